This is an optimization exercise on Yosys and OpenROAD, whose aim is small area, a short achievable clock period and few clock cycles, not a production implementation.
The RTL was checked by simulation tests, not by an equivalence proof against the original design.
The runs stand in the order in which they began. Some may have run side by side, so a run need not build on the results above it, and the first need not be the original design.
The series may have gaps, and a smaller design here may also do less where the tests do not look.
No activity file was given, so power comes from the tool's default toggle rates.

$ cat flow/constraint.sdc
create_clock -name core_clock -period 5.5 [get_ports {clk}]
set_input_delay 1.1000 -clock core_clock [delete_from_list [all_inputs] [get_ports {clk}]]
set_output_delay 1.1000 -clock core_clock [all_outputs]
set_load 0.01 [all_outputs]
$ cat flow/design.v
`timescale 1ns / 1ps
module ADD (
    input [31:0] a,
    input [31:0] b,
    output [32:0] sum
);
    assign sum = a + b;
endmodule
module SUB (
    input [31:0] a,
    input [31:0] b,
    output [32:0] diff
);
    assign diff = a - b;
endmodule
module AND (
    input [31:0] a,
    input [31:0] b,
    output [31:0] res
);
    assign res = a & b;
endmodule
module OR (
    input [31:0] a,
    input [31:0] b,
    output [31:0] res
);
    assign res = a | b;
endmodule
module XOR (
    input [31:0] a,
    input [31:0] b,
    output [31:0] res
);
    assign res = a ^ b;
endmodule
module NOT (
    input [31:0] a,
    output [31:0] res
);
    assign res = ~a;
endmodule
module SLA (
    input [31:0] a,
    input  b,
    output [31:0] res
);
    assign res = a << b;
endmodule
module SRA (
    input [31:0] a,
    input  b,
    output [31:0] res
);
    wire [31:0] y,resu;
    assign y = a;
    assign resu = y >> b;
    assign res = {a[31],resu[30:0]};
endmodule
module SRL (
    input [31:0] a,
    input  b,
    output [31:0] res
);
    assign res = a >> b;
endmodule
module ALU (
    input [31:0] a,
    input [31:0] b,
    input [3:0] opcode,
    input en,
    output reg [31:0] res
);
    wire [31:0] ano,oro,xoo,noo,slao,srao,srlo;
    wire [32:0] ado,suo;
    ADD func1(a,b,ado);
    SUB func2(a,b,suo);
    AND func3(a,b,ano);
    OR func4(a,b,oro);
    XOR func5(a,b,xoo);
    NOT func6(a,noo);
    SLA func7(a,b[0],slao);
    SRA func8(a,b[0],srao);
    SRL func9(a,b[0],srlo);
    always @(*) begin
        case(opcode)
            4'b0000: res = ado[31:0];
            4'b0001: res = suo[31:0];
            4'b0010: res = ano;
            4'b0011: res = oro;
            4'b0100: res = xoo;
            4'b0101: res = noo;
            4'b0110: res = slao;
            4'b0111: res = srao;
            4'b1000: res = srlo;
            4'b1001: res = a + 4;
            4'b1010: res = a - 4;
            4'b1011: res = a;
            default: res = 32'd0;
        endcase
    end
endmodule
module regBank (
    input clk,
    input reset,
    input [4:0] rd1,
    input [4:0] rd2,
    input [4:0] wr,
    input [31:0] data_in,
    input we,
    input re1,
    input re2,
    output [31:0] data_out1,
    output [31:0] data_out2,
    input [1:0] incdec
    );
    reg [31:0] regi [1:15];
    reg [31:0] sp;
    wire [31:0] temp = 32'd0;
    always @(posedge clk) begin
        if(we) begin
            if(wr != 5'd0 && wr < 5'd16) regi[wr] <= data_in;
        end
    end
    always @(posedge clk) begin
        if(reset) sp <= 32'd900;
        else if(incdec == 2'b01) begin
            sp <= sp + 32'd4;
        end
        else if(incdec == 2'b10) begin
            sp <= sp - 32'd4;
        end
        else if(we && wr == 5'd16) sp <= data_in;
    end
    function [31:0] rdreg(input [4:0] r);
        if(r == 5'd0 || r > 5'd16) rdreg = 32'd0;
        else if(r == 5'd16) rdreg = sp;
        else rdreg = regi[r[3:0]];
    endfunction
    assign data_out1 = re1 ? rdreg(rd1) : temp;
    assign data_out2 = re2 ? rdreg(rd2) : temp;
endmodule
module CheckReg (
    input clk,
    input re,
    input we,
    input [31:0] data_in,
    output [31:0] data_out
);
    reg [31:0] data;
    wire [31:0] temp = 32'd0;
    always @(posedge clk) begin
        if(we) data <= data_in;
    end
    assign data_out = re ? data : temp;
endmodule
module CheckRegR (
    input clk,
    input reset,
    input re,
    input we,
    input [31:0] data_in,
    output [31:0] data_out
);
    reg [31:0] data;
    wire [31:0] temp = 32'd0;
    always @(posedge clk) begin
        if(reset) data <= 32'd0;
        else if(we) data <= data_in;
    end
    assign data_out = re ? data : temp;
endmodule
module regdecoder (
    input [31:0] ir,
    output [4:0] rd1,
    output [4:0] rd2,
    output [4:0] wr
);
    assign rd1 = (ir[31:28] == 4'b0101 || ir[31:28] == 4'b0111)?5'b10000:ir[27:23];
    assign rd2 = (ir[31:28] == 4'b0110)?5'd16:(ir[31:28] == 4'b0101)?ir[27:23]:ir[22:18];
    assign wr = (ir[31:28] == 0) ? ir[17:13] : (ir[31:28] == 4'b0101)?ir[27:23]:ir[22:18];
endmodule
`timescale 1ns / 1ps
module signextend1 (
    input [13:0] imm1,
    input en,
    output [31:0] extout
);
    assign extout = imm1[13] ? {18'b111111111111111111,imm1} : {18'd0,imm1};
endmodule
module signextend2 (
    input [27:0] imm2,
    input en,
    output [31:0] extout
);
    assign extout = imm2[27] ? {{2'b11,imm2},{2'b00}} : {{2'd0,imm2},2'b00}; 
endmodule
module signextend3 (
    input [8:0] shamt,
    input en,
    output [31:0] extout
);
    assign extout = shamt[8] ? {23'b11111111111111111111111,shamt} : {23'd0,shamt};
endmodule
module signextend4 (
    input [18:0] shamt1,
    input en,
    output [31:0] extout
);
    assign extout = shamt1[18] ? {11'b11111111111,shamt1,2'd0} : {11'd0,shamt1,2'd0};
endmodule
module pcselect (
    input [31:0] lmdo,npco,
    input select,
    output [31:0] pco
);
    assign pco = (select == 1'b1) ? lmdo : npco;
endmodule
module Mux2_1 (
    input [31:0] in1,
    input [31:0] in2,
    input sel,
    output [31:0] out
);
    assign out = sel ? in2 : in1;
endmodule
module Mux4_1 (
    input [31:0] in1,
    input [31:0] in2,
    input [31:0] in3,
    input [31:0] in4,
    input [1:0] sel,
    output [31:0] out
);
    assign out = (sel == 2'b00) ? in1 : (sel == 2'b01) ? in2 : (sel == 2'b10) ? in3 : in4;
endmodule
`timescale 1ns / 1ps
module incr (
    input [31:0] in,
    output [31:0] out
);
    assign out = in + 4;
endmodule
module conditionb (
    input [31:0] val,
    input [2:0] cond,
    output flag
);
    assign flag = (cond == 3'b000) ? 1'b0 : (cond == 3'b001) ? (val[31] ) ? 1'b1 : 1'b0 : (cond == 3'b010) ? (val[31] == 0) ? 1'b1 : 1'b0 : (cond == 3'b011) ? (val == 0 ) ? 1'b1 : 1'b0 : 1'b1;
endmodule
`timescale 1ns / 1ps
module controlunit (
    input clk,
    input en,
    input reset,
    input [31:0] ir,
    output reg pcre,pcwe,npcre,npcwe,regbwe,regbre1,regbre2,sgen,alumux1sel,alumux2sel,aluoutre,aluoutwe,Are,Awe,Bre,Bwe,dmemwe,lmdre,lmdwe,reginmuxsel,irwe,
    output reg [1:0] immmuxsel,
    output reg [3:0] alusel,
    output reg [2:0] cond,
    output reg [1:0] incdec,
    output reg swap,select,
    output halted
);
    reg [3:0] mainstate;
    reg [3:0] substate;
    reg [31:0] irst;
    assign halted = (mainstate == 4'd12);
    always @(posedge clk) begin
        if(reset) begin
            mainstate <= 4'd0;
            substate <= 4'd0;
            {pcre,pcwe,npcre,npcwe,regbwe,regbre1,regbre2,sgen,alumux1sel,alumux2sel,aluoutre,aluoutwe,Are,Awe,Bre,Bwe,dmemwe,lmdre,lmdwe,reginmuxsel,irwe} <= 21'd0;
            immmuxsel <= 2'd0;
            alusel <= 4'd0;
            cond <= 3'd0;
            incdec <= 2'd0;
            swap <= 1'b0;
            select <= 1'b0;
        end
        else begin
        case (mainstate)
            4'd0: begin
                if(en) begin
                pcre <= 1;
                npcwe <= 1;
                irwe <= 1;
                mainstate <= 4'd1;
                end
            end 
            4'd1: begin
                pcre <= 1;
                npcwe <= 0;
                irwe <= 0;
                mainstate <= 4'd2;
                select <= 1'd0;
            end
            4'd2: begin
                irst <= ir;
                if(ir[31:28] == 4'b1000) mainstate <= 4'd4;
                else mainstate <= ir[31:28] + 3;
                pcre <= 0;
            end
            4'd3: begin
                case (substate)
                    4'd0: begin
                        regbwe <= 0;
                        regbre1 <= 1;
                        regbre2 <= 1;
                        substate <= 4'd1;
                        sgen <= 1'b1;
                        Awe <= 1;
                        Bwe <= 1;
                        immmuxsel <= 2'b10;
                    end 
                    4'd1: begin
                        regbre1 <= 0;
                        regbre2 <= 0;
                        substate <= 4'd2;
                        Awe <= 0;
                        Bwe <= 0;
                        Are <= 1;
                        Bre <= 1;
                        alumux1sel <= 0;
                        alumux2sel <= 0;
                        alusel <= irst[3:0];
                    end
                    4'd2: begin
                        substate <= 4'd3;
                        aluoutwe <= 1;
                    end
                    4'd3: begin
                        substate <= 4'd4;
                        aluoutwe <= 0;
                        aluoutre <= 1;
                        reginmuxsel <= 1;
                        cond <= 3'b000;
                        npcre <= 1;
                        pcwe <= 1;
                        regbwe <= 1;
                    end
                    4'd4: begin
                        substate <= 4'd0;
                        mainstate <= 4'd0;
                        aluoutre <= 0;
                        reginmuxsel <= 0;
                        cond <= 3'b000;
                        npcre <= 0;
                        pcwe <= 0;
                        regbwe <= 0;
                    end
                    default: 
                    substate <= 4'd0;
                endcase
            end
            4'd4: begin
                case (substate)
                    4'd0: begin
                        regbwe <= 0;
                        regbre1 <= 1;
                        regbre2 <= 0;
                        substate <= 4'd1;
                        sgen <= 1'b1;
                        Awe <= 1;
                        Bwe <= 0;
                        immmuxsel <= 2'b00;
                    end
                    4'd1: begin
                        regbre1 <= 0;
                        substate <= 4'd2;
                        Awe <= 0;
                        Are <= 1;
                        alumux1sel <= 0;
                        alumux2sel <= 1;
                        alusel <= irst[3:0];
                    end
                    4'd2: begin
                        substate <= 4'd3;
                        aluoutwe <= 1;
                    end
                    4'd3: begin
                        substate <= 4'd4;
                        aluoutwe <= 0;
                        aluoutre <= 1;
                        reginmuxsel <= 1;
                        cond <= 3'b000;
                        npcre <= 1;
                        pcwe <= 1;
                        regbwe <= 1;
                    end
                    4'd4: begin
                        substate <= 4'd0;
                        mainstate <= 4'd0;
                        aluoutre <= 0;
                        reginmuxsel <= 0;
                        cond <= 3'b000;
                        npcre <= 0;
                        pcwe <= 0;
                        regbwe <= 0;
                    end
                    default:
                    substate <= 4'd0;
                endcase
            end 
            4'd5 : begin
                case (substate)
                    4'd0: begin
                        regbwe <= 0;
                        regbre1 <= 1;
                        regbre2 <= 1;
                        substate <= 4'd1;
                        sgen <= 1'b1;
                        Awe <= 1;
                        Bwe <= 1;
                        immmuxsel <= 2'b00;
                    end
                    4'd1: begin
                        regbre1 <= 0;
                        regbre2 <= 0;
                        substate <= 4'd2;
                        Awe <= 0;
                        Are <= 1;
                        Bwe <= 0;
                        Bre <= 1;
                        alumux1sel <= 0;
                        alumux2sel <= 1;
                        alusel <= 4'd0;
                    end
                    4'd2: begin
                        substate <= 4'd3;
                        aluoutwe <= 1;
                    end
                    4'd3: begin
                        aluoutwe <= 0;
                        aluoutre <= 1;
                        cond <= 3'b000;
                        npcre <= 1;
                        pcwe <= 1;
                        if(irst[0]==0) begin
                            substate <= 4'd4;
                            lmdwe <= 1'b1;
                            lmdre <= 1'b1;
                            reginmuxsel <= 1'b0;
                        end
                        else begin
                            substate <= 4'd5;
                            dmemwe <= 1'b1;
                        end
                    end
                    4'd4: begin
                        lmdwe <= 1'b0;
                        regbwe <= 1'b1;
                        substate <= 4'd6;
                    end
                    4'd5: begin
                        dmemwe <= 1'b0;
                        regbwe <= 1'b0;
                        substate <= 4'd6;
                    end
                    4'd6: begin
                        substate <= 4'd0;
                        mainstate <= 4'd0;
                        aluoutre <= 0;
                        cond <= 3'b000;
                        npcre <= 0;
                        pcwe <= 0;
                        regbwe <= 0;
                    end
                    default:
                    substate <= 4'd0;
                endcase
            end
            4'd6 : begin
                case (substate)
                    4'd0: begin
                        sgen <= 1'b1;
                        regbwe <= 0;
                        immmuxsel <= 2'b01;
                        substate <= 4'd1;
                        npcre <= 1'b1;
                        alumux1sel <= 1'b1;
                        alumux2sel <= 1'b1;
                        alusel <= 4'd0;
                        aluoutwe <= 1'b1;
                    end 
                    4'd1: begin
                        substate <= 4'd2;
                        aluoutwe <= 0;
                        aluoutre <= 1'b1;
                        cond <= 3'b100;
                        pcwe <= 1'b1;
                        regbwe <= 1'b0;
                    end
                    4'd2: begin
                        substate <= 4'd0;
                        aluoutre <= 0;
                        cond <= 3'b000;
                        npcre <= 0;
                        pcwe <= 0;
                        regbwe <= 0;
                        mainstate <= 4'd0;
                    end
                    default: 
                    substate <= 4'd0;
                endcase
            end
            4'd7: begin
                case (substate)
                    4'd0: begin
                        regbwe <= 0;
                        regbre1 <= 1;
                        regbre2 <= 0;
                        substate <= 4'd1;
                        sgen <= 1'b1;
                        Awe <= 1;
                        Bwe <= 0;
                        immmuxsel <= 2'b11;
                    end
                    4'd1: begin
                        regbre1 <= 0;
                        substate <= 4'd2;
                        npcre <= 1'b1;
                        Awe <= 0;
                        Are <= 1;
                        alumux1sel <= 1;
                        alumux2sel <= 1;
                        alusel <= 4'd0;
                        aluoutwe <= 1'b1;
                        cond <= irst[2:0] + 1;
                    end
                    4'd2: begin
                        substate <= 4'd3;
                        aluoutwe <= 0;
                        aluoutre <= 1'b1;
                        pcwe <= 1'b1;
                        regbwe <= 1'b0;
                    end
                    4'd3: begin
                        substate <= 4'd0;
                        aluoutre <= 0;
                        cond <= 3'b000;
                        npcre <= 0;
                        pcwe <= 0;
                        regbwe <= 0;
                        mainstate <= 4'd0;
                    end
                    default: 
                    substate <= 4'd0;
                endcase
            end
            4'd8: begin
                case (substate)
                    4'd0: begin
                        regbwe <= 0;
                        regbre1 <= 0;
                        regbre2 <= 1;
                        Awe <= 0;
                        Bwe <= 1;
                        if(irst[0] == 1'b0) begin
                        incdec <= 2'b10;
                        substate <= 4'd1;
                        end
                        else begin
                        incdec <= 2'b01;
                        substate <= 4'd2;
                        end
                    end
                    4'd1: begin
                        regbre2 <= 0;
                        substate <= 4'd3;
                        Are <= 1;
                        aluoutwe <= 1'b0;
                        regbre1 <= 1'b1;
                        Awe <= 1'b1;
                        alumux1sel <= 1'b0;
                        alusel <= 4'b1001;
                        incdec <= 2'b00;
                        Bwe <= 1'b0;
                    end
                    4'd3: begin
                        regbre2 <= 0;
                        substate <= 4'd4;
                        Are <= 1;
                        aluoutwe <= 1'b1;
                        regbre1 <= 1'b0;
                        Awe <= 1'b0;
                    end
                    4'd4: begin
                        substate <= 4'd5;
                        aluoutre <= 1'b1;
                        Bre <= 1;
                        dmemwe <= 1'b1;
                        npcre <= 1'b1;
                        pcwe <= 1'b1;
                        cond <= 3'b000;
                    end
                    4'd5: begin
                        substate <= 4'd0;
                        mainstate <= 4'd0;
                        aluoutre <= 0;
                        dmemwe <= 1'b0;
                        npcre <= 0;
                        pcwe <= 0;
                        cond <= 3'b000;
                    end
                    4'd2: begin
                        regbre2 <= 0;
                        substate <= 4'd6;
                        Are <= 1;
                        aluoutwe <= 1'b0;
                        regbre1 <= 1'b1;
                        Awe <= 1'b1;
                        alumux1sel <= 1'b0;
                        alusel <= 4'b1011;
                        incdec <= 2'b00;
                    end
                    4'd6: begin
                        regbre2 <= 0;
                        substate <= 4'd7;
                        Are <= 1;
                        aluoutwe <= 1'b1;
                        regbre1 <= 1'b0;
                        Awe <= 1'b0;
                    end
                    4'd7: begin
                        substate <= 4'd8;
                        aluoutre <= 1'b1;
                        Bre <= 0;
                        npcre <= 1'b1;
                        pcwe <= 1'b1;
                        cond <= 3'b000;
                        lmdwe <= 1'b1;
                    end
                    4'd8: begin
                        substate <= 4'd9;
                        aluoutre <= 0;
                        npcre <= 0;
                        pcwe <= 0;
                        cond <= 3'b000;
                        lmdwe <= 1'b0;
                        lmdre <= 1'b1;
                        reginmuxsel <= 1'b0;
                        regbwe <= 1'b1;
                    end
                    4'd9: begin
                        substate <= 4'd0;
                        mainstate <= 4'd0;
                        lmdre <= 1'b0;
                        reginmuxsel <= 1'b0;
                        regbwe <= 1'b0;
                        cond <= 3'b000;
                        npcre <= 0;
                        pcwe <= 0;
                        Bwe <= 0;
                    end
                    default: 
                    substate <= 4'd0;
                endcase
            end
            4'd9: begin
                case (substate)
                    4'd0: begin
                        incdec <= 2'b00;
                        regbwe <= 0;
                        substate <= 4'd1;
                        sgen <= 1'b1;
                        npcre <= 1'b1;
                    end 
                    4'd1: begin
                        substate <= 4'd2;
                        regbre2 <= 1'b1;
                        Awe <= 1;
                        Bwe <= 1;
                        alumux1sel <= 1'b1;
                        alusel <= 4'b1011;
                        Are <= 1'b1;
                        Bre <= 1'b1;
                        incdec <= 2'b00;
                    end
                    4'd2: begin
                        substate <= 4'd3;
                        aluoutwe <= 1'b1;
                        aluoutre <= 1'b1;
                        regbre1 <= 1'b0;
                        Awe <= 1'b0;
                        Bwe <= 1'b0;
                    end
                    4'd3: begin
                        substate <= 4'd4;
                        aluoutwe <= 1'b0;
                        aluoutre <= 1'b1;
                        swap <= 1'b1;
                        dmemwe <= 1'b1;
                    end
                    4'd4: begin
                        substate <= 4'd5;
                        aluoutre <= 1;
                        dmemwe <= 1'b1;
                        swap <= 1'b1;
                        npcre <= 1'b1;
                        pcwe <= 1'b0;
                        cond <= 3'b000;
                    end
                    4'd5: begin
                        swap <= 0;
                        dmemwe <= 0;
                        substate <= 4'd6;
                        npcre <= 1'b1;
                        cond <= 3'b000;
                        sgen <= 1'b1;
                        immmuxsel <= 2'b01;
                        alumux1sel <= 1'b1;
                        alumux2sel <= 1'b1;
                        alusel <= 4'b0000;
                        aluoutwe <= 1'b1;
                        aluoutre <= 1'b1;
                        incdec <= 2'b10;
                    end
                    4'd6: begin
                        substate <= 4'd7;
                        aluoutwe <= 1'b0;
                        aluoutre <= 1'b1;
                        Awe <= 1'b0;
                        Bwe <= 1'b0;
                        cond <= 3'b100;
                        regbwe <= 1'b0;
                        pcwe <= 1'b1;
                        incdec <= 2'b00;
                    end
                    4'd7: begin
                        substate <= 4'd0;
                        aluoutre <= 0;
                        cond <= 3'b000;
                        npcre <= 0;
                        pcwe <= 0;
                        regbwe <= 0;
                        mainstate <= 4'd0;
                    end
                    default:
                    substate <= 4'd0; 
                endcase
            end
            4'd10: begin
                case (substate)
                    4'd0: begin
                        substate <= 4'd1;
                        regbre1 <= 1'b1;
                        Awe <= 1'b1;
                        Are <= 1'b1;
                        alumux1sel <= 1'b0;
                        alusel <= 4'b1001;
                        incdec <= 2'b00;
                    end
                    4'd1: begin
                        substate <= 4'd2;
                        aluoutwe <= 1'b1;
                        aluoutre <= 1'b1;
                        regbre1 <= 1'b0;
                        Awe <= 1'b0;
                        incdec <= 2'b01;
                    end
                    4'd2: begin
                        substate <= 4'd3;
                        aluoutwe <= 1'b0;
                        aluoutre <= 1'b1;
                        regbre2 <= 1'b0;
                        Bwe <= 1'b0;
                        Bre <= 1'b0;
                        incdec <= 2'b00;
                        lmdwe <= 1'b1;
                    end
                    4'd3: begin
                        substate <= 4'd4;
                        aluoutre <= 0;
                        lmdwe <= 1'b0;
                        lmdre <= 1'b1;
                        reginmuxsel <= 1'b0;
                        regbwe <= 1'b0;
                        select <= 1'b1;
                        cond <= 3'b000;
                        npcre <= 1'b1;
                        pcwe <= 1'b1;
                    end
                    4'd4: begin
                        substate <= 4'd0;
                        mainstate <= 4'd0;
                        lmdre <= 1'b0;
                        select <= 1'b0;
                        pcwe <= 0;
                    end
                    default: 
                    substate <= 4'd0;
                endcase
            end
            4'd12: begin
                mainstate <= mainstate;
            end
            4'd13: begin
                case (substate)
                    4'd0: begin
                        cond <= 3'b000;
                        npcre <= 1'b1;
                        pcwe <= 1'b1;
                        substate <= 4'd1;
                    end 
                    4'd1: begin
                        substate <= 0;
                        mainstate <= 0;
                        npcre <= 0;
                        pcwe <= 0;
                    end
                    default: 
                    substate <= 4'd0;
                endcase
            end
        endcase
    end
    end
endmodule
`timescale 1ns / 1ps
module topmodule (
    input clk,
    input en,reset,
    output [31:0] imem_addr,
    input  [31:0] imem_rdata,
    output [31:0] dmem_addr,
    output [31:0] dmem_wdata,
    output dmem_we,
    input  [31:0] dmem_rdata,
    output halted
);
    wire pcre,pcwe,npcre,npcwe,regbwe,regbre1,regbre2,sgen,alumux1sel,alumux2sel,aluoutre,aluoutwe,Are,Awe,Bre,Bwe,dmemwe,lmdre,lmdwe,reginmuxsel,irwe,swap,select;
    wire [1:0] immmuxsel,incdec;
    wire [3:0] alusel;
    wire [2:0] cond;
    wire [31:0] ir;
    controlunit cu(clk,en,reset,ir,pcre,pcwe,npcre,npcwe,regbwe,regbre1,regbre2,sgen,alumux1sel,alumux2sel,aluoutre,aluoutwe,Are,Awe,Bre,Bwe,dmemwe,lmdre,lmdwe,reginmuxsel,irwe,immmuxsel,alusel,cond,incdec,swap,select,halted);
    datapath dp(clk,reset,pcre,pcwe,npcre,npcwe,regbwe,regbre1,regbre2,sgen,alumux1sel,alumux2sel,aluoutre,aluoutwe,Are,Awe,Bre,Bwe,dmemwe,lmdre,lmdwe,reginmuxsel,irwe,immmuxsel,cond,alusel,ir,incdec,swap,select,
                imem_addr,imem_rdata,dmem_addr,dmem_wdata,dmem_we,dmem_rdata);
endmodule
`timescale 1ns / 1ps
module datapath (
    input clk,
    input reset,
    input pcre,pcwe,npcre,npcwe,regbwe,regbre1,regbre2,sgen,alumux1sel,alumux2sel,aluoutre,aluoutwe,Are,Awe,Bre,Bwe,dmemwe,lmdre,lmdwe,reginmuxsel,irwe,
    input [1:0] immmuxsel,
    input[2:0] cond,
    input [3:0] alusel,
    output [31:0] dpout,
    input [1:0] incdec,
    input swap,select,
    output [31:0] imem_addr,
    input  [31:0] imem_rdata,
    output [31:0] dmem_addr,
    output [31:0] dmem_wdata,
    output dmem_we,
    input  [31:0] dmem_rdata
);
    wire [4:0] rd1,rd2,wr;
    wire flag;
    wire [31:0] pcdatout,npcout,pcplus4,irout,inst,regbdata_out1,regbdata_out2,sg1out,sg2out,sg3out,sg4out,siexval,alumux1out,alumux2out,aluresult,aluoutout,Aout,Bout,dmemout,pcdatin,lmdout,regbdata_in,pcin;
    CheckRegR pc(clk,reset,pcre,pcwe,pcdatin,pcdatout);
    incr pcp4(pcdatout,pcplus4);
    CheckReg npc(clk,npcre,npcwe,pcplus4,npcout);
    assign imem_addr = pcdatout;
    assign inst = imem_rdata;
    assign dpout = inst;
    CheckReg ir(clk,1'b1,irwe,inst,irout);
    regdecoder rd(irout,rd1,rd2,wr);
    regBank regb(clk,reset,rd1,rd2,wr,regbdata_in,regbwe,regbre1,regbre2,regbdata_out1,regbdata_out2,incdec);
    CheckReg A(clk,Are,Awe,regbdata_out1,Aout);
    CheckReg B(clk,Bre,Bwe,regbdata_out2,Bout);
    signextend1 sg1(irout[17:4],sgen,sg1out);
    signextend2 sg2(irout[27:0],sgen,sg2out);
    signextend3 sg3(irout[12:4],sgen,sg3out);
    signextend4 sg4(irout[22:4],sgen,sg4out);
    Mux4_1 immmux(sg1out,sg2out,sg3out,sg4out,immmuxsel,siexval);
    Mux2_1 alumux1(Aout,npcout,alumux1sel,alumux1out);
    Mux2_1 alumux2(Bout,siexval,alumux2sel,alumux2out);
    ALU alu(alumux1out,alumux2out,alusel,1'b1,aluresult);
    CheckReg aluout(clk,aluoutre,aluoutwe,aluresult,aluoutout);
    assign dmem_addr = swap ? Bout : aluoutout;
    assign dmem_wdata = swap ? aluoutout : Bout;
    assign dmem_we = dmemwe;
    assign dmemout = dmem_rdata;
    CheckReg LMD(clk,lmdre,lmdwe,dmemout,lmdout);
    conditionb cdb(Aout,cond,flag);
    Mux2_1 pcmux(npcout,aluoutout,flag,pcin);
    pcselect selector(lmdout,pcin,select,pcdatin);
    Mux2_1 reginmux(lmdout,aluoutout,reginmuxsel,regbdata_in);
endmodule
$ cat flow/config.mk
export PLATFORM = sky130hd
export DESIGN_NAME = topmodule
export DESIGN_NICKNAME = topmodule
export VERILOG_FILES = /design/flow/design.v
export SDC_FILE = /design/flow/constraint.sdc
export NUM_CORES = 4
export LEC_CHECK = 0
export CAP_MARGIN = 20
export CORE_MARGIN = 2
export CORE_UTILIZATION = 40
export PLACE_DENSITY = 0.6
export SLEW_MARGIN = 20
$ cat flow/run.sh
#!/bin/bash
# synth_recipe.tcl (not shown) runs the flow's synth.tcl, then flattens the netlist and writes it again
# the make line also repeats each setting of config.mk as NAME=value (left out here)
make -C /OpenROAD-flow-scripts/flow DESIGN_CONFIG=/design/flow/config.mk WORK_HOME=/design/flow/orfs CLKGATE_MAP_FILE= SYNTH_SCRIPT=/design/flow/synth_recipe.tcl finish
==> results of run 1 <==
==> critical path, stage by stage (launching register included) <==
cell and delay (ns):
dfxtp_1 0.69, nor2b_1 0.64, a21oi_1 0.18, buf_4 0.19, ha_1 0.26, nand4_1 0.22
or2_2 0.20, o31ai_1 0.09, xnor2_1 0.20, ha_1 0.39, nand2_1 0.16, nor2_1 0.18
or4b_2 0.61, nand4_1 0.14, a21oi_1 0.10, a2111oi_0 0.44, buf_4 0.19, a221oi_1 0.06
o31ai_1 0.14
==> Yosys cell counts, types with 33 or more instances <==
library cell / number / share of area, %
a21oi_1: 342 / 3.6
o211ai_1: 144 / 2.3
mux2i_1: 296 / 6.2
nor3_1: 71 / 0.75
nor2_1: 294 / 2.3
clkbuf_1: 316 / 2.5
xor2_1: 37 / 0.68
buf_2: 50 / 0.53
ha_1: 135 / 3.5
inv_1: 128 / 1.0
o21ai_0: 461 / 4.8
o221ai_1: 240 / 4.4
buf_1: 33 / 0.26
a31oi_1: 52 / 0.68
nand2b_1: 65 / 0.85
a22oi_1: 33 / 0.52
xnor2_1: 87 / 1.6
and2_1: 61 / 0.80
o22ai_1: 45 / 0.59
dfxtp_1: 104 / 4.4
a221oi_1: 47 / 0.86
edfxtp_1: 676 / 43
nand2_1: 390 / 3.1
nand3_1: 147 / 1.5
a211oi_1: 140 / 2.2
==> final cells by class <==
class                      instances  area (um^2)  area share (%)
clock buffer                     109         2360            4.37
clock inverter                    51          557            1.03
timing repair buffer             337         3060            5.66
multi-input combinational       3499        23300            43.1
sequential                       780        22400            41.4
tap                             1536         1920            3.55
inverter                         132          497           0.918
antenna                            1         2.50         0.00462
==> logic make-up after synthesis <==
family | Yosys count
simple gates | 1225
xor+xnor | 124
buf+inv | 545
flops | 780
fa+ha+maj | 138
compound gates | 1708
mux | 304
==> flip-flops by register name (all words and copies together) (netlist names), 2 cells and up <==
name / count
dp.aluout.data: 32
cu.alusel: 4
dp.A.data: 32
cu.irst: 4
dp.LMD.data: 32
cu.incdec: 2
dp.pc.data: 32
cu.substate: 4
cu.cond: 3
dp.ir.data: 32
cu.immmuxsel: 2
dp.B.data: 32
cu.mainstate: 4
dp.regb.regi: 480
dp.npc.data: 32
dp.regb.sp: 32
==> metal layers <==
layer / vias up / share of wire, % / global-route usage, %
met5: - / 0 / 0
met4: 0 / 4.7 / 12.2
met3: 400 / 9.5 / 4.98
met2: 2287 / 46 / 47.4
met1: 20500 / 40 / 40.3
li1: 18657 / - / -
==> power by group <==
group	switching [uW]	internal, uW
Combinational	7030	3910
Sequential	942	7340
Clock	2600	3450
Total	10600	14700
==> metrics by stage <==
step / utilization (%) / worst slack, ns
after floorplan: - / 1.11
after global placement: 43.3 / 0.371
final: 45.8 / 0.238
after detailed placement: 43.3 / 0.351
after global routing: 45.8 / 0.0486
after CTS: 45.8 / 0.296
==> how the worst min path moves through the flow <==
stage / start / end / slack (ns) / depth (start not counted)
5_1_grt: cu.lmdre / cu.lmdre / 0.47 / 2
2_1_floorplan: cu.regbre2 / cu.regbre2 / 0.43 / 2
4_1_cts: cu.lmdre / cu.lmdre / 0.46 / 2
3_5_place_dp: cu.lmdre / cu.lmdre / 0.45 / 2
3_3_place_gp: cu.lmdre / cu.lmdre / 0.44 / 2
6_report: cu.lmdre / cu.lmdre / 0.45 / 2
==> what timing repair did <==
| action | 4_1_cts | 5_1_grt |
|---|---|---|
| buffers inserted | 0 | 0 |
| setup endpoints to repair | 0 | 2 |
| resized for setup | 0 | 1 |
| hold endpoints to repair | 0 | 0 |
==> results.sh, run 1 <==
export IMPL_place_hpwl_um=128000
export IMPL_leakage_uw=0.0180
export IMPL_finClkSkew_ns=0.0395
export IMPL_syn_to_final_growth_pct=13.7
export IMPL_r2r_end="dp.aluout.data[24]"
export IMPL_cp_endpoint="dp.aluout.data[24]"
export IMPL_placementRows=126
export IMPL_syn_instance_count=4824
export IMPL_wl_per_cell_um=29.0
export IMPL_total_power_uw=25300
export IMPL_cts_buffer_depth=3
export IMPL_place_gp_congestion=0.974
export IMPL_status="finished clean"
export IMPL_power_density_mw_per_mm2=467
export IMPL_routed_via_count=41844
export IMPL_synth_top_family_by_area="compound AO/OA/AOI/OAI gates"
export IMPL_yosys_warnings=5
export IMPL_synth_flop_cell="edfxtp_1"
export IMPL_route_detailed_drc=0
export IMPL_antenna_found_initial=6
export IMPL_initial_core_util_pct=40.3
export IMPL_avgSynthCellArea_um2=9.87
export IMPL_final_common_cell="edfxtp_1"
export IMPL_cts_made_buffers=89
export IMPL_postSynthNetCount=5028
export IMPL_ys_ff_latch=780
export IMPL_crit_fanout=13
export IMPL_ys_types=93
export IMPL_end_kind="flip-flop"
export IMPL_clk_root_buffer_cell="clkbuf_16"
export IMPL_final_cell_mix="edfxtp_1 (676), o21ai_0 (432), nand2_1 (390), a21oi_1 (341), mux2i_1 (295)"
export IMPL_reg2reg_slack_ns=0.24
export IMPL_cts_hold_buf=0
export IMPL_yosysSeqAreaShare_pct=47.0
export IMPL_core_mm2=0.118
export IMPL_peakVddDrop_v=0.000250
export IMPL_clk_latency_ns=0.71
export IMPL_design_area_mm2=0.0541
export IMPL_grt_util_all_layers_pct=29.8
export IMPL_synth_edf_count=676
export IMPL_clk_transition_reported_paths_ns=0.07
export IMPL_final_cell_count_no_fill=6445
export IMPL_reg2reg_depth=18
export IMPL_grt_pass1_wl_um=271000
export IMPL_dieArea_mm2=0.122
export IMPL_fin_crit_sh_pct=95.7
export IMPL_slew_violations=0
export IMPL_synth_compound_area_share_pct=23.7
export IMPL_rr_startpoint="cu.alumux2sel"
export IMPL_synth_xor_area_share_pct=2.28
export IMPL_start_kind="flip-flop"
export IMPL_period_minus_slack_ns=5.26
export IMPL_cp_arrival_ns=5.75
export IMPL_nNetsFinal=5043
export IMPL_die_x_um=349
export IMPL_cts_tree="done"
export IMPL_dp_cells=6284
export IMPL_chipHeight_um=349
export IMPL_tightest_slew_ns=1.12
export IMPL_vias_per_cell=6.49
export IMPL_synth_simple_area_share_pct=12.3
export IMPL_totalWireLength_um=187000
export IMPL_placement_io_buffers=164
export IMPL_syn_area_mm2=0.0476
export IMPL_path_class="reg -> reg"
export IMPL_crit_start="cu.alumux2sel"
export IMPL_place_area_mm2=0.0512
export IMPL_rsz0062_at_grt="no"
export IMPL_synth_async_sr_flop_share_pct=0
export IMPL_holdWs_ns=0.454
export IMPL_worstPathRequired_ns=5.99
export IMPL_grt_pass1_vias=39426
export IMPL_fmax_mhz=190
export IMPL_slew_headroom_pct=25.4
export IMPL_synthMuxAreaShare_pct=6.46
export IMPL_drive_above_1_share_pct=8.48
export IMPL_cap_violations=0
export IMPL_setup_violations=0
export IMPL_hold_violations=0
export IMPL_synth_fa_ha_area_share_pct=3.65
export IMPL_overflow=0
export IMPL_firstDrtPassIters=6
export IMPL_setup_tns_final_ns=0
export IMPL_ios=165
export IMPL_nFillCells=10983
export IMPL_numClockSinks=780
export IMPL_dr_first_iter_drc_count=5541
export IMPL_grt_max_degree=193
export IMPL_hold_class="reg -> reg"
export IMPL_ant_nets=0
export IMPL_cts_max_level=3
Testbench counts, summed over its fixed seeds: cycles 585,216.
==> run 2, diff against run 1 <==
==> flow/design.v (replaced) <==
`timescale 1ns / 1ps
module topmodule (
    input clk,
    input en,reset,
    output [31:0] imem_addr,
    input  [31:0] imem_rdata,
    output [31:0] dmem_addr,
    output [31:0] dmem_wdata,
    output dmem_we,
    input  [31:0] dmem_rdata,
    output halted
);
    reg [31:0] pc;
    reg [31:0] sp;
    reg        halt_r;
    reg [31:0] regi [1:15];
    wire [31:0] ir = imem_rdata;
    wire [3:0]  op = ir[31:28];
    wire is_alur = (op == 4'd0);
    wire is_alui = (op == 4'd1) || (op == 4'd8);
    wire is_mem  = (op == 4'd2);
    wire is_ld   = is_mem & ~ir[0];
    wire is_st   = is_mem &  ir[0];
    wire is_jmp  = (op == 4'd3);
    wire is_br   = (op == 4'd4);
    wire is_push = (op == 4'd5) & ~ir[0];
    wire is_pop  = (op == 4'd5) &  ir[0];
    wire is_call = (op == 4'd6);
    wire is_ret  = (op == 4'd7);
    wire is_halt = (op == 4'd9);
    function [31:0] rdreg(input [4:0] r);
        if (r[4]) rdreg = sp;
        else if (r[3:0] == 4'd0) rdreg = 32'd0;
        else rdreg = regi[r[3:0]];
    endfunction
    wire [31:0] a = rdreg(ir[27:23]);
    wire [31:0] b = rdreg(ir[22:18]);
    wire [31:0] imm = {{18{ir[17]}}, ir[17:4]};
    wire [31:0] bop = is_alur ? b : imm;
    wire [3:0]  f = ir[3:0];
    wire        use4 = ~is_mem & ((f == 4'd9) | (f == 4'd10));
    wire        sub  = ~is_mem & ((f == 4'd1) | (f == 4'd10));
    wire [31:0] addb = use4 ? 32'd4 : bop;
    wire [31:0] sum  = a + (addb ^ {32{sub}}) + {31'd0, sub};
    reg [31:0] res;
    always @(*) begin
        case (f)
            4'd0, 4'd1, 4'd9, 4'd10: res = sum;
            4'd2: res = a & bop;
            4'd3: res = a | bop;
            4'd4: res = a ^ bop;
            4'd5: res = ~a;
            4'd6: res = bop[0] ? {a[30:0], 1'b0} : a;
            4'd7: res = bop[0] ? {a[31], a[31:1]} : a;
            4'd8: res = bop[0] ? {1'b0, a[31:1]} : a;
            4'd11: res = a;
            default: res = 32'd0;
        endcase
    end
    wire [31:0] spp4 = {sp[31:2] + 30'd1, sp[1:0]};
    wire [31:0] spm4 = {sp[31:2] - 30'd1, sp[1:0]};
    wire [31:0] npc = {pc[31:2] + 30'd1, pc[1:0]};
    wire [29:0] off = (is_jmp | is_call) ? {{2{ir[27]}}, ir[27:0]} : {{11{ir[22]}}, ir[22:4]};
    wire [31:0] target = {npc[31:2] + off, pc[1:0]};
    reg taken;
    always @(*) begin
        case (ir[2:0])
            3'd7: taken = 1'b0;
            3'd0: taken = a[31];
            3'd1: taken = ~a[31];
            3'd2: taken = (a == 32'd0);
            default: taken = 1'b1;
        endcase
    end
    assign imem_addr  = pc;
    assign dmem_addr  = is_mem ? sum : (is_pop | is_ret) ? spp4 : sp;
    assign dmem_wdata = is_call ? npc : is_push ? a : b;
    assign dmem_we    = en & (is_st | is_push | is_call);
    assign halted     = halt_r;
    wire [4:0]  widx  = is_alur ? ir[17:13] : is_pop ? ir[27:23] : ir[22:18];
    wire        wen   = en & (is_alur | is_alui | is_ld | is_pop);
    wire [31:0] wdata = (is_ld | is_pop) ? dmem_rdata : res;
    always @(posedge clk) begin
        if (wen && widx[4] == 1'b0 && widx[3:0] != 4'd0) regi[widx[3:0]] <= wdata;
    end
    always @(posedge clk) begin
        if (reset) sp <= 32'd900;
        else if (en) begin
            if (wen && widx == 5'd16) sp <= wdata;
            else if (is_push | is_call) sp <= spm4;
            else if (is_pop | is_ret) sp <= spp4;
        end
    end
    always @(posedge clk) begin
        if (reset) pc <= 32'd0;
        else if (en && !is_halt) begin
            if (is_ret) pc <= dmem_rdata;
            else if (is_jmp | is_call | (is_br & taken)) pc <= target;
            else pc <= npc;
        end
    end
    always @(posedge clk) begin
        if (reset) halt_r <= 1'b0;
        else if (en && is_halt) halt_r <= 1'b1;
    end
endmodule
==> results.sh, run 2 <==
export IMPL_setup_ws_ns=-1.41
export IMPL_cp_arrival_ns=5.81
export IMPL_setup_tns_final_ns=-48.72
export IMPL_slew_headroom_pct=32.5
export IMPL_largest_reg_flops=480
export IMPL_place_hpwl_um=112000
export IMPL_clk_root_buffer_cell="clkbuf_16"
export IMPL_end_kind="output pin"
export IMPL_multi_input_area_mm2=0.0204
export IMPL_syn_to_final_growth_pct=34.6
export IMPL_yosysTopAreaCellShare_pct=39.8
export IMPL_n_antenna_cell=0
export IMPL_ys_ff_latch=545
export IMPL_fmax_mhz=145
export IMPL_cts_buffer_depth=3
export IMPL_ys_top_cells_by_count="edfxtp_1 (480), nor2_1 (311), mux4_2 (223), nand2_1 (209), clkbuf_1 (193)"
export IMPL_combinationalPowerShare_pct=32.1
export IMPL_start_kind="input port"
export IMPL_synth_area_top_cells="edfxtp_1 (40%), mux4_2 (14%), ha_1 (4.4%), dfxtp_1 (3.6%), mux2i_1 (3.3%)"
export IMPL_final_cell_count_no_fill=5226
export IMPL_crit_start="imem_rdata[18]"
export IMPL_status="finished with violations"
export IMPL_syn_instance_count=3215
export IMPL_slew_violations=0
export IMPL_drive_above_1_share_pct=35.3
export IMPL_grt_max_degree=57
export IMPL_yosysSeqAreaShare_pct=43.4
export IMPL_fin_crit_sh_pct=126
export IMPL_seqCellArea_mm2=0.0157
export IMPL_leakage_uw=0.0193
export IMPL_vias_per_cell=6.18
export IMPL_final_common_cell="buf_4"
export IMPL_cts_max_level=2
export IMPL_pwr_share_seq_pct=37.0
export IMPL_postSynthNetCount=3411
export IMPL_dieArea_mm2=0.0929
export IMPL_rr_startpoint="regi[12][11]"
export IMPL_reg2reg_depth=28
export IMPL_worstPathRequired_ns=4.40
export IMPL_clk_latency_ns=0.65
export IMPL_cap_violations=0
export IMPL_peakVddDrop_v=0.000228
export IMPL_ios=165
export IMPL_path_class="in -> out"
export IMPL_die_x_um=305
export IMPL_nNetsFinal=4200
export IMPL_internal_power_uw=8870
export IMPL_route_detailed_drc=0
export IMPL_syn_area_mm2=0.0362
export IMPL_totalWireLength_um=153000
export IMPL_nFillCells=7671
export IMPL_ys_types=84
export IMPL_cts_made_buffers=57
export IMPL_initial_core_util_pct=40.3
export IMPL_dp_cells=5007
export IMPL_rsz0062_at_grt="yes"
export IMPL_synth_area_leader_cell="edfxtp_1"
export IMPL_power_density_mw_per_mm2=263
export IMPL_chipHeight_um=305
export IMPL_synth_edf_count=480
export IMPL_dr_first_iter_drc_count=4286
export IMPL_numClockSinks=545
export IMPL_grt_util_all_layers_pct=32.0
export IMPL_final_cell_mix="buf_4 (713), edfxtp_1 (480), nor2_1 (274), mux4_2 (223), nand2_1 (206)"
export IMPL_clkPwrFrac_pct=30.9
export IMPL_r2r_end="regi[7][26]"
export IMPL_core_mm2=0.0899
export IMPL_synth_flop_cell="edfxtp_1"
export IMPL_place_gp_congestion=1.08
export IMPL_placement_io_buffers=164
export IMPL_yosysMostFrequentCell="edfxtp_1"
export IMPL_routed_via_count=32294
export IMPL_period_minus_slack_ns=6.91
export IMPL_wl_per_cell_um=29.3
export IMPL_ant_nets=0
export IMPL_p_switching_uw=3960
export IMPL_firstDrtPassIters=8
export IMPL_reg2reg_slack_ns=-0.15
export IMPL_so_faults="setup timing"
export IMPL_swShare_pct=30.8
export IMPL_overflow=0
export IMPL_finClkSkew_ns=0.0344
export IMPL_hold_depth=2
export IMPL_hold_violations=0
export IMPL_grt_pass1_vias=30404
export IMPL_total_power_uw=12800
export IMPL_synth_async_sr_flop_share_pct=0
export IMPL_placementRows=110
export IMPL_avgSynthCellArea_um2=11.3
export IMPL_setup_violations=178
export IMPL_crit_fanout=8
export IMPL_tightest_slew_ns=1.01
export IMPL_cts_tree="done"
export IMPL_yosys_warnings=1
export IMPL_clk_transition_reported_paths_ns=0.06
export IMPL_hold_class="reg -> reg"
export IMPL_grt_pass1_wl_um=217000
export IMPL_cp_endpoint="dmem_addr[24]"
export IMPL_fin_util_pct=54.2
export IMPL_antenna_found_initial=0
-- run 2: cell count changes after synthesis, sizes merged, moves of 123 or more --
| cell | before | now |
|---|---|---|
| o211ai | 144 | 21 |
| edfxtp | 676 | 480 |
| o221ai | 240 | 49 |
| mux2i | 297 | 119 |
| o21ai | 464 | 147 |
| clkbuf | 316 | 193 |
| nand2 | 391 | 209 |
| a21oi | 342 | 181 |
| mux4 | 1 | 223 |
-- run 2: per-layer routing --
layer  vias up  part of all wire, %  global-route usage, %
met2      1851                   44                   48.7
met4         0                  6.9                   18.8
met1     16028                   39                   43.3
li1      14061                    -                      -
met3       354                  9.3                   4.92
met5         -                    0                      0
-- run 2: cell families after synthesis --
family / after synthesis / synth area share [%]
compound gates: 830 / 15.8
xor+xnor: 156 / 3.77
fa+ha+maj: 129 / 4.50
buf+inv: 366 / 4.05
flops: 545 / 43.4
mux: 374 / 18.2
simple gates: 815 / 10.3
-- run 2: power by group through the flow --
| stage | Sequential (uW) | Combinational (uW) | Clock [uW] |
|---|---|---|---|
| 2_1_floorplan | 4830 | 1710 | 0 |
| 3_3_place_gp | 4830 | 3520 | 0 |
| 3_5_place_dp | 4830 | 3530 | 0 |
| 4_1_cts | 4740 | 3780 | 4000 |
| 5_1_grt | 4750 | 4310 | 4150 |
| 6_report | 4740 | 4120 | 3970 |
-- run 2: repair_timing --
item / in CTS / in global routing
pin swaps: 72 / 86
hold buffers: 0 / 0
gates cloned: 4 / 6
resized for setup: 239 / 135
buffers inserted: 69 / 50
setup endpoints to repair: 354 / 320
-- run 2: worst max-delay path, stage by stage --
cell     delay [ns]
buf_16         0.14
buf_6          0.12
mux4_2         0.48
mux4_2         0.49
a22oi_2        0.29
nor2_1         0.11
a21oi_2        0.13
nand2_1        0.08
xor2_1         0.16
ha_1           0.30
nor2b_4        0.14
o21ai_2        0.15
a21oi_2        0.08
o41a_1         0.38
o21ai_4        0.25
buf_6          0.15
a21oi_4        0.05
o311a_4        0.33
o41ai_4        0.29
xnor2_1        0.20
nor2_1         0.08
a21oi_2        0.12
buf_2          0.14
-- run 2: worst min path at each step --
stage	from	endpoint
2_1_floorplan	pc[0]	pc[0]
3_3_place_gp	halt_r	halt_r
6_report	halt_r	halt_r
4_1_cts	halt_r	halt_r
5_1_grt	halt_r	halt_r
3_5_place_dp	halt_r	halt_r
-- run 2: final cells by class --
cell class                      count  share of cell area (%)
Inverter                          110                   0.848
Clock inverter                     40                   0.863
Tap cell                         1176                    3.02
Sequential cell                   545                    32.3
Multi-Input combinational cell   2306                    41.9
Clock buffer                       65                    3.03
Timing Repair Buffer              984                    18.1
-- run 2: per-stage QoR --
stage          hold WS (ns)  setup WS (ns)  cell area [um^2]
2_1_floorplan         0.493          -1.26             36600
3_3_place_gp          0.452          -2.24             44700
3_5_place_dp          0.472          -2.31             44700
4_1_cts               0.485          -1.39             47800
5_1_grt               0.513          -1.55             48700
6_report              0.473          -1.41             48700
Testbench counts for the RTL of run 2, summed over its fixed seeds: cycles 71,172.
==> run 3, diff against run 2 <==
==> flow/design.v (replaced) <==
`timescale 1ns / 1ps
module topmodule (
    input clk,
    input en,reset,
    output [31:0] imem_addr,
    input  [31:0] imem_rdata,
    output [31:0] dmem_addr,
    output [31:0] dmem_wdata,
    output dmem_we,
    input  [31:0] dmem_rdata,
    output halted
);
    reg [31:0] pc;
    reg [31:0] sp;
    reg        halt_r;
    reg [31:0] regi [1:15];
    reg        v2;           
    reg [31:0] a2;           
    reg [31:0] b2;           
    reg        cin2;         
    reg [31:0] d2;           
    reg [31:0] t2;           
    reg [3:0]  f2;           
    reg [2:0]  c2;           
    reg [4:0]  w2;           
    reg        wen2;         
    reg        ld2, st2, br2, push2, pop2, call2, ret2;
    reg        pred2;        
    reg        retd2;        
    wire [32:0] sum33 = {a2, 1'b1} + {b2, cin2};
    wire [31:0] sum = sum33[32:1];
    reg [31:0] res;
    always @(*) begin
        case (f2)
            4'd0, 4'd1, 4'd9, 4'd10: res = sum;
            4'd2: res = a2 & b2;
            4'd3: res = a2 | b2;
            4'd4: res = a2 ^ b2;
            4'd5: res = ~a2;
            4'd6: res = b2[0] ? {a2[30:0], 1'b0} : a2;
            4'd7: res = b2[0] ? {a2[31], a2[31:1]} : a2;
            4'd8: res = b2[0] ? {1'b0, a2[31:1]} : a2;
            4'd11: res = a2;
            default: res = 32'd0;
        endcase
    end
    reg taken2;
    always @(*) begin
        case (c2)
            3'd7: taken2 = 1'b0;
            3'd0: taken2 = a2[31];
            3'd1: taken2 = ~a2[31];
            3'd2: taken2 = (a2 == 32'd0);
            default: taken2 = 1'b1;
        endcase
    end
    wire        spdec = push2 | call2;
    wire [31:0] spn   = {sp[31:2] + {{29{spdec}}, 1'b1}, sp[1:0]};    
    wire        ldw   = ld2 | pop2;
    wire [31:0] wd2   = ldw ? dmem_rdata : res;
    wire        wr2   = v2 & wen2;
    wire        redirect = v2 & ((br2 & (taken2 ^ pred2)) | (ret2 & ~retd2));
    reg [31:0] sp_d;
    always @(*) begin
        if (wr2 && w2 == 5'd16) sp_d = wd2;
        else if (v2 & (push2 | call2 | pop2 | ret2)) sp_d = spn;
        else sp_d = sp;
    end
    assign dmem_addr  = (ld2 | st2) ? sum : (push2 | call2) ? sp : spn;
    assign dmem_wdata = call2 ? t2 : push2 ? a2 : d2;
    assign dmem_we    = en & v2 & (st2 | push2 | call2);
    assign imem_addr  = pc;
    assign halted     = halt_r;
    wire [31:0] ir = imem_rdata;
    wire [3:0]  op = ir[31:28];
    wire is_alur = (op == 4'd0);
    wire is_alui = (op == 4'd1) || (op == 4'd8);
    wire is_mem  = (op == 4'd2);
    wire is_jmp  = (op == 4'd3);
    wire is_br   = (op == 4'd4);
    wire is_stk  = (op == 4'd5);
    wire is_call = (op == 4'd6);
    wire is_ret  = (op == 4'd7);
    wire is_halt = (op == 4'd9);
    function [31:0] rdreg(input [4:0] r);
        if (r[4]) rdreg = sp_d;
        else if (r[3:0] == 4'd0) rdreg = 32'd0;
        else if (wr2 && w2 == r) rdreg = wd2;
        else rdreg = regi[r[3:0]];
    endfunction
    wire [31:0] ra = rdreg(ir[27:23]);
    wire [31:0] rb = rdreg(ir[22:18]);
    wire [3:0]  f1    = (is_alur | is_alui) ? ir[3:0] : 4'd0;
    wire        use4  = (f1 == 4'd9) | (f1 == 4'd10);
    wire        sub1  = (f1 == 4'd1) | (f1 == 4'd10);
    wire [31:0] imm   = {{18{ir[17]}}, ir[17:4]};
    wire [31:0] bsel  = use4 ? 32'd4 : is_alur ? rb : imm;
    wire [31:0] npc    = {pc[31:2] + 30'd1, pc[1:0]};
    wire [29:0] off    = (is_jmp | is_call) ? {{2{ir[27]}}, ir[27:0]} : {{11{ir[22]}}, ir[22:4]};
    wire [30:0] tgt31  = {pc[31:2], 1'b1} + {off, 1'b1};
    wire [31:0] target = {tgt31[30:1], pc[1:0]};
    wire [4:0]  w1   = is_alur ? ir[17:13] : is_stk ? ir[27:23] : ir[22:18];
    wire        wen1 = is_alur | is_alui | (is_mem & ~ir[0]) | (is_stk & ir[0]);
    wire        stop1 = is_halt & ~redirect;
    wire        bdyn = (ir[2:0] == 3'd0) | (ir[2:0] == 3'd1) | (ir[2:0] == 3'd2);
    wire        pt1  = is_br & (bdyn ? ir[22] : (ir[2:0] != 3'd7));
    wire        rfast = is_ret & ~(ld2 | st2 | push2 | pop2 | call2 | ret2) & ~(wr2 & w2 == 5'd16);    
    always @(posedge clk) begin
        if (reset) begin
            pc <= 32'd0;
            v2 <= 1'b0;
            halt_r <= 1'b0;
        end else if (en && !halt_r) begin
            if (redirect) pc <= ret2 ? dmem_rdata : t2;
            else if (rfast) pc <= dmem_rdata;
            else if (is_jmp | is_call | pt1) pc <= target;
            else if (!is_halt) pc <= npc;
            v2 <= ~redirect & ~is_halt;
            if (stop1) halt_r <= 1'b1;
        end
    end
    always @(posedge clk) begin
        if (en) begin
            a2    <= ra;
            b2    <= sub1 ? ~bsel : bsel;
            cin2  <= sub1;
            d2    <= rb;
            t2    <= (is_call | pt1) ? npc : target;
            pred2 <= pt1;
            retd2 <= rfast;
            f2    <= f1;
            c2    <= ir[2:0];
            w2    <= w1;
            wen2  <= wen1;
            ld2   <= is_mem & ~ir[0];
            st2   <= is_mem & ir[0];
            br2   <= is_br;
            push2 <= is_stk & ~ir[0];
            pop2  <= is_stk & ir[0];
            call2 <= is_call;
            ret2  <= is_ret;
        end
    end
    always @(posedge clk) begin
        if (en && wr2 && w2[4] == 1'b0 && w2[3:0] != 4'd0) regi[w2[3:0]] <= wd2;
    end
    always @(posedge clk) begin
        if (reset) sp <= 32'd900;
        else if (en) sp <= sp_d;
    end
endmodule
==> results.sh, run 3 <==
export IMPL_setup_violations=0
export IMPL_fin_util_pct=46.9
export IMPL_yosysSeqAreaShare_pct=46.1
export IMPL_n_antenna_cell=0
export IMPL_yosysTopAreaCellShare_pct=43.1
export IMPL_chipHeight_um=335
export IMPL_placementRows=121
export IMPL_combinationalPowerShare_pct=25.9
export IMPL_overflow=0
export IMPL_synth_xor_area_share_pct=2.99
export IMPL_grt_max_degree=75
export IMPL_swShare_pct=32.1
export IMPL_clk_root_buffer_cell="clkbuf_16"
export IMPL_dr_first_iter_drc_count=5420
export IMPL_slew_violations=0
export IMPL_pwr_share_seq_pct=39.9
export IMPL_ios=165
export IMPL_syn_to_final_growth_pct=16.2
export IMPL_rr_startpoint="a2[2]"
export IMPL_yosysMostFrequentCell="edfxtp_1"
export IMPL_worst_path_most_repeated_cell="mux2i_1"
export IMPL_synth_edf_count=631
export IMPL_reg2reg_slack_ns=0.79
export IMPL_fin_crit_sh_pct=97.7
export IMPL_slew_headroom_pct=21.1
export IMPL_drive_above_1_share_pct=17.4
export IMPL_ys_types=109
export IMPL_synth_compound_area_share_pct=15.9
export IMPL_internal_power_uw=10700
export IMPL_hold_depth=0
export IMPL_reg2reg_depth=10
export IMPL_nNetsFinal=4320
export IMPL_grt_pass1_wl_um=246000
export IMPL_clkPwrFrac_pct=34.1
export IMPL_leakage_uw=0.0185
export IMPL_finClkSkew_ns=0.0561
export IMPL_place_hpwl_um=124000
export IMPL_cts_max_level=3
export IMPL_period_minus_slack_ns=5.37
export IMPL_hold_end="t2[1]"
export IMPL_yosys_warnings=1
export IMPL_numClockSinks=697
export IMPL_final_cell_count_no_fill=5606
export IMPL_hold_class="reg -> reg"
export IMPL_cap_violations=0
export IMPL_rsz0062_at_grt="yes"
export IMPL_crit_fanout=15
export IMPL_synth_top_family_by_area="multiplexers"
export IMPL_synth_simple_area_share_pct=11.1
export IMPL_placement_io_buffers=164
export IMPL_status="finished clean"
export IMPL_die_x_um=335
export IMPL_ys_ff_latch=697
export IMPL_vias_per_cell=6.47
export IMPL_ant_nets=0
export IMPL_syn_instance_count=3925
export IMPL_grt_util_all_layers_pct=30.1
export IMPL_tightest_slew_ns=1.18
export IMPL_synth_area_leader_cell="edfxtp_1"
export IMPL_cts_buffer_depth=3
export IMPL_r2r_end="pc[27]"
export IMPL_fmax_mhz=186
export IMPL_ys_top_cells_by_count="edfxtp_1 (631), nand2_1 (394), nor2_1 (325), a21oi_1 (249), o21ai_0 (230)"
export IMPL_worstPathRequired_ns=4.40
export IMPL_cp_arrival_ns=4.27
export IMPL_postSynthNetCount=4118
export IMPL_synth_area_top_cells="edfxtp_1 (43%), mux4_2 (12%), mux2i_1 (4.3%), ha_1 (3.5%), nand2_1 (3.4%)"
export IMPL_start_kind="flip-flop"
export IMPL_synthMuxAreaShare_pct=16.5
export IMPL_hold_violations=0
export IMPL_final_common_cell="edfxtp_1"
export IMPL_syn_area_mm2=0.0440
export IMPL_grt_pass1_vias=34005
export IMPL_routed_via_count=36279
export IMPL_synth_fa_ha_area_share_pct=3.64
export IMPL_nFillCells=9843
export IMPL_final_cell_mix="edfxtp_1 (631), nand2_1 (394), nor2_1 (312), a21oi_1 (238), mux4_2 (225)"
export IMPL_core_mm2=0.109
export IMPL_slowest_delay_ns=0.57
export IMPL_cts_hold_buf=0
export IMPL_totalWireLength_um=174000
export IMPL_wl_per_cell_um=31.0
export IMPL_avgSynthCellArea_um2=11.2
export IMPL_initial_core_util_pct=40.4
export IMPL_p_switching_uw=5080
export IMPL_route_detailed_drc=0
export IMPL_antenna_found_initial=4
export IMPL_crit_slowest_cell="clkdlybuf4s50_1"
export IMPL_dieArea_mm2=0.113
export IMPL_largest_reg_flops=480
export IMPL_synth_flop_cell="edfxtp_1"
export IMPL_crit_chain="or2_4 -> buf_12 -> ha_2 -> a21o_1 -> a21oi_2 -> a211oi_4 -> buf_4 -> a211o_1 -> a21oi_1 -> xnor2_2 -> mux2i_1 -> mux2i_1 -> clkdlybuf4s50_1"
export IMPL_path_class="reg -> out"
export IMPL_setup_tns_final_ns=0
export IMPL_power_density_mw_per_mm2=310
export IMPL_synth_async_sr_flop_share_pct=0
export IMPL_min_delay_start="pc[1]"
export IMPL_clk_latency_ns=0.67
export IMPL_cts_tree="done"
export IMPL_peakVddDrop_v=0.000229
export IMPL_cts_made_buffers=78
export IMPL_clk_transition_reported_paths_ns=0.06
export IMPL_place_gp_congestion=1.03
export IMPL_dp_cells=5449
export IMPL_end_kind="output pin"
export IMPL_firstDrtPassIters=6
-- run 3: changes by cell type after synthesis, moves of 33 or more --
cell	delta
nand2_1	+185
edfxtp_1	+151
a21oi_1	+69
o21ai_1	+46
buf_2	+33
o21ai_0	+86
mux2i_1	+68
-- run 3: cell type report --
type | count | area (um^2) | share of cell area (%)
Timing Repair Buffer | 390 | 3480 | 6.82
Inverter | 129 | 484 | 0.948
Tap cell | 1414 | 1770 | 3.46
Clock inverter | 52 | 564 | 1.11
Sequential cell | 697 | 20300 | 39.7
Multi-Input combinational cell | 2831 | 22400 | 43.9
Clock buffer | 93 | 2060 | 4.03
-- run 3: timing repair --
| action | in CTS | in global routing |
|---|---|---|
| pin swaps | 3 | 7 |
| buffers inserted | 4 | 6 |
| resized for setup | 11 | 49 |
| endpoints found under the setup margin | 11 | 19 |
| gates cloned | 0 | 2 |
-- run 3: per-stage QoR --
stage | worst slack (ns) | area, um^2 | power (uW) | hold WS [ns]
after floorplan | 0.0821 | 44000 | 8540 | 0.473
after global placement | -0.0275 | 48100 | 10300 | 0.475
after detailed placement | -0.0142 | 48100 | 10300 | 0.476
after CTS | -0.0918 | 50800 | 15700 | 0.490
after global routing | -0.0297 | 51100 | 16200 | 0.501
final | 0.126 | 51100 | 15800 | 0.495
-- run 3: power by group through the flow --
stage	clock [uW]	sequential, uW	combinational [uW]
5_1_grt	5630	6310	4300
3_3_place_gp	0	6410	3890
4_1_cts	5450	6300	3940
2_1_floorplan	0	6310	2230
3_5_place_dp	0	6410	3900
6_report	5400	6310	4100
-- run 3: logic make-up after synthesis --
family                     count (synthesis)
and+or+nand+nor                         1059
buffers and inverters                    397
xor gates and xnor gates                 150
DFF                                      697
muxes                                    440
AOI/OAI and AO/OA                       1056
adders and majority gates                126
-- run 3: routing by layer --
metal  up-vias  wire (um)  track usage [%]
li1      15552          -                -
met3       455      18800             5.98
met5         -         35                0
met1     18005      68000             40.8
met4         6      10200             14.4
met2      2261      76900             46.2
-- run 3: critical path, delay by kind of cell (launching register included) --
family,cells,cell delay [ns]
fa+ha+maj,1,0.31
compound gates,5,1.06
buf+inv,3,0.91
xor+xnor,1,0.19
simple gates,1,0.34
mux,2,0.42
flops,1,0.38
-- run 3: how the worst max path moves through the flow --
| stage | start | to | slack, ns | cells after the start |
|---|---|---|---|---|
| 2_1_floorplan | push2 | dmem_addr[28] | 0.08 | 17 |
| 3_3_place_gp | imem_rdata[28] | t2[29] | -0.03 | 17 |
| 3_5_place_dp | imem_rdata[28] | pc[27] | -0.01 | 17 |
| 4_1_cts | push2 | dmem_addr[31] | -0.09 | 16 |
| 5_1_grt | push2 | dmem_addr[18] | -0.03 | 15 |
| 6_report | push2 | dmem_addr[13] | 0.13 | 13 |
Testbench counts for the RTL of run 3, summed over its fixed seeds: cycles 73,723.
==> run 4, diff against run 3 <==
--- a/flow/design.v
+++ b/flow/design.v
@@ -54,19 +54,15 @@
             default: taken2 = 1'b1;
         endcase
     end
-    wire        spdec = push2 | call2;
-    wire [31:0] spn   = {sp[31:2] + {{29{spdec}}, 1'b1}, sp[1:0]};    
+    wire [31:0] spp4 = {sp[31:2] + 30'd1, sp[1:0]};
+    wire [31:0] spm4 = {sp[31:2] - 30'd1, sp[1:0]};
     wire        ldw   = ld2 | pop2;
     wire [31:0] wd2   = ldw ? dmem_rdata : res;
     wire        wr2   = v2 & wen2;
     wire        redirect = v2 & ((br2 & (taken2 ^ pred2)) | (ret2 & ~retd2));
-    reg [31:0] sp_d;
-    always @(*) begin
-        if (wr2 && w2 == 5'd16) sp_d = wd2;
-        else if (v2 & (push2 | call2 | pop2 | ret2)) sp_d = spn;
-        else sp_d = sp;
-    end
-    assign dmem_addr  = (ld2 | st2) ? sum : (push2 | call2) ? sp : spn;
+    wire [31:0] sp_s = ~v2 ? sp : (push2 | call2) ? spm4 : (pop2 | ret2) ? spp4 : sp;
+    wire [31:0] sp_d = (wr2 && w2 == 5'd16) ? wd2 : sp_s;
+    assign dmem_addr  = (ld2 | st2) ? b2 : (push2 | call2) ? sp : spp4;
     assign dmem_wdata = call2 ? t2 : push2 ? a2 : d2;
     assign dmem_we    = en & v2 & (st2 | push2 | call2);
     assign imem_addr  = pc;
@@ -90,21 +86,25 @@
     endfunction
     wire [31:0] ra = rdreg(ir[27:23]);
     wire [31:0] rb = rdreg(ir[22:18]);
+    wire [4:0]  rbase = ir[27:23];
+    wire [31:0] base  = rbase[4] ? sp_s : (rbase[3:0] == 4'd0) ? 32'd0 : regi[rbase[3:0]];
+    wire        hazard = is_mem & wr2 & (w2 == rbase);
+    wire [31:0] imm   = {{18{ir[17]}}, ir[17:4]};
+    wire [31:0] addr1 = base + imm;
     wire [3:0]  f1    = (is_alur | is_alui) ? ir[3:0] : 4'd0;
     wire        use4  = (f1 == 4'd9) | (f1 == 4'd10);
     wire        sub1  = (f1 == 4'd1) | (f1 == 4'd10);
-    wire [31:0] imm   = {{18{ir[17]}}, ir[17:4]};
     wire [31:0] bsel  = use4 ? 32'd4 : is_alur ? rb : imm;
     wire [31:0] npc    = {pc[31:2] + 30'd1, pc[1:0]};
-    wire [29:0] off    = (is_jmp | is_call) ? {{2{ir[27]}}, ir[27:0]} : {{11{ir[22]}}, ir[22:4]};
-    wire [30:0] tgt31  = {pc[31:2], 1'b1} + {off, 1'b1};
-    wire [31:0] target = {tgt31[30:1], pc[1:0]};
+    wire [30:0] tj31   = {pc[31:2], 1'b1} + {{2{ir[27]}}, ir[27:0], 1'b1};
+    wire [30:0] tb31   = {pc[31:2], 1'b1} + {{11{ir[22]}}, ir[22:4], 1'b1};
+    wire [31:0] tgt_j  = {tj31[30:1], pc[1:0]};
+    wire [31:0] tgt_b  = {tb31[30:1], pc[1:0]};
     wire [4:0]  w1   = is_alur ? ir[17:13] : is_stk ? ir[27:23] : ir[22:18];
     wire        wen1 = is_alur | is_alui | (is_mem & ~ir[0]) | (is_stk & ir[0]);
-    wire        stop1 = is_halt & ~redirect;
     wire        bdyn = (ir[2:0] == 3'd0) | (ir[2:0] == 3'd1) | (ir[2:0] == 3'd2);
     wire        pt1  = is_br & (bdyn ? ir[22] : (ir[2:0] != 3'd7));
-    wire        rfast = is_ret & ~(ld2 | st2 | push2 | pop2 | call2 | ret2) & ~(wr2 & w2 == 5'd16);    
+    wire        rfast = is_ret & ~(ld2 | st2 | push2 | pop2 | call2 | ret2) & ~(wr2 & w2 == 5'd16);
     always @(posedge clk) begin
         if (reset) begin
             pc <= 32'd0;
@@ -112,22 +112,22 @@
             halt_r <= 1'b0;
         end else if (en && !halt_r) begin
             if (redirect) pc <= ret2 ? dmem_rdata : t2;
+            else if (hazard | is_halt) pc <= pc;
             else if (rfast) pc <= dmem_rdata;
-            else if (is_jmp | is_call | pt1) pc <= target;
-            else if (!is_halt) pc <= npc;
-            v2 <= ~redirect & ~is_halt;
-            if (stop1) halt_r <= 1'b1;
+            else if (is_jmp | is_call) pc <= tgt_j;
+            else if (pt1) pc <= tgt_b;
+            else pc <= npc;
+            v2 <= ~redirect & ~is_halt & ~hazard;
+            if (is_halt & ~redirect) halt_r <= 1'b1;
         end
     end
     always @(posedge clk) begin
         if (en) begin
             a2    <= ra;
-            b2    <= sub1 ? ~bsel : bsel;
+            b2    <= is_mem ? addr1 : sub1 ? ~bsel : bsel;
             cin2  <= sub1;
             d2    <= rb;
-            t2    <= (is_call | pt1) ? npc : target;
-            pred2 <= pt1;
-            retd2 <= rfast;
+            t2    <= (is_call | pt1) ? npc : tgt_b;
             f2    <= f1;
             c2    <= ir[2:0];
             w2    <= w1;
@@ -139,6 +139,8 @@
             pop2  <= is_stk & ir[0];
             call2 <= is_call;
             ret2  <= is_ret;
+            pred2 <= pt1;
+            retd2 <= rfast;
         end
     end
     always @(posedge clk) begin
==> results.sh, run 4 <==
export IMPL_status="finished clean"
export IMPL_pwr_share_seq_pct=40.2
export IMPL_wl_met1_um=74700
export IMPL_synth_flop_cell="edfxtp_1"
export IMPL_fmax_mhz=191
export IMPL_wl_met2_um=83000
export IMPL_combinationalPowerShare_pct=23.4
export IMPL_dr_wl_met3_um=19400
export IMPL_highest_layer="met4"
export IMPL_grt_max_degree=107
export IMPL_synth_edf_count=631
export IMPL_path_class="in -> reg"
export IMPL_firstDrtPassIters=6
export IMPL_cts_tree="done"
export IMPL_place_area_mm2=0.0516
export IMPL_total_power_uw=15600
export IMPL_tightest_slew_ns=1.22
export IMPL_drive_above_1_share_pct=17.6
export IMPL_ys_ff_latch=697
export IMPL_cts_buffer_depth=3
export IMPL_dieArea_mm2=0.119
export IMPL_worstPathRequired_ns=5.92
export IMPL_end_kind="flip-flop"
export IMPL_grt_pass1_wl_um=271000
export IMPL_synth_area_top_cells="edfxtp_1 (41%), mux4_2 (12%), ha_1 (4.3%), mux2i_1 (3.6%), o21ai_0 (3.5%)"
export IMPL_cts_max_level=3
export IMPL_postSynthNetCount=4556
export IMPL_overflow=0
export IMPL_yosysTopAreaCellShare_pct=40.7
export IMPL_nFillCells=10573
export IMPL_period_minus_slack_ns=5.24
export IMPL_post_cts_resize_count=0
export IMPL_syn_to_final_growth_pct=16.9
export IMPL_vias_per_cell=6.45
export IMPL_final_common_cell="edfxtp_1"
export IMPL_crit_fanout=7
export IMPL_design_area_mm2=0.0544
export IMPL_antenna_found_initial=5
export IMPL_ios=165
export IMPL_wl_per_cell_um=30.8
export IMPL_yosys_warnings=1
export IMPL_placement_io_buffers=164
export IMPL_peakVddDrop_v=0.000218
export IMPL_p_switching_uw=4810
export IMPL_fin_crit_sh_pct=95.3
export IMPL_ys_types=100
export IMPL_yosysSeqAreaShare_pct=43.5
export IMPL_setup_violations=0
export IMPL_numClockSinks=697
export IMPL_grt_pass1_vias=37593
export IMPL_initial_core_util_pct=40.2
export IMPL_yosysMostFrequentCell="edfxtp_1"
export IMPL_cp_arrival_ns=5.67
export IMPL_internal_power_uw=10800
export IMPL_totalWireLength_um=190000
export IMPL_grt_util_all_layers_pct=31.1
export IMPL_routed_via_count=39918
export IMPL_hold_violations=0
export IMPL_power_density_mw_per_mm2=286
export IMPL_synth_async_sr_flop_share_pct=0
export IMPL_final_cell_mix="edfxtp_1 (631), nand2_1 (388), nor2_1 (357), o21ai_0 (327), buf_4 (312)"
export IMPL_setup_ws_ns=0.257
export IMPL_placementRows=125
export IMPL_route_detailed_drc=0
export IMPL_syn_area_mm2=0.0466
export IMPL_clk_transition_reported_paths_ns=0.06
export IMPL_largest_reg_flops=480
export IMPL_cts_made_buffers=78
export IMPL_chipHeight_um=345
export IMPL_rsz0062_at_grt="no"
export IMPL_ant_nets=0
export IMPL_synth_area_leader_cell="edfxtp_1"
export IMPL_place_hpwl_um=140000
export IMPL_swShare_pct=30.8
export IMPL_die_x_um=345
export IMPL_nNetsFinal=4822
export IMPL_leakage_uw=0.0200
export IMPL_ys_top_cells_by_count="edfxtp_1 (631), nand2_1 (388), nor2_1 (371), o21ai_0 (328), a21oi_1 (306)"
export IMPL_hold_class="reg -> reg"
export IMPL_holdWs_ns=0.477
export IMPL_slew_violations=0
export IMPL_core_mm2=0.116
export IMPL_avgSynthCellArea_um2=10.8
export IMPL_place_gp_congestion=1.05
export IMPL_syn_instance_count=4326
export IMPL_fin_util_pct=47.0
export IMPL_cts_setup_buffers=0
export IMPL_dr_first_iter_drc_count=5882
export IMPL_place_worst_setup_slack_ns=-0.385
export IMPL_slew_headroom_pct=19.0
export IMPL_start_kind="input port"
export IMPL_clk_root_buffer_cell="clkbuf_16"
export IMPL_clkPwrFrac_pct=36.3
export IMPL_cap_violations=0
export IMPL_cts_hold_buf=0
export IMPL_finClkSkew_ns=0.0607
export IMPL_clk_latency_ns=0.69
==> run 4: changes by cell type after synthesis, moves of 22 or more <==
cell | previous run | this run
mux4_2 | 225 | 254
o21ai_1 | 49 | 3
nor3_1 | 53 | 75
nor2_1 | 325 | 371
ha_1 | 123 | 159
a22o_1 | 14 | 47
clkbuf_1 | 165 | 210
inv_1 | 126 | 161
o21ai_0 | 230 | 328
a21oi_1 | 249 | 306
==> run 4: worst paths after layout <==
check	startpoint	slack [ns]	endpoint	cells after the start
worst max-delay path	imem_rdata[23]	0.26	b2[30]	18
worst min-delay path	pc[0]	0.48	t2[0]	0
worst max register to register	sp[2]	0.31	b2[31]	21
worst min register to register	pc[0]	0.48	t2[0]	0
==> run 4: power groups by stage <==
stage          combinational (uW)  clock, uW  sequential, uW
6_report                     3650       5660            6270
5_1_grt                      3850       5930            6270
4_1_cts                      3540       5710            6260
3_5_place_dp                 3530          0            6370
3_3_place_gp                 3510          0            6360
2_1_floorplan                2080          0            6260
==> run 4: logic make-up (layout without fill, tap and decap cells) <==
logic type,after synthesis,in the layout,synth area share (%)
muxes,432,432,16.2
adders and majority gates,163,163,4.45
AOI/OAI and AO/OA,1198,1198,16.6
DFF,697,697,43.5
other,0,4,0
xor gates and xnor gates,173,173,3.25
and+or+nand+nor,1200,1200,12.1
buffers and inverters,463,795,3.92
==> run 4: layout make-up <==
type	count	area [um^2]	share of cell area [%]
Antenna cell	4	10.0	0.0184
Clock buffer	92	2040	3.74
Clock inverter	54	714	1.31
Inverter	161	604	1.11
Multi-Input combinational cell	3166	24600	45.3
Sequential cell	697	20300	37.2
Tap cell	1524	1910	3.50
Timing Repair Buffer	488	4230	7.78
==> run 4: metrics by stage <==
step                TNS, ns  cells
floorplan           -0.0125   4326
finish                    0   6186
CTS                       0   6182
detailed placement    -2.50   6036
global placement      -2.38   6035
global route              0   6184
==> run 4: layer usage <==
| metal | GRT usage, % | up-vias |
|---|---|---|
| met1 | 41.8 | 19737 |
| met5 | 0 | - |
| met3 | 5.95 | 462 |
| met4 | 18.1 | 0 |
| met2 | 47.0 | 2506 |
| li1 | - | 17213 |
==> run 4: critical path, stage by stage <==
cell and delay, ns:
clkbuf_8 0.17, buf_4 0.19, mux4_2 0.49, mux4_2 0.53, a22o_1 0.22, ha_1 0.21
fa_1 0.42, a211o_1 0.29, a21oi_1 0.28, o31ai_1 0.13, buf_4 0.16, a221o_1 0.35
nand2_1 0.18, a211oi_2 0.13, o21ai_0 0.26, a21o_1 0.15, a21oi_1 0.05, a2111oi_1 0.34
Testbench counts for the RTL of run 4, summed over its fixed seeds: cycles 73,737.
==> run 5, diff against run 4 <==
==> flow/flow/run.sh (new file) <==
#!/bin/bash
# Standard layout (standard.sh, unchanged synthesis) with extra ORFS
# settings from flow/extra.mk appended to the config: the port buffers are
# plain buffers instead of the default delay-cell buffers.
set -euo pipefail
cat flow/extra.mk >> config.mk
bash standard.sh > standard.log 2>&1
==> flow/flow/extra.mk (new file) <==
export BUFFER_PORTS_ARGS = -buffer_cell sky130_fd_sc_hd__buf_2
==> flow/standard.sh (new file) <==
#!/bin/bash
# synth_recipe.tcl (not shown) runs the flow's synth.tcl, then flattens the netlist and writes it again
# the make line also repeats each setting of config.mk as NAME=value (left out here)
make -C /OpenROAD-flow-scripts/flow DESIGN_CONFIG=/design/flow/config.mk WORK_HOME=/design/flow/orfs CLKGATE_MAP_FILE= SYNTH_SCRIPT=/design/flow/synth_recipe.tcl "${@:-finish}"
--- a/flow/config.mk
+++ b/flow/config.mk
@@ -10,3 +10,4 @@
 export CORE_UTILIZATION = 40
 export PLACE_DENSITY = 0.6
 export SLEW_MARGIN = 20
+export BUFFER_PORTS_ARGS = -buffer_cell sky130_fd_sc_hd__buf_2
removed: flow/run.sh
==> results.sh, run 5 <==
export IMPL_tightest_slew_ns=1.28
export IMPL_crit_fanout=7
export IMPL_grt_pass1_vias=37414
export IMPL_highest_layer="met5"
export IMPL_postSynthNetCount=4556
export IMPL_cap_violations=0
export IMPL_grt_max_degree=119
export IMPL_cts_setup_buffers=0
export IMPL_slew_headroom_pct=13.7
export IMPL_path_class="in -> reg"
export IMPL_yosysTopAreaCellShare_pct=40.7
export IMPL_final_common_cell="edfxtp_1"
export IMPL_synth_async_sr_flop_share_pct=0
export IMPL_routed_via_count=39278
export IMPL_place_hpwl_um=140000
export IMPL_setup_tns_final_ns=0
export IMPL_grt_pass1_wl_um=269000
export IMPL_synth_area_top_cells="edfxtp_1 (41%), mux4_2 (12%), ha_1 (4.3%), mux2i_1 (3.6%), o21ai_0 (3.5%)"
export IMPL_crit_buf_inv=3
export IMPL_crit_chain="buf_8 -> buf_4 -> mux4_2 -> mux4_2 -> a22o_1 -> ha_1 -> fa_1 -> a211o_1 -> a21oi_1 -> o31ai_1 -> a221o_1 -> nand2_1 -> a211oi_1 -> buf_4 -> o21ai_0 -> a21o_1 -> a21oi_1 -> a2111oi_1"
export IMPL_synth_edf_count=631
export IMPL_period_minus_slack_ns=5.21
export IMPL_fin_util_pct=46.1
export IMPL_clk_root_buffer_cell="clkbuf_16"
export IMPL_cts_max_level=3
export IMPL_peakVddDrop_v=0.000206
export IMPL_vias_per_cell=6.40
export IMPL_ys_types=100
export IMPL_drive_above_1_share_pct=20.1
export IMPL_place_worst_setup_slack_ns=-0.344
export IMPL_synth_area_leader_cell="edfxtp_1"
export IMPL_worstPathRequired_ns=5.94
export IMPL_ios=165
export IMPL_leakage_uw=0.0199
export IMPL_dieArea_mm2=0.119
export IMPL_finClkSkew_ns=0.0432
export IMPL_ys_ff_latch=697
export IMPL_avgSynthCellArea_um2=10.8
export IMPL_place_gp_congestion=1.01
export IMPL_cp_top_family="compound AO/OA/AOI/OAI gates"
export IMPL_wl_per_cell_um=30.7
export IMPL_core_mm2=0.116
export IMPL_cts_tree="done"
export IMPL_cts_buffer_depth=3
export IMPL_power_density_mw_per_mm2=286
export IMPL_hold_violations=0
export IMPL_wl_met2_um=83300
export IMPL_yosys_warnings=1
export IMPL_hold_class="reg -> reg"
export IMPL_status="finished clean"
export IMPL_antenna_found_initial=4
export IMPL_grt_util_all_layers_pct=30.9
export IMPL_nNetsFinal=4781
export IMPL_start_kind="input port"
export IMPL_dr_first_iter_drc_count=5215
export IMPL_cp_arrival_ns=5.65
export IMPL_firstDrtPassIters=6
export IMPL_syn_area_mm2=0.0466
export IMPL_yosysMostFrequentCell="edfxtp_1"
export IMPL_ant_nets=0
export IMPL_chipHeight_um=345
export IMPL_setup_ws_ns=0.286
export IMPL_design_area_mm2=0.0534
export IMPL_die_x_um=345
export IMPL_ys_top_cells_by_count="edfxtp_1 (631), nand2_1 (388), nor2_1 (371), o21ai_0 (328), a21oi_1 (306)"
export IMPL_placementRows=125
export IMPL_cts_made_buffers=79
export IMPL_end_kind="flip-flop"
export IMPL_cts_hold_buf=0
export IMPL_slew_violations=0
export IMPL_initial_core_util_pct=40.2
export IMPL_setup_violations=0
export IMPL_fin_crit_sh_pct=94.8
export IMPL_syn_instance_count=4326
export IMPL_route_detailed_drc=0
export IMPL_final_cell_mix="edfxtp_1 (631), nand2_1 (388), nor2_1 (356), o21ai_0 (327), a21oi_1 (306)"
export IMPL_fmax_mhz=192
export IMPL_numClockSinks=697
export IMPL_overflow=0
export IMPL_synth_flop_cell="edfxtp_1"
export IMPL_rsz0062_at_grt="no"
export IMPL_syn_to_final_growth_pct=14.6
export IMPL_yosysSeqAreaShare_pct=43.5
export IMPL_place_area_mm2=0.0506
export IMPL_crit_slowest_cell="mux4_2"
export IMPL_clk_transition_reported_paths_ns=0.06
export IMPL_clk_latency_ns=0.68
export IMPL_totalWireLength_um=188000
export IMPL_largest_reg_flops=480
export IMPL_slowest_delay_ns=0.51
export IMPL_dr_wl_met3_um=17500
export IMPL_placement_io_buffers=164
export IMPL_wl_met1_um=75300
## run 5: cell count changes in the layout (fill, tap and decap cells not counted), moves of 3 or more
cell             delta
buf_12              +7
buf_2             +152
buf_4              -50
bufinv_16           -6
clkbuf_8            +3
clkdlybuf4s50_1   -152
clkinv_2            -4
clkinv_4            +5
clkinvlp_4          +4
diode_2             -3
## run 5: routing by layer
metal	vias up	global-route usage [%]
met4	2	17.3
met2	2234	47.0
met3	436	5.88
li1	17117	-
met1	19489	41.4
met5	-	0
## run 5: kinds of logic (layout without fill, tap and decap cells)
logic type | after synthesis | count (layout) | share of synthesized area, %
XOR/XNOR | 173 | 173 | 3.25
adder cells (fa/ha/maj) | 163 | 163 | 4.45
flip-flops | 697 | 697 | 43.5
other | 0 | 1 | 0
AND/OR/NAND/NOR | 1200 | 1200 | 12.1
AO/OA/AOI/OAI | 1198 | 1198 | 16.6
buffers and inverters | 463 | 752 | 3.92
multiplexers | 432 | 432 | 16.2
## run 5: stage by stage
stage | hold slack (ns) | std cells | total power (uW)
CTS | 0.479 | 6139 | 15200
finish | 0.479 | 6140 | 15300
global placement | 0.464 | 5994 | 9770
global route | 0.491 | 6139 | 15700
detailed placement | 0.459 | 5994 | 9770
floorplan | 0.483 | 4326 | 8340
## run 5: cell type report
type	count	area, um^2
Fill cell	10656	62400
Clock buffer	95	2110
Multi-Input combinational cell	3166	24600
Inverter	161	604
Timing Repair Buffer	446	3250
Antenna cell	1	2.50
Tap cell	1524	1910
Sequential cell	697	20300
Clock inverter	50	579
## run 5: path summary, 6_finish.rpt
kind             to           start  depth (start not counted)  slack (ns)
max          b2[30]  imem_rdata[23]                         18        0.29
min reg2reg   t2[0]           pc[0]                          0        0.48
max reg2reg  b2[29]           sp[2]                         20        0.36
min           t2[0]           pc[0]                          0        0.48
## run 5: power by group
group | total, uW | internal, uW | switching [uW] | leakage (uW)
clock | 5480 | 3150 | 2330 | 0.00129
combinational | 3510 | 1290 | 2220 | 0.0123
sequential | 6270 | 6030 | 233 | 0.00637
total | 15300 | 10500 | 4790 | 0.0199
## run 5: worst register-to-register path, cell delays in order, from the launching register on
cell,delay (ns)
dfxtp_1,0.46
ha_1,0.21
and4_1,0.30
buf_4,0.18
nand4_1,0.14
a21o_1,0.24
xnor2_2,0.19
a22o_1,0.26
ha_1,0.31
buf_4,0.15
o211ai_1,0.11
o21ai_0,0.17
a22oi_1,0.26
buf_4,0.16
o21ai_0,0.18
a221oi_1,0.42
o21ai_0,0.17
buf_4,0.17
a21oi_1,0.28
o21ai_0,0.13
a2111oi_0,0.41
## run 5: what timing repair did
| action | 4_1_cts | 5_1_grt |
|---|---|---|
| endpoints found under the hold margin | 0 | 0 |
| endpoints found under the setup margin | 0 | 4 |
| gates resized for setup | 0 | 2 |
==> run 6, diff against run 5 <==
--- a/flow/design.v
+++ b/flow/design.v
@@ -18,14 +18,10 @@
     reg [31:0] a2;           
     reg [31:0] b2;           
     reg        cin2;         
-    reg [31:0] d2;           
-    reg [31:0] t2;           
     reg [3:0]  f2;           
-    reg [2:0]  c2;           
     reg [4:0]  w2;           
     reg        wen2;         
-    reg        ld2, st2, br2, push2, pop2, call2, ret2;
-    reg        pred2;        
+    reg        ld2, st2, push2, pop2, call2, ret2;
     reg        retd2;        
     wire [32:0] sum33 = {a2, 1'b1} + {b2, cin2};
     wire [31:0] sum = sum33[32:1];
@@ -44,26 +40,16 @@
             default: res = 32'd0;
         endcase
     end
-    reg taken2;
-    always @(*) begin
-        case (c2)
-            3'd7: taken2 = 1'b0;
-            3'd0: taken2 = a2[31];
-            3'd1: taken2 = ~a2[31];
-            3'd2: taken2 = (a2 == 32'd0);
-            default: taken2 = 1'b1;
-        endcase
-    end
     wire [31:0] spp4 = {sp[31:2] + 30'd1, sp[1:0]};
     wire [31:0] spm4 = {sp[31:2] - 30'd1, sp[1:0]};
     wire        ldw   = ld2 | pop2;
     wire [31:0] wd2   = ldw ? dmem_rdata : res;
     wire        wr2   = v2 & wen2;
-    wire        redirect = v2 & ((br2 & (taken2 ^ pred2)) | (ret2 & ~retd2));
+    wire        redirect = v2 & ret2 & ~retd2;
     wire [31:0] sp_s = ~v2 ? sp : (push2 | call2) ? spm4 : (pop2 | ret2) ? spp4 : sp;
     wire [31:0] sp_d = (wr2 && w2 == 5'd16) ? wd2 : sp_s;
     assign dmem_addr  = (ld2 | st2) ? b2 : (push2 | call2) ? sp : spp4;
-    assign dmem_wdata = call2 ? t2 : push2 ? a2 : d2;
+    assign dmem_wdata = call2 ? b2 : a2;
     assign dmem_we    = en & v2 & (st2 | push2 | call2);
     assign imem_addr  = pc;
     assign halted     = halt_r;
@@ -102,8 +88,17 @@
     wire [31:0] tgt_b  = {tb31[30:1], pc[1:0]};
     wire [4:0]  w1   = is_alur ? ir[17:13] : is_stk ? ir[27:23] : ir[22:18];
     wire        wen1 = is_alur | is_alui | (is_mem & ~ir[0]) | (is_stk & ir[0]);
-    wire        bdyn = (ir[2:0] == 3'd0) | (ir[2:0] == 3'd1) | (ir[2:0] == 3'd2);
-    wire        pt1  = is_br & (bdyn ? ir[22] : (ir[2:0] != 3'd7));
+    reg taken1;
+    always @(*) begin
+        case (ir[2:0])
+            3'd7: taken1 = 1'b0;
+            3'd0: taken1 = ra[31];
+            3'd1: taken1 = ~ra[31];
+            3'd2: taken1 = (ra == 32'd0);
+            default: taken1 = 1'b1;
+        endcase
+    end
+    wire        pt1  = is_br & taken1;
     wire        rfast = is_ret & ~(ld2 | st2 | push2 | pop2 | call2 | ret2) & ~(wr2 & w2 == 5'd16);
     always @(posedge clk) begin
         if (reset) begin
@@ -111,7 +106,7 @@
             v2 <= 1'b0;
             halt_r <= 1'b0;
         end else if (en && !halt_r) begin
-            if (redirect) pc <= ret2 ? dmem_rdata : t2;
+            if (redirect) pc <= dmem_rdata;
             else if (hazard | is_halt) pc <= pc;
             else if (rfast) pc <= dmem_rdata;
             else if (is_jmp | is_call) pc <= tgt_j;
@@ -123,23 +118,18 @@
     end
     always @(posedge clk) begin
         if (en) begin
-            a2    <= ra;
-            b2    <= is_mem ? addr1 : sub1 ? ~bsel : bsel;
+            a2    <= (is_mem & ir[0]) ? rb : ra;
+            b2    <= is_mem ? addr1 : is_call ? npc : sub1 ? ~bsel : bsel;
             cin2  <= sub1;
-            d2    <= rb;
-            t2    <= (is_call | pt1) ? npc : tgt_b;
             f2    <= f1;
-            c2    <= ir[2:0];
             w2    <= w1;
             wen2  <= wen1;
             ld2   <= is_mem & ~ir[0];
             st2   <= is_mem & ir[0];
-            br2   <= is_br;
             push2 <= is_stk & ~ir[0];
             pop2  <= is_stk & ir[0];
             call2 <= is_call;
             ret2  <= is_ret;
-            pred2 <= pt1;
             retd2 <= rfast;
         end
     end
==> flow/run.sh (new file) <==
#!/bin/bash
# synth_recipe.tcl (not shown) runs the flow's synth.tcl, then flattens the netlist and writes it again
# the make line also repeats each setting of config.mk as NAME=value (left out here)
make -C /OpenROAD-flow-scripts/flow DESIGN_CONFIG=/design/flow/config.mk WORK_HOME=/design/flow/orfs CLKGATE_MAP_FILE= SYNTH_SCRIPT=/design/flow/synth_recipe.tcl finish
--- a/flow/config.mk
+++ b/flow/config.mk
@@ -10,4 +10,3 @@
 export CORE_UTILIZATION = 40
 export PLACE_DENSITY = 0.6
 export SLEW_MARGIN = 20
-export BUFFER_PORTS_ARGS = -buffer_cell sky130_fd_sc_hd__buf_2
removed: flow/flow/run.sh
removed: flow/flow/extra.mk
removed: flow/standard.sh
==> results.sh, run 6 <==
export IMPL_status="finished with violations"
export IMPL_so_faults="setup timing"
export IMPL_place_hpwl_um=152000
export IMPL_synth_async_sr_flop_share_pct=0
export IMPL_place_gp_congestion=1.07
export IMPL_fin_util_pct=49.6
export IMPL_synth_fa_ha_area_share_pct=4.57
export IMPL_routed_via_count=41250
export IMPL_initial_core_util_pct=40.3
export IMPL_ys_ff_latch=628
export IMPL_cts_buffer_depth=3
export IMPL_slew_violations=0
export IMPL_hold_depth=2
export IMPL_power_density_mw_per_mm2=261
export IMPL_reg2reg_slack_ns=-0.04
export IMPL_firstDrtPassIters=7
export IMPL_clk_root_buffer_cell="clkbuf_16"
export IMPL_syn_to_final_growth_pct=23.3
export IMPL_slew_headroom_pct=26.6
export IMPL_total_power_uw=14300
export IMPL_cp_arrival_ns=6.12
export IMPL_cts_tree="done"
export IMPL_yosysSeqAreaShare_pct=40.9
export IMPL_start_kind="flip-flop"
export IMPL_clk_latency_ns=0.67
export IMPL_cts_made_buffers=70
export IMPL_setup_ws_ns=-0.0414
export IMPL_min_delay_start="sp[3]"
export IMPL_nNetsFinal=5146
export IMPL_synth_flop_cell="edfxtp_1"
export IMPL_synth_xor_area_share_pct=3.74
export IMPL_peakVddDrop_v=0.000214
export IMPL_antenna_found_initial=4
export IMPL_final_common_cell="buf_4"
export IMPL_crit_fanout=14
export IMPL_yosysMostFrequentCell="edfxtp_1"
export IMPL_grt_pass1_wl_um=280000
export IMPL_postSynthNetCount=4553
export IMPL_holdWs_ns=0.549
export IMPL_rr_startpoint="f2[3]"
export IMPL_cts_max_level=3
export IMPL_yosysTopAreaCellShare_pct=37.9
export IMPL_end_kind="flip-flop"
export IMPL_r2r_end="pc[3]"
export IMPL_place_worst_setup_slack_ns=-0.718
export IMPL_synth_compound_area_share_pct=18.2
export IMPL_clk_transition_reported_paths_ns=0.06
export IMPL_totalWireLength_um=200000
export IMPL_p_switching_uw=4690
export IMPL_reg2reg_depth=19
export IMPL_wl_met1_um=77900
export IMPL_grt_util_all_layers_pct=34.2
export IMPL_finClkSkew_ns=0.0379
export IMPL_avgSynthCellArea_um2=10.3
export IMPL_period_minus_slack_ns=5.54
export IMPL_syn_area_mm2=0.0445
export IMPL_hold_violations=0
export IMPL_grt_max_degree=68
export IMPL_swShare_pct=32.8
export IMPL_ys_top_cells_by_count="edfxtp_1 (562), nand2_1 (390), nor2_1 (382), a21oi_1 (305), o21ai_0 (287)"
export IMPL_highest_layer="met5"
export IMPL_cap_violations=0
export IMPL_worstPathRequired_ns=6.08
export IMPL_fin_crit_sh_pct=101
export IMPL_numClockSinks=628
export IMPL_yosys_warnings=1
export IMPL_synthMuxAreaShare_pct=14.7
export IMPL_ys_types=104
export IMPL_combinationalPowerShare_pct=28.7
export IMPL_route_detailed_drc=0
export IMPL_vias_per_cell=6.38
export IMPL_setup_violations=3
export IMPL_placementRows=122
export IMPL_syn_instance_count=4326
export IMPL_dieArea_mm2=0.114
export IMPL_internal_power_uw=9630
export IMPL_core_mm2=0.111
export IMPL_leakage_uw=0.0206
export IMPL_synth_edf_count=562
export IMPL_synth_area_top_cells="edfxtp_1 (38%), mux4_2 (10%), ha_1 (4.4%), mux2i_1 (4.3%), a21oi_1 (3.4%)"
export IMPL_setup_tns_final_ns=-0.0490
export IMPL_tightest_slew_ns=1.10
export IMPL_chipHeight_um=337
export IMPL_pwr_share_seq_pct=38.8
export IMPL_die_x_um=337
export IMPL_synth_area_leader_cell="edfxtp_1"
export IMPL_final_cell_mix="buf_4 (641), edfxtp_1 (562), nand2_1 (390), nor2_1 (367), a21oi_1 (299)"
export IMPL_synth_top_family_by_area="compound AO/OA/AOI/OAI gates"
export IMPL_ios=165
export IMPL_fmax_mhz=180
export IMPL_overflow=0
export IMPL_ant_nets=0
export IMPL_clkPwrFrac_pct=32.5
export IMPL_path_class="reg -> reg"
export IMPL_n_antenna_cell=0
export IMPL_largest_reg_flops=480
export IMPL_wl_met2_um=88300
export IMPL_placement_io_buffers=164
export IMPL_dr_first_iter_drc_count=5480
export IMPL_wl_per_cell_um=31.0
export IMPL_hold_end="sp[3]"
export IMPL_hold_class="reg -> reg"
export IMPL_synth_simple_area_share_pct=13.6
export IMPL_dr_wl_met3_um=18400
export IMPL_drive_above_1_share_pct=22.9
export IMPL_grt_pass1_vias=38232
export IMPL_rsz0062_at_grt="yes"
==> run 6: worst max path at each step <==
stage,startpoint,to,slack [ns]
2_1_floorplan,imem_rdata[23],b2[31],0.007
3_3_place_gp,imem_rdata[23],pc[10],-0.58
5_1_grt,f2[3],pc[19],-0.008
4_1_cts,b2[0],pc[17],0.009
6_report,f2[3],pc[3],-0.04
3_5_place_dp,imem_rdata[23],pc[17],-0.72
==> run 6: cell families after synthesis <==
| logic type | count (synthesis) |
|---|---|
| muxes | 405 |
| xor gates and xnor gates | 190 |
| and+or+nand+nor | 1268 |
| DFF | 628 |
| AOI/OAI and AO/OA | 1227 |
| adders and majority gates | 160 |
| buffers and inverters | 448 |
==> run 6: power groups by stage <==
stage	Sequential [uW]	Combinational, uW	Clock [uW]
final	5550	4110	4650
after global routing	5550	4310	4860
after CTS	5550	3920	4690
after detailed placement	5650	3890	0
after global placement	5650	3880	0
after floorplan	5580	2060	0
==> run 6: final cells by class <==
cell class	count	area, um^2
Clock buffer	85	1870
Clock inverter	41	342
Fill cell	10248	55700
Inverter	129	484
Multi-Input combinational cell	3250	24900
Sequential cell	628	18200
Tap cell	1488	1860
Timing Repair Buffer	840	7140
==> run 6: stage by stage <==
stage               cells  cell area (um^2)
floorplan            4326             44700
finish               6461             54800
detailed placement   6301             52100
global route         6461             54800
CTS                  6428             54300
global placement     6300             52100
==> run 6: metal layers <==
layer  vias up  GRT usage (%)
li1      17838              -
met1     20306           44.8
met2      2545           53.0
met3       557           5.66
met4         4           21.5
met5         -              0
==> run 6: critical path, cell delays in order, from the launching register on <==
cell and delay (ns):
edfxtp_1 0.57, buf_4 0.31, nor2_1 0.23, a22oi_1 0.24, nor2_1 0.09, o41ai_2 0.48, buf_4 0.19, a31oi_1 0.13
a222oi_1 0.47, nand4b_1 0.34, nor4_1 0.27, buf_4 0.15, nand4b_1 0.09, or4_4 0.59, o21ai_4 0.34, clkbuf_16 0.23
buf_4 0.11, mux2i_1 0.06, a211o_1 0.31, a311oi_2 0.23
==> run 6: what timing repair did <==
action | 4_1_cts | 5_1_grt
gates resized for setup | 6 | 53
setup buffers | 1 | 30
pin swaps | 2 | 31
hold buffers | 0 | 0
gates cloned | 0 | 3
setup endpoints to repair | 29 | 29
Testbench counts for the RTL of run 6, summed over its fixed seeds: cycles 72,631.
==> run 7, diff against run 6 <==
--- a/flow/config.mk
+++ b/flow/config.mk
@@ -9,4 +9,5 @@
 export CORE_MARGIN = 2
 export CORE_UTILIZATION = 40
 export PLACE_DENSITY = 0.6
+export SETUP_SLACK_MARGIN = 0.8
 export SLEW_MARGIN = 20
==> results.sh, run 7 <==
export IMPL_synth_edf_count=562
export IMPL_hold_end="v2"
export IMPL_final_cell_mix="buf_4 (625), edfxtp_1 (562), nand2_1 (381), nor2_1 (363), a21oi_1 (274)"
export IMPL_slew_violations=0
export IMPL_peakVddDrop_v=0.000287
export IMPL_reg2reg_depth=21
export IMPL_min_delay_start="v2"
export IMPL_setup_violations=0
export IMPL_cts_made_buffers=71
export IMPL_r2r_end="pc[21]"
export IMPL_worstPathRequired_ns=6.08
export IMPL_ios=165
export IMPL_grt_use_met2_pct=53.6
export IMPL_met1_usage_pct=44.5
export IMPL_yosysTopAreaCellShare_pct=37.9
export IMPL_crit_start="b2[19]"
export IMPL_start_kind="flip-flop"
export IMPL_initial_core_util_pct=40.3
export IMPL_use_met3_pct=6.99
export IMPL_finClkSkew_ns=0.0355
export IMPL_syn_to_final_growth_pct=27.4
export IMPL_cts_buffer_depth=3
export IMPL_rr_startpoint="b2[19]"
export IMPL_die_x_um=337
export IMPL_nNetsFinal=5178
export IMPL_clk_root_buffer_cell="clkbuf_16"
export IMPL_hold_class="reg -> reg"
export IMPL_cp_arrival_ns=5.76
export IMPL_cts_tree="done"
export IMPL_ant_nets=0
export IMPL_tightest_slew_ns=1.09
export IMPL_placementRows=122
export IMPL_slew_headroom_pct=27.3
export IMPL_place_gp_congestion=1.06
export IMPL_fin_util_pct=51.3
export IMPL_design_area_mm2=0.0567
export IMPL_yosys_warnings=1
export IMPL_final_common_cell="buf_4"
export IMPL_syn_instance_count=4326
export IMPL_dr_first_iter_drc_count=5380
export IMPL_cts_hold_buf=0
export IMPL_numClockSinks=628
export IMPL_period_minus_slack_ns=5.18
export IMPL_wl_per_cell_um=31.1
export IMPL_fin_crit_sh_pct=94.1
export IMPL_antenna_found_initial=6
export IMPL_status="finished clean"
export IMPL_leakage_uw=0.0212
export IMPL_dieArea_mm2=0.114
export IMPL_synth_flop_cell="edfxtp_1"
export IMPL_overflow=0
export IMPL_crit_fanout=5
export IMPL_cts_max_level=3
export IMPL_drive_above_1_share_pct=26.7
export IMPL_grt_busiest_layer="met2"
export IMPL_route_detailed_drc=0
export IMPL_avgSynthCellArea_um2=10.3
export IMPL_largest_reg_flops=480
export IMPL_power_density_mw_per_mm2=264
export IMPL_synth_area_top_cells="edfxtp_1 (38%), mux4_2 (10%), ha_1 (4.4%), mux2i_1 (4.3%), a21oi_1 (3.4%)"
export IMPL_place_hpwl_um=150000
export IMPL_grt_max_degree=120
export IMPL_grt_pass1_vias=39104
export IMPL_yosysMostFrequentCell="edfxtp_1"
export IMPL_hold_violations=0
export IMPL_firstDrtPassIters=6
export IMPL_end_kind="flip-flop"
export IMPL_synth_async_sr_flop_share_pct=0
export IMPL_grt_pass1_wl_um=284000
export IMPL_totalWireLength_um=202000
export IMPL_chipHeight_um=337
export IMPL_path_class="reg -> reg"
export IMPL_clk_latency_ns=0.67
export IMPL_fmax_mhz=193
export IMPL_ys_types=104
export IMPL_core_mm2=0.111
export IMPL_vias_per_cell=6.35
export IMPL_placement_io_buffers=164
export IMPL_reg2reg_slack_ns=0.32
export IMPL_cap_violations=0
export IMPL_rsz0062_at_grt="yes"
export IMPL_hold_depth=2
export IMPL_synth_area_leader_cell="edfxtp_1"
export IMPL_yosysSeqAreaShare_pct=40.9
export IMPL_clk_transition_reported_paths_ns=0.06
export IMPL_ys_top_cells_by_count="edfxtp_1 (562), nand2_1 (390), nor2_1 (382), a21oi_1 (305), o21ai_0 (287)"
export IMPL_postSynthNetCount=4553
export IMPL_place_area_mm2=0.0518
export IMPL_ys_ff_latch=628
export IMPL_syn_area_mm2=0.0445
export IMPL_grt_util_all_layers_pct=34.6
export IMPL_routed_via_count=41251
-- run 7: cell families after synthesis --
group / count (synthesis) / share of synthesized area [%]
AO/OA/AOI/OAI: 1227 / 18.2
flip-flops: 628 / 40.9
AND/OR/NAND/NOR: 1268 / 13.6
adder cells (fa/ha/maj): 160 / 4.57
XOR/XNOR: 190 / 3.74
multiplexers: 405 / 14.7
buffers and inverters: 448 / 4.27
-- run 7: routing by layer --
layer / vias up / part of all wire [%]
li1: 17913 / -
met1: 20324 / 39
met2: 2451 / 45
met3: 555 / 9.6
met4: 8 / 7.2
met5: - / 0.028
-- run 7: worst max-delay path, cell delays in order, from the launching register on --
cell	delay [ns]
edfxtp_1	0.56
inv_1	0.14
ha_4	0.24
and3_1	0.18
o21a_1	0.17
a211o_1	0.38
a2111o_1	0.53
nand2_2	0.14
buf_4	0.12
o21a_1	0.11
nor3_1	0.04
o32ai_1	0.28
buf_4	0.20
o221ai_4	0.12
or4_4	0.57
buf_6	0.15
o21ai_4	0.14
buf_6	0.16
buf_12	0.14
mux2_2	0.34
o31ai_2	0.19
a31o_2	0.17
-- run 7: how the worst max path moves through the flow --
stage / to / slack, ns / cells after the start
2_1_floorplan: b2[31] / 0.05 / 24
3_3_place_gp: b2[31] / -0.26 / 22
3_5_place_dp: pc[16] / -0.34 / 17
4_1_cts: pc[21] / 0.37 / 22
5_1_grt: pc[23] / 0.26 / 21
6_report: pc[21] / 0.32 / 21
-- run 7: through the flow --
step                cells  power, uW  worst slack, ns  setup TNS, ns  hold WS [ns]
detailed placement   6260       9520           -0.339          -6.23         0.504
global placement     6260       9530           -0.261          -3.73         0.500
global route         6494      15400            0.259              0         0.554
finish               6498      14900            0.325              0         0.526
floorplan            4326       7650           0.0536              0         0.473
CTS                  6458      14700            0.366              0         0.515
-- run 7: layout make-up --
cell class              instances  area, um^2
fillers                     10053       53900
multi-input cells            3250       25900
repair buffers                871        7750
clock buffers                  81        1900
flip-flops and latches        628       18200
well taps                    1488        1860
clock inverters                47         558
inverters                     129         484
diodes                          4        10.0
-- run 7: report_power, final --
| group | internal [uW] | switching, uW |
|---|---|---|
| clock network | 2900 | 2120 |
| logic | 1800 | 2570 |
| registers | 5390 | 165 |
| total | 10100 | 4850 |
-- run 7: repair_timing --
item	CTS	global route
resized for setup	156	171
gates cloned	6	2
buffers inserted	64	34
pin swaps	71	83
endpoints found under the setup margin	49	51
==> run 8, diff against run 7 <==
--- a/flow/design.v
+++ b/flow/design.v
@@ -22,6 +22,9 @@
     reg [4:0]  w2;           
     reg        wen2;         
     reg        ld2, st2, push2, pop2, call2, ret2;
+    reg        br2;          
+    reg        pred2;        
+    reg [2:0]  c2;           
     reg        retd2;        
     wire [32:0] sum33 = {a2, 1'b1} + {b2, cin2};
     wire [31:0] sum = sum33[32:1];
@@ -45,7 +48,15 @@
     wire        ldw   = ld2 | pop2;
     wire [31:0] wd2   = ldw ? dmem_rdata : res;
     wire        wr2   = v2 & wen2;
-    wire        redirect = v2 & ret2 & ~retd2;
+    reg taken2;
+    always @(*) begin
+        case (c2)
+            3'd0: taken2 = a2[31];
+            3'd1: taken2 = ~a2[31];
+            default: taken2 = (a2 == 32'd0);
+        endcase
+    end
+    wire        redirect = v2 & ((ret2 & ~retd2) | (br2 & (taken2 ^ pred2)));
     wire [31:0] sp_s = ~v2 ? sp : (push2 | call2) ? spm4 : (pop2 | ret2) ? spp4 : sp;
     wire [31:0] sp_d = (wr2 && w2 == 5'd16) ? wd2 : sp_s;
     assign dmem_addr  = (ld2 | st2) ? b2 : (push2 | call2) ? sp : spp4;
@@ -73,8 +84,9 @@
     wire [31:0] ra = rdreg(ir[27:23]);
     wire [31:0] rb = rdreg(ir[22:18]);
     wire [4:0]  rbase = ir[27:23];
-    wire [31:0] base  = rbase[4] ? sp_s : (rbase[3:0] == 4'd0) ? 32'd0 : regi[rbase[3:0]];
-    wire        hazard = is_mem & wr2 & (w2 == rbase);
+    wire [31:0] base  = rbase[4] ? sp : (rbase[3:0] == 4'd0) ? 32'd0 : regi[rbase[3:0]];
+    wire        fwd_a = (wr2 & (w2 == rbase)) | (rbase[4] & v2 & (push2 | pop2 | call2 | ret2));
+    wire        hazard = is_mem & fwd_a;
     wire [31:0] imm   = {{18{ir[17]}}, ir[17:4]};
     wire [31:0] addr1 = base + imm;
     wire [3:0]  f1    = (is_alur | is_alui) ? ir[3:0] : 4'd0;
@@ -88,17 +100,19 @@
     wire [31:0] tgt_b  = {tb31[30:1], pc[1:0]};
     wire [4:0]  w1   = is_alur ? ir[17:13] : is_stk ? ir[27:23] : ir[22:18];
     wire        wen1 = is_alur | is_alui | (is_mem & ~ir[0]) | (is_stk & ir[0]);
+    wire        bdyn = (ir[2:0] == 3'd0) | (ir[2:0] == 3'd1) | (ir[2:0] == 3'd2);
     reg taken1;
     always @(*) begin
         case (ir[2:0])
             3'd7: taken1 = 1'b0;
-            3'd0: taken1 = ra[31];
-            3'd1: taken1 = ~ra[31];
-            3'd2: taken1 = (ra == 32'd0);
+            3'd0: taken1 = base[31];
+            3'd1: taken1 = ~base[31];
+            3'd2: taken1 = (base == 32'd0);
             default: taken1 = 1'b1;
         endcase
     end
-    wire        pt1  = is_br & taken1;
+    wire        bpred = is_br & bdyn & fwd_a;
+    wire        pt1  = is_br & (bpred ? ir[22] : taken1);
     wire        rfast = is_ret & ~(ld2 | st2 | push2 | pop2 | call2 | ret2) & ~(wr2 & w2 == 5'd16);
     always @(posedge clk) begin
         if (reset) begin
@@ -106,7 +120,7 @@
             v2 <= 1'b0;
             halt_r <= 1'b0;
         end else if (en && !halt_r) begin
-            if (redirect) pc <= dmem_rdata;
+            if (redirect) pc <= ret2 ? dmem_rdata : b2;
             else if (hazard | is_halt) pc <= pc;
             else if (rfast) pc <= dmem_rdata;
             else if (is_jmp | is_call) pc <= tgt_j;
@@ -119,7 +133,11 @@
     always @(posedge clk) begin
         if (en) begin
             a2    <= (is_mem & ir[0]) ? rb : ra;
-            b2    <= is_mem ? addr1 : is_call ? npc : sub1 ? ~bsel : bsel;
+            b2    <= is_mem ? addr1 : (is_call | (bpred & ir[22])) ? npc : bpred ? tgt_b :
+                     sub1 ? ~bsel : bsel;
+            br2   <= bpred;
+            pred2 <= ir[22];
+            c2    <= ir[2:0];
             cin2  <= sub1;
             f2    <= f1;
             w2    <= w1;
==> flow/flow/run.sh (new file) <==
#!/bin/bash
# Standard layout (standard.sh, unchanged synthesis) with extra ORFS
# settings from flow/extra.mk appended to the config: the port buffers are
# plain buffers instead of the default delay-cell buffers.
set -euo pipefail
cat flow/extra.mk >> config.mk
bash standard.sh > standard.log 2>&1
==> flow/flow/extra.mk (new file) <==
export BUFFER_PORTS_ARGS = -buffer_cell sky130_fd_sc_hd__buf_2
==> flow/standard.sh (new file) <==
#!/bin/bash
# synth_recipe.tcl (not shown) runs the flow's synth.tcl, then flattens the netlist and writes it again
# the make line also repeats each setting of config.mk as NAME=value (left out here)
make -C /OpenROAD-flow-scripts/flow DESIGN_CONFIG=/design/flow/config.mk WORK_HOME=/design/flow/orfs CLKGATE_MAP_FILE= SYNTH_SCRIPT=/design/flow/synth_recipe.tcl "${@:-finish}"
--- a/flow/config.mk
+++ b/flow/config.mk
@@ -9,5 +9,6 @@
 export CORE_MARGIN = 2
 export CORE_UTILIZATION = 40
 export PLACE_DENSITY = 0.6
-export SETUP_SLACK_MARGIN = 0.8
+export SETUP_SLACK_MARGIN = 0.3
 export SLEW_MARGIN = 20
+export BUFFER_PORTS_ARGS = -buffer_cell sky130_fd_sc_hd__buf_2
removed: flow/run.sh
==> results.sh, run 8 <==
export IMPL_grt_util_all_layers_pct=36.3
export IMPL_fin_crit_sh_pct=92.6
export IMPL_nNetsFinal=4854
export IMPL_yosys_warnings=1
export IMPL_place_gp_congestion=1.04
export IMPL_clkPwrFrac_pct=34.0
export IMPL_core_mm2=0.111
export IMPL_setup_tns_final_ns=0
export IMPL_grt_max_degree=78
export IMPL_synth_area_leader_cell="edfxtp_1"
export IMPL_cts_setup_buffers=0
export IMPL_grt_pass1_vias=39003
export IMPL_chipHeight_um=338
export IMPL_placement_io_buffers=164
export IMPL_syn_instance_count=4373
export IMPL_swShare_pct=33.5
export IMPL_route_detailed_drc=0
export IMPL_synth_async_sr_flop_share_pct=0
export IMPL_start_kind="flip-flop"
export IMPL_avgSynthCellArea_um2=10.2
export IMPL_ios=165
export IMPL_ys_types=84
export IMPL_slew_headroom_pct=21.6
export IMPL_total_power_uw=14100
export IMPL_synth_area_top_cells="edfxtp_1 (38%), mux4_2 (9.3%), mux2i_1 (5.1%), ha_1 (4.4%), o21ai_0 (3.6%)"
export IMPL_largest_reg_flops=480
export IMPL_power_density_mw_per_mm2=275
export IMPL_dr_first_iter_drc_count=6136
export IMPL_design_area_mm2=0.0514
export IMPL_setup_violations=0
export IMPL_tightest_slew_ns=1.16
export IMPL_cts_made_buffers=73
export IMPL_finClkSkew_ns=0.0291
export IMPL_overflow=0
export IMPL_clk_transition_reported_paths_ns=0.06
export IMPL_p_switching_uw=4730
export IMPL_cts_hold_buf=0
export IMPL_place_hpwl_um=162000
export IMPL_syn_to_final_growth_pct=14.9
export IMPL_postSynthNetCount=4600
export IMPL_syn_area_mm2=0.0447
export IMPL_clk_latency_ns=0.67
export IMPL_placementRows=122
export IMPL_hold_violations=0
export IMPL_grt_pass1_wl_um=300000
export IMPL_synth_edf_count=567
export IMPL_synth_flop_cell="edfxtp_1"
export IMPL_crit_fanout=5
export IMPL_yosysTopAreaCellShare_pct=38.1
export IMPL_clk_root_buffer_cell="clkbuf_16"
export IMPL_ys_ff_latch=633
export IMPL_combinationalPowerShare_pct=26.1
export IMPL_dieArea_mm2=0.115
export IMPL_numClockSinks=633
export IMPL_drive_above_1_share_pct=18.6
export IMPL_period_minus_slack_ns=5.09
export IMPL_pwr_share_seq_pct=39.9
export IMPL_firstDrtPassIters=8
export IMPL_cp_arrival_ns=5.46
export IMPL_path_class="reg -> reg"
export IMPL_post_cts_resize_count=0
export IMPL_initial_core_util_pct=40.4
export IMPL_antenna_found_initial=12
export IMPL_worstPathRequired_ns=5.87
export IMPL_wl_per_cell_um=34.7
export IMPL_totalWireLength_um=214000
export IMPL_yosysSeqAreaShare_pct=41.0
export IMPL_final_cell_mix="edfxtp_1 (567), nand2_1 (412), nor2_1 (335), o21ai_0 (314), a21oi_1 (294)"
export IMPL_peakVddDrop_v=0.000224
export IMPL_rsz0062_at_grt="no"
export IMPL_vias_per_cell=6.68
export IMPL_cts_tree="done"
export IMPL_cts_max_level=3
export IMPL_slew_violations=0
export IMPL_ys_top_cells_by_count="edfxtp_1 (567), nand2_1 (412), nor2_1 (348), o21ai_0 (323), a21oi_1 (294)"
export IMPL_final_common_cell="edfxtp_1"
export IMPL_hold_class="reg -> reg"
export IMPL_cap_violations=0
export IMPL_yosysMostFrequentCell="edfxtp_1"
export IMPL_routed_via_count=41221
export IMPL_status="finished clean"
export IMPL_cts_buffer_depth=3
export IMPL_leakage_uw=0.0191
export IMPL_die_x_um=338
export IMPL_ant_nets=0
export IMPL_internal_power_uw=9390
export IMPL_fmax_mhz=196
export IMPL_place_area_mm2=0.0491
export IMPL_end_kind="flip-flop"
==> run 8: worst max-delay path: stages (launching register included) <==
cell and delay [ns]:
edfxtp_1 0.48, inv_1 0.18, fa_1 0.51, nand2b_1 0.21
a21oi_1 0.51, o21ai_0 0.29, o21ai_1 0.39, xor2_1 0.18
a21oi_1 0.15, o21ai_1 0.78, mux2_2 0.35, a22oi_1 0.09
buf_4 0.19, mux2i_1 0.33, o21ai_0 0.17
==> run 8: per-layer routing <==
layer / up-vias / part of all wire (%) / track usage [%]
met5: - / 0.045 / 0
met4: 16 / 7.2 / 21.9
met3: 596 / 9.9 / 6.32
met2: 2711 / 44 / 56.1
met1: 20440 / 39 / 47.5
li1: 17458 / - / -
==> run 8: path summary, 6_finish.rpt <==
path / startpoint / end / slack [ns] / depth (start not counted)
setup / recovery: a2[0] / b2[9] / 0.41 / 14
hold / removal: halt_r / halt_r / 0.60 / 2
setup reg to reg: a2[0] / b2[9] / 0.41 / 14
hold reg to reg: halt_r / halt_r / 0.60 / 2
==> run 8: final cells by class <==
class / count / area (um^2)
antenna: 1 / 2.50
fill: 10357 / 59400
clock inverter: 35 / 322
sequential: 633 / 18300
timing repair buffer: 481 / 3570
tap: 1488 / 1860
multi-input combinational: 3313 / 24900
inverter: 125 / 469
clock buffer: 96 / 1950
==> run 8: power groups by stage <==
stage / logic, uW / registers, uW / clock network (uW)
3_3_place_gp: 3550 / 5720 / 0
6_report: 3690 / 5640 / 4790
2_1_floorplan: 2010 / 5620 / 0
4_1_cts: 3570 / 5620 / 4820
5_1_grt: 3850 / 5630 / 5000
3_5_place_dp: 3550 / 5720 / 0
==> run 8: per-stage QoR <==
step / util [%] / instances / hold WS (ns) / setup slack [ns]
after floorplan: - / 4373 / 0.498 / 0.308
after global placement: 44.3 / 6039 / 0.561 / 0.111
after detailed placement: 44.3 / 6039 / 0.565 / 0.0901
after CTS: 46.4 / 6170 / 0.578 / 0.479
after global routing: 46.4 / 6171 / 0.619 / 0.305
final: 46.4 / 6172 / 0.597 / 0.406
==> run 8: cells by family (layout without fill, tap and decap cells) <==
family                     count (synthesis)  after routing  synth area share [%]
AOI/OAI and AO/OA                       1301           1301                  19.0
xor gates and xnor gates                 192            192                  3.76
adders and majority gates                160            160                  4.54
buffers and inverters                    427            737                  3.80
DFF                                      633            633                  41.0
muxes                                    461            461                  15.6
other                                      0              1                     0
and+or+nand+nor                         1199           1199                  12.3
Testbench counts for the RTL of run 8, summed over its fixed seeds: cycles 73,073.
==> run 9, diff against run 8 <==
--- a/flow/design.v
+++ b/flow/design.v
@@ -17,6 +17,7 @@
     reg        v2;           
     reg [31:0] a2;           
     reg [31:0] b2;           
+    reg        ac2, as2;     
     reg        cin2;         
     reg [3:0]  f2;           
     reg [4:0]  w2;           
@@ -43,8 +44,18 @@
             default: res = 32'd0;
         endcase
     end
-    wire [31:0] spp4 = {sp[31:2] + 30'd1, sp[1:0]};
-    wire [31:0] spm4 = {sp[31:2] - 30'd1, sp[1:0]};
+    function [29:0] inc30(input [29:0] x);
+        integer i;
+        for (i = 0; i < 30; i = i + 1)
+            inc30[i] = x[i] ^ (&(x | ~({30{1'b1}} >> (30 - i))));
+    endfunction
+    function [29:0] dec30(input [29:0] x);
+        integer i;
+        for (i = 0; i < 30; i = i + 1)
+            dec30[i] = x[i] ^ ~(|(x & ({30{1'b1}} >> (30 - i))));
+    endfunction
+    wire [31:0] spp4 = {inc30(sp[31:2]), sp[1:0]};
+    wire [31:0] spm4 = {dec30(sp[31:2]), sp[1:0]};
     wire        ldw   = ld2 | pop2;
     wire [31:0] wd2   = ldw ? dmem_rdata : res;
     wire        wr2   = v2 & wen2;
@@ -59,7 +70,18 @@
     wire        redirect = v2 & ((ret2 & ~retd2) | (br2 & (taken2 ^ pred2)));
     wire [31:0] sp_s = ~v2 ? sp : (push2 | call2) ? spm4 : (pop2 | ret2) ? spp4 : sp;
     wire [31:0] sp_d = (wr2 && w2 == 5'd16) ? wd2 : sp_s;
-    assign dmem_addr  = (ld2 | st2) ? b2 : (push2 | call2) ? sp : spp4;
+    wire [17:0] bhi   = b2[31:14];
+    wire        ainc  = ac2 & ~as2;
+    wire        adec  = ~ac2 & as2;
+    reg  [17:0] aflip;
+    integer k;
+    always @(*) begin
+        for (k = 0; k < 18; k = k + 1)
+            aflip[k] = (ainc & (&(bhi | ~({18{1'b1}} >> (18 - k))))) |
+                       (adec & ~(|(bhi & ({18{1'b1}} >> (18 - k)))));
+    end
+    wire [31:0] maddr = {bhi ^ aflip, b2[13:0]};
+    assign dmem_addr  = (ld2 | st2) ? maddr : (push2 | call2) ? sp : spp4;
     assign dmem_wdata = call2 ? b2 : a2;
     assign dmem_we    = en & v2 & (st2 | push2 | call2);
     assign imem_addr  = pc;
@@ -75,25 +97,35 @@
     wire is_call = (op == 4'd6);
     wire is_ret  = (op == 4'd7);
     wire is_halt = (op == 4'd9);
-    function [31:0] rdreg(input [4:0] r);
+    function [31:0] rdraw(input [4:0] r);
+        integer k;
+        begin
+            rdraw = 32'd0;
+            for (k = 1; k < 16; k = k + 1)
+                rdraw = rdraw | ({32{r == k}} & regi[k]);
+        end
+    endfunction
+    function [31:0] rdreg(input [4:0] r, input [31:0] raw);
         if (r[4]) rdreg = sp_d;
-        else if (r[3:0] == 4'd0) rdreg = 32'd0;
-        else if (wr2 && w2 == r) rdreg = wd2;
-        else rdreg = regi[r[3:0]];
+        else if (wr2 && w2 == r && r != 5'd0) rdreg = wd2;
+        else rdreg = raw;
     endfunction
-    wire [31:0] ra = rdreg(ir[27:23]);
-    wire [31:0] rb = rdreg(ir[22:18]);
+    wire [31:0] ra_raw = rdraw(ir[27:23]);
+    wire [31:0] rb_raw = rdraw(ir[22:18]);
+    wire [31:0] ra = rdreg(ir[27:23], ra_raw);
+    wire [31:0] rb = rdreg(ir[22:18], rb_raw);
     wire [4:0]  rbase = ir[27:23];
-    wire [31:0] base  = rbase[4] ? sp : (rbase[3:0] == 4'd0) ? 32'd0 : regi[rbase[3:0]];
+    wire [31:0] base  = rbase[4] ? sp : ra_raw;
     wire        fwd_a = (wr2 & (w2 == rbase)) | (rbase[4] & v2 & (push2 | pop2 | call2 | ret2));
     wire        hazard = is_mem & fwd_a;
     wire [31:0] imm   = {{18{ir[17]}}, ir[17:4]};
-    wire [31:0] addr1 = base + imm;
+    wire [14:0] alo   = {1'b0, base[13:0]} + {1'b0, ir[17:4]};
+    wire [31:0] addr1 = {base[31:14], alo[13:0]};
     wire [3:0]  f1    = (is_alur | is_alui) ? ir[3:0] : 4'd0;
     wire        use4  = (f1 == 4'd9) | (f1 == 4'd10);
     wire        sub1  = (f1 == 4'd1) | (f1 == 4'd10);
     wire [31:0] bsel  = use4 ? 32'd4 : is_alur ? rb : imm;
-    wire [31:0] npc    = {pc[31:2] + 30'd1, pc[1:0]};
+    wire [31:0] npc    = {inc30(pc[31:2]), pc[1:0]};
     wire [30:0] tj31   = {pc[31:2], 1'b1} + {{2{ir[27]}}, ir[27:0], 1'b1};
     wire [30:0] tb31   = {pc[31:2], 1'b1} + {{11{ir[22]}}, ir[22:4], 1'b1};
     wire [31:0] tgt_j  = {tj31[30:1], pc[1:0]};
@@ -135,6 +167,8 @@
             a2    <= (is_mem & ir[0]) ? rb : ra;
             b2    <= is_mem ? addr1 : (is_call | (bpred & ir[22])) ? npc : bpred ? tgt_b :
                      sub1 ? ~bsel : bsel;
+            ac2   <= alo[14];
+            as2   <= ir[17];
             br2   <= bpred;
             pred2 <= ir[22];
             c2    <= ir[2:0];
--- a/flow/config.mk
+++ b/flow/config.mk
@@ -9,6 +9,6 @@
 export CORE_MARGIN = 2
 export CORE_UTILIZATION = 40
 export PLACE_DENSITY = 0.6
-export SETUP_SLACK_MARGIN = 0.3
+export SETUP_SLACK_MARGIN = 0.15
 export SLEW_MARGIN = 20
 export BUFFER_PORTS_ARGS = -buffer_cell sky130_fd_sc_hd__buf_2
==> results.sh, run 9 <==
export IMPL_yosysSeqAreaShare_pct=43.6
export IMPL_grt_max_degree=77
export IMPL_end_kind="output pin"
export IMPL_die_x_um=329
export IMPL_yosysTopAreaCellShare_pct=40.5
export IMPL_nFillCells=9914
export IMPL_slew_headroom_pct=6.45
export IMPL_wl_per_cell_um=36.3
export IMPL_reg2reg_slack_ns=0.51
export IMPL_yosys_warnings=1
export IMPL_place_gp_congestion=1.06
export IMPL_finClkSkew_ns=0.0423
export IMPL_placementRows=119
export IMPL_final_common_cell="edfxtp_1"
export IMPL_nNetsFinal=4851
export IMPL_syn_to_final_growth_pct=15.8
export IMPL_fin_util_pct=46.5
export IMPL_overflow=0
export IMPL_ios=165
export IMPL_yosysMostFrequentCell="edfxtp_1"
export IMPL_path_class="reg -> out"
export IMPL_antenna_found_initial=9
export IMPL_multi_input_area_mm2=0.0223
export IMPL_hold_end="sp[4]"
export IMPL_dr_first_iter_drc_count=7009
export IMPL_tightest_slew_ns=1.40
export IMPL_synth_area_top_cells="edfxtp_1 (41%), a22oi_1 (6.4%), ha_1 (4.5%), nand2_1 (3.7%), dfxtp_1 (3.1%)"
export IMPL_place_hpwl_um=164000
export IMPL_ys_top_cells_by_count="edfxtp_1 (569), nand2_1 (416), a22oi_1 (361), nor2_1 (348), o21ai_0 (251)"
export IMPL_ant_nets=0
export IMPL_dieArea_mm2=0.108
export IMPL_setup_violations=0
export IMPL_rsz0062_at_grt="yes"
export IMPL_cap_violations=0
export IMPL_reg2reg_depth=15
export IMPL_core_mm2=0.105
export IMPL_largest_reg_flops=480
export IMPL_setup_ws_ns=0.0925
export IMPL_rr_startpoint="b2[9]"
export IMPL_vias_per_cell=6.89
export IMPL_syn_instance_count=4370
export IMPL_power_density_mw_per_mm2=283
export IMPL_worstPathRequired_ns=4.40
export IMPL_fmax_mhz=185
export IMPL_ys_types=107
export IMPL_start_kind="flip-flop"
export IMPL_cts_tree="done"
export IMPL_totalWireLength_um=221000
export IMPL_placement_io_buffers=164
export IMPL_cts_max_level=3
export IMPL_cts_buffer_depth=3
export IMPL_clk_root_buffer_cell="clkbuf_16"
export IMPL_crit_fanout=4
export IMPL_peakVddDrop_v=0.000296
export IMPL_postSynthNetCount=4594
export IMPL_firstDrtPassIters=11
export IMPL_route_detailed_drc=0
export IMPL_ys_ff_latch=635
export IMPL_initial_core_util_pct=40.2
export IMPL_holdWs_ns=0.598
export IMPL_place_worst_setup_slack_ns=-0.0694
export IMPL_leakage_uw=0.0185
export IMPL_chipHeight_um=329
export IMPL_routed_via_count=41947
export IMPL_min_delay_start="sp[4]"
export IMPL_avgSynthCellArea_um2=9.65
export IMPL_period_minus_slack_ns=5.41
export IMPL_slew_violations=0
export IMPL_cp_arrival_ns=4.31
export IMPL_grt_pass1_vias=38538
export IMPL_synth_async_sr_flop_share_pct=0
export IMPL_grt_util_all_layers_pct=39.7
export IMPL_drive_above_1_share_pct=16.0
export IMPL_final_cell_mix="edfxtp_1 (569), nand2_1 (416), a22oi_1 (361), nor2_1 (314), buf_4 (305)"
export IMPL_hold_class="reg -> reg"
export IMPL_syn_area_mm2=0.0422
export IMPL_synth_area_leader_cell="edfxtp_1"
export IMPL_synth_flop_cell="edfxtp_1"
export IMPL_seqCellArea_mm2=0.0184
export IMPL_numClockSinks=635
export IMPL_status="finished clean"
export IMPL_clk_latency_ns=0.68
export IMPL_hold_violations=0
export IMPL_grt_pass1_wl_um=303000
export IMPL_fin_crit_sh_pct=98.3
export IMPL_cts_made_buffers=73
export IMPL_synth_edf_count=569
export IMPL_hold_depth=2
export IMPL_r2r_end="b2[19]"
export IMPL_clk_transition_reported_paths_ns=0.06
[run 9: cell count changes after synthesis, sizes merged, moves of 25 or more]
cell / change
mux4: -184
a211oi: -54
mux2i: -127
a21oi: -54
clkbuf: -27
a22oi: +302
nand4: +29
o22ai: -25
o21ai: -55
and3: +40
[run 9: worst max-delay path: stages, from the launching register on]
cell and delay [ns]:
edfxtp_1 0.42, buf_12 0.17, inv_2 0.05, ha_2 0.16, or4b_4 0.45, nand2b_4 0.17
nor3_4 0.20, nand3_2 0.11, or3_4 0.36, or3_4 0.38, nor4_4 0.34, nand3_1 0.11
o21ai_1 0.10, xnor2_1 0.08, mux2i_1 0.34, buf_2 0.22
[run 9: final cells by class]
class	instances	share of cell area [%]
clock buffer	87	3.91
antenna	8	0.0410
timing repair buffer	481	6.90
multi-input combinational	3301	45.7
sequential	635	37.7
clock inverter	47	1.12
inverter	135	1.04
tap	1391	3.56
[run 9: metal layers]
layer,global-route usage [%],wire [um],vias up
li1,-,-,17523
met1,50.5,82400,20343
met2,60.6,95400,3287
met3,9.48,26000,786
met4,25.0,17300,8
met5,0,46,-
[run 9: how the worst max path moves through the flow]
| stage | slack [ns] | from | depth (start not counted) | end |
|---|---|---|---|---|
| after CTS | 0.22 | ac2 | 15 | dmem_addr[31] |
| after global placement | -0.08 | imem_rdata[25] | 21 | b2[12] |
| after global routing | 0.02 | ac2 | 15 | dmem_addr[31] |
| final | 0.09 | ac2 | 15 | dmem_addr[31] |
| after detailed placement | -0.07 | imem_rdata[25] | 21 | b2[12] |
| after floorplan | 0.71 | imem_rdata[26] | 22 | b2[10] |
[run 9: power by group]
part	switching, uW	internal [uW]
Sequential	230	5430
Clock	2160	2900
Combinational	2100	1010
[run 9: cells by family (layout without fill, tap and decap cells)]
kind of cell               Yosys count  count (layout)  synth area share, %
and+or+nand+nor                   1344            1344                 15.6
adders and majority gates          157             157                 4.73
muxes                              128             128                 3.12
buffers and inverters              434             750                 4.33
DFF                                635             635                 43.6
AOI/OAI and AO/OA                 1491            1491                 24.9
xor gates and xnor gates           181             181                 3.76
other                                0               8                    0
[run 9: stage by stage]
stage / cell area [um^2] / std cells / total power (uW) / TNS (ns)
floorplan: 42200 / 4370 / 7300 / 0
finish: 48900 / 6085 / 13800 / 0
CTS: 48800 / 6076 / 13700 / 0
global route: 48800 / 6077 / 14100 / 0
detailed placement: 46300 / 5941 / 8710 / -0.111
global placement: 46300 / 5941 / 8720 / -0.0928
[run 9: timing repair]
item                                    in CTS  in global routing
buffers inserted                             1                  1
endpoints found under the setup margin       5                  5
hold buffers                                 0                  0
gates resized for setup                      5                  8
pin swaps                                    0                  5
Testbench counts for the RTL of run 9, summed over its fixed seeds: cycles 73,073.
==> run 10, diff against run 9 <==
--- a/flow/design.v
+++ b/flow/design.v
@@ -70,17 +70,17 @@
     wire        redirect = v2 & ((ret2 & ~retd2) | (br2 & (taken2 ^ pred2)));
     wire [31:0] sp_s = ~v2 ? sp : (push2 | call2) ? spm4 : (pop2 | ret2) ? spp4 : sp;
     wire [31:0] sp_d = (wr2 && w2 == 5'd16) ? wd2 : sp_s;
-    wire [17:0] bhi   = b2[31:14];
+    wire [7:0]  bhi   = b2[31:24];
     wire        ainc  = ac2 & ~as2;
     wire        adec  = ~ac2 & as2;
-    reg  [17:0] aflip;
+    reg  [7:0]  aflip;
     integer k;
     always @(*) begin
-        for (k = 0; k < 18; k = k + 1)
-            aflip[k] = (ainc & (&(bhi | ~({18{1'b1}} >> (18 - k))))) |
-                       (adec & ~(|(bhi & ({18{1'b1}} >> (18 - k)))));
+        for (k = 0; k < 8; k = k + 1)
+            aflip[k] = (ainc & (&(bhi | ~({8{1'b1}} >> (8 - k))))) |
+                       (adec & ~(|(bhi & ({8{1'b1}} >> (8 - k)))));
     end
-    wire [31:0] maddr = {bhi ^ aflip, b2[13:0]};
+    wire [31:0] maddr = {bhi ^ aflip, b2[23:0]};
     assign dmem_addr  = (ld2 | st2) ? maddr : (push2 | call2) ? sp : spp4;
     assign dmem_wdata = call2 ? b2 : a2;
     assign dmem_we    = en & v2 & (st2 | push2 | call2);
@@ -119,8 +119,8 @@
     wire        fwd_a = (wr2 & (w2 == rbase)) | (rbase[4] & v2 & (push2 | pop2 | call2 | ret2));
     wire        hazard = is_mem & fwd_a;
     wire [31:0] imm   = {{18{ir[17]}}, ir[17:4]};
-    wire [14:0] alo   = {1'b0, base[13:0]} + {1'b0, ir[17:4]};
-    wire [31:0] addr1 = {base[31:14], alo[13:0]};
+    wire [24:0] alo   = {1'b0, base[23:0]} + {1'b0, imm[23:0]};
+    wire [31:0] addr1 = {base[31:24], alo[23:0]};
     wire [3:0]  f1    = (is_alur | is_alui) ? ir[3:0] : 4'd0;
     wire        use4  = (f1 == 4'd9) | (f1 == 4'd10);
     wire        sub1  = (f1 == 4'd1) | (f1 == 4'd10);
@@ -167,7 +167,7 @@
             a2    <= (is_mem & ir[0]) ? rb : ra;
             b2    <= is_mem ? addr1 : (is_call | (bpred & ir[22])) ? npc : bpred ? tgt_b :
                      sub1 ? ~bsel : bsel;
-            ac2   <= alo[14];
+            ac2   <= alo[24];
             as2   <= ir[17];
             br2   <= bpred;
             pred2 <= ir[22];
==> results.sh, run 10 <==
export IMPL_leakage_uw=0.0183
export IMPL_crit_fanout=18
export IMPL_fin_crit_sh_pct=95.5
export IMPL_grt_pass1_wl_um=301000
export IMPL_design_area_mm2=0.0489
export IMPL_clkPwrFrac_pct=36.3
export IMPL_synth_area_leader_cell="edfxtp_1"
export IMPL_grt_pass1_vias=38732
export IMPL_tightest_slew_ns=1.11
export IMPL_fin_util_pct=47.3
export IMPL_finClkSkew_ns=0.0290
export IMPL_dr_first_iter_drc_count=7826
export IMPL_min_delay_start="sp[3]"
export IMPL_crit_start="a2[0]"
export IMPL_rsz0062_at_grt="yes"
export IMPL_yosys_warnings=1
export IMPL_synth_flop_cell="edfxtp_1"
export IMPL_cap_violations=0
export IMPL_internal_power_uw=9390
export IMPL_power_density_mw_per_mm2=286
export IMPL_path_class="reg -> reg"
export IMPL_numClockSinks=635
export IMPL_hold_violations=0
export IMPL_slew_headroom_pct=25.7
export IMPL_setup_violations=0
export IMPL_reg2reg_depth=16
export IMPL_cts_made_buffers=73
export IMPL_drive_above_1_share_pct=16.4
export IMPL_synth_edf_count=569
export IMPL_final_cell_mix="edfxtp_1 (569), buf_4 (387), nand2_1 (378), nor2_1 (314), a22oi_1 (283)"
export IMPL_largest_reg_flops=480
export IMPL_route_detailed_drc=0
export IMPL_postSynthNetCount=4552
export IMPL_cp_arrival_ns=5.66
export IMPL_syn_instance_count=4318
export IMPL_cts_max_level=3
export IMPL_hold_depth=2
export IMPL_synth_async_sr_flop_share_pct=0
export IMPL_ys_ff_latch=635
export IMPL_peakVddDrop_v=0.000278
export IMPL_worstPathRequired_ns=5.91
export IMPL_ios=165
export IMPL_core_mm2=0.103
export IMPL_place_hpwl_um=162000
export IMPL_start_kind="flip-flop"
export IMPL_routed_via_count=42054
export IMPL_totalWireLength_um=218000
export IMPL_cts_tree="done"
export IMPL_grt_max_degree=70
export IMPL_multi_input_area_mm2=0.0217
export IMPL_reg2reg_slack_ns=0.25
export IMPL_pwr_share_seq_pct=40.5
export IMPL_p_switching_uw=4560
export IMPL_status="finished clean"
export IMPL_clk_root_buffer_cell="clkbuf_16"
export IMPL_syn_to_final_growth_pct=17.7
export IMPL_cts_setup_buffers=0
export IMPL_antenna_found_initial=13
export IMPL_clk_transition_reported_paths_ns=0.06
export IMPL_ys_types=86
export IMPL_yosysTopAreaCellShare_pct=41.2
export IMPL_initial_core_util_pct=40.2
export IMPL_hold_class="reg -> reg"
export IMPL_hold_end="sp[3]"
export IMPL_yosysSeqAreaShare_pct=44.3
export IMPL_chipHeight_um=326
export IMPL_dieArea_mm2=0.106
export IMPL_seqCellArea_mm2=0.0184
export IMPL_combinationalPowerShare_pct=23.2
export IMPL_grt_util_all_layers_pct=39.6
export IMPL_r2r_end="b2[6]"
export IMPL_place_area_mm2=0.0463
export IMPL_clk_latency_ns=0.67
export IMPL_nNetsFinal=4885
export IMPL_ys_top_cells_by_count="edfxtp_1 (569), nand2_1 (379), nor2_1 (336), a22oi_1 (283), a21oi_1 (275)"
export IMPL_firstDrtPassIters=10
export IMPL_end_kind="flip-flop"
export IMPL_rr_startpoint="a2[0]"
export IMPL_placementRows=118
export IMPL_synth_area_top_cells="edfxtp_1 (41%), a22oi_1 (5.1%), ha_1 (4.9%), nand2_1 (3.4%), a21oi_1 (3.3%)"
export IMPL_fmax_mhz=190
export IMPL_period_minus_slack_ns=5.25
export IMPL_nFillCells=9699
export IMPL_place_gp_congestion=1.08
export IMPL_swShare_pct=32.7
export IMPL_avgSynthCellArea_um2=9.61
export IMPL_final_common_cell="edfxtp_1"
export IMPL_wl_per_cell_um=35.8
export IMPL_placement_io_buffers=164
export IMPL_syn_area_mm2=0.0415
export IMPL_ant_nets=0
export IMPL_vias_per_cell=6.89
export IMPL_cts_buffer_depth=3
export IMPL_yosysMostFrequentCell="edfxtp_1"
export IMPL_die_x_um=326
export IMPL_overflow=0
export IMPL_slew_violations=0
-- run 10: cell count changes after synthesis, sizes merged, moves of 17 or more --
cell    previous run  this run
a21oi            240       275
clkbuf           198       263
or3               39        18
a211o             25         8
a222oi            27        79
o41ai             22         2
buf              101        43
nand2            416       379
and3              67        93
a22oi            361       283
-- run 10: area by class of cell --
| type | count | area share (%) |
|---|---|---|
| Clock buffer | 87 | 3.91 |
| Sequential cell | 635 | 37.7 |
| Inverter | 139 | 1.07 |
| Tap cell | 1380 | 3.53 |
| Timing Repair Buffer | 564 | 8.17 |
| Antenna cell | 9 | 0.0461 |
| Clock inverter | 48 | 1.09 |
| Multi-Input combinational cell | 3238 | 44.5 |
-- run 10: worst max-delay path by stage --
stage                    end  slack, ns  depth (start not counted)
2_1_floorplan         b2[22]       0.17                         20
3_3_place_gp          b2[22]      -0.35                         20
3_5_place_dp          b2[23]      -0.30                         21
4_1_cts        dmem_addr[31]       0.20                         12
5_1_grt        dmem_addr[31]       0.13                         12
6_report               b2[6]       0.25                         16
-- run 10: what timing repair did --
item,4_1_cts,5_1_grt
gates resized for setup,0,13
endpoints found under the setup margin,0,8
hold buffers,0,0
-- run 10: per-layer routing --
metal  routed length (um)  GRT usage (%)  share of wire (%)  vias up
met3                27400           11.0                 13      861
li1                     -              -                  -    17529
met1                80600           50.2                 37    20191
met2                92500           59.3                 42     3461
met4                17600           25.6                8.1       12
met5                   89              0              0.041        -
-- run 10: power groups by stage --
stage / Sequential, uW / Clock [uW] / Combinational, uW
after floorplan: 5640 / 0 / 1710
after global placement: 5740 / 0 / 3070
after detailed placement: 5740 / 0 / 3080
after CTS: 5630 / 5070 / 3090
after global routing: 5640 / 5270 / 3380
final: 5650 / 5070 / 3230
-- run 10: logic make-up after synthesis --
group                    share of synthesized area (%)
AO/OA/AOI/OAI                                     25.2
buffers and inverters                             4.09
AND/OR/NAND/NOR                                   14.8
flip-flops                                        44.3
adder cells (fa/ha/maj)                           5.11
XOR/XNOR                                          3.84
multiplexers                                      2.65
-- run 10: critical path: stages, from the launching register on --
cell      delay [ns]
edfxtp_1        0.53
inv_1           0.19
ha_1            0.37
a211oi_1        0.39
o21ai_0         0.19
a31oi_1         0.34
buf_4           0.20
xnor2_1         0.08
a211oi_1        0.45
o21ai_1         0.14
buf_4           0.26
o22ai_1         0.69
mux2_2          0.40
a21oi_1         0.12
xnor2_1         0.17
o21ai_0         0.09
a221o_1         0.37
-- run 10: through the flow --
| step | hold WS [ns] | setup slack (ns) | total power (uW) | cells | TNS, ns |
|---|---|---|---|---|---|
| 6_report | 0.557 | 0.246 | 13900 | 6100 | 0 |
| 5_1_grt | 0.572 | 0.132 | 14300 | 6092 | 0 |
| 4_1_cts | 0.549 | 0.204 | 13800 | 6091 | 0 |
| 3_5_place_dp | 0.541 | -0.300 | 8810 | 5956 | -1.04 |
| 3_3_place_gp | 0.540 | -0.347 | 8810 | 5956 | -1.22 |
| 2_1_floorplan | 0.503 | 0.172 | 7350 | 4318 | 0 |
Testbench counts for the RTL of run 10, summed over its fixed seeds: cycles 73,073.
==> run 11, diff against run 10 <==
--- a/flow/config.mk
+++ b/flow/config.mk
@@ -9,6 +9,6 @@
 export CORE_MARGIN = 2
 export CORE_UTILIZATION = 40
 export PLACE_DENSITY = 0.6
-export SETUP_SLACK_MARGIN = 0.15
+export SETUP_SLACK_MARGIN = 0.3
 export SLEW_MARGIN = 20
 export BUFFER_PORTS_ARGS = -buffer_cell sky130_fd_sc_hd__buf_2
==> results.sh, run 11 <==
export IMPL_cts_max_level=3
export IMPL_yosysSeqAreaShare_pct=44.3
export IMPL_firstDrtPassIters=13
export IMPL_start_kind="flip-flop"
export IMPL_ant_nets=0
export IMPL_synth_async_sr_flop_share_pct=0
export IMPL_final_cell_mix="edfxtp_1 (569), buf_4 (420), nand2_1 (378), nor2_1 (312), a22oi_1 (282)"
export IMPL_final_common_cell="edfxtp_1"
export IMPL_cap_violations=0
export IMPL_clk_transition_reported_paths_ns=0.05
export IMPL_placement_io_buffers=164
export IMPL_route_detailed_drc=0
export IMPL_clk_latency_ns=0.68
export IMPL_slew_headroom_pct=22.4
export IMPL_place_hpwl_um=164000
export IMPL_status="finished clean"
export IMPL_syn_instance_count=4318
export IMPL_synth_edf_count=569
export IMPL_leakage_uw=0.0186
export IMPL_cp_arrival_ns=5.63
export IMPL_ios=165
export IMPL_period_minus_slack_ns=5.17
export IMPL_ys_ff_latch=635
export IMPL_syn_area_mm2=0.0415
export IMPL_grt_pass1_vias=38891
export IMPL_largest_reg_flops=480
export IMPL_hold_class="reg -> reg"
export IMPL_grt_util_all_layers_pct=39.8
export IMPL_setup_violations=0
export IMPL_syn_to_final_growth_pct=18.9
export IMPL_fin_crit_sh_pct=94.0
export IMPL_crit_fanout=5
export IMPL_cts_buffer_depth=3
export IMPL_hold_violations=0
export IMPL_antenna_found_initial=10
export IMPL_cts_hold_buf=0
export IMPL_grt_pass1_wl_um=303000
export IMPL_dr_first_iter_drc_count=7590
export IMPL_grt_max_degree=66
export IMPL_totalWireLength_um=220000
export IMPL_tightest_slew_ns=1.15
export IMPL_cts_tree="done"
export IMPL_synth_area_leader_cell="edfxtp_1"
export IMPL_peakVddDrop_v=0.000322
export IMPL_clk_root_buffer_cell="clkbuf_16"
export IMPL_numClockSinks=635
export IMPL_synth_area_top_cells="edfxtp_1 (41%), a22oi_1 (5.1%), ha_1 (4.9%), nand2_1 (3.4%), a21oi_1 (3.3%)"
export IMPL_core_mm2=0.103
export IMPL_fin_util_pct=47.8
export IMPL_fmax_mhz=193
export IMPL_dp_cells=5992
export IMPL_yosys_warnings=1
export IMPL_routed_via_count=42086
export IMPL_worstPathRequired_ns=5.96
export IMPL_slew_violations=0
export IMPL_drive_above_1_share_pct=17.2
export IMPL_initial_core_util_pct=40.2
export IMPL_setup_tns_final_ns=0
export IMPL_rsz0062_at_grt="yes"
export IMPL_finClkSkew_ns=0.0454
export IMPL_end_kind="flip-flop"
export IMPL_final_cell_count_no_fill=6143
export IMPL_ys_types=86
export IMPL_die_x_um=326
export IMPL_synth_flop_cell="edfxtp_1"
export IMPL_placementRows=118
export IMPL_cts_made_buffers=75
export IMPL_power_density_mw_per_mm2=284
export IMPL_dieArea_mm2=0.106
export IMPL_overflow=0
export IMPL_postSynthNetCount=4552
export IMPL_chipHeight_um=326
export IMPL_ys_top_cells_by_count="edfxtp_1 (569), nand2_1 (379), nor2_1 (336), a22oi_1 (283), a21oi_1 (275)"
export IMPL_yosysMostFrequentCell="edfxtp_1"
export IMPL_vias_per_cell=6.85
export IMPL_yosysTopAreaCellShare_pct=41.2
export IMPL_path_class="reg -> reg"
export IMPL_place_gp_congestion=1.07
export IMPL_nNetsFinal=4927
export IMPL_wl_per_cell_um=35.8
export IMPL_avgSynthCellArea_um2=9.61
## run 11: what timing repair did
item | CTS | global route
gates resized for setup | 2 | 16
setup buffers | 1 | 3
pin swaps | 1 | 2
endpoints found under the hold margin | 0 | 0
setup endpoints to repair | 3 | 14
## run 11: cell type report
class                   instances  area [um^2]
diodes                         10         25.0
clock buffers                  90         1960
clock inverters                47          531
fillers                      9797        53900
inverters                     139          522
multi-input cells            3238        21800
flip-flops and latches        635        18400
well taps                    1380         1730
repair buffers                604         4390
## run 11: cell families (layout without fill, tap and decap cells)
logic type      count (synthesis)  count (layout)  synth area share, %
fa+ha+maj                     167             167                 5.11
flops                         635             635                 44.3
buf+inv                       445             880                 4.09
simple gates                 1277            1277                 14.8
other cells                     0              10                    0
xor+xnor                      182             182                 3.84
mux                           108             108                 2.65
compound gates               1504            1504                 25.2
## run 11: worst max-delay path, stage by stage (launching register included)
cell,delay (ns)
edfxtp_1,0.90
inv_1,0.10
ha_1,0.33
a21oi_1,0.13
o21ai_0,0.15
nor3_1,0.30
o311ai_1,0.25
o21ai_0,0.57
o21ai_0,0.26
xor2_1,0.20
a221o_1,0.56
o32ai_1,0.30
buf_4,0.23
mux2i_1,0.11
mux2i_1,0.16
buf_4,0.16
o31ai_1,0.24
## run 11: metrics by stage
| step | hold slack (ns) | worst slack [ns] | cell area, um^2 | total power, uW |
|---|---|---|---|---|
| 6_report | 0.561 | 0.328 | 49300 | 14000 |
| 5_1_grt | 0.586 | 0.265 | 49300 | 14400 |
| 4_1_cts | 0.556 | 0.325 | 49200 | 13900 |
| 3_5_place_dp | 0.550 | -0.255 | 46700 | 8850 |
| 3_3_place_gp | 0.534 | -0.264 | 46700 | 8850 |
| 2_1_floorplan | 0.503 | 0.304 | 41600 | 7350 |
## run 11: routing by layer
layer,vias up,global-route usage (%),wire length (um)
met2,3447,59.4,93200
met1,20272,51.7,81900
met3,761,9.76,27600
met4,6,25.4,17000
met5,-,0,36
li1,17600,-,-
## run 11: where the power goes
group / internal (uW) / leakage, uW / total [uW] / switching [uW]
sequential: 5430 / 0.00575 / 5640 / 211
combinational: 1120 / 0.0116 / 3270 / 2150
clock: 2910 / 0.00121 / 5100 / 2190
## run 11: path summary, 6_finish.rpt
path | startpoint | end | slack [ns] | depth (start not counted)
max | b2[15] | b2[30] | 0.33 | 16
min | sp[31] | sp[31] | 0.56 | 2
max reg2reg | b2[15] | b2[30] | 0.33 | 16
min reg2reg | sp[31] | sp[31] | 0.56 | 2
==> run 12, diff against run 11 <==
--- a/flow/design.v
+++ b/flow/design.v
@@ -126,10 +126,10 @@
     wire        sub1  = (f1 == 4'd1) | (f1 == 4'd10);
     wire [31:0] bsel  = use4 ? 32'd4 : is_alur ? rb : imm;
     wire [31:0] npc    = {inc30(pc[31:2]), pc[1:0]};
-    wire [30:0] tj31   = {pc[31:2], 1'b1} + {{2{ir[27]}}, ir[27:0], 1'b1};
-    wire [30:0] tb31   = {pc[31:2], 1'b1} + {{11{ir[22]}}, ir[22:4], 1'b1};
-    wire [31:0] tgt_j  = {tj31[30:1], pc[1:0]};
-    wire [31:0] tgt_b  = {tb31[30:1], pc[1:0]};
+    wire [29:0] offs   = is_br ? {{11{ir[22]}}, ir[22:4]} : {{2{ir[27]}}, ir[27:0]};
+    wire [30:0] t31    = {pc[31:2], 1'b1} + {offs, 1'b1};
+    wire [31:0] tgt_j  = {t31[30:1], pc[1:0]};
+    wire [31:0] tgt_b  = tgt_j;
     wire [4:0]  w1   = is_alur ? ir[17:13] : is_stk ? ir[27:23] : ir[22:18];
     wire        wen1 = is_alur | is_alui | (is_mem & ~ir[0]) | (is_stk & ir[0]);
     wire        bdyn = (ir[2:0] == 3'd0) | (ir[2:0] == 3'd1) | (ir[2:0] == 3'd2);
==> flow/flow/run.sh (replaced) <==
#!/bin/bash
# Standard layout (standard.sh, unchanged synthesis) with extra ORFS
# settings from flow/extra.mk appended to the config: plain buffers on the
# ports instead of the default delay-cell buffers, and no dummy loads in the
# clock tree.
set -euo pipefail
cat flow/extra.mk >> config.mk
bash standard.sh > standard.log 2>&1
==> flow/flow/extra.mk (replaced) <==
export BUFFER_PORTS_ARGS = -buffer_cell sky130_fd_sc_hd__buf_2
export CTS_ARGS = -sink_clustering_enable -repair_clock_nets -dont_use_dummy_load
--- a/flow/config.mk
+++ b/flow/config.mk
@@ -9,6 +9,7 @@
 export CORE_MARGIN = 2
 export CORE_UTILIZATION = 40
 export PLACE_DENSITY = 0.6
-export SETUP_SLACK_MARGIN = 0.3
+export SETUP_SLACK_MARGIN = 0.15
 export SLEW_MARGIN = 20
 export BUFFER_PORTS_ARGS = -buffer_cell sky130_fd_sc_hd__buf_2
+export CTS_ARGS = -sink_clustering_enable -repair_clock_nets -dont_use_dummy_load
==> results.sh, run 12 <==
export IMPL_status="finished clean"
export IMPL_synth_edf_count=569
export IMPL_end_kind="flip-flop"
export IMPL_power_density_mw_per_mm2=274
export IMPL_antenna_found_initial=5
export IMPL_synth_flop_cell="edfxtp_1"
export IMPL_ios=165
export IMPL_synth_compound_area_share_pct=24.6
export IMPL_synth_fa_ha_area_share_pct=4.35
export IMPL_clk_transition_reported_paths_ns=0.06
export IMPL_slowest_delay_ns=0.56
export IMPL_ys_types=86
export IMPL_tightest_slew_ns=1.30
export IMPL_finClkSkew_ns=0.0662
export IMPL_syn_area_mm2=0.0402
export IMPL_yosysTopAreaCellShare_pct=42.5
export IMPL_yosysMostFrequentCell="edfxtp_1"
export IMPL_setup_violations=0
export IMPL_placement_io_buffers=164
export IMPL_vias_per_cell=6.99
export IMPL_reg2reg_depth=16
export IMPL_grt_pass1_wl_um=281000
export IMPL_hold_class="reg -> reg"
export IMPL_worstPathRequired_ns=5.85
export IMPL_cts_tree="done"
export IMPL_ys_top_cells_by_count="edfxtp_1 (569), nand2_1 (398), a22oi_1 (307), nor2_1 (288), o21ai_0 (240)"
export IMPL_period_minus_slack_ns=5.18
export IMPL_grt_util_all_layers_pct=38.2
export IMPL_crit_slowest_cell="mux2i_1"
export IMPL_nNetsFinal=4592
export IMPL_drive_above_1_share_pct=16.2
export IMPL_slew_headroom_pct=12.3
export IMPL_fmax_mhz=193
export IMPL_clk_latency_ns=0.65
export IMPL_place_area_mm2=0.0446
export IMPL_slew_violations=0
export IMPL_synth_top_family_by_area="compound AO/OA/AOI/OAI gates"
export IMPL_syn_to_final_growth_pct=15.5
export IMPL_die_x_um=321
export IMPL_cts_made_buffers=74
export IMPL_setup_tns_final_ns=0
export IMPL_initial_core_util_pct=40.3
export IMPL_syn_instance_count=4099
export IMPL_grt_max_degree=65
export IMPL_dr_first_iter_drc_count=7215
export IMPL_firstDrtPassIters=17
export IMPL_cts_max_level=3
export IMPL_synth_area_top_cells="edfxtp_1 (42%), a22oi_1 (5.7%), ha_1 (4.2%), nand2_1 (3.7%), dfxtp_1 (3.3%)"
export IMPL_chipHeight_um=321
export IMPL_hold_depth=2
export IMPL_synth_area_leader_cell="edfxtp_1"
export IMPL_placementRows=116
export IMPL_yosysSeqAreaShare_pct=45.7
export IMPL_synth_simple_area_share_pct=14.4
export IMPL_cts_buffer_depth=3
export IMPL_ys_ff_latch=635
export IMPL_largest_reg_flops=480
export IMPL_totalWireLength_um=203000
export IMPL_yosys_warnings=1
export IMPL_design_area_mm2=0.0465
export IMPL_hold_violations=0
export IMPL_grt_pass1_vias=36436
export IMPL_route_detailed_drc=0
export IMPL_rsz0062_at_grt="no"
export IMPL_leakage_uw=0.0173
export IMPL_place_hpwl_um=151000
export IMPL_numClockSinks=635
export IMPL_postSynthNetCount=4304
export IMPL_final_cell_mix="edfxtp_1 (569), nand2_1 (397), buf_4 (344), a22oi_1 (307), nor2_1 (262)"
export IMPL_holdWs_ns=0.545
export IMPL_cp_arrival_ns=5.53
export IMPL_avgSynthCellArea_um2=9.82
export IMPL_routed_via_count=39761
export IMPL_final_common_cell="edfxtp_1"
export IMPL_peakVddDrop_v=0.000209
export IMPL_synth_async_sr_flop_share_pct=0
export IMPL_cap_violations=0
export IMPL_start_kind="flip-flop"
export IMPL_clk_root_buffer_cell="clkbuf_16"
export IMPL_synth_xor_area_share_pct=3.39
export IMPL_fin_crit_sh_pct=94.1
export IMPL_path_class="reg -> reg"
export IMPL_crit_fanout=7
export IMPL_dieArea_mm2=0.103
export IMPL_synthMuxAreaShare_pct=3.08
export IMPL_worst_path_most_repeated_cell="o21ai_0"
export IMPL_wl_per_cell_um=35.6
export IMPL_overflow=0
export IMPL_core_mm2=0.0999
export IMPL_crit_chain="inv_1 -> ha_1 -> a211o_1 -> o211ai_1 -> a22oi_1 -> buf_4 -> a31o_2 -> a21o_1 -> o31ai_1 -> o21ai_0 -> o31ai_2 -> o21ai_0 -> mux2i_1 -> mux2i_1 -> o21ai_0 -> buf_4"
export IMPL_place_gp_congestion=1.06
export IMPL_ant_nets=0
-- run 12: changes by cell type in the layout (fill, tap and decap cells not counted), moves of 24 or more --
| cell | before | now |
|---|---|---|
| ha_1 | 162 | 134 |
| a221oi_1 | 61 | 98 |
| a21oi_1 | 271 | 193 |
| a22o_1 | 47 | 90 |
| a22oi_1 | 282 | 307 |
| buf_4 | 420 | 344 |
| a211oi_1 | 54 | 24 |
| nor3_1 | 76 | 46 |
| nor2_1 | 312 | 262 |
| o21ai_0 | 256 | 227 |
| xnor2_1 | 111 | 87 |
-- run 12: final timing paths --
check | slack [ns] | end | start
min | 0.55 | halt_r | halt_r
max | 0.32 | b2[26] | a2[0]
max reg2reg | 0.32 | b2[26] | a2[0]
min reg2reg | 0.55 | halt_r | halt_r
-- run 12: kinds of logic (layout without fill, tap and decap cells) --
| family | count (synthesis) | count (layout) |
|---|---|---|
| muxes | 122 | 122 |
| other | 0 | 6 |
| xor gates and xnor gates | 154 | 154 |
| and+or+nand+nor | 1214 | 1214 |
| DFF | 635 | 635 |
| buffers and inverters | 434 | 720 |
| adders and majority gates | 138 | 138 |
| AOI/OAI and AO/OA | 1402 | 1402 |
-- run 12: worst max-delay path, delay by kind of cell, from the launching register on --
kind	cells	cell delay, ns
buffers and inverters	3	0.50
multiplexers	2	0.83
AO/OA/AOI/OAI	10	2.68
flip-flops	1	0.55
adder cells (fa/ha/maj)	1	0.35
-- run 12: layer usage --
| layer | GRT usage, % | share of wire [%] | routed length (um) | up-vias |
|---|---|---|---|---|
| met5 | 0 | 0.015 | 30 | - |
| met4 | 25.5 | 8.1 | 16400 | 4 |
| met3 | 8.24 | 12 | 24200 | 778 |
| met2 | 57.0 | 42 | 85800 | 3338 |
| met1 | 49.8 | 38 | 76300 | 19141 |
| li1 | - | - | - | 16500 |
-- run 12: timing repair --
item,CTS,global route
buffers inserted,0,1
hold buffers,0,0
gates resized for setup,0,6
endpoints found under the setup margin,0,5
-- run 12: cell type report --
cell class                      instances  area [um^2]
Sequential cell                       635        18400
Inverter                              125          469
Tap cell                             1298         1620
Antenna cell                            6         15.0
Clock buffer                           74         1850
Timing Repair Buffer                  521         3680
Fill cell                            9455        53400
Multi-Input combinational cell       3030        20400
-- run 12: where the power goes --
group / internal [uW] / switching [uW]
clock network: 2350 / 1870
logic: 970 / 1920
registers: 5430 / 196
total: 8750 / 3990
-- run 12: metrics by stage --
| step | util [%] | std cells | total power (uW) | worst slack, ns |
|---|---|---|---|---|
| after global placement | 44.6 | 5607 | 8460 | -0.175 |
| after CTS | 46.5 | 5682 | 12600 | 0.304 |
| after detailed placement | 44.6 | 5608 | 8460 | -0.288 |
| after floorplan | - | 4099 | 7140 | 0.150 |
| final | 46.5 | 5689 | 12700 | 0.323 |
| after global routing | 46.5 | 5686 | 13100 | 0.117 |
Testbench counts for the RTL of run 12, summed over its fixed seeds: cycles 73,073.
==> run 13, diff against run 12 <==
--- a/flow/config.mk
+++ b/flow/config.mk
@@ -7,8 +7,8 @@
 export LEC_CHECK = 0
 export CAP_MARGIN = 20
 export CORE_MARGIN = 2
-export CORE_UTILIZATION = 40
-export PLACE_DENSITY = 0.6
+export CORE_UTILIZATION = 50
+export PLACE_DENSITY = 0.7
 export SETUP_SLACK_MARGIN = 0.15
 export SLEW_MARGIN = 20
 export BUFFER_PORTS_ARGS = -buffer_cell sky130_fd_sc_hd__buf_2
==> results.sh, run 13 <==
export IMPL_reg2reg_depth=16
export IMPL_hold_class="reg -> reg"
export IMPL_cts_max_level=3
export IMPL_clk_latency_ns=0.66
export IMPL_place_worst_setup_slack_ns=-0.266
export IMPL_cap_violations=0
export IMPL_worst_path_most_repeated_cell="o21ai_0"
export IMPL_die_x_um=288
export IMPL_crit_buf_inv=3
export IMPL_largest_reg_flops=480
export IMPL_route_detailed_drc=0
export IMPL_synth_area_top_cells="edfxtp_1 (42%), a22oi_1 (5.7%), ha_1 (4.2%), nand2_1 (3.7%), dfxtp_1 (3.3%)"
export IMPL_power_density_mw_per_mm2=273
export IMPL_totalWireLength_um=194000
export IMPL_ios=165
export IMPL_path_class="reg -> reg"
export IMPL_postSynthNetCount=4304
export IMPL_wl_met2_um=81500
export IMPL_initial_core_util_pct=50.2
export IMPL_placementRows=104
export IMPL_ys_ff_latch=635
export IMPL_firstDrtPassIters=10
export IMPL_synth_edf_count=569
export IMPL_dieArea_mm2=0.0828
export IMPL_overflow=0
export IMPL_ys_top_cells_by_count="edfxtp_1 (569), nand2_1 (398), a22oi_1 (307), nor2_1 (288), o21ai_0 (240)"
export IMPL_ys_types=86
export IMPL_avgSynthCellArea_um2=9.82
export IMPL_core_mm2=0.0802
export IMPL_place_gp_congestion=1.12
export IMPL_yosys_warnings=1
export IMPL_yosysMostFrequentCell="edfxtp_1"
export IMPL_cts_tree="done"
export IMPL_synth_simple_area_share_pct=14.4
export IMPL_routed_via_count=40404
export IMPL_slew_headroom_pct=21.9
export IMPL_syn_instance_count=4099
export IMPL_end_kind="flip-flop"
export IMPL_crit_start="a2[0]"
export IMPL_synth_xor_area_share_pct=3.39
export IMPL_vias_per_cell=7.41
export IMPL_clk_root_buffer_cell="clkbuf_16"
export IMPL_setup_tns_final_ns=0
export IMPL_grt_pass1_vias=36741
export IMPL_wl_met1_um=68200
export IMPL_fin_crit_sh_pct=94.6
export IMPL_placement_io_buffers=164
export IMPL_yosysTopAreaCellShare_pct=42.5
export IMPL_dr_wl_met3_um=27500
export IMPL_syn_to_final_growth_pct=14.5
export IMPL_r2r_end="b2[26]"
export IMPL_status="finished clean"
export IMPL_yosysSeqAreaShare_pct=45.7
export IMPL_synth_compound_area_share_pct=24.6
export IMPL_slew_violations=0
export IMPL_cts_buffer_depth=3
export IMPL_cp_top_family="compound AO/OA/AOI/OAI gates"
export IMPL_synth_flop_cell="edfxtp_1"
export IMPL_crit_slowest_cell="o31ai_2"
export IMPL_synth_fa_ha_area_share_pct=4.35
export IMPL_final_cell_mix="edfxtp_1 (569), nand2_1 (397), buf_4 (353), a22oi_1 (307), nor2_1 (262)"
export IMPL_drive_above_1_share_pct=16.1
export IMPL_antenna_found_initial=10
export IMPL_slowest_delay_ns=0.53
export IMPL_wl_per_cell_um=35.6
export IMPL_synth_area_leader_cell="edfxtp_1"
export IMPL_rsz0062_at_grt="no"
export IMPL_grt_util_all_layers_pct=45.6
export IMPL_peakVddDrop_v=0.000397
export IMPL_cp_endpoint="b2[26]"
export IMPL_fmax_mhz=192
export IMPL_synth_async_sr_flop_share_pct=0
export IMPL_grt_pass1_wl_um=271000
export IMPL_highest_layer="met5"
export IMPL_worstPathRequired_ns=5.85
export IMPL_cp_arrival_ns=5.56
export IMPL_leakage_uw=0.0172
export IMPL_nNetsFinal=4593
export IMPL_reg2reg_slack_ns=0.30
export IMPL_tightest_slew_ns=1.17
export IMPL_start_kind="flip-flop"
export IMPL_chipHeight_um=288
export IMPL_crit_fanout=5
export IMPL_dr_first_iter_drc_count=8437
export IMPL_hold_violations=0
export IMPL_place_hpwl_um=143000
export IMPL_period_minus_slack_ns=5.20
export IMPL_syn_area_mm2=0.0402
export IMPL_synth_top_family_by_area="compound AO/OA/AOI/OAI gates"
export IMPL_final_common_cell="edfxtp_1"
export IMPL_setup_violations=0
export IMPL_ant_nets=0
export IMPL_cp_depth=16
export IMPL_synthMuxAreaShare_pct=3.08
export IMPL_grt_max_degree=65
export IMPL_crit_chain="buf_4 -> inv_1 -> ha_1 -> a211o_1 -> o211ai_1 -> a22oi_1 -> a31o_2 -> a21o_1 -> o31ai_1 -> o21ai_0 -> o31ai_2 -> o21ai_0 -> mux2i_2 -> mux2i_1 -> o21ai_0 -> buf_4"
export IMPL_finClkSkew_ns=0.0943
export IMPL_cts_made_buffers=71
export IMPL_setup_ws_ns=0.297
export IMPL_clk_transition_reported_paths_ns=0.05
export IMPL_numClockSinks=635
export IMPL_rr_startpoint="a2[0]"
run 13: cell count changes in the layout (fill, tap and decap cells not counted), sizes merged:
cell,delta
clkbuf,-3
diode,-1
buf,+4
run 13: kinds of logic after synthesis:
| group | Yosys count |
|---|---|
| compound gates | 1402 |
| simple gates | 1214 |
| flops | 635 |
| buf+inv | 434 |
| xor+xnor | 154 |
| fa+ha+maj | 138 |
| mux | 122 |
run 13: power by group:
group | switching [uW] | total, uW | leakage, uW | internal, uW
combinational | 1910 | 2880 | 0.0106 | 969
clock | 1820 | 4080 | 0.000875 | 2260
sequential | 183 | 5610 | 0.00576 | 5430
run 13: worst min-delay path by stage:
| stage | cells after the start | to | startpoint | slack [ns] |
|---|---|---|---|---|
| after floorplan | 2 | sp[27] | sp[27] | 0.51 |
| after global placement | 2 | halt_r | halt_r | 0.52 |
| after detailed placement | 2 | halt_r | halt_r | 0.51 |
| after CTS | 2 | halt_r | halt_r | 0.53 |
| after global routing | 2 | halt_r | halt_r | 0.54 |
| final | 2 | halt_r | halt_r | 0.53 |
run 13: cell type report:
cell class	count	area, um^2
fill	7098	34100
sequential	635	18400
antenna	5	12.5
multi-input combinational	3030	20400
clock buffer	71	1780
timing repair buffer	525	3650
inverter	125	469
tap	1060	1330
run 13: timing repair:
action	4_1_cts	5_1_grt
hold endpoints to repair	0	0
setup buffers	0	0
resized for setup	0	11
hold buffers	0	0
endpoints found under the setup margin	0	6
run 13: layer usage:
| layer | global-route usage (%) | vias up |
|---|---|---|
| met2 | 67.6 | 3782 |
| met1 | 58.1 | 19170 |
| met5 | 0 | - |
| met4 | 30.8 | 8 |
| met3 | 12.5 | 943 |
| li1 | - | 16501 |
run 13: tightest hold or removal path: stages (launching register included):
cell and delay [ns]:
dfxtp_1 0.35, a31oi_1 0.05, nor2_1 0.09
run 13: stage by stage:
| step | utilization (%) | cell area, um^2 | instances | total power, uW | hold slack [ns] |
|---|---|---|---|---|---|
| final | 57.5 | 46100 | 5451 | 12600 | 0.532 |
| after global routing | 57.5 | 46100 | 5449 | 12900 | 0.545 |
| after global placement | 55.2 | 44200 | 5375 | 8410 | 0.515 |
| after CTS | 57.4 | 46000 | 5446 | 12400 | 0.529 |
| after detailed placement | 55.2 | 44200 | 5375 | 8420 | 0.508 |
| after floorplan | - | 40300 | 4099 | 7140 | 0.507 |
==> run 14, diff against run 13 <==
--- a/flow/design.v
+++ b/flow/design.v
@@ -29,20 +29,29 @@
     reg        retd2;        
     wire [32:0] sum33 = {a2, 1'b1} + {b2, cin2};
     wire [31:0] sum = sum33[32:1];
-    reg [31:0] res;
+    reg  [3:0]  lut2;        
     always @(*) begin
         case (f2)
-            4'd0, 4'd1, 4'd9, 4'd10: res = sum;
-            4'd2: res = a2 & b2;
-            4'd3: res = a2 | b2;
-            4'd4: res = a2 ^ b2;
-            4'd5: res = ~a2;
-            4'd6: res = b2[0] ? {a2[30:0], 1'b0} : a2;
-            4'd7: res = b2[0] ? {a2[31], a2[31:1]} : a2;
-            4'd8: res = b2[0] ? {1'b0, a2[31:1]} : a2;
-            4'd11: res = a2;
-            default: res = 32'd0;
+            4'd2: lut2 = 4'b1000;
+            4'd3: lut2 = 4'b1110;
+            4'd4: lut2 = 4'b0110;
+            4'd5: lut2 = 4'b0011;
+            4'd6, 4'd7, 4'd8, 4'd11: lut2 = 4'b1100;
+            default: lut2 = 4'b0000;
         endcase
+    end
+    wire        arith = (f2 == 4'd0) | (f2 == 4'd1) | (f2 == 4'd9) | (f2 == 4'd10);
+    wire        shl   = (f2 == 4'd6) & b2[0];
+    wire        shr   = ((f2 == 4'd7) | (f2 == 4'd8)) & b2[0];
+    wire        fill  = (f2 == 4'd7) & a2[31];
+    reg  [31:0] res;
+    integer j;
+    always @(*) begin
+        for (j = 0; j < 32; j = j + 1)
+            res[j] = arith ? sum[j] :
+                     shl ? ((j == 0) ? 1'b0 : a2[(j + 31) % 32]) :
+                     shr ? ((j == 31) ? fill : a2[(j + 1) % 32]) :
+                     lut2[{a2[j], b2[j]}];
     end
     function [29:0] inc30(input [29:0] x);
         integer i;
--- a/flow/config.mk
+++ b/flow/config.mk
@@ -7,8 +7,8 @@
 export LEC_CHECK = 0
 export CAP_MARGIN = 20
 export CORE_MARGIN = 2
-export CORE_UTILIZATION = 50
-export PLACE_DENSITY = 0.7
+export CORE_UTILIZATION = 40
+export PLACE_DENSITY = 0.6
 export SETUP_SLACK_MARGIN = 0.15
 export SLEW_MARGIN = 20
 export BUFFER_PORTS_ARGS = -buffer_cell sky130_fd_sc_hd__buf_2
==> results.sh, run 14 <==
export IMPL_hold_violations=0
export IMPL_drive_above_1_share_pct=18.7
export IMPL_dieArea_mm2=0.103
export IMPL_synth_compound_area_share_pct=21.9
export IMPL_dr_first_iter_drc_count=7397
export IMPL_grt_pass1_wl_um=281000
export IMPL_hold_class="reg -> reg"
export IMPL_ios=165
export IMPL_vias_per_cell=6.96
export IMPL_reg2reg_slack_ns=0.15
export IMPL_cap_violations=0
export IMPL_cts_max_level=3
export IMPL_tightest_slew_ns=1.16
export IMPL_syn_area_mm2=0.0404
export IMPL_place_worst_setup_slack_ns=-0.0232
export IMPL_numClockSinks=639
export IMPL_synth_xor_area_share_pct=3.56
export IMPL_crit_slowest_cell="o21ai_0"
export IMPL_synth_edf_count=569
export IMPL_clk_root_buffer_cell="clkbuf_16"
export IMPL_final_common_cell="edfxtp_1"
export IMPL_synth_area_top_cells="edfxtp_1 (42%), a22oi_1 (6.7%), dfxtp_1 (3.5%), nand2_1 (3.3%), nor2_1 (3.3%)"
export IMPL_clk_latency_ns=0.66
export IMPL_power_density_mw_per_mm2=275
export IMPL_synth_fa_ha_area_share_pct=3.31
export IMPL_slew_headroom_pct=22.0
export IMPL_syn_to_final_growth_pct=16.2
export IMPL_leakage_uw=0.0176
export IMPL_synthMuxAreaShare_pct=6.01
export IMPL_wl_per_cell_um=36.0
export IMPL_start_kind="flip-flop"
export IMPL_final_cell_count_no_fill=5687
export IMPL_syn_instance_count=4050
export IMPL_route_detailed_drc=0
export IMPL_fmax_mhz=187
export IMPL_grt_pass1_vias=36472
export IMPL_setup_violations=0
export IMPL_postSynthNetCount=4222
export IMPL_final_cell_mix="edfxtp_1 (569), buf_4 (395), a22oi_1 (358), nand2_1 (354), nor2_1 (328)"
export IMPL_worst_path_most_repeated_cell="o21ai_0"
export IMPL_ys_types=95
export IMPL_crit_chain="fa_1 -> a211oi_1 -> o21ai_0 -> a221o_1 -> a31oi_1 -> xnor2_1 -> a21oi_1 -> o21ai_1 -> buf_4 -> o21ai_0 -> mux2i_1 -> nor2_1 -> a21oi_1 -> o21ai_0"
export IMPL_synth_async_sr_flop_share_pct=0
export IMPL_path_class="reg -> reg"
export IMPL_ys_top_cells_by_count="edfxtp_1 (569), a22oi_1 (358), nand2_1 (354), nor2_1 (354), a21oi_1 (247)"
export IMPL_chipHeight_um=322
export IMPL_period_minus_slack_ns=5.35
export IMPL_setup_ws_ns=0.148
export IMPL_yosysMostFrequentCell="edfxtp_1"
export IMPL_initial_core_util_pct=40.4
export IMPL_cts_hold_buf=0
export IMPL_clk_transition_reported_paths_ns=0.06
export IMPL_synth_flop_cell="edfxtp_1"
export IMPL_routed_via_count=39602
export IMPL_overflow=0
export IMPL_worstPathRequired_ns=5.82
export IMPL_synth_simple_area_share_pct=15.7
export IMPL_cts_setup_buffers=0
export IMPL_totalWireLength_um=205000
export IMPL_slowest_delay_ns=0.58
export IMPL_peakVddDrop_v=0.000286
export IMPL_placementRows=116
export IMPL_placement_io_buffers=164
export IMPL_rsz0062_at_grt="no"
export IMPL_crit_fanout=18
export IMPL_core_mm2=0.100
export IMPL_crit_buf_inv=1
export IMPL_place_hpwl_um=148000
export IMPL_status="finished clean"
export IMPL_die_x_um=322
export IMPL_nNetsFinal=4557
export IMPL_post_cts_resize_count=0
export IMPL_place_gp_congestion=1.05
export IMPL_ys_ff_latch=639
export IMPL_slew_violations=0
export IMPL_finClkSkew_ns=0.0937
export IMPL_firstDrtPassIters=14
export IMPL_cp_arrival_ns=5.68
export IMPL_fin_crit_sh_pct=97.3
export IMPL_avgSynthCellArea_um2=9.97
export IMPL_yosysTopAreaCellShare_pct=42.3
export IMPL_antenna_found_initial=14
export IMPL_end_kind="flip-flop"
export IMPL_largest_reg_flops=480
export IMPL_dp_cells=5609
export IMPL_synth_area_leader_cell="edfxtp_1"
export IMPL_grt_max_degree=57
export IMPL_cts_tree="done"
export IMPL_cts_made_buffers=72
export IMPL_cts_buffer_depth=3
export IMPL_ant_nets=0
export IMPL_grt_util_all_layers_pct=38.3
export IMPL_yosysSeqAreaShare_pct=45.8
export IMPL_yosys_warnings=1
export IMPL_synth_top_family_by_area="compound AO/OA/AOI/OAI gates"
export IMPL_cp_top_family="compound AO/OA/AOI/OAI gates"
## run 14: cell types whose count changed after synthesis, moves of 51 or more
cell | previous run | this run
a22oi_1 | 307 | 358
a21oi_1 | 194 | 247
a221oi_1 | 99 | 25
nor2_1 | 288 | 354
inv_1 | 120 | 47
a22o_1 | 90 | 23
## run 14: worst register-to-register path, delay by kind of cell (launching register included)
family	cells	cell delay, ns
adder cells (fa/ha/maj)	1	0.54
buffers and inverters	1	0.26
AO/OA/AOI/OAI	9	3.31
XOR/XNOR	1	0.11
flip-flops	1	0.43
multiplexers	1	0.29
AND/OR/NAND/NOR	1	0.16
## run 14: layout make-up
class | count | area [um^2]
Antenna cell | 6 | 15.0
Clock buffer | 72 | 1800
Timing Repair Buffer | 575 | 4120
Inverter | 51 | 191
Sequential cell | 639 | 18500
Tap cell | 1298 | 1620
Multi-Input combinational cell | 3046 | 20600
Fill cell | 9376 | 53100
## run 14: power breakdown
| part | total [uW] | switching, uW | internal [uW] | leakage (uW) |
|---|---|---|---|---|
| sequential | 5660 | 190 | 5470 | 0.00578 |
| combinational | 3090 | 2000 | 1090 | 0.0109 |
| clock | 4140 | 1850 | 2290 | 0.000887 |
## run 14: path summary, 6_finish.rpt
check,start,endpoint,cells past startpoint
worst min register to register,sp[29],sp[29],2
worst min-delay path,sp[29],sp[29],2
worst max-delay path,a2[0],b2[11],14
worst max register to register,a2[0],b2[11],14
## run 14: cell families (layout without fill, tap and decap cells)
family	count (synthesis)	after routing
DFF	639	639
muxes	195	195
AOI/OAI and AO/OA	1280	1280
other	0	6
adders and majority gates	105	105
buffers and inverters	365	698
xor gates and xnor gates	164	164
and+or+nand+nor	1302	1302
## run 14: routing by layer
metal  up-vias  GRT usage (%)  share of wire (%)
li1      16417              -                  -
met1     19010           49.3                 37
met2      3384           56.6                 42
met3       777           11.0                 13
met4        14           23.6                7.7
met5         -              0              0.049
## run 14: stage by stage
stage	TNS, ns	instance area [um^2]	hold WS, ns	util [%]	power [uW]
final	0	46900	0.617	46.9	12900
after global routing	0	46900	0.614	46.9	13200
after CTS	0	46900	0.595	46.9	12800
after detailed placement	-0.0464	45100	0.586	45.1	8690
after global placement	0	45100	0.577	45.1	8700
after floorplan	0	40400	0.510	-	7240
Testbench counts for the RTL of run 14, summed over its fixed seeds: cycles 73,073.
==> run 15, diff against run 14 <==
--- a/flow/design.v
+++ b/flow/design.v
@@ -79,17 +79,17 @@
     wire        redirect = v2 & ((ret2 & ~retd2) | (br2 & (taken2 ^ pred2)));
     wire [31:0] sp_s = ~v2 ? sp : (push2 | call2) ? spm4 : (pop2 | ret2) ? spp4 : sp;
     wire [31:0] sp_d = (wr2 && w2 == 5'd16) ? wd2 : sp_s;
-    wire [7:0]  bhi   = b2[31:24];
+    wire [11:0] bhi   = b2[31:20];
     wire        ainc  = ac2 & ~as2;
     wire        adec  = ~ac2 & as2;
-    reg  [7:0]  aflip;
+    reg  [11:0] aflip;
     integer k;
     always @(*) begin
-        for (k = 0; k < 8; k = k + 1)
-            aflip[k] = (ainc & (&(bhi | ~({8{1'b1}} >> (8 - k))))) |
-                       (adec & ~(|(bhi & ({8{1'b1}} >> (8 - k)))));
-    end
-    wire [31:0] maddr = {bhi ^ aflip, b2[23:0]};
+        for (k = 0; k < 12; k = k + 1)
+            aflip[k] = (ainc & (&(bhi | ~({12{1'b1}} >> (12 - k))))) |
+                       (adec & ~(|(bhi & ({12{1'b1}} >> (12 - k)))));
+    end
+    wire [31:0] maddr = {bhi ^ aflip, b2[19:0]};
     assign dmem_addr  = (ld2 | st2) ? maddr : (push2 | call2) ? sp : spp4;
     assign dmem_wdata = call2 ? b2 : a2;
     assign dmem_we    = en & v2 & (st2 | push2 | call2);
@@ -128,8 +128,8 @@
     wire        fwd_a = (wr2 & (w2 == rbase)) | (rbase[4] & v2 & (push2 | pop2 | call2 | ret2));
     wire        hazard = is_mem & fwd_a;
     wire [31:0] imm   = {{18{ir[17]}}, ir[17:4]};
-    wire [24:0] alo   = {1'b0, base[23:0]} + {1'b0, imm[23:0]};
-    wire [31:0] addr1 = {base[31:24], alo[23:0]};
+    wire [20:0] alo   = {1'b0, base[19:0]} + {1'b0, imm[19:0]};
+    wire [31:0] addr1 = {base[31:20], alo[19:0]};
     wire [3:0]  f1    = (is_alur | is_alui) ? ir[3:0] : 4'd0;
     wire        use4  = (f1 == 4'd9) | (f1 == 4'd10);
     wire        sub1  = (f1 == 4'd1) | (f1 == 4'd10);
@@ -176,7 +176,7 @@
             a2    <= (is_mem & ir[0]) ? rb : ra;
             b2    <= is_mem ? addr1 : (is_call | (bpred & ir[22])) ? npc : bpred ? tgt_b :
                      sub1 ? ~bsel : bsel;
-            ac2   <= alo[24];
+            ac2   <= alo[20];
             as2   <= ir[17];
             br2   <= bpred;
             pred2 <= ir[22];
==> results.sh, run 15 <==
export IMPL_p_switching_uw=4000
export IMPL_ios=165
export IMPL_yosysMostFrequentCell="edfxtp_1"
export IMPL_slew_violations=0
export IMPL_tightest_slew_ns=1.11
export IMPL_nNetsFinal=4509
export IMPL_rsz0062_at_grt="no"
export IMPL_hold_violations=0
export IMPL_fmax_mhz=192
export IMPL_ys_ff_latch=639
export IMPL_syn_instance_count=4041
export IMPL_final_cell_mix="edfxtp_1 (569), nand2_1 (408), a22oi_1 (373), buf_4 (338), nor2_1 (314)"
export IMPL_routed_via_count=39261
export IMPL_drive_above_1_share_pct=18.1
export IMPL_route_detailed_drc=0
export IMPL_syn_to_final_growth_pct=15.6
export IMPL_avgSynthCellArea_um2=10.0
export IMPL_total_power_uw=12800
export IMPL_largest_reg_flops=480
export IMPL_multi_input_area_mm2=0.0209
export IMPL_numClockSinks=639
export IMPL_seqCellArea_mm2=0.0185
export IMPL_placement_io_buffers=164
export IMPL_grt_pass1_wl_um=281000
export IMPL_nFillCells=9352
export IMPL_setup_ws_ns=0.305
export IMPL_cts_buffer_depth=3
export IMPL_status="finished clean"
export IMPL_period_minus_slack_ns=5.20
export IMPL_setup_violations=0
export IMPL_internal_power_uw=8770
export IMPL_fin_crit_sh_pct=94.5
export IMPL_swShare_pct=31.3
export IMPL_hold_class="reg -> reg"
export IMPL_place_worst_setup_slack_ns=-0.0965
export IMPL_synth_async_sr_flop_share_pct=0
export IMPL_setup_tns_final_ns=0
export IMPL_crit_fanout=10
export IMPL_dp_cells=5565
export IMPL_cts_tree="done"
export IMPL_end_kind="flip-flop"
export IMPL_place_hpwl_um=151000
export IMPL_synth_edf_count=569
export IMPL_cts_made_buffers=72
export IMPL_core_mm2=0.100
export IMPL_postSynthNetCount=4209
export IMPL_cap_violations=0
export IMPL_firstDrtPassIters=8
export IMPL_power_density_mw_per_mm2=273
export IMPL_wl_per_cell_um=36.2
export IMPL_yosysSeqAreaShare_pct=45.7
export IMPL_clk_root_buffer_cell="clkbuf_16"
export IMPL_cts_hold_buf=0
export IMPL_overflow=0
export IMPL_grt_max_degree=54
export IMPL_clk_latency_ns=0.67
export IMPL_peakVddDrop_v=0.000202
export IMPL_ys_types=96
export IMPL_worstPathRequired_ns=5.88
export IMPL_dr_first_iter_drc_count=7385
export IMPL_finClkSkew_ns=0.0834
export IMPL_antenna_found_initial=6
export IMPL_grt_pass1_vias=35557
export IMPL_cp_arrival_ns=5.58
export IMPL_dieArea_mm2=0.104
export IMPL_ant_nets=0
export IMPL_leakage_uw=0.0175
export IMPL_pwr_share_seq_pct=44.6
export IMPL_synth_flop_cell="edfxtp_1"
export IMPL_totalWireLength_um=204000
export IMPL_clkPwrFrac_pct=32.6
export IMPL_start_kind="flip-flop"
export IMPL_synth_area_leader_cell="edfxtp_1"
export IMPL_final_cell_count_no_fill=5643
export IMPL_initial_core_util_pct=40.4
export IMPL_grt_util_all_layers_pct=38.3
export IMPL_final_common_cell="edfxtp_1"
export IMPL_yosys_warnings=1
export IMPL_die_x_um=322
export IMPL_placementRows=116
export IMPL_syn_area_mm2=0.0404
export IMPL_vias_per_cell=6.96
export IMPL_cts_max_level=3
export IMPL_slew_headroom_pct=25.3
export IMPL_yosysTopAreaCellShare_pct=42.3
export IMPL_path_class="reg -> reg"
export IMPL_clk_transition_reported_paths_ns=0.06
export IMPL_chipHeight_um=322
export IMPL_place_gp_congestion=1.04
export IMPL_ys_top_cells_by_count="edfxtp_1 (569), nand2_1 (409), a22oi_1 (373), nor2_1 (350), clkbuf_1 (226)"
export IMPL_synth_area_top_cells="edfxtp_1 (42%), a22oi_1 (6.9%), nand2_1 (3.8%), dfxtp_1 (3.5%), nor2_1 (3.3%)"
export IMPL_combinationalPowerShare_pct=22.8
-- run 15: cell types whose count changed after synthesis, sizes merged, moves of 12 or more --
cell,previous run,this run
nor3,88,70
xor2,77,63
inv,49,63
nand2,354,409
clkbuf,242,226
o21ai,212,182
a2111oi,19,31
a22oi,358,373
a21oi,250,201
-- run 15: timing repair --
item                       in CTS  in global routing
buffers inserted                0                  0
resized for setup               0                  2
hold endpoints to repair        0                  0
setup endpoints to repair       0                  2
-- run 15: path summary, 6_finish.rpt --
path / start / endpoint / slack (ns) / cells after the start
hold / removal: halt_r / halt_r / 0.55 / 2
setup reg to reg: b2[0] / b2[11] / 0.30 / 12
setup / recovery: b2[0] / b2[11] / 0.30 / 12
hold reg to reg: halt_r / halt_r / 0.55 / 2
-- run 15: power groups by stage --
stage	sequential, uW	clock (uW)	combinational [uW]
2_1_floorplan	5670	0	1530
3_3_place_gp	5770	0	2770
3_5_place_dp	5770	0	2770
4_1_cts	5670	4160	2790
5_1_grt	5680	4320	3030
6_report	5690	4160	2920
-- run 15: per-stage QoR --
stage                     utilization [%]  cell area [um^2]  hold WS, ns
after floorplan                         -             40400        0.459
after global placement               44.8             44900        0.545
after detailed placement             44.8             44900        0.553
after CTS                            46.6             46700        0.565
after global routing                 46.6             46700        0.596
final                                46.6             46700        0.553
-- run 15: cells by family (layout without fill, tap and decap cells) --
| kind of cell | Yosys count | count (layout) | share of synthesized area [%] |
|---|---|---|---|
| buffers and inverters | 355 | 653 | 3.57 |
| flip-flops | 639 | 639 | 45.7 |
| AO/OA/AOI/OAI | 1247 | 1247 | 21.8 |
| multiplexers | 202 | 202 | 6.15 |
| AND/OR/NAND/NOR | 1336 | 1336 | 16.0 |
| adder cells (fa/ha/maj) | 101 | 101 | 3.18 |
| XOR/XNOR | 161 | 161 | 3.49 |
| other | 0 | 6 | 0 |
-- run 15: routing by layer --
layer | up-vias | track usage [%] | share of wire, %
met4 | 6 | 22.1 | 7.2
met1 | 19047 | 50.8 | 38
met5 | - | 0 | 0.021
met2 | 3261 | 56.5 | 42
met3 | 642 | 10.0 | 13
li1 | 16305 | - | -
-- run 15: cell type report --
cell class | count | area share (%)
Multi-Input combinational cell | 3047 | 44.7
Timing Repair Buffer | 518 | 7.89
Inverter | 63 | 0.506
Antenna cell | 6 | 0.0321
Tap cell | 1298 | 3.48
Sequential cell | 639 | 39.6
Clock buffer | 72 | 3.86
-- run 15: critical path: stages, from the launching register on --
cell and delay (ns):
edfxtp_1 0.61, fa_1 0.57, a211oi_1 0.36, o21ai_0 0.34, a221oi_1 0.43, nand3_1 0.12, a41oi_1 0.66, o21ai_0 0.37
a22oi_1 0.56, o211ai_1 0.20, mux2i_1 0.23, o211ai_1 0.16, a21oi_1 0.36
Testbench counts for the RTL of run 15, summed over its fixed seeds: cycles 73,073.
==> run 16, diff against run 15 <==
==> flow/design.v: back to that of run 12 <==
--- a/flow/config.mk
+++ b/flow/config.mk
@@ -5,11 +5,11 @@
 export SDC_FILE = /design/flow/constraint.sdc
 export NUM_CORES = 4
 export LEC_CHECK = 0
-export CAP_MARGIN = 20
+export CAP_MARGIN = 0
 export CORE_MARGIN = 2
 export CORE_UTILIZATION = 40
 export PLACE_DENSITY = 0.6
 export SETUP_SLACK_MARGIN = 0.15
-export SLEW_MARGIN = 20
+export SLEW_MARGIN = 0
 export BUFFER_PORTS_ARGS = -buffer_cell sky130_fd_sc_hd__buf_2
 export CTS_ARGS = -sink_clustering_enable -repair_clock_nets -dont_use_dummy_load
==> results.sh, run 16 <==
export IMPL_numClockSinks=635
export IMPL_highest_layer="met5"
export IMPL_syn_to_final_growth_pct=15.4
export IMPL_yosysMostFrequentCell="edfxtp_1"
export IMPL_antenna_found_initial=5
export IMPL_die_x_um=321
export IMPL_cts_made_buffers=74
export IMPL_cap_violations=0
export IMPL_start_kind="input port"
export IMPL_crit_fanout=10
export IMPL_final_cell_mix="edfxtp_1 (569), nand2_1 (397), buf_4 (344), a22oi_1 (307), nor2_1 (262)"
export IMPL_setup_violations=0
export IMPL_cp_top_family="simple AND/OR/NAND/NOR gates"
export IMPL_status="finished clean"
export IMPL_clk_latency_ns=0.66
export IMPL_synth_edf_count=569
export IMPL_crit_start="imem_rdata[23]"
export IMPL_largest_reg_flops=480
export IMPL_chipHeight_um=321
export IMPL_yosysTopAreaCellShare_pct=42.5
export IMPL_synth_area_top_cells="edfxtp_1 (42%), a22oi_1 (5.7%), ha_1 (4.2%), nand2_1 (3.7%), dfxtp_1 (3.3%)"
export IMPL_hold_depth=2
export IMPL_cts_hold_buf=0
export IMPL_leakage_uw=0.0173
export IMPL_placement_io_buffers=164
export IMPL_reg2reg_depth=16
export IMPL_synth_flop_cell="edfxtp_1"
export IMPL_hold_class="reg -> reg"
export IMPL_drive_above_1_share_pct=16.1
export IMPL_setup_ws_ns=0.360
export IMPL_dieArea_mm2=0.103
export IMPL_path_class="in -> reg"
export IMPL_wl_per_cell_um=35.7
export IMPL_synth_area_leader_cell="edfxtp_1"
export IMPL_worstPathRequired_ns=5.97
export IMPL_syn_area_mm2=0.0402
export IMPL_crit_buf_inv=3
export IMPL_end_kind="flip-flop"
export IMPL_avgSynthCellArea_um2=9.82
export IMPL_ys_types=86
export IMPL_wl_met1_um=76200
export IMPL_synth_async_sr_flop_share_pct=0
export IMPL_period_minus_slack_ns=5.14
export IMPL_fmax_mhz=195
export IMPL_grt_pass1_wl_um=281000
export IMPL_peakVddDrop_v=0.000181
export IMPL_crit_chain="buf_2 -> buf_4 -> nor3b_4 -> and2_2 -> buf_4 -> a222oi_1 -> and3_1 -> nand4_1 -> a21o_1 -> ha_1 -> nor3_1 -> nand2_1 -> or4b_1 -> o211ai_1 -> o31ai_1 -> or4_1 -> and2_1 -> xnor2_1 -> a221o_1 -> nor2_1"
export IMPL_place_gp_congestion=1.06
export IMPL_cp_endpoint="b2[21]"
export IMPL_r2r_end="b2[26]"
export IMPL_reg2reg_slack_ns=0.37
export IMPL_yosysSeqAreaShare_pct=45.7
export IMPL_cts_tree="done"
export IMPL_rsz0062_at_grt="no"
export IMPL_totalWireLength_um=203000
export IMPL_place_hpwl_um=151000
export IMPL_dr_wl_met3_um=24500
export IMPL_vias_per_cell=7.00
export IMPL_ys_top_cells_by_count="edfxtp_1 (569), nand2_1 (398), a22oi_1 (307), nor2_1 (288), o21ai_0 (240)"
export IMPL_total_power_uw=12700
export IMPL_yosys_warnings=1
export IMPL_clk_transition_reported_paths_ns=0.06
export IMPL_grt_pass1_vias=36498
export IMPL_postSynthNetCount=4304
export IMPL_routed_via_count=39796
export IMPL_power_density_mw_per_mm2=274
export IMPL_syn_instance_count=4099
export IMPL_grt_util_all_layers_pct=38.2
export IMPL_fin_crit_sh_pct=93.4
export IMPL_clk_root_buffer_cell="clkbuf_16"
export IMPL_ant_nets=0
export IMPL_hold_violations=0
export IMPL_cts_buffer_depth=3
export IMPL_overflow=0
export IMPL_grt_max_degree=65
export IMPL_worst_path_most_repeated_cell="buf_4"
export IMPL_core_mm2=0.0999
export IMPL_crit_slowest_cell="or4b_1"
export IMPL_wl_met2_um=85800
export IMPL_initial_core_util_pct=40.3
export IMPL_ios=165
export IMPL_place_worst_setup_slack_ns=-0.206
export IMPL_slowest_delay_ns=0.47
export IMPL_tightest_slew_ns=1.26
export IMPL_route_detailed_drc=0
export IMPL_nNetsFinal=4591
export IMPL_dr_first_iter_drc_count=7577
export IMPL_cp_depth=20
export IMPL_finClkSkew_ns=0.0593
export IMPL_slew_headroom_pct=16.1
export IMPL_cts_max_level=3
export IMPL_final_common_cell="edfxtp_1"
export IMPL_cp_arrival_ns=5.61
export IMPL_rr_startpoint="a2[0]"
export IMPL_placementRows=116
export IMPL_slew_violations=0
export IMPL_firstDrtPassIters=13
export IMPL_setup_tns_final_ns=0
export IMPL_ys_ff_latch=635
==> run 16: worst min path at each step <==
stage,from,endpoint,slack [ns]
2_1_floorplan,sp[27],sp[27],0.51
3_3_place_gp,halt_r,halt_r,0.52
3_5_place_dp,halt_r,halt_r,0.52
4_1_cts,halt_r,halt_r,0.54
5_1_grt,halt_r,halt_r,0.57
6_report,halt_r,halt_r,0.53
==> run 16: power by group <==
part | internal [uW] | switching, uW | leakage (uW)
Clock | 2350 | 1870 | 0.000912
Sequential | 5430 | 194 | 0.00576
Combinational | 969 | 1920 | 0.0106
Total | 8750 | 3990 | 0.0173
==> run 16: logic make-up after synthesis <==
group	share of synthesized area, %
AO/OA/AOI/OAI	24.6
XOR/XNOR	3.39
adder cells (fa/ha/maj)	4.35
buffers and inverters	4.35
flip-flops	45.7
multiplexers	3.08
AND/OR/NAND/NOR	14.4
==> run 16: final cells by class <==
type,count,area [um^2]
Inverter,125,469
Timing Repair Buffer,520,3650
Multi-Input combinational cell,3030,20400
Fill cell,9426,53400
Antenna cell,4,10.0
Sequential cell,635,18400
Tap cell,1298,1620
Clock buffer,74,1850
==> run 16: per-stage QoR <==
| stage | utilization (%) | hold WS [ns] | cells | cell area [um^2] |
|---|---|---|---|---|
| floorplan | - | 0.507 | 4099 | 40300 |
| global placement | 44.6 | 0.517 | 5607 | 44500 |
| detailed placement | 44.6 | 0.522 | 5607 | 44500 |
| CTS | 46.5 | 0.537 | 5681 | 46400 |
| global route | 46.5 | 0.575 | 5683 | 46400 |
| finish | 46.5 | 0.532 | 5686 | 46400 |
==> run 16: per-layer routing <==
metal	up-vias	global-route usage, %
li1	16508	-
met1	19165	49.8
met2	3314	56.9
met3	805	8.19
met4	4	25.6
met5	-	0
==> run 16: worst register-to-register path, stage by stage, from the launching register on <==
cell,delay [ns]
edfxtp_1,0.54
inv_1,0.15
ha_1,0.35
a211o_1,0.31
o211ai_1,0.18
a22oi_1,0.12
buf_4,0.18
a31o_2,0.31
a21o_1,0.29
o31ai_1,0.41
o21ai_0,0.22
o31ai_2,0.47
o21ai_0,0.22
mux2i_1,0.55
mux2i_1,0.28
o21ai_0,0.13
buf_4,0.19
==> run 16: what timing repair did <==
| item | 4_1_cts | 5_1_grt |
|---|---|---|
| setup endpoints to repair | 0 | 5 |
| gates resized for setup | 0 | 4 |
| buffers inserted | 0 | 1 |
Testbench counts for the RTL of run 16, summed over its fixed seeds: cycles 73,073.

[afterwards: timing with drivers on the ports]
Ports are ideal in the flow. The routed layouts listed here were re-timed in OpenROAD.
Step 1, drivers: a clkbuf_16 drives clk and a buf_2 each remaining input, both assumed.
Step 2 moves the port delays by t, midway between the first and last clock arrival at a register: inputs arrive t later, outputs are due t later. That takes back most of the time a late clock gives input paths.
Slacks: ideal ports / drivers / drivers and shift; pairs: ideal ports / drivers.
| run | t, ns | setup WS [ns] | slew at the worst register clock pin (ns) |
|---|---|---|---|
| run 1 | 0.760 | 0.238 / 0.238 / 0.238 | 0.07 / 0.07 |
| run 2 | 0.706 | -1.411 / -1.743 / -1.743 | 0.07 / 0.07 |
| run 3 | 0.710 | 0.126 / 0.055 / -0.136 | 0.07 / 0.07 |
| run 4 | 0.726 | 0.257 / 0.238 / -0.489 | 0.07 / 0.07 |
| run 5 | 0.734 | 0.286 / 0.261 / -0.472 | 0.07 / 0.07 |
| run 6 | 0.722 | -0.041 / -0.041 / -0.511 | 0.07 / 0.07 |
| run 7 | 0.724 | 0.325 / 0.325 / -0.253 | 0.07 / 0.07 |
| run 8 | 0.728 | 0.406 / 0.406 / 0.010 | 0.06 / 0.06 |
| run 9 | 0.725 | 0.093 / 0.020 / -0.200 | 0.07 / 0.07 |
| run 10 | 0.732 | 0.246 / 0.206 / -0.301 | 0.07 / 0.07 |
| run 11 | 0.730 | 0.328 / 0.328 / -0.250 | 0.07 / 0.07 |
| run 12 | 0.696 | 0.323 / 0.323 / -0.324 | 0.07 / 0.07 |
| run 13 | 0.683 | 0.297 / 0.267 / -0.416 | 0.07 / 0.07 |
| run 14 | 0.680 | 0.148 / 0.148 / -0.304 | 0.06 / 0.06 |
| run 15 | 0.703 | 0.305 / 0.305 / -0.303 | 0.06 / 0.06 |
| run 16 | 0.703 | 0.360 / 0.295 / -0.407 | 0.07 / 0.07 |
With both steps, setup timing fails in 12 of these runs, where it was met with ideal ports. The setup slack of run 16, which loses most, moves by -0.065 ns with the drivers and by -0.767 ns with both steps.
